From an optimization exercise on the open Yosys and OpenROAD flow, aimed at small area, a short achievable clock period and few clock cycles per item; shortcuts taken in it are not production practice.
RTL that was checked went through simulation tests only; none was proved equivalent to the original.
The runs stand in the order in which they began. Some may have run side by side, so a run need not build on the results above it, and the first need not be the original design.
Not every run is shown, and edits may drop behaviour that the tests do not exercise.
Function not checked in runs 3, 6, 8, 9 and 11 to 14: the RTL went through the layout flow alone.
Power is estimated from default activity; no workload was simulated.

==> flow/design.v <==
module DMAC_FIFO #(
    parameter       DEPTH_LG2           = 4,
    parameter       DATA_WIDTH          = 32
    )
(
    input   wire                        clk,
    input   wire                        rst_n,
    output  wire                        full_o,
    input   wire                        wren_i,
    input   wire    [DATA_WIDTH-1:0]    wdata_i,
    output  wire                        empty_o,
    input   wire                        rden_i,
    output  wire    [DATA_WIDTH-1:0]    rdata_o
);
    localparam  FIFO_DEPTH              = (1<<DEPTH_LG2);
    reg     [DATA_WIDTH-1:0]            mem[FIFO_DEPTH];
    reg                                 full,       full_n,
                                        empty,      empty_n;
    reg     [DEPTH_LG2:0]               wrptr,      wrptr_n,
                                        rdptr,      rdptr_n;
    always_ff @(posedge clk)
        if (!rst_n) begin
            for (int i=0; i<FIFO_DEPTH; i++) begin
                mem[i]                      <= {DATA_WIDTH{1'b0}};
            end
        end
        else begin
            if (wren_i) begin
                mem[wrptr[DEPTH_LG2-1:0]]   <= wdata_i;
            end
        end
    always_ff @(posedge clk)
        if (!rst_n) begin
            full                        <= 1'b0;
            empty                       <= 1'b1;     
            wrptr                       <= {(DEPTH_LG2+1){1'b0}};
            rdptr                       <= {(DEPTH_LG2+1){1'b0}};
        end
        else begin
            full                        <= full_n;
            empty                       <= empty_n;
            wrptr                       <= wrptr_n;
            rdptr                       <= rdptr_n;
        end
    always_comb begin
        wrptr_n                     = wrptr;
        rdptr_n                     = rdptr;
        if (wren_i) begin
            wrptr_n                     = wrptr + 'd1;
        end
        if (rden_i) begin
            rdptr_n                     = rdptr + 'd1;
        end
        empty_n                     = (wrptr_n == rdptr_n);
        full_n                      = (wrptr_n[DEPTH_LG2]!=rdptr_n[DEPTH_LG2])
                                     &(wrptr_n[DEPTH_LG2-1:0]==rdptr_n[DEPTH_LG2-1:0]);
    end
    assign  full_o                      = full;
    assign  empty_o                     = empty;
    assign  rdata_o                     = mem[rdptr[DEPTH_LG2-1:0]];
endmodule
`timescale 1ns/1ps
module s_axi_control
#(parameter
    C_S_AXI_ADDR_WIDTH = 6,
    C_S_AXI_DATA_WIDTH = 32
)(
    input  wire                          ACLK,
    input  wire                          ARESET,
    input  wire                          ACLK_EN,
    input  wire [C_S_AXI_ADDR_WIDTH-1:0] AWADDR,
    input  wire                          AWVALID,
    output wire                          AWREADY,
    input  wire [C_S_AXI_DATA_WIDTH-1:0] WDATA,
    input  wire [C_S_AXI_DATA_WIDTH/8-1:0] WSTRB,
    input  wire                          WVALID,
    output wire                          WREADY,
    output wire [1:0]                    BRESP,
    output wire                          BVALID,
    input  wire                          BREADY,
    input  wire [C_S_AXI_ADDR_WIDTH-1:0] ARADDR,
    input  wire                          ARVALID,
    output wire                          ARREADY,
    output wire [C_S_AXI_DATA_WIDTH-1:0] RDATA,
    output wire [1:0]                    RRESP,
    output wire                          RVALID,
    input  wire                          RREADY,
    output wire                          user_start,    
    input  wire                          user_done,     
    output wire                          user_busy,
    output wire [31:0]                   byte_len,
    output wire [31:0]                   src_addr,
    output wire [31:0]                   dst_addr
);
localparam
    ADDR_USER_CTRL       = 6'h10,
    ADDR_BYTE_LEN_DATA   = 6'h14,
    ADDR_SRC_DATA        = 6'h18,
    ADDR_DST_DATA        = 6'h1c;
reg         aw_held;                     
reg         bvalid;
reg  [3:0]  wsel_q;                      
wire [3:0]  wsel_in;
wire [3:0]  wsel;
wire        w_hs;
wire [31:0] wmask;
assign wsel_in = { AWADDR[5:0] == ADDR_DST_DATA,
                   AWADDR[5:0] == ADDR_SRC_DATA,
                   AWADDR[5:0] == ADDR_BYTE_LEN_DATA,
                   AWADDR[5:0] == ADDR_USER_CTRL };
assign wsel    = aw_held ? wsel_q : wsel_in;
assign AWREADY = !aw_held & !bvalid;
assign WREADY  = aw_held | (AWVALID & !bvalid);
assign BVALID  = bvalid;
assign BRESP   = 2'b00;
assign w_hs    = WVALID & WREADY;
assign wmask   = { {8{WSTRB[3]}}, {8{WSTRB[2]}}, {8{WSTRB[1]}}, {8{WSTRB[0]}} };
always @(posedge ACLK) begin
    if (ARESET) begin
        aw_held <= 1'b0;
        bvalid  <= 1'b0;
        wsel_q  <= 4'd0;
    end else begin
        if (AWVALID & AWREADY & !WVALID) begin
            aw_held <= 1'b1;
            wsel_q  <= wsel_in;
        end
        if (w_hs) begin
            aw_held <= 1'b0;
            bvalid  <= 1'b1;
        end else if (BREADY) begin
            bvalid  <= 1'b0;
        end
    end
end
reg  [31:0] byte_len_reg;
reg  [31:0] src_addr_reg;
reg  [31:0] dst_addr_reg;
reg         start_f;
reg         done_f;
reg         idle_f;
always @(posedge ACLK) begin
    if (ARESET) begin
        byte_len_reg <= 32'd0;
        src_addr_reg <= 32'd0;
        dst_addr_reg <= 32'd0;
    end else if (w_hs) begin
        if (wsel[1]) byte_len_reg <= (WDATA & wmask) | (byte_len_reg & ~wmask);
        if (wsel[2]) src_addr_reg <= (WDATA & wmask) | (src_addr_reg & ~wmask);
        if (wsel[3]) dst_addr_reg <= (WDATA & wmask) | (dst_addr_reg & ~wmask);
    end
end
assign user_start = w_hs & wsel[0] & WSTRB[0] & WDATA[0] & !start_f;
assign user_busy  = start_f;
assign byte_len   = byte_len_reg;
assign src_addr   = src_addr_reg;
assign dst_addr   = dst_addr_reg;
reg         rvalid;
reg  [31:0] rdata;
wire        ar_hs;
wire [5:0]  raddr;
wire        rd_ctrl;
assign ARREADY = !rvalid;
assign RVALID  = rvalid;
assign RDATA   = rdata;
assign RRESP   = 2'b00;
assign ar_hs   = ARVALID & !rvalid;
assign raddr   = ARADDR[5:0];
assign rd_ctrl = ar_hs & (raddr == ADDR_USER_CTRL);
always @(posedge ACLK) begin
    if (ARESET) begin
        rvalid <= 1'b0;
        rdata  <= 32'd0;
    end else begin
        if (ar_hs)
            rvalid <= 1'b1;
        else if (RREADY)
            rvalid <= 1'b0;
        if (ar_hs) begin
            case (raddr)
                ADDR_USER_CTRL:     rdata[2:0] <= { idle_f, done_f | user_done, start_f & !user_done };
                ADDR_BYTE_LEN_DATA: rdata      <= byte_len_reg;
                ADDR_SRC_DATA:      rdata      <= src_addr_reg;
                ADDR_DST_DATA:      rdata      <= dst_addr_reg;
                default: ;
            endcase
        end
    end
end
always @(posedge ACLK) begin
    if (ARESET) begin
        start_f <= 1'b0;
        done_f  <= 1'b0;
        idle_f  <= 1'b0;
    end else begin
        if (user_start)
            start_f <= 1'b1;
        else if (user_done)
            start_f <= 1'b0;
        done_f  <= (done_f | user_done) & !rd_ctrl;
        idle_f  <= !start_f;
    end
end
endmodule
`timescale 1ns/1ps
module DMAC_ENGINE
(
    input   wire                clk,
    input   wire                rst_n,   
    input   wire    [31:0]      src_addr_i,
    input   wire    [31:0]      dst_addr_i,
    input   wire    [31:0]      byte_len_i,
    input   wire                start_i,     
    input   wire                busy_i,
    output  wire                done_o,      
    output  wire    [31:0]      awaddr_o,
    output  wire    [7:0]       awlen_o,
    output  wire                awvalid_o,
    input   wire                awready_i,
    output  wire    [255:0]     wdata_o,
    output  wire                wlast_o,
    output  wire                wvalid_o,
    input   wire                wready_i,
    input   wire                bvalid_i,
    output  wire    [31:0]      araddr_o,
    output  wire    [7:0]       arlen_o,
    output  wire                arvalid_o,
    input   wire                arready_i,
    input   wire    [255:0]     rdata_i,
    input   wire                rlast_i,
    input   wire                rvalid_i,
    output  wire                rready_o
);
    reg     [18:0]      bcnt;        
    reg                 arvalid,
                        awvalid,
                        issued;      
    reg     [1:0]       wout;        
    wire    [18:0]      nfull   = byte_len_i[31:13];     
    wire    [7:0]       nlast   = byte_len_i[12:5];      
    wire                at_last = (bcnt == nfull);
    wire                no_more = issued | (at_last & (nlast == 8'd0));
    wire                ar_fin  = !arvalid | arready_i;
    wire                aw_fin  = !awvalid | awready_i;
    wire                sent    = (arvalid | awvalid) & ar_fin & aw_fin;
    wire                aw_hs   = awvalid & awready_i;
    always @(posedge clk) begin
        if (!rst_n) begin
            bcnt    <= 19'd0;
            arvalid <= 1'b0;
            awvalid <= 1'b0;
            issued  <= 1'b0;
            wout    <= 2'd0;
        end else begin
            if (start_i) begin
                bcnt    <= 19'd0;
                issued  <= 1'b0;
                arvalid <= 1'b1;
                awvalid <= 1'b1;
            end else if (sent) begin
                arvalid <= 1'b0;
                awvalid <= 1'b0;
                if (at_last) issued <= 1'b1;
                else         bcnt   <= bcnt + 19'd1;
            end else begin
                if (arvalid & arready_i) arvalid <= 1'b0;
                if (awvalid & awready_i) awvalid <= 1'b0;
                if (busy_i & !arvalid & !awvalid & !no_more & (wout != 2'd3)) begin
                    arvalid <= 1'b1;
                    awvalid <= 1'b1;
                end
            end
            wout <= wout + {1'b0, aw_hs} - {1'b0, bvalid_i};
        end
    end
    assign done_o    = busy_i & !arvalid & !awvalid & no_more
                     & ((wout == 2'd0) | ((wout == 2'd1) & bvalid_i));
    assign araddr_o  = { src_addr_i[31:13] + bcnt, src_addr_i[12:5], 5'd0 };
    assign awaddr_o  = { dst_addr_i[31:13] + bcnt, dst_addr_i[12:5], 5'd0 };
    assign arlen_o   = at_last ? nlast - 8'd1 : 8'hFF;
    assign awlen_o   = arlen_o;
    assign arvalid_o = arvalid;
    assign awvalid_o = awvalid;
    assign wdata_o   = rdata_i;
    assign wlast_o   = rlast_i;
    assign wvalid_o  = rvalid_i;
    assign rready_o  = wready_i;
endmodule
`timescale 1ns / 1ps
module DMAC_TOP #(
  parameter integer C_S_AXI_CONTROL_ADDR_WIDTH = 12 ,
  parameter integer C_S_AXI_CONTROL_DATA_WIDTH = 32
)(
    input  wire                                    ap_clk,
    input  wire                                    ap_rstn,
    input  wire                                    s_axi_control_awvalid,
    output wire                                    s_axi_control_awready,
    input  wire [C_S_AXI_CONTROL_ADDR_WIDTH-1:0]   s_axi_control_awaddr ,
    input  wire                                    s_axi_control_wvalid ,
    output wire                                    s_axi_control_wready ,
    input  wire [C_S_AXI_CONTROL_DATA_WIDTH-1:0]   s_axi_control_wdata  ,
    input  wire [C_S_AXI_CONTROL_DATA_WIDTH/8-1:0] s_axi_control_wstrb  ,
    input  wire                                    s_axi_control_arvalid,
    output wire                                    s_axi_control_arready,
    input  wire [C_S_AXI_CONTROL_ADDR_WIDTH-1:0]   s_axi_control_araddr ,
    output wire                                    s_axi_control_rvalid ,
    input  wire                                    s_axi_control_rready ,
    output wire [C_S_AXI_CONTROL_DATA_WIDTH-1:0]   s_axi_control_rdata  ,
    output wire [2-1:0]                            s_axi_control_rresp  ,
    output wire                                    s_axi_control_bvalid ,
    input  wire                                    s_axi_control_bready ,
    output wire [2-1:0]                            s_axi_control_bresp  ,
    output  wire    [3:0]       m_axi_awid,
    output  wire    [31:0]      m_axi_awaddr,
    output  wire    [7:0]       m_axi_awlen,
    output  wire    [2:0]       m_axi_awsize,
    output  wire    [1:0]       m_axi_awburst,
    output  wire                m_axi_awvalid,
    input   wire                m_axi_awready,
    output  wire                m_axi_awlock,
    output  wire    [3:0]       m_axi_awcache,
    output  wire    [2:0]       m_axi_awprot,
    output  wire    [3:0]       m_axi_awqos,
    output  wire    [3:0]       m_axi_awregion,
    output  wire    [255:0]      m_axi_wdata,
    output  wire    [31:0]       m_axi_wstrb,
    output  wire                m_axi_wlast,
    output  wire                m_axi_wvalid,
    input   wire                m_axi_wready,
    input   wire    [3:0]       m_axi_bid,
    input   wire    [1:0]       m_axi_bresp,
    input   wire                m_axi_bvalid,
    output  wire                m_axi_bready,
    output  wire    [3:0]       m_axi_arid,
    output  wire    [31:0]      m_axi_araddr,
    output  wire    [7:0]       m_axi_arlen,
    output  wire    [2:0]       m_axi_arsize,
    output  wire    [1:0]       m_axi_arburst,
    output  wire                m_axi_arvalid,
    input   wire                m_axi_arready,
    output  wire                m_axi_arlock,
    output  wire    [3:0]       m_axi_arcache,
    output  wire    [2:0]       m_axi_arprot,
    output  wire    [3:0]       m_axi_arqos,
    output  wire    [3:0]       m_axi_arregion,
    input   wire    [3:0]       m_axi_rid,
    input   wire    [255:0]      m_axi_rdata,
    input   wire    [1:0]       m_axi_rresp,
    input   wire                m_axi_rlast,
    input   wire                m_axi_rvalid,
    output  wire                m_axi_rready
);
    wire                        user_start,
                                user_done,
                                user_busy;
    wire    [31:0]              src_addr,
                                dst_addr;
    wire    [31:0]              byte_len;
    assign m_axi_awlock    = 1'b0;
    assign m_axi_awcache   = 4'd0;
    assign m_axi_awprot    = 3'd0;
    assign m_axi_awqos     = 4'd0;
    assign m_axi_awregion  = 4'd0;
    assign m_axi_arlock    = 1'b0;
    assign m_axi_arcache   = 4'd0;
    assign m_axi_arprot    = 3'd0;
    assign m_axi_arqos     = 4'd0;
    assign m_axi_arregion  = 4'd0;
    assign m_axi_awid      = 4'd0;
    assign m_axi_arid      = 4'd0;
    assign m_axi_awsize    = 3'b101;         
    assign m_axi_awburst   = 2'b01;          
    assign m_axi_arsize    = 3'b101;
    assign m_axi_arburst   = 2'b01;
    assign m_axi_wstrb     = 32'hFFFF_FFFF;
    assign m_axi_bready    = 1'b1;
    s_axi_control #(
        .C_S_AXI_ADDR_WIDTH ( C_S_AXI_CONTROL_ADDR_WIDTH ),
        .C_S_AXI_DATA_WIDTH ( C_S_AXI_CONTROL_DATA_WIDTH )
    ) inst_control_s_axi (
        .ACLK      ( ap_clk                ),
        .ARESET    ( !ap_rstn              ),
        .ACLK_EN   ( 1'b1                  ),
        .AWVALID   ( s_axi_control_awvalid ),
        .AWREADY   ( s_axi_control_awready ),
        .AWADDR    ( s_axi_control_awaddr  ),
        .WVALID    ( s_axi_control_wvalid  ),
        .WREADY    ( s_axi_control_wready  ),
        .WDATA     ( s_axi_control_wdata   ),
        .WSTRB     ( s_axi_control_wstrb   ),
        .ARVALID   ( s_axi_control_arvalid ),
        .ARREADY   ( s_axi_control_arready ),
        .ARADDR    ( s_axi_control_araddr  ),
        .RVALID    ( s_axi_control_rvalid  ),
        .RREADY    ( s_axi_control_rready  ),
        .RDATA     ( s_axi_control_rdata   ),
        .RRESP     ( s_axi_control_rresp   ),
        .BVALID    ( s_axi_control_bvalid  ),
        .BREADY    ( s_axi_control_bready  ),
        .BRESP     ( s_axi_control_bresp   ),
        .user_start( user_start            ),
        .user_done ( user_done             ),
        .user_busy ( user_busy             ),
        .byte_len  ( byte_len              ),
        .src_addr  ( src_addr              ),
        .dst_addr  ( dst_addr              )
    );
    DMAC_ENGINE u_engine (
        .clk        ( ap_clk        ),
        .rst_n      ( ap_rstn       ),
        .src_addr_i ( src_addr      ),
        .dst_addr_i ( dst_addr      ),
        .byte_len_i ( byte_len      ),
        .start_i    ( user_start    ),
        .busy_i     ( user_busy     ),
        .done_o     ( user_done     ),
        .awaddr_o   ( m_axi_awaddr  ),
        .awlen_o    ( m_axi_awlen   ),
        .awvalid_o  ( m_axi_awvalid ),
        .awready_i  ( m_axi_awready ),
        .wdata_o    ( m_axi_wdata   ),
        .wlast_o    ( m_axi_wlast   ),
        .wvalid_o   ( m_axi_wvalid  ),
        .wready_i   ( m_axi_wready  ),
        .bvalid_i   ( m_axi_bvalid  ),
        .araddr_o   ( m_axi_araddr  ),
        .arlen_o    ( m_axi_arlen   ),
        .arvalid_o  ( m_axi_arvalid ),
        .arready_i  ( m_axi_arready ),
        .rdata_i    ( m_axi_rdata   ),
        .rlast_i    ( m_axi_rlast   ),
        .rvalid_i   ( m_axi_rvalid  ),
        .rready_o   ( m_axi_rready  )
    );
endmodule
==> flow/run.sh <==
#!/bin/bash
# synth_recipe.tcl (not shown) runs the flow's synth.tcl, then flattens the netlist and writes it again
# the make line also repeats each setting of config.mk as NAME=value (left out here)
make -C /OpenROAD-flow-scripts/flow DESIGN_CONFIG=/design/flow/config.mk WORK_HOME=/design/flow/orfs CLKGATE_MAP_FILE= SYNTH_SCRIPT=/design/flow/synth_recipe.tcl finish
==> flow/config.mk <==
export PLATFORM = sky130hd
export DESIGN_NAME = DMAC_TOP
export DESIGN_NICKNAME = DMAC_TOP
export VERILOG_FILES = /design/flow/design.v
export SDC_FILE = /design/flow/constraint.sdc
export NUM_CORES = 4
export LEC_CHECK = 0
export CAP_MARGIN = 20
export CORE_MARGIN = 2
export CORE_UTILIZATION = 40
export PLACE_DENSITY = 0.6
export SLEW_MARGIN = 20
==> flow/constraint.sdc <==
create_clock -name core_clock -period 10.0 [get_ports {ap_clk}]
set_input_delay 2.0000 -clock core_clock [delete_from_list [all_inputs] [get_ports {ap_clk}]]
set_output_delay 2.0000 -clock core_clock [all_outputs]
set_load 0.01 [all_outputs]
==> results_dict.tcl, run 1 <==
set metrics [dict create \
    run_status "aborted with a tool error" \
    stage_at_which_the_flow_ended "I/O pin placement" \
    firstError "[ERROR PPL-0024] Number of IO pins (806) exceeds maximum number of available positions (628). Increase the die perimeter from 703.38um to 1096.16um." \
    synth_top_area_cell "dfxtp_1" \
    synth.distinct_cells 63 \
    synth_top_flop_cell "dfxtp_1" \
    synthAdderAreaFrac 0.04682 \
    synth_edf_count 0 \
    synth.most_common_cell "buf_4" \
    synthesis.yosys.warnings 2 \
    synth_top_cell_area_share 0.2745 \
    synth_compound_area_frac 0.1519 \
    sequential_fraction_of_the_synthesis_area 0.2745 \
    synthXorXnorAreaFrac 0.04300 \
    initial_utilization 0.4093 \
    synth_top_cells_by_area "dfxtp_1 27%, buf_4 24%, a21oi_1 7.2%" \
    async_set_reset_flop_share_out_of_synthesis 0 \
    netlist_top_cells_count "380 x buf_4, 171 x a21oi_1, 162 x dfxtp_1" \
    die-width_um 175.8 \
    synth.mux.area_fraction 0.02881 \
    die-height_um 175.8 \
    main_combinational_cell_family_by_area_after_synthesis "buffers and inverters" \
    syn-instance-count 1521 \
    synth_simple_gate_area_share 0.1806 \
    synthesis.area_um2 11810 \
    placement_rows 62 \
    avgSynthCellArea_um2 7.766 \
    synth_seq_cells 162 \
]
[logic make-up after synthesis]
logic type      Yosys count
mux                      34
compound gates          301
simple gates            454
other cells               2
xor+xnor                 58
flops                   162
fa+ha+maj                43
buf+inv                 467
Testbench counts, summed over its fixed seeds: cycles 8,784, beats 6,955.
==> run 2, diff against run 1 <==
--- a/flow/config.mk
+++ b/flow/config.mk
@@ -6,7 +6,7 @@
 export NUM_CORES = 4
 export LEC_CHECK = 0
 export CAP_MARGIN = 20
-export CORE_MARGIN = 2
-export CORE_UTILIZATION = 40
+export CORE_AREA = 2 2 288 288
+export DIE_AREA = 0 0 290 290
 export PLACE_DENSITY = 0.6
 export SLEW_MARGIN = 20
==> run 2 against run 1 <==
Now clean on timing, DRC and antenna; synthesized cell count stayed put; synthesized area stayed put.
==> results_dict.tcl, run 2 <==
set metrics [dict create \
    cts_resized 0 \
    critical_path_arrival_ns 4.05 \
    drt_first_pass_iters 5 \
    run_status "no timing/DRC/antenna violations" \
    clk_transition_reported_paths_ns 0.07 \
    max_cap_violations 0 \
    worst-r2r-setup-slack_ns 7.34 \
    area_growth_syn_to_layout_pct 8.252 \
    antenna_violations_before_repair 5 \
    detail_route.wl_per_cell_um 18.02 \
    maxSlewViolCount 0 \
    pin_count_of_the_biggest_net_entering_global_routing 75 \
    dp_slack_ns 4.340 \
    cts.path.max_buffers 2 \
    final_core_utilization 0.1582 \
    most-common-layout-cells "171 x a21oi_1, 165 x clkdlybuf4s50_1, 162 x dfxtp_1" \
    placement_rows 104 \
    async_set_reset_flop_share_out_of_synthesis 0 \
    synth.most_common_cell "buf_4" \
    worstSkewPairLatency_ns 0.46 \
    finalCriticalPeriod_ns 6.050 \
    tritoncts_clock_tree "built" \
    synth_top_flop_cell "dfxtp_1" \
    drive_gt1_frac 0.04113 \
    sum_of_net_half_perimeters_after_detailed_placement_um 34390 \
    power.total_mw 1.471 \
    avgSynthCellArea_um2 7.766 \
    most_frequent_standard_cell_in_the_layout_excluding_fill_and_tap_cells "a21oi_1" \
    timing.setup.critical_path_class "reg -> out" \
    vias 9439 \
    gr-usage-all-layers 0.1001 \
    crit_start "u_engine.bcnt[0]" \
    synthesis.area_um2 11810 \
    placed_area_um2 12150 \
    netlist_top_cells_count "380 x buf_4, 171 x a21oi_1, 162 x dfxtp_1" \
    post-cts-setup-buffer-count 0 \
    clock_skew_ns 0.01077 \
    min-delay-path-class "reg -> reg" \
    hold_viol 0 \
    number_of_buffers_inserted_during_clock_tree_synthesis 17 \
    initial_utilization 0.1462 \
    power_density_nw_per_um2 115.0 \
    clock_sinks 162 \
    initialDrtViolationCount 515 \
    peakVddDrop_v 0.0001181 \
    syn-instance-count 1521 \
    hold_bufs_inserted_after_cts 0 \
    ctsHtreeMaxLevel 4 \
    final_instance_area_um2 12790 \
    grt_pass1_vias 8767 \
    grt_overflow_total 0 \
    fin_nets 1758 \
    timing.setup.tns_ns 0 \
    synth_top_cell_area_share 0.2745 \
    finalCritPeriodShare 0.6050 \
    timing.max_slew.rel_slack 0.3124 \
    synthesis.yosys.warnings 2 \
    totalWireLength_um 44090 \
    final_weighted_congestion_in_routability_driven_placement 0.7986 \
    synth_edf_count 0 \
    synth_top_area_cell "dfxtp_1" \
    setup_viol_count_final 0 \
    full_die_area_um2 84100 \
    reg2reg_start "inst_control_s_axi.aw_held" \
    cp_data_required_time_ns 8.00 \
    detail_route.vias_per_cell 3.857 \
    power.leakage_nw 4.468 \
    timing.critical_path.fanout_max 6 \
    drt_drc_violations_left 0 \
    max_slew.worst_pin.slew_ns 1.028 \
    max_freq_mhz 165.3 \
    die-height_um 290 \
    sequential_fraction_of_the_synthesis_area 0.2745 \
    setup.worst_path.end_class "output port" \
    ant_nets 0 \
    grt_first_pass_wirelength_um 61860 \
    synth_top_cells_by_area "dfxtp_1 27%, buf_4 24%, a21oi_1 7.2%" \
    clockRootBuffer "clkbuf_16" \
    critical_path.startpoint_type "flop" \
    io_buffer_count 166 \
    core_um2 80810 \
    synth_seq_cells 162 \
    synth.distinct_cells 63 \
    number_of_ports_placed_on_the_die_boundary 806 \
    rsz0062_at_grt "no" \
    die-width_um 290 \
    timing.final.ws_setup_ns 3.950 \
]
-- run 2: critical path, stage by stage, from the launching register on --
cell and delay (ns):
dfxtp_1 0.52, ha_1 0.25, inv_1 0.06, fa_1 0.40
nor2b_1 0.18, o31a_1 0.24, o41ai_2 0.14, o21ai_0 0.54
o21ai_0 0.27, xnor2_1 0.35, clkdlybuf4s50_1 0.64
-- run 2: final timing paths --
| kind | to | cells past startpoint |
|---|---|---|
| max | m_axi_araddr[29] | 10 |
| min | flop | 2 |
| max reg2reg | u_engine.bcnt[18] | 5 |
| min reg2reg | flop | 2 |
-- run 2: logic make-up (layout without fill, tap and decap cells) --
family	count (synthesis)	in the layout	synth area share
AND/OR/NAND/NOR	454	454	0.1806
multiplexers	34	34	0.02881
other	2	98	0.0006358
AO/OA/AOI/OAI	301	301	0.1519
adder cells (fa/ha/maj)	43	43	0.04682
buffers and inverters	467	237	0.2737
flip-flops	162	162	0.2745
XOR/XNOR	58	58	0.04300
-- run 2: power by group --
part / internal (mW) / switching [mW] / total [mW]
logic: 0.0355 / 0.0657 / 0.101
clock network: 0.442 / 0.277 / 0.719
registers: 0.648 / 0.00242 / 0.650
total: 1.13 / 0.345 / 1.47
-- run 2: per-layer routing --
metal | up-vias | wire (um) | global-route usage
met5 | - | 80 | 0.002836
met2 | 503 | 19850 | 0.1551
met4 | 10 | 1729 | 0.04370
met1 | 4344 | 17780 | 0.1159
met3 | 124 | 4656 | 0.04956
li1 | 4458 | - | -
-- run 2: final cells by class --
class	count	area [um^2]
flip-flops and latches	162	3243
well taps	1060	1326
clock buffers	22	444.2
diodes	1	2.502
repair buffers	178	1747
fillers	9166	68020
multi-input cells	987	5737
clock inverters	9	180.2
inverters	28	107.6
-- run 2: per-stage QoR --
step | std cells | hold WS, ns
final | 2447 | 0.4558
after global routing | 2446 | 0.4814
after CTS | 2446 | 0.4552
after detailed placement | 2415 | 0.4461
after global placement | 2415 | 0.4428
after floorplan | 1616 | 0.4332
==> run 3, diff against run 2 <==
--- a/flow/design.v
+++ b/flow/design.v
@@ -99,31 +99,27 @@
     ADDR_DST_DATA        = 6'h1c;
 reg         aw_held;                     
 reg         bvalid;
-reg  [3:0]  wsel_q;                      
-wire [3:0]  wsel_in;
-wire [3:0]  wsel;
+reg  [3:0]  wsel;                        
 wire        w_hs;
 wire [31:0] wmask;
-assign wsel_in = { AWADDR[5:0] == ADDR_DST_DATA,
-                   AWADDR[5:0] == ADDR_SRC_DATA,
-                   AWADDR[5:0] == ADDR_BYTE_LEN_DATA,
-                   AWADDR[5:0] == ADDR_USER_CTRL };
-assign wsel    = aw_held ? wsel_q : wsel_in;
 assign AWREADY = !aw_held & !bvalid;
-assign WREADY  = aw_held | (AWVALID & !bvalid);
+assign WREADY  = aw_held;
 assign BVALID  = bvalid;
 assign BRESP   = 2'b00;
-assign w_hs    = WVALID & WREADY;
+assign w_hs    = WVALID & aw_held;
 assign wmask   = { {8{WSTRB[3]}}, {8{WSTRB[2]}}, {8{WSTRB[1]}}, {8{WSTRB[0]}} };
 always @(posedge ACLK) begin
     if (ARESET) begin
         aw_held <= 1'b0;
         bvalid  <= 1'b0;
-        wsel_q  <= 4'd0;
+        wsel    <= 4'd0;
     end else begin
-        if (AWVALID & AWREADY & !WVALID) begin
+        if (AWVALID & AWREADY) begin
             aw_held <= 1'b1;
-            wsel_q  <= wsel_in;
+            wsel    <= { AWADDR[5:0] == ADDR_DST_DATA,
+                         AWADDR[5:0] == ADDR_SRC_DATA,
+                         AWADDR[5:0] == ADDR_BYTE_LEN_DATA,
+                         AWADDR[5:0] == ADDR_USER_CTRL };
         end
         if (w_hs) begin
             aw_held <= 1'b0;
@@ -211,7 +207,6 @@
     input   wire    [31:0]      dst_addr_i,
     input   wire    [31:0]      byte_len_i,
     input   wire                start_i,     
-    input   wire                busy_i,
     output  wire                done_o,      
     output  wire    [31:0]      awaddr_o,
     output  wire    [7:0]       awlen_o,
@@ -231,56 +226,74 @@
     input   wire                rvalid_i,
     output  wire                rready_o
 );
+    reg                 s_ar,        
+                        s_aw,        
+                        s_nx,        
+                        s_wb;        
     reg     [18:0]      bcnt;        
-    reg                 arvalid,
-                        awvalid,
-                        issued;      
+    reg     [18:0]      hi;          
+    reg                 last;        
     reg     [1:0]       wout;        
     wire    [18:0]      nfull   = byte_len_i[31:13];     
     wire    [7:0]       nlast   = byte_len_i[12:5];      
     wire                at_last = (bcnt == nfull);
-    wire                no_more = issued | (at_last & (nlast == 8'd0));
-    wire                ar_fin  = !arvalid | arready_i;
-    wire                aw_fin  = !awvalid | awready_i;
-    wire                sent    = (arvalid | awvalid) & ar_fin & aw_fin;
-    wire                aw_hs   = awvalid & awready_i;
+    wire                ar_hs   = s_ar & arready_i;
+    wire                aw_hs   = s_aw & awready_i;
+    wire    [18:0]      hi_sum  = (s_ar ? dst_addr_i[31:13] : src_addr_i[31:13]) + bcnt;
+    wire                fin     = (wout == 2'd0) | ((wout == 2'd1) & bvalid_i);
     always @(posedge clk) begin
         if (!rst_n) begin
+            s_ar    <= 1'b0;
+            s_aw    <= 1'b0;
+            s_nx    <= 1'b0;
+            s_wb    <= 1'b0;
             bcnt    <= 19'd0;
-            arvalid <= 1'b0;
-            awvalid <= 1'b0;
-            issued  <= 1'b0;
+            hi      <= 19'd0;
+            last    <= 1'b0;
             wout    <= 2'd0;
         end else begin
-            if (start_i) begin
-                bcnt    <= 19'd0;
-                issued  <= 1'b0;
-                arvalid <= 1'b1;
-                awvalid <= 1'b1;
-            end else if (sent) begin
-                arvalid <= 1'b0;
-                awvalid <= 1'b0;
-                if (at_last) issued <= 1'b1;
-                else         bcnt   <= bcnt + 19'd1;
-            end else begin
-                if (arvalid & arready_i) arvalid <= 1'b0;
-                if (awvalid & awready_i) awvalid <= 1'b0;
-                if (busy_i & !arvalid & !awvalid & !no_more & (wout != 2'd3)) begin
-                    arvalid <= 1'b1;
-                    awvalid <= 1'b1;
+            if (start_i | ar_hs | s_nx)
+                hi      <= hi_sum;
+            if (start_i | s_nx)
+                last    <= at_last;
+            if (start_i)
+                s_ar    <= 1'b1;
+            if (ar_hs) begin
+                s_ar    <= 1'b0;
+                s_aw    <= 1'b1;
+            end
+            if (aw_hs) begin
+                s_aw    <= 1'b0;
+                if (last) begin
+                    s_wb    <= 1'b1;
+                end else begin
+                    s_nx    <= 1'b1;
+                    bcnt    <= bcnt + 19'd1;
+                end
+            end
+            if (s_nx) begin
+                if (at_last & (nlast == 8'd0)) begin
+                    s_nx    <= 1'b0;
+                    s_wb    <= 1'b1;
+                end else if (wout != 2'd3) begin
+                    s_nx    <= 1'b0;
+                    s_ar    <= 1'b1;
                 end
             end
+            if (s_wb & fin) begin
+                s_wb    <= 1'b0;
+                bcnt    <= 19'd0;
+            end
             wout <= wout + {1'b0, aw_hs} - {1'b0, bvalid_i};
         end
     end
-    assign done_o    = busy_i & !arvalid & !awvalid & no_more
-                     & ((wout == 2'd0) | ((wout == 2'd1) & bvalid_i));
-    assign araddr_o  = { src_addr_i[31:13] + bcnt, src_addr_i[12:5], 5'd0 };
-    assign awaddr_o  = { dst_addr_i[31:13] + bcnt, dst_addr_i[12:5], 5'd0 };
-    assign arlen_o   = at_last ? nlast - 8'd1 : 8'hFF;
+    assign done_o    = s_wb & fin;
+    assign araddr_o  = { hi, src_addr_i[12:5], 5'd0 };
+    assign awaddr_o  = { hi, dst_addr_i[12:5], 5'd0 };
+    assign arlen_o   = last ? nlast - 8'd1 : 8'hFF;
     assign awlen_o   = arlen_o;
-    assign arvalid_o = arvalid;
-    assign awvalid_o = awvalid;
+    assign arvalid_o = s_ar;
+    assign awvalid_o = s_aw;
     assign wdata_o   = rdata_i;
     assign wlast_o   = rlast_i;
     assign wvalid_o  = rvalid_i;
@@ -412,7 +425,6 @@
         .dst_addr_i ( dst_addr      ),
         .byte_len_i ( byte_len      ),
         .start_i    ( user_start    ),
-        .busy_i     ( user_busy     ),
         .done_o     ( user_done     ),
         .awaddr_o   ( m_axi_awaddr  ),
         .awlen_o    ( m_axi_awlen   ),
==> run 3 against run 2 <==
Sequential share of layout area grew 3.4 points; count of clock-buffer cells in the layout shrank 4; critical path type unchanged; register-to-register slack lost 0.71 ns; die area stayed put; final cell count shrank 0.90%; first-iteration DRC count increased by 10%; synthesized cell count down 0.79%; routed wire length grew 1.0%; largest power group is now sequential cells; hold slack worse by 0.0012 ns; still clean on timing, DRC and antenna; clock skew grew 0.0050 ns.
==> results_dict.tcl, run 3 <==
set metrics [dict create \
    synth.most_common_cell "buf_4" \
    hold_ws_ns 0.4546 \
    max_cap_violations 0 \
    tritoncts_clock_tree "built" \
    initial_utilization 0.1485 \
    pin_count_of_the_biggest_net_entering_global_routing 82 \
    post-cts-setup-buffer-count 0 \
    grt_overflow_total 0 \
    critical_path_arrival_ns 2.58 \
    hold_bufs_inserted_after_cts 0 \
    number_of_buffers_inserted_during_clock_tree_synthesis 17 \
    finalCritPeriodShare 0.4582 \
    core_um2 80810 \
    most_frequent_standard_cell_in_the_layout_excluding_fill_and_tap_cells "nand2_1" \
    peakVddDrop_v 0.0001237 \
    finalCriticalPeriod_ns 4.582 \
    maxSlewViolCount 0 \
    p_sw_mw 0.4087 \
    gr-usage-all-layers 0.1029 \
    synth_seq_cells 183 \
    power.clock.fraction 0.451 \
    power_switching_share 0.2709 \
    slowest_stage "clkdlybuf4s50_1" \
    max_freq_mhz 218.3 \
    final_core_utilization 0.1578 \
    cts.path.max_buffers 2 \
    netlist_top_cells_count "404 x buf_4, 302 x nand2_1, 183 x dfxtp_1" \
    final.fill_count 9126 \
    intPower_mw 1.100 \
    avgSynthCellArea_um2 7.954 \
    placement_rows 104 \
    drt_drc_violations_left 0 \
    number_of_ports_placed_on_the_die_boundary 806 \
    power_frac_comb 0.063 \
    power.total_mw 1.508 \
    drive_gt1_frac 0.06676 \
    sequential_power_share 0.486 \
    timing.setup.tns_ns 0 \
    vias 8957 \
    timing.setup.critical_path_class "reg -> out" \
    io_buffer_count 166 \
    grt_pass1_vias 8565 \
    synth_top_area_cell "dfxtp_1" \
    final_weighted_congestion_in_routability_driven_placement 0.7926 \
    initialDrtViolationCount 567 \
    synth.distinct_cells 78 \
    synth_top_cells_by_area "dfxtp_1 31%, buf_4 25%, nand2_1 9.4%" \
    clock_skew_ns 0.01575 \
    clockRootBuffer "clkbuf_16" \
    clock_sinks 183 \
    setup_viol_count_final 0 \
    cp_data_required_time_ns 8.00 \
    full_die_area_um2 84100 \
    rsz0062_at_grt "no" \
    run_status "no timing/DRC/antenna violations" \
    die-width_um 290 \
    cts_resized 0 \
    die-height_um 290 \
    power_density_nw_per_um2 118.3 \
    ctsHtreeMaxLevel 4 \
    synth_top_flop_cell "dfxtp_1" \
    worstPathCellList "or3_1 -> nor3_1 -> nor3b_1 -> xnor2_1 -> nand2_1 -> clkdlybuf4s50_1" \
    sum_of_net_half_perimeters_after_detailed_placement_um 34850 \
    fin_nets 1714 \
    setup.worst_path.end_class "output port" \
    timing.critical_path.fanout_max 5 \
    detail_route.wl_per_cell_um 18.37 \
    max_slew.worst_pin.slew_ns 1.006 \
    clk_transition_reported_paths_ns 0.08 \
    cp_slowest_stage_delay_ns 0.53 \
    power.leakage_nw 4.186 \
    placed_area_um2 12170 \
    totalWireLength_um 44540 \
    antenna_violations_before_repair 10 \
    sequential_fraction_of_the_synthesis_area 0.3052 \
    most-common-layout-cells "302 x nand2_1, 183 x dfxtp_1, 165 x clkdlybuf4s50_1" \
    synth_edf_count 0 \
    area_growth_syn_to_layout_pct 6.244 \
    async_set_reset_flop_share_out_of_synthesis 0 \
    timing.max_slew.rel_slack 0.3276 \
    syn-instance-count 1509 \
    drt_first_pass_iters 5 \
    worstSkewPairLatency_ns 0.47 \
    min-delay-path-class "reg -> reg" \
    grt_first_pass_wirelength_um 62590 \
    detail_route.vias_per_cell 3.694 \
    synthesis.area_um2 12000 \
    hold_viol 0 \
    synth_top_cell_area_share 0.3052 \
    critical_path.startpoint_type "flop" \
    final_instance_area_um2 12750 \
    ant_nets 0 \
    synthesis.yosys.warnings 2 \
]
[run 3: area by class of cell]
class	instances	area (um^2)	share of cell area
repair buffers	178	1747	0.1370
flip-flops and latches	183	3664	0.2873
diodes	2	5.005	0.0003925
multi-input cells	956	5380	0.4219
clock buffers	18	439.2	0.03444
clock inverters	14	136.4	0.01069
inverters	14	55.05	0.004317
well taps	1060	1326	0.1040
[run 3: worst paths after layout]
path | startpoint | endpoint | slack (ns) | cells after the start
max | flop | m_axi_awlen[7] | 5.42 | 6
max reg2reg | u_engine.s_ar | u_engine.hi[10] | 6.63 | 10
min | inst_control_s_axi.rdata[22] | inst_control_s_axi.rdata[22] | 0.45 | 2
min reg2reg | inst_control_s_axi.rdata[22] | inst_control_s_axi.rdata[22] | 0.45 | 2
[run 3: per-stage QoR]
step	worst slack (ns)	instances
after floorplan	5.881	1604
after global placement	5.274	2391
after detailed placement	5.226	2391
after CTS	5.355	2423
after global routing	5.246	2423
final	5.418	2425
[run 3: cell families (layout without fill, tap and decap cells)]
logic type,count (synthesis),in the layout,synth area share
adders and majority gates,23,23,0.02460
xor gates and xnor gates,53,53,0.03867
muxes,60,60,0.05212
other,2,99,0.0006257
DFF,183,183,0.3052
AOI/OAI and AO/OA,244,244,0.1253
buffers and inverters,465,224,0.2768
and+or+nand+nor,479,479,0.1767
[run 3: power groups by stage]
stage / registers (mW) / logic [mW] / clock network (mW)
2_1_floorplan: 0.749 / 0.184 / 0
3_3_place_gp: 0.750 / 0.0946 / 0
3_5_place_dp: 0.750 / 0.0951 / 0
5_1_grt: 0.733 / 0.103 / 0.724
4_1_cts: 0.732 / 0.0955 / 0.699
6_report: 0.732 / 0.0956 / 0.680
[run 3: metal layers]
| metal | up-vias | part of all wire | GRT usage |
|---|---|---|---|
| met5 | - | 0.0025 | 0.007374 |
| met4 | 10 | 0.033 | 0.04802 |
| met3 | 116 | 0.10 | 0.04925 |
| met2 | 446 | 0.41 | 0.1459 |
| met1 | 4144 | 0.45 | 0.1294 |
| li1 | 4241 | - | - |
[run 3: worst max-delay path, delay by kind of cell, from the launching register on]
family / cells / cell delay (ns)
buf+inv: 1 / 0.53
xor+xnor: 1 / 0.15
simple gates: 4 / 1.07
flops: 1 / 0.37
==> run 4, diff against run 3 <==
--- a/flow/design.v
+++ b/flow/design.v
@@ -233,6 +233,7 @@
     reg     [18:0]      bcnt;        
     reg     [18:0]      hi;          
     reg                 last;        
+    reg     [7:0]       len;         
     reg     [1:0]       wout;        
     wire    [18:0]      nfull   = byte_len_i[31:13];     
     wire    [7:0]       nlast   = byte_len_i[12:5];      
@@ -241,6 +242,7 @@
     wire                aw_hs   = s_aw & awready_i;
     wire    [18:0]      hi_sum  = (s_ar ? dst_addr_i[31:13] : src_addr_i[31:13]) + bcnt;
     wire                fin     = (wout == 2'd0) | ((wout == 2'd1) & bvalid_i);
+    wire                idle    = !(s_ar | s_aw | s_nx | s_wb);
     always @(posedge clk) begin
         if (!rst_n) begin
             s_ar    <= 1'b0;
@@ -250,12 +252,15 @@
             bcnt    <= 19'd0;
             hi      <= 19'd0;
             last    <= 1'b0;
+            len     <= 8'd0;
             wout    <= 2'd0;
         end else begin
-            if (start_i | ar_hs | s_nx)
+            if (idle | ar_hs | s_nx)
                 hi      <= hi_sum;
-            if (start_i | s_nx)
+            if (idle | s_nx) begin
                 last    <= at_last;
+                len     <= at_last ? nlast - 8'd1 : 8'hFF;
+            end
             if (start_i)
                 s_ar    <= 1'b1;
             if (ar_hs) begin
@@ -290,7 +295,7 @@
     assign done_o    = s_wb & fin;
     assign araddr_o  = { hi, src_addr_i[12:5], 5'd0 };
     assign awaddr_o  = { hi, dst_addr_i[12:5], 5'd0 };
-    assign arlen_o   = last ? nlast - 8'd1 : 8'hFF;
+    assign arlen_o   = len;
     assign awlen_o   = arlen_o;
     assign arvalid_o = s_ar;
     assign awvalid_o = s_aw;
==> run 4 against run 3 <==
Via count up 0.21%; largest power group unchanged; sequential power increased by 5.2%; largest cell class unchanged; worst setup slack improved by 0.38 ns.
==> results_dict.tcl, run 4 <==
set metrics [dict create \
    clock_sinks 191 \
    grt_first_pass_wirelength_um 61880 \
    full_die_area_um2 84100 \
    area_growth_syn_to_layout_pct 6.090 \
    detail_route.wl_per_cell_um 18.50 \
    cp_data_required_time_ns 10.40 \
    pin_count_of_the_biggest_net_entering_global_routing 90 \
    power.leakage_nw 4.418 \
    synth_seq_cells 191 \
    sum_of_net_half_perimeters_after_detailed_placement_um 35220 \
    vias 8976 \
    peakVddDrop_v 0.00007939 \
    power.total_mw 1.567 \
    max_freq_mhz 237.8 \
    rsz0062_at_grt "no" \
    synth_edf_count 0 \
    hold_viol 0 \
    synth_top_area_cell "dfxtp_1" \
    avgSynthCellArea_um2 8.153 \
    run_status "no timing/DRC/antenna violations" \
    ant_nets 0 \
    max_slew.worst_pin.slew_ns 1.005 \
    die-height_um 290 \
    finalCriticalPeriod_ns 4.205 \
    post-cts-setup-buffer-count 0 \
    cts_resized 0 \
    netlist_top_cells_count "401 x buf_4, 310 x nand2_1, 191 x dfxtp_1" \
    drt_drc_violations_left 0 \
    min-delay-path-class "reg -> reg" \
    clk_transition_reported_paths_ns 0.08 \
    maxSlewViolCount 0 \
    number_of_buffers_and_inverters_on_the_critical_path 1 \
    io_buffer_count 166 \
    worstSkewPairLatency_ns 0.47 \
    route.met2.wl_um 18430 \
    fin_nets 1709 \
    clock_skew_ns 0.01725 \
    grt_pass1_vias 8258 \
    totalWireLength_um 44750 \
    cp_slowest_stage_delay_ns 0.80 \
    setup_viol_count_final 0 \
    placement_rows 104 \
    ctsHtreeMaxLevel 4 \
    setup.worst_path.end_class "flop" \
    tritoncts_clock_tree "built" \
    critical_path_arrival_ns 4.60 \
    wl_met1_um 19010 \
    initial_utilization 0.1525 \
    most-common-layout-cells "310 x nand2_1, 191 x dfxtp_1, 164 x clkdlybuf4s50_1" \
    timing.critical_path.fanout_max 29 \
    synth.distinct_cells 68 \
    met3RoutedLength_um 5221 \
    async_set_reset_flop_share_out_of_synthesis 0 \
    timing.setup.critical_path_class "in -> reg" \
    slowest_stage "nor2_4" \
    worstPathCellList "clkdlybuf4s50_1 -> nor4b_4 -> nand2_2 -> nor2_4 -> o211ai_1 -> a21boi_0" \
    synthesis.area_um2 12330 \
    core_um2 80810 \
    gr-usage-all-layers 0.1024 \
    number_of_buffers_inserted_during_clock_tree_synthesis 17 \
    syn-instance-count 1512 \
    max_cap_violations 0 \
    power_density_nw_per_um2 119.8 \
    synth.most_common_cell "buf_4" \
    final_weighted_congestion_in_routability_driven_placement 0.7847 \
    synth_top_flop_cell "dfxtp_1" \
    final_instance_area_um2 13080 \
    top_layer "met5" \
    placed_area_um2 12490 \
    antenna_violations_before_repair 14 \
    die-width_um 290 \
    synth_top_cell_area_share 0.3102 \
    critical_path.startpoint_type "primary input" \
    finalCritPeriodShare 0.4205 \
    grt_overflow_total 0 \
    most_frequent_standard_cell_in_the_layout_excluding_fill_and_tap_cells "nand2_1" \
    initialDrtViolationCount 451 \
    hold_bufs_inserted_after_cts 0 \
    synthesis.yosys.warnings 2 \
    timing.max_slew.rel_slack 0.3300 \
    drive_gt1_frac 0.05376 \
    number_of_ports_placed_on_the_die_boundary 806 \
    timing.setup.tns_ns 0 \
    kind_of_cell_with_the_highest_combined_delay_on_the_critical_path "simple AND/OR/NAND/NOR gates" \
    synth_top_cells_by_area "dfxtp_1 31%, buf_4 24%, nand2_1 9.4%" \
    clockRootBuffer "clkbuf_16" \
    cts.path.max_buffers 2 \
    drt_first_pass_iters 5 \
    detail_route.vias_per_cell 3.711 \
    sequential_fraction_of_the_synthesis_area 0.3102 \
]
run 4: cell count changes after synthesis, moves of 10 or more:
cell,change
a21boi_0,+133
a21oi_1,-120
nor2_1,-23
o21ai_0,+17
clkbuf_1,+15
xnor2_1,+12
nand3_1,-10
run 4: cells by family after synthesis:
group | share of synthesized area
buffers and inverters | 0.2660
AND/OR/NAND/NOR | 0.1612
AO/OA/AOI/OAI | 0.1518
flip-flops | 0.3102
XOR/XNOR | 0.04050
multiplexers | 0.04568
adder cells (fa/ha/maj) | 0.02395
other | 0.0006092
run 4: cell type report:
type                       count  area (um^2)
antenna                        1        2.502
clock buffer                  18        439.2
clock inverter                14        145.1
fill                        9161        67730
inverter                      14        52.55
multi-input combinational    949         5589
sequential                   191         3824
tap                         1060         1326
timing repair buffer         172         1699
run 4: path summary, 6_finish.rpt:
path	from	to	slack [ns]	depth (start not counted)
max	s_axi_control_araddr[5]	inst_control_s_axi.rdata[24]	5.79	6
min	inst_control_s_axi.start_f	inst_control_s_axi.idle_f	0.44	1
max reg2reg	u_engine.s_ar	u_engine.hi[12]	6.71	10
min reg2reg	inst_control_s_axi.start_f	inst_control_s_axi.idle_f	0.44	1
run 4: worst reg2reg max path, stage by stage (launching register included):
cell	delay [ns]
dfxtp_1	0.34
buf_4	0.35
mux2_2	0.41
ha_1	0.24
fa_1	0.45
a21o_1	0.21
a21boi_0	0.30
o21ai_1	0.25
a31oi_1	0.26
nor4b_1	0.07
a311o_1	0.31
run 4: metal layers:
metal	vias to the layer above	GRT usage
li1	4217	-
met1	4157	0.1232
met2	450	0.1441
met3	126	0.06143
met4	26	0.04395
met5	-	0.01305
run 4: metrics by stage:
step,worst slack (ns),instances,hold slack [ns],utilization
after CTS,5.747,2418,0.4428,0.1618
final,5.795,2419,0.4418,0.1618
after global routing,5.656,2418,0.4817,0.1618
after detailed placement,5.242,2386,0.4375,0.1546
after global placement,5.264,2386,0.4365,0.1546
after floorplan,5.881,1607,0.4060,-
run 4: power breakdown:
part / internal (mW) / switching (mW)
clock network: 0.339 / 0.353
registers: 0.764 / 0.00598
logic: 0.0448 / 0.0592
Testbench counts for the RTL of run 4, summed over its fixed seeds: cycles 9,168, beats 6,955.
==> run 5, diff against run 4 <==
==> flow/flow/run.sh (new file) <==
#!/bin/bash
# The standard layout (standard.sh, unchanged synthesis, floorplan, power grid and
# routing), with two settings changed:
#  - the port buffers that global placement inserts are buf_2 cells, not the
#    slow delay-buffer cell buffer_ports picks by default;
#  - timing repair aims for 5.9 ns of setup slack instead of 0, so it sizes and
#    buffers paths down toward the 4 ns that the port delays leave.
# The clock, its period and the I/O constraints are the standard flow's, untouched.
set -euo pipefail
export BUFFER_PORTS_ARGS="-buffer_cell sky130_fd_sc_hd__buf_2"
export SETUP_SLACK_MARGIN=5.9
bash standard.sh finish > standard.log 2>&1
==> flow/standard.sh (new file) <==
#!/bin/bash
# synth_recipe.tcl (not shown) runs the flow's synth.tcl, then flattens the netlist and writes it again
# the make line also repeats each setting of config.mk as NAME=value (left out here)
make -C /OpenROAD-flow-scripts/flow DESIGN_CONFIG=/design/flow/config.mk WORK_HOME=/design/flow/orfs CLKGATE_MAP_FILE= SYNTH_SCRIPT=/design/flow/synth_recipe.tcl "${@:-finish}"
removed: flow/run.sh
==> run 5 against run 4 <==
Synthesized area stayed put; clock skew is 0.0064 ns lower; fmax is 5.1% higher; largest cell class unchanged; still clean on timing, DRC and antenna; clock power is 24% higher.
==> results_dict.tcl, run 5 <==
set metrics [dict create \
    run_status "no timing/DRC/antenna violations" \
    most-common-layout-cells "310 x nand2_1, 191 x dfxtp_1, 165 x buf_2" \
    max_freq_mhz 249.9 \
    die-height_um 290 \
    syn-instance-count 1512 \
    setup.worst_path.end_class "output port" \
    maxSlewViolCount 0 \
    timing.setup.tns_ns 0 \
    worst-r2r-setup-slack_ns 6.58 \
    synth_top_cells_by_area "dfxtp_1 31%, buf_4 24%, nand2_1 9.4%" \
    peakVddDrop_v 0.0001003 \
    timing.setup.critical_path_class "in -> out" \
    min-delay-start "inst_control_s_axi.rdata[8]" \
    rsz0062_at_grt "no" \
    finalCriticalPeriod_ns 4.002 \
    setup_viol_count_final 0 \
    gr-usage-all-layers 0.1002 \
    synthesis.area_um2 12330 \
    io_buffer_count 166 \
    hold_end "inst_control_s_axi.rdata[8]" \
    drt_first_pass_iters 5 \
    grt_overflow_total 0 \
    post-cts-setup-buffer-count 0 \
    placedCellCount 2386 \
    synth.distinct_cells 68 \
    post_layout_nonfiller_instances 2421 \
    sequential_fraction_of_the_synthesis_area 0.3102 \
    placed_area_um2 11670 \
    fin_nets 1709 \
    avgSynthCellArea_um2 8.153 \
    max_slew.worst_pin.slew_ns 0.9895 \
    synth_edf_count 0 \
    grt_pass1_vias 8111 \
    cp_data_required_time_ns 8.00 \
    synth_seq_cells 191 \
    totalWireLength_um 43740 \
    critical_path.startpoint_type "primary input" \
    synth_top_area_cell "dfxtp_1" \
    most_frequent_standard_cell_in_the_layout_excluding_fill_and_tap_cells "nand2_1" \
    synthesis.yosys.warnings 2 \
    vias 9023 \
    placement_rows 104 \
    clock_skew_ns 0.01085 \
    die-width_um 290 \
    max_cap_violations 0 \
    final_weighted_congestion_in_routability_driven_placement 0.8032 \
    core_um2 80810 \
    ant_nets 0 \
    tritoncts_clock_tree "built" \
    clockRootBuffer "clkbuf_16" \
    number_of_ports_placed_on_the_die_boundary 806 \
    netlist_top_cells_count "401 x buf_4, 310 x nand2_1, 191 x dfxtp_1" \
    cts.path.max_buffers 2 \
    power_density_nw_per_um2 138.2 \
    final_instance_area_um2 12410 \
    full_die_area_um2 84100 \
    final.fill_count 9204 \
    detail_route.wl_per_cell_um 18.07 \
    drt_drc_violations_left 0 \
    final_core_utilization 0.1536 \
    min_delay_path_depth 2 \
    timing.max_slew.rel_slack 0.3403 \
    area_growth_syn_to_layout_pct 0.6602 \
    critical_path_arrival_ns 2.00 \
    multi_input_comb_area_um2 5594 \
    clock_sinks 191 \
    initial_utilization 0.1525 \
    synth.most_common_cell "buf_4" \
    antenna_violations_before_repair 19 \
    sum_of_net_half_perimeters_after_detailed_placement_um 34520 \
    initialDrtViolationCount 512 \
    register_cell_area_after_layout_um2 3824 \
    synth_top_cell_area_share 0.3102 \
    async_set_reset_flop_share_out_of_synthesis 0 \
    r2r_cells 10 \
    detail_route.vias_per_cell 3.727 \
    timing.rr.end "u_engine.hi[12]" \
    hold_viol 0 \
    power.leakage_nw 4.677 \
    ctsHtreeMaxLevel 4 \
    finalCritPeriodShare 0.4002 \
    grt_first_pass_wirelength_um 60320 \
    number_of_buffers_inserted_during_clock_tree_synthesis 17 \
    timing.critical_path.fanout_max 1 \
    pin_count_of_the_biggest_net_entering_global_routing 94 \
    min-delay-path-class "reg -> reg" \
    synth_top_flop_cell "dfxtp_1" \
    drive_gt1_frac 0.1745 \
    worstSkewPairLatency_ns 0.49 \
    clk_transition_reported_paths_ns 0.07 \
    reg2reg_start "u_engine.s_ar" \
]
-- run 5: cell counts after synthesis --
Identical to the previous run, type by type.
-- run 5: logic make-up (layout without fill, tap and decap cells) --
logic type	count (synthesis)	count (layout)	synth area share
DFF	191	191	0.3102
adders and majority gates	23	23	0.02395
AOI/OAI and AO/OA	266	266	0.1518
buffers and inverters	467	218	0.2660
xor gates and xnor gates	57	57	0.04050
and+or+nand+nor	452	452	0.1612
muxes	54	54	0.04568
other	2	100	0.0006092
-- run 5: layout make-up --
| cell class | instances | area share |
|---|---|---|
| inverter | 14 | 0.004235 |
| clock buffer | 19 | 0.03570 |
| clock inverter | 13 | 0.02249 |
| sequential | 191 | 0.3082 |
| antenna | 3 | 0.0006050 |
| multi-input combinational | 949 | 0.4508 |
| tap | 1060 | 0.1069 |
| timing repair buffer | 172 | 0.07109 |
-- run 5: worst max path at each step --
stage,from,to,cells past startpoint
floorplan,m_axi_wready,m_axi_rready,1
global placement,ap_rstn,u_engine.hi[16],5
detailed placement,s_axi_control_araddr[2],inst_control_s_axi.rdata[10],8
CTS,s_axi_control_araddr[2],inst_control_s_axi.rdata[4],8
global route,s_axi_control_araddr[5],inst_control_s_axi.rdata[17],6
finish,m_axi_rdata[192],m_axi_wdata[192],0
-- run 5: report_power, final --
group | total [mW] | switching, mW | leakage [nW] | internal, mW
clock | 0.857 | 0.330 | 0.349 | 0.527
sequential | 0.770 | 0.00579 | 1.54 | 0.764
combinational | 0.0876 | 0.0591 | 2.79 | 0.0284
-- run 5: repair_timing --
action	4_1_cts	5_1_grt
hold endpoints to repair	0	0
gates resized for setup	0	2
endpoints found under the setup margin	0	35
hold buffers	0	0
-- run 5: layer usage --
layer / routed length [um] / track usage / up-vias
li1: - / - / 4216
met1: 18100 / 0.1170 / 4169
met2: 18110 / 0.1424 / 463
met3: 5545 / 0.06319 / 147
met4: 1757 / 0.04548 / 28
met5: 224 / 0.007941 / -
-- run 5: per-stage QoR --
step / worst slack, ns / power, mW / hold WS [ns]
5_1_grt: 5.968 / 1.773 / 0.4733
3_5_place_dp: 5.384 / 0.8753 / 0.4475
2_1_floorplan: 5.904 / 1.010 / 0.4060
6_report: 5.998 / 1.715 / 0.4584
3_3_place_gp: 5.445 / 0.8749 / 0.4387
4_1_cts: 5.913 / 1.740 / 0.4581
==> run 6, diff against run 5 <==
--- a/flow/design.v
+++ b/flow/design.v
@@ -232,8 +232,6 @@
                         s_wb;        
     reg     [18:0]      bcnt;        
     reg     [18:0]      hi;          
-    reg                 last;        
-    reg     [7:0]       len;         
     reg     [1:0]       wout;        
     wire    [18:0]      nfull   = byte_len_i[31:13];     
     wire    [7:0]       nlast   = byte_len_i[12:5];      
@@ -251,16 +249,10 @@
             s_wb    <= 1'b0;
             bcnt    <= 19'd0;
             hi      <= 19'd0;
-            last    <= 1'b0;
-            len     <= 8'd0;
             wout    <= 2'd0;
         end else begin
             if (idle | ar_hs | s_nx)
                 hi      <= hi_sum;
-            if (idle | s_nx) begin
-                last    <= at_last;
-                len     <= at_last ? nlast - 8'd1 : 8'hFF;
-            end
             if (start_i)
                 s_ar    <= 1'b1;
             if (ar_hs) begin
@@ -269,7 +261,7 @@
             end
             if (aw_hs) begin
                 s_aw    <= 1'b0;
-                if (last) begin
+                if (at_last) begin
                     s_wb    <= 1'b1;
                 end else begin
                     s_nx    <= 1'b1;
@@ -295,7 +287,7 @@
     assign done_o    = s_wb & fin;
     assign araddr_o  = { hi, src_addr_i[12:5], 5'd0 };
     assign awaddr_o  = { hi, dst_addr_i[12:5], 5'd0 };
-    assign arlen_o   = len;
+    assign arlen_o   = at_last ? nlast - 8'd1 : 8'hFF;
     assign awlen_o   = arlen_o;
     assign arvalid_o = s_ar;
     assign awvalid_o = s_aw;
==> flow/flow/run.sh (replaced) <==
#!/bin/bash
# The standard layout (standard.sh: unchanged synthesis, floorplan, power grid and
# routing), with these settings changed:
#  - the port buffers that global placement inserts are buf_1 cells, not the
#    slow delay-buffer cell buffer_ports picks by default;
#  - clock tree synthesis uses clkbuf_4/clkbuf_8 and adds no dummy loads;
#  - timing repair aims for 5.9 ns of setup slack instead of 0, so it sizes and
#    buffers paths down toward the 4 ns that the port delays leave.
# The clock, its period and the I/O constraints are the standard flow's, untouched.
set -euo pipefail
export BUFFER_PORTS_ARGS="-buffer_cell sky130_fd_sc_hd__buf_1"
export CTS_ARGS="-sink_clustering_enable -repair_clock_nets -dont_use_dummy_load -buf_list {sky130_fd_sc_hd__clkbuf_4 sky130_fd_sc_hd__clkbuf_8}"
export SETUP_SLACK_MARGIN=5.9
bash standard.sh finish > standard.log 2>&1
==> run 6 against run 5 <==
Critical path depth increased by 8; worst setup slack got worse by 0.30 ns; sequential share of layout area increased by 0.93 points; synthesized cell count increased by 1.1%; hold slack got worse by 0.0016 ns; routed wire length increased by 6.2%; clock skew increased by 0.052 ns.
==> results_dict.tcl, run 6 <==
set metrics [dict create \
    most_frequent_standard_cell_in_the_layout_excluding_fill_and_tap_cells "nand2_1" \
    max_freq_mhz 232.3 \
    synthesis.yosys.warnings 2 \
    cp_data_required_time_ns 8.00 \
    setup_viol_count_final 0 \
    synth_seq_cells 182 \
    hold_viol 0 \
    max_cap_violations 0 \
    number_of_ports_placed_on_the_die_boundary 806 \
    sequential_fraction_of_the_synthesis_area 0.3052 \
    clockRootBuffer "clkbuf_8" \
    intPower_mw 0.8914 \
    run_status "no timing/DRC/antenna violations" \
    worst-r2r-setup-slack_ns 6.69 \
    initial_utilization 0.1477 \
    placement_rows 104 \
    final_core_utilization 0.1431 \
    area_growth_syn_to_layout_pct -3.123 \
    fin_nets 1736 \
    die-width_um 290 \
    timing.rr.end "u_engine.hi[17]" \
    critical_path_arrival_ns 2.31 \
    power_density_nw_per_um2 104.7 \
    synthesis.area_um2 11940 \
    finalCritPeriodShare 0.4305 \
    drt_first_pass_iters 5 \
    min_delay_path_depth 2 \
    timing.critical_path.fanout_max 8 \
    io_buffer_count 166 \
    clock_skew_ns 0.06325 \
    ant_nets 0 \
    maxSlewViolCount 0 \
    totalWireLength_um 46430 \
    min-delay-path-class "reg -> reg" \
    hold_bufs_inserted_after_cts 0 \
    drt_drc_violations_left 0 \
    grt_first_pass_wirelength_um 63650 \
    die-height_um 290 \
    setup.worst_path.end_class "output port" \
    finalCriticalPeriod_ns 4.305 \
    antenna_violations_before_repair 14 \
    reg2reg_start "u_engine.s_ar" \
    max_slew.worst_pin.slew_ns 1.174 \
    synth.distinct_cells 65 \
    synth_top_cells_by_area "dfxtp_1 31%, buf_4 25%, nand2_1 10%" \
    power.clock.fraction 0.335 \
    netlist_top_cells_count "401 x buf_4, 323 x nand2_1, 182 x dfxtp_1" \
    power_switching_share 0.2639 \
    power_frac_comb 0.064 \
    tritoncts_clock_tree "built" \
    hold_end "inst_control_s_axi.rdata[9]" \
    p_sw_mw 0.3196 \
    drive_gt1_frac 0.08102 \
    ctsHtreeMaxLevel 4 \
    detail_route.wl_per_cell_um 19.06 \
    cts.path.max_buffers 2 \
    async_set_reset_flop_share_out_of_synthesis 0 \
    power.leakage_nw 3.947 \
    grt_overflow_total 0 \
    final_instance_area_um2 11570 \
    critical_path.startpoint_type "flop" \
    gr-usage-all-layers 0.1056 \
    vias 9329 \
    core_um2 80810 \
    clock_sinks 182 \
    placed_area_um2 11060 \
    most-common-layout-cells "316 x nand2_1, 169 x a21oi_1, 165 x dfxtp_1" \
    clk_transition_reported_paths_ns 0.10 \
    syn-instance-count 1529 \
    timing.setup.critical_path_class "reg -> out" \
    avgSynthCellArea_um2 7.808 \
    synth.most_common_cell "buf_4" \
    sum_of_net_half_perimeters_after_detailed_placement_um 35540 \
    synth_top_cell_area_share 0.3052 \
    min-delay-start "inst_control_s_axi.rdata[9]" \
    grt_pass1_vias 8461 \
    final_weighted_congestion_in_routability_driven_placement 0.7897 \
    detail_route.vias_per_cell 3.830 \
    peakVddDrop_v 0.00007672 \
    number_of_buffers_inserted_during_clock_tree_synthesis 17 \
    full_die_area_um2 84100 \
    timing.setup.tns_ns 0 \
    worstSkewPairLatency_ns 0.54 \
    crit_start "u_engine.bcnt[12]" \
    pin_count_of_the_biggest_net_entering_global_routing 86 \
    timing.max_slew.rel_slack 0.2163 \
    initialDrtViolationCount 644 \
    sequential_power_share 0.601 \
    r2r_cells 9 \
    rsz0062_at_grt "yes" \
    synth_top_area_cell "dfxtp_1" \
    synth_edf_count 0 \
    timing.final.ws_setup_ns 5.695 \
    synth_top_flop_cell "dfxtp_1" \
    dp_slack_ns 5.382 \
]
-- run 6: cell count changes after synthesis, moves of 12 or more --
cell,previous run,this run
xnor2_1,44,19
o21ai_0,29,17
a21boi_0,133,1
xor2_1,13,26
nand2_1,310,323
a21oi_1,29,169
-- run 6: final cells by class --
type                            count  area (um^2)
Fill cell                        9331        69240
Multi-Input combinational cell    975         5454
Sequential cell                   182         3672
Tap cell                         1060         1326
Timing Repair Buffer              182        809.5
Clock buffer                       17        234.0
Inverter                           14        55.05
Antenna cell                        6        15.01
-- run 6: logic make-up (layout without fill, tap and decap cells) --
family,Yosys count,in the layout,synth area share
compound gates,273,273,0.1349
simple gates,478,480,0.1748
buf+inv,469,213,0.2770
xor+xnor,45,45,0.03301
fa+ha+maj,23,23,0.02473
mux,57,57,0.04978
other cells,2,103,0.0006290
flops,182,182,0.3052
-- run 6: what timing repair did --
item | 4_1_cts | 5_1_grt
pin swaps | 7 | 4
setup buffers | 9 | 0
gates cloned | 1 | 1
endpoints found under the setup margin | 16 | 20
gates resized for setup | 43 | 18
hold endpoints to repair | 0 | 0
-- run 6: critical path, cell delays in order, from the launching register on --
cell	delay, ns
dfxtp_4	0.38
xor2_1	0.15
nor4_2	0.37
nand4_1	0.24
nor2_4	0.16
buf_12	0.15
buf_8	0.12
nand2_4	0.06
buf_6	0.13
-- run 6: stage by stage --
step           total power, mW  instances  hold slack (ns)
2_1_floorplan           0.9607       1624           0.4213
3_3_place_gp            0.8217       2402           0.4423
3_5_place_dp            0.8220       2402           0.4470
4_1_cts                  1.226       2429           0.4567
5_1_grt                  1.260       2431           0.4842
6_report                 1.211       2436           0.4568
-- run 6: routing by layer --
layer,part of all wire,wire length (um),GRT usage
met3,0.11,5257,0.05308
met2,0.43,20110,0.1571
met1,0.42,19280,0.1264
met5,0.0025,115,0
met4,0.036,1677,0.04827
-- run 6: how the worst max path moves through the flow --
stage / endpoint / slack (ns) / cells after the start
after floorplan: m_axi_rready / 5.90 / 1
after global routing: m_axi_arlen[0] / 5.60 / 8
final: m_axi_awlen[0] / 5.69 / 8
after detailed placement: inst_control_s_axi.rdata[18] / 5.38 / 6
after global placement: m_axi_awlen[5] / 5.36 / 6
after CTS: m_axi_arlen[0] / 5.68 / 8
-- run 6: power by group through the flow --
stage          Combinational, mW  Clock (mW)  Sequential (mW)
2_1_floorplan              0.216           0            0.745
3_3_place_gp              0.0763           0            0.745
3_5_place_dp              0.0766           0            0.745
4_1_cts                   0.0772       0.421            0.728
5_1_grt                   0.0856       0.446            0.728
6_report                  0.0780       0.405            0.728
==> run 7, diff against run 6 <==
--- a/flow/design.v
+++ b/flow/design.v
@@ -232,6 +232,8 @@
                         s_wb;        
     reg     [18:0]      bcnt;        
     reg     [18:0]      hi;          
+    reg                 last;        
+    reg     [7:0]       len;         
     reg     [1:0]       wout;        
     wire    [18:0]      nfull   = byte_len_i[31:13];     
     wire    [7:0]       nlast   = byte_len_i[12:5];      
@@ -249,10 +251,16 @@
             s_wb    <= 1'b0;
             bcnt    <= 19'd0;
             hi      <= 19'd0;
+            last    <= 1'b0;
+            len     <= 8'd0;
             wout    <= 2'd0;
         end else begin
             if (idle | ar_hs | s_nx)
                 hi      <= hi_sum;
+            if (idle | s_nx) begin
+                last    <= at_last;
+                len     <= at_last ? nlast - 8'd1 : 8'hFF;
+            end
             if (start_i)
                 s_ar    <= 1'b1;
             if (ar_hs) begin
@@ -261,7 +269,7 @@
             end
             if (aw_hs) begin
                 s_aw    <= 1'b0;
-                if (at_last) begin
+                if (last) begin
                     s_wb    <= 1'b1;
                 end else begin
                     s_nx    <= 1'b1;
@@ -287,7 +295,7 @@
     assign done_o    = s_wb & fin;
     assign araddr_o  = { hi, src_addr_i[12:5], 5'd0 };
     assign awaddr_o  = { hi, dst_addr_i[12:5], 5'd0 };
-    assign arlen_o   = at_last ? nlast - 8'd1 : 8'hFF;
+    assign arlen_o   = len;
     assign awlen_o   = arlen_o;
     assign arvalid_o = s_ar;
     assign awvalid_o = s_aw;
--- a/flow/config.mk
+++ b/flow/config.mk
@@ -5,6 +5,7 @@
 export SDC_FILE = /design/flow/constraint.sdc
 export NUM_CORES = 4
 export LEC_CHECK = 0
+export ABC_AREA = 1
 export CAP_MARGIN = 20
 export CORE_AREA = 2 2 288 288
 export DIE_AREA = 0 0 290 290
==> run 7 against run 6 <==
Still clean on timing, DRC and antenna; routed wire length grew 1.4%; fmax is 7.6% higher; flip-flop and latch count grew 9; critical endpoint is now m_axi_wdata[54]; critical path depth shrank 8; sequential power grew 8.2%; power increased by 8.5%; die area stayed put; count of clock-buffer cells in the layout did not move.
==> results_dict.tcl, run 7 <==
set metrics [dict create \
    timing.critical_path.fanout_max 1 \
    die-width_um 290 \
    p_sw_mw 0.3574 \
    synth.distinct_cells 41 \
    synthesis.yosys.warnings 2 \
    worstSkewPairLatency_ns 0.49 \
    peakVddDrop_v 0.00008934 \
    critical_path.startpoint_type "primary input" \
    sequential_fraction_of_the_synthesis_area 0.3069 \
    initial_utilization 0.1542 \
    finalCritPeriodShare 0.4003 \
    pin_count_of_the_biggest_net_entering_global_routing 97 \
    core_um2 80810 \
    placedCellCount 2662 \
    synth.most_common_cell "buf_4" \
    avgSynthCellArea_um2 6.991 \
    synth_seq_cells 191 \
    timing.setup.tns_ns 0 \
    clock_sinks 191 \
    power_density_nw_per_um2 110.7 \
    full_die_area_um2 84100 \
    timing.setup.critical_path_class "in -> out" \
    post_layout_nonfiller_instances 2684 \
    synth_top_cells_by_area "dfxtp_1 31%, buf_4 24%, nand2_1 8.6%" \
    clk_transition_reported_paths_ns 0.07 \
    netlist_top_cells_count "399 x buf_4, 287 x nand2_1, 191 x dfxtp_1" \
    io_buffer_count 166 \
    cts.path.max_buffers 2 \
    synth_top_area_cell "dfxtp_1" \
    synth_top_flop_cell "dfxtp_1" \
    initialDrtViolationCount 667 \
    drt_first_pass_iters 5 \
    run_status "no timing/DRC/antenna violations" \
    critical_path_arrival_ns 2.00 \
    setup.worst_path.end_class "output port" \
    clockRootBuffer "clkbuf_8" \
    placement_rows 104 \
    synth_edf_count 0 \
    totalWireLength_um 47070 \
    async_set_reset_flop_share_out_of_synthesis 0 \
    rsz0062_at_grt "no" \
    hold_bufs_inserted_after_cts 0 \
    final_core_utilization 0.1468 \
    syn-instance-count 1782 \
    power_frac_comb 0.093 \
    most-common-layout-cells "287 x nand2_1, 191 x dfxtp_1, 186 x o21ai_0" \
    maxSlewViolCount 0 \
    vias 10190 \
    number_of_buffers_inserted_during_clock_tree_synthesis 17 \
    cp_data_required_time_ns 8.00 \
    detail_route.wl_per_cell_um 17.54 \
    power.total_mw 1.314 \
    drive_gt1_frac 0.03580 \
    number_of_ports_placed_on_the_die_boundary 806 \
    tritoncts_clock_tree "built" \
    min-delay-path-class "reg -> reg" \
    power_switching_share 0.2721 \
    area_growth_syn_to_layout_pct -4.790 \
    sum_of_net_half_perimeters_after_detailed_placement_um 37470 \
    most_frequent_standard_cell_in_the_layout_excluding_fill_and_tap_cells "nand2_1" \
    grt_first_pass_wirelength_um 66060 \
    clock_skew_ns 0.04281 \
    power.clock.fraction 0.308 \
    final_weighted_congestion_in_routability_driven_placement 0.8041 \
    grt_pass1_vias 9230 \
    fin_nets 1986 \
    sequential_power_share 0.600 \
    max_cap_violations 0 \
    finalCriticalPeriod_ns 4.003 \
    timing.max_slew.rel_slack 0.3265 \
    setup_viol_count_final 0 \
    grt_overflow_total 0 \
    max_freq_mhz 249.8 \
    detail_route.vias_per_cell 3.798 \
    synthesis.area_um2 12460 \
    drt_drc_violations_left 0 \
    antenna_violations_before_repair 4 \
    ctsHtreeMaxLevel 4 \
    gr-usage-all-layers 0.1067 \
    intPower_mw 0.9561 \
    synth_top_cell_area_share 0.3069 \
    max_slew.worst_pin.slew_ns 1.008 \
    post-cts-setup-buffer-count 0 \
    ant_nets 0 \
    power.leakage_nw 4.857 \
    hold_viol 0 \
    die-height_um 290 \
]
-- run 7: cell count changes in the layout (fill, tap and decap cells not counted), sizes merged, moves of 25 or more --
cell	change
o21ai	+169
inv	+159
nor2	+127
nand3	+43
a21oi	-40
mux2i	-38
o211ai	-35
nand2	-30
a31oi	+25
-- run 7: per-stage QoR --
stage	setup WS (ns)	hold slack, ns	instance area (um^2)
final	5.997	0.4655	11860
after global routing	5.938	0.4935	11850
after CTS	5.990	0.4661	11840
after detailed placement	5.491	0.4552	11610
after global placement	5.493	0.4504	11610
after floorplan	5.904	0.4134	13790
-- run 7: repair_timing --
item	CTS	global route
hold endpoints to repair	0	0
resized for setup	0	1
endpoints found under the setup margin	0	19
-- run 7: cell type report --
type / instances / area [um^2]
multi-input combinational: 1067 / 5152
fill: 9454 / 68950
timing repair buffer: 169 / 649.4
tap: 1060 / 1326
clock buffer: 17 / 234.0
antenna: 4 / 10.01
inverter: 176 / 665.6
sequential: 191 / 3824
-- run 7: logic make-up after synthesis --
kind of cell,after synthesis,share of synthesized area
buffers and inverters,620,0.3090
and+or+nand+nor,565,0.1939
AOI/OAI and AO/OA,360,0.1510
DFF,191,0.3069
adders and majority gates,23,0.02370
xor gates and xnor gates,21,0.01476
other,2,0.0006028
-- run 7: worst paths after layout --
path              cells after the start            start              end  slack, ns
setup / recovery                      0  m_axi_rdata[54]  m_axi_wdata[54]       6.00
hold / removal                        2             flop             flop       0.47
setup reg to reg                     14    u_engine.s_ar  u_engine.hi[16]       7.19
hold reg to reg                       2             flop             flop       0.47
-- run 7: layer usage --
layer	global-route usage	part of all wire
met1	0.1317	0.42
met5	0.01361	0.0032
met3	0.05522	0.13
met4	0.03900	0.031
met2	0.1557	0.42
-- run 7: power by group through the flow --
stage | Clock, mW | Sequential (mW) | Combinational [mW]
after floorplan | 0 | 0.803 | 0.246
after global placement | 0 | 0.806 | 0.120
after detailed placement | 0 | 0.806 | 0.120
after CTS | 0.414 | 0.788 | 0.121
after global routing | 0.441 | 0.790 | 0.136
final | 0.404 | 0.788 | 0.122
Testbench counts for the RTL of run 7, summed over its fixed seeds: cycles 9,168, beats 6,955.
==> run 8, diff against run 7 <==
--- a/flow/design.v
+++ b/flow/design.v
@@ -232,7 +232,6 @@
                         s_wb;        
     reg     [18:0]      bcnt;        
     reg     [18:0]      hi;          
-    reg                 last;        
     reg     [7:0]       len;         
     reg     [1:0]       wout;        
     wire    [18:0]      nfull   = byte_len_i[31:13];     
@@ -251,16 +250,13 @@
             s_wb    <= 1'b0;
             bcnt    <= 19'd0;
             hi      <= 19'd0;
-            last    <= 1'b0;
             len     <= 8'd0;
             wout    <= 2'd0;
         end else begin
             if (idle | ar_hs | s_nx)
                 hi      <= hi_sum;
-            if (idle | s_nx) begin
-                last    <= at_last;
+            if (idle | s_nx)
                 len     <= at_last ? nlast - 8'd1 : 8'hFF;
-            end
             if (start_i)
                 s_ar    <= 1'b1;
             if (ar_hs) begin
@@ -269,7 +265,7 @@
             end
             if (aw_hs) begin
                 s_aw    <= 1'b0;
-                if (last) begin
+                if (at_last) begin
                     s_wb    <= 1'b1;
                 end else begin
                     s_nx    <= 1'b1;
==> flow/flow/run.sh (replaced) <==
#!/bin/bash
# The standard layout (standard.sh: unchanged synthesis, floorplan, power grid and
# routing), with these settings changed:
#  - the port buffers that global placement inserts are buf_1 cells, not the
#    slow delay-buffer cell buffer_ports picks by default;
#  - clock tree synthesis uses clkbuf_4/clkbuf_8, clusters of at most 12 sinks within 40 um, and adds no dummy loads;
#  - timing repair aims for 5.9 ns of setup slack instead of 0, so it sizes and
#    buffers paths down toward the 4 ns that the port delays leave.
# The clock, its period and the I/O constraints are the standard flow's, untouched.
set -euo pipefail
export BUFFER_PORTS_ARGS="-buffer_cell sky130_fd_sc_hd__buf_1"
export CTS_ARGS="-sink_clustering_enable -sink_clustering_size 12 -sink_clustering_max_diameter 40 -repair_clock_nets -dont_use_dummy_load -buf_list {sky130_fd_sc_hd__clkbuf_4 sky130_fd_sc_hd__clkbuf_8}"
export SETUP_SLACK_MARGIN=5.9
bash standard.sh finish > standard.log 2>&1
--- a/flow/config.mk
+++ b/flow/config.mk
@@ -5,7 +5,6 @@
 export SDC_FILE = /design/flow/constraint.sdc
 export NUM_CORES = 4
 export LEC_CHECK = 0
-export ABC_AREA = 1
 export CAP_MARGIN = 20
 export CORE_AREA = 2 2 288 288
 export DIE_AREA = 0 0 290 290
==> run 8 against run 7 <==
Sequential share of layout area shrank 0.25 points; global-route usage decreased by 0.54 points; die area did not move; clock power rose by 2%; critical endpoint is now m_axi_wdata[158].
==> results_dict.tcl, run 8 <==
set metrics [dict create \
    placement_rows 104 \
    r2r_cells 9 \
    crit_start "m_axi_rdata[158]" \
    placed_area_um2 11630 \
    setup_viol_count_final 0 \
    area_growth_syn_to_layout_pct -4.703 \
    max_freq_mhz 249.9 \
    clock_skew_ns 0.03384 \
    cts_resized 0 \
    antenna_violations_before_repair 17 \
    finalCritPeriodShare 0.4001 \
    drt_drc_violations_left 0 \
    timing.setup.tns_ns 0 \
    avgSynthCellArea_um2 8.128 \
    number_of_buffers_inserted_during_clock_tree_synthesis 17 \
    full_die_area_um2 84100 \
    synth_top_cells_by_area "dfxtp_1 30%, buf_4 24%, nand2_1 9.0%" \
    power.leakage_nw 4.074 \
    totalWireLength_um 45000 \
    critical_path.startpoint_type "primary input" \
    post-cts-setup-buffer-count 0 \
    max_slew.worst_pin.slew_ns 0.9732 \
    clk_transition_reported_paths_ns 0.07 \
    cp-endpoint "m_axi_wdata[158]" \
    timing.setup.critical_path_class "in -> out" \
    power.total_mw 1.263 \
    die-height_um 290 \
    die-width_um 290 \
    final_core_utilization 0.1471 \
    multi_input_comb_area_um2 5769 \
    final.fill_count 9249 \
    number_of_ports_placed_on_the_die_boundary 806 \
    timing.critical_path.depth 0 \
    min-delay-path-class "reg -> reg" \
    synth_simple_gate_area_share 0.1625 \
    initialDrtViolationCount 643 \
    fin_nets 1734 \
    synthesis.yosys.warnings 2 \
    pin_count_of_the_biggest_net_entering_global_routing 107 \
    gr-usage-all-layers 0.1013 \
    worstSkewPairLatency_ns 0.52 \
    timing.critical_path.fanout_max 1 \
    drive_gt1_frac 0.04386 \
    most_frequent_standard_cell_in_the_layout_excluding_fill_and_tap_cells "nand2_1" \
    synth_edf_count 0 \
    timing.max_slew.rel_slack 0.3512 \
    synthXorXnorAreaFrac 0.03159 \
    max_cap_violations 0 \
    reg2reg_start "u_engine.s_ar" \
    timing.rr.end "u_engine.hi[15]" \
    most-common-layout-cells "300 x nand2_1, 190 x dfxtp_1, 164 x buf_1" \
    clock_sinks 190 \
    io_buffer_count 166 \
    core_um2 80810 \
    critical_path_arrival_ns 2.00 \
    cts.path.max_buffers 2 \
    detail_route.vias_per_cell 3.845 \
    grt_first_pass_wirelength_um 61620 \
    register_cell_area_after_layout_um2 3804 \
    dp_slack_ns 5.384 \
    synth_top_flop_cell "dfxtp_1" \
    ctsHtreeMaxLevel 4 \
    rsz0062_at_grt "no" \
    synth_seq_cells 190 \
    ant_nets 0 \
    synth_top_area_cell "dfxtp_1" \
    synth.most_common_cell "buf_4" \
    hold_viol 0 \
    power_density_nw_per_um2 106.3 \
    sum_of_net_half_perimeters_after_detailed_placement_um 34800 \
    hold_bufs_inserted_after_cts 0 \
    initial_utilization 0.1544 \
    maxSlewViolCount 0 \
    grt_pass1_vias 8397 \
    final_weighted_congestion_in_routability_driven_placement 0.7767 \
    vias 9356 \
    main_combinational_cell_family_by_area_after_synthesis "buffers and inverters" \
    finalCriticalPeriod_ns 4.001 \
    synth.distinct_cells 67 \
    run_status "no timing/DRC/antenna violations" \
    final_instance_area_um2 11890 \
    synth_compound_area_frac 0.1678 \
    syn-instance-count 1535 \
    sequential_fraction_of_the_synthesis_area 0.3049 \
    clockRootBuffer "clkbuf_8" \
    async_set_reset_flop_share_out_of_synthesis 0 \
    worst-r2r-setup-slack_ns 6.73 \
    netlist_top_cells_count "399 x buf_4, 300 x nand2_1, 190 x dfxtp_1" \
    synthesis.area_um2 12480 \
    synth_top_cell_area_share 0.3049 \
    timing.final.ws_setup_ns 5.999 \
    synthAdderAreaFrac 0.02367 \
    detail_route.wl_per_cell_um 18.49 \
    setup.worst_path.end_class "output port" \
    grt_overflow_total 0 \
    drt_first_pass_iters 5 \
    cp_data_required_time_ns 8.00 \
    peakVddDrop_v 0.00008060 \
    synth.mux.area_fraction 0.04613 \
    tritoncts_clock_tree "built" \
]
run 8: cell types whose count changed in the layout (fill, tap and decap cells not counted), sizes merged, moves of 35 or more:
cell / change
nor2: -148
a21boi: +133
a21oi: -93
o21ai: -159
mux2i: +35
inv: -154
run 8: where the power goes:
group | total [mW] | switching (mW) | internal, mW | leakage [nW]
sequential | 0.766 | 0.00569 | 0.760 | 1.53
clock | 0.413 | 0.263 | 0.150 | 0.122
combinational | 0.0844 | 0.0598 | 0.0246 | 2.42
total | 1.26 | 0.328 | 0.935 | 4.07
run 8: logic make-up after synthesis:
group	Yosys count
AOI/OAI and AO/OA	293
buffers and inverters	471
other	2
muxes	55
and+or+nand+nor	456
DFF	190
adders and majority gates	23
xor gates and xnor gates	45
run 8: worst min-delay path by stage:
stage                                      to  slack (ns)  cells past startpoint                       start
global route        inst_control_s_axi.idle_f        0.47                      1  inst_control_s_axi.start_f
finish              inst_control_s_axi.idle_f        0.45                      1  inst_control_s_axi.start_f
floorplan           inst_control_s_axi.idle_f        0.41                      1  inst_control_s_axi.start_f
CTS                 inst_control_s_axi.idle_f        0.44                      1  inst_control_s_axi.start_f
global placement    inst_control_s_axi.idle_f        0.43                      1  inst_control_s_axi.start_f
detailed placement  inst_control_s_axi.idle_f        0.43                      1  inst_control_s_axi.start_f
run 8: final cells by class:
class	count	area share
diodes	5	0.001052
multi-input cells	970	0.4852
repair buffers	172	0.05661
well taps	1060	0.1115
flip-flops and latches	190	0.3199
inverters	19	0.005998
clock buffers	17	0.01968
run 8: metrics by stage:
stage	hold WS, ns	cells
after CTS	0.4415	2427
after floorplan	0.4060	1630
after detailed placement	0.4292	2410
after global routing	0.4671	2428
final	0.4468	2433
after global placement	0.4262	2410
run 8: routing by layer:
metal,up-vias,GRT usage,wire (um)
li1,4344,-,-
met1,4322,0.1212,18510
met2,512,0.1421,18440
met3,154,0.05928,5891
met4,24,0.04954,1942
met5,-,0.007374,218
==> run 9, diff against run 8 <==
==> flow/flow/run.sh (replaced) <==
#!/bin/bash
# The standard layout (standard.sh: unchanged synthesis, floorplan, power grid and
# routing), with these settings changed:
#  - the port buffers that global placement inserts are buf_1 cells, not the
#    slow delay-buffer cell buffer_ports picks by default;
#  - clock tree synthesis uses clkbuf_8/clkbuf_16 and adds no dummy loads;
#  - timing repair aims for 5.9 ns of setup slack instead of 0, so it sizes and
#    buffers paths down toward the 4 ns that the port delays leave.
# The clock, its period and the I/O constraints are the standard flow's, untouched.
set -euo pipefail
export BUFFER_PORTS_ARGS="-buffer_cell sky130_fd_sc_hd__buf_1"
export CTS_ARGS="-sink_clustering_enable -repair_clock_nets -dont_use_dummy_load -buf_list {sky130_fd_sc_hd__clkbuf_8 sky130_fd_sc_hd__clkbuf_16}"
export SETUP_SLACK_MARGIN=5.9
bash standard.sh finish > standard.log 2>&1
==> run 9 against run 8 <==
Still clean on timing, DRC and antenna; die area stayed put; power grew 13%; clock skew down 0.011 ns; combinational power hardly changed; synthesized cell count stayed put; fmax is essentially flat; flip-flop and latch count did not move; clock power up about 40%; via count about the same; critical path type unchanged; largest cell class unchanged; highest routed layer unchanged.
==> results_dict.tcl, run 9 <==
set metrics [dict create \
    run_status "no timing/DRC/antenna violations" \
    synth_simple_gate_area_share 0.1625 \
    p_sw_mw 0.3474 \
    synth.distinct_cells 67 \
    number_of_ports_placed_on_the_die_boundary 806 \
    synthesis.yosys.warnings 2 \
    grt_pass1_vias 8404 \
    power.leakage_nw 4.173 \
    clock_skew_ns 0.02239 \
    critical_path_arrival_ns 2.00 \
    synth.most_common_cell "buf_4" \
    area_growth_syn_to_layout_pct -2.968 \
    setup.worst_path.end_class "output port" \
    power_switching_share 0.2432 \
    full_die_area_um2 84100 \
    detail_route.vias_per_cell 3.842 \
    hold_viol 0 \
    clock_sinks 190 \
    max_cap_violations 0 \
    reg2reg_start "u_engine.s_ar" \
    synth_top_area_cell "dfxtp_1" \
    synthXorXnorAreaFrac 0.03159 \
    clk_transition_reported_paths_ns 0.06 \
    detail_route.wl_per_cell_um 18.46 \
    drt_first_pass_iters 5 \
    crit_start "m_axi_rdata[246]" \
    placed_area_um2 11630 \
    multi_input_comb_area_um2 5769 \
    timing.max_slew.rel_slack 0.3558 \
    synth_top_flop_cell "dfxtp_1" \
    final_core_utilization 0.1498 \
    final.fill_count 9232 \
    max_slew.worst_pin.slew_ns 0.9662 \
    timing.rr.end "u_engine.hi[15]" \
    drt_drc_violations_left 0 \
    min-delay-path-class "reg -> reg" \
    timing.final.ws_setup_ns 5.998 \
    synth_top_cells_by_area "dfxtp_1 30%, buf_4 24%, nand2_1 9.0%" \
    timing.critical_path.fanout_max 1 \
    gr-usage-all-layers 0.1015 \
    cts.path.max_buffers 2 \
    async_set_reset_flop_share_out_of_synthesis 0 \
    netlist_top_cells_count "399 x buf_4, 300 x nand2_1, 190 x dfxtp_1" \
    timing.setup.critical_path_class "in -> out" \
    most_frequent_standard_cell_in_the_layout_excluding_fill_and_tap_cells "nand2_1" \
    setup_viol_count_final 0 \
    io_buffer_count 166 \
    ant_nets 0 \
    register_cell_area_after_layout_um2 3804 \
    sum_of_net_half_perimeters_after_detailed_placement_um 34800 \
    r2r_cells 9 \
    maxSlewViolCount 0 \
    synth.mux.area_fraction 0.04613 \
    timing.setup.tns_ns 0 \
    cp_data_required_time_ns 8.00 \
    worst-r2r-setup-slack_ns 6.74 \
    core_um2 80810 \
    synthAdderAreaFrac 0.02367 \
    syn-instance-count 1535 \
    die-width_um 290 \
    rsz0062_at_grt "no" \
    post_layout_nonfiller_instances 2434 \
    die-height_um 290 \
    max_freq_mhz 249.9 \
    fin_nets 1736 \
    min_delay_path_depth 1 \
    main_combinational_cell_family_by_area_after_synthesis "buffers and inverters" \
    initialDrtViolationCount 685 \
    synth_seq_cells 190 \
    placedCellCount 2410 \
    grt_first_pass_wirelength_um 61670 \
    final_instance_area_um2 12110 \
    synthesis.area_um2 12480 \
    power.clock.fraction 0.404 \
    min-delay-start "inst_control_s_axi.start_f" \
    ctsHtreeMaxLevel 4 \
    hold_bufs_inserted_after_cts 0 \
    clockRootBuffer "clkbuf_16" \
    sequential_power_share 0.536 \
    power_density_nw_per_um2 118.0 \
    synth_top_cell_area_share 0.3049 \
    sequential_fraction_of_the_synthesis_area 0.3049 \
    hold_end "inst_control_s_axi.idle_f" \
    tritoncts_clock_tree "built" \
    vias 9351 \
    power.total_mw 1.429 \
    worstSkewPairLatency_ns 0.46 \
    power_frac_comb 0.059 \
    placement_rows 104 \
    most-common-layout-cells "300 x nand2_1, 190 x dfxtp_1, 164 x buf_1" \
    avgSynthCellArea_um2 8.128 \
    intPower_mw 1.081 \
    dp_slack_ns 5.384 \
    totalWireLength_um 44940 \
    finalCriticalPeriod_ns 4.002 \
    finalCritPeriodShare 0.4002 \
    number_of_buffers_inserted_during_clock_tree_synthesis 17 \
    antenna_violations_before_repair 17 \
    peakVddDrop_v 0.0001161 \
    drive_gt1_frac 0.04526 \
    synth_edf_count 0 \
    pin_count_of_the_biggest_net_entering_global_routing 107 \
    synth_compound_area_frac 0.1678 \
    hold_ws_ns 0.4443 \
    critical_path.startpoint_type "primary input" \
    initial_utilization 0.1544 \
    grt_overflow_total 0 \
    final_weighted_congestion_in_routability_driven_placement 0.7767 \
]
-- run 9: cell counts after synthesis --
No cell type changed its count.
-- run 9: layout make-up --
type / instances / share of cell area
timing repair buffer: 174 / 0.05788
sequential: 190 / 0.3142
tap: 1060 / 0.1095
inverter: 19 / 0.005891
antenna: 4 / 0.0008268
multi-input combinational: 970 / 0.4765
clock buffer: 17 / 0.03514
-- run 9: repair_timing --
item	in CTS	in global routing
cloned	0	1
setup buffers	0	2
pin swaps	1	1
endpoints found under the setup margin	3	29
gates resized for setup	0	1
-- run 9: how the worst max path moves through the flow --
stage,slack (ns),end,cells after the start
finish,6.00,m_axi_wdata[246],0
global placement,5.39,inst_control_s_axi.rdata[19],6
CTS,5.89,inst_control_s_axi.rdata[19],6
detailed placement,5.38,inst_control_s_axi.rdata[19],6
floorplan,5.90,m_axi_rready,1
global route,5.92,inst_control_s_axi.rdata[30],6
-- run 9: kinds of logic (layout without fill, tap and decap cells) --
kind of cell / count (synthesis) / after routing
buffers and inverters: 471 / 210
AND/OR/NAND/NOR: 456 / 457
AO/OA/AOI/OAI: 293 / 293
flip-flops: 190 / 190
multiplexers: 55 / 55
XOR/XNOR: 45 / 45
adder cells (fa/ha/maj): 23 / 23
other: 2 / 101
-- run 9: power groups by stage --
stage / logic (mW) / registers (mW) / clock network, mW
after floorplan: 0.225 / 0.782 / 0
after global placement: 0.0829 / 0.784 / 0
after detailed placement: 0.0831 / 0.784 / 0
after CTS: 0.0833 / 0.766 / 0.599
after global routing: 0.0930 / 0.767 / 0.623
final: 0.0846 / 0.766 / 0.578
-- run 9: routing by layer --
layer | vias up | share of wire | track usage
met2 | 488 | 0.41 | 0.1424
met1 | 4346 | 0.41 | 0.1212
met4 | 22 | 0.044 | 0.05259
met5 | - | 0.0046 | 0.007374
met3 | 151 | 0.13 | 0.05821
li1 | 4344 | - | -
==> run 10, diff against run 9 <==
--- a/flow/design.v
+++ b/flow/design.v
@@ -232,6 +232,7 @@
                         s_wb;        
     reg     [18:0]      bcnt;        
     reg     [18:0]      hi;          
+    reg                 last;        
     reg     [7:0]       len;         
     reg     [1:0]       wout;        
     wire    [18:0]      nfull   = byte_len_i[31:13];     
@@ -250,13 +251,16 @@
             s_wb    <= 1'b0;
             bcnt    <= 19'd0;
             hi      <= 19'd0;
+            last    <= 1'b0;
             len     <= 8'd0;
             wout    <= 2'd0;
         end else begin
             if (idle | ar_hs | s_nx)
                 hi      <= hi_sum;
-            if (idle | s_nx)
+            if (idle | s_nx) begin
+                last    <= at_last;
                 len     <= at_last ? nlast - 8'd1 : 8'hFF;
+            end
             if (start_i)
                 s_ar    <= 1'b1;
             if (ar_hs) begin
@@ -265,7 +269,7 @@
             end
             if (aw_hs) begin
                 s_aw    <= 1'b0;
-                if (at_last) begin
+                if (last) begin
                     s_wb    <= 1'b1;
                 end else begin
                     s_nx    <= 1'b1;
==> flow/flow/run.sh (replaced) <==
#!/bin/bash
# The standard layout (standard.sh: unchanged synthesis, floorplan, power grid and
# routing), with these settings changed:
#  - the port buffers that global placement inserts are buf_1 cells, not the
#    slow delay-buffer cell buffer_ports picks by default;
#  - clock tree synthesis uses clkbuf_4/clkbuf_8 and adds no dummy loads;
#  - timing repair aims for 5.9 ns of setup slack instead of 0, so it sizes and
#    buffers paths down toward the 4 ns that the port delays leave.
# The clock, its period and the I/O constraints are the standard flow's, untouched.
set -euo pipefail
export BUFFER_PORTS_ARGS="-buffer_cell sky130_fd_sc_hd__buf_1"
export CTS_ARGS="-sink_clustering_enable -repair_clock_nets -dont_use_dummy_load -buf_list {sky130_fd_sc_hd__clkbuf_4 sky130_fd_sc_hd__clkbuf_8}"
export SETUP_SLACK_MARGIN=5.9
bash standard.sh finish > standard.log 2>&1
==> run 10 against run 9 <==
Utilization is 0.49 points lower; clock power is 29% lower; sequential share of layout area is 1.2 points higher; flip-flop and latch count is 1 higher; clock skew is 0.0085 ns higher; sequential power is 0.7% higher; largest cell class unchanged; largest power group unchanged; highest routed layer unchanged.
==> results_dict.tcl, run 10 <==
set metrics [dict create \
    run_status "no timing/DRC/antenna violations" \
    most_frequent_standard_cell_in_the_layout_excluding_fill_and_tap_cells "nand2_1" \
    number_of_ports_placed_on_the_die_boundary 806 \
    synth.distinct_cells 68 \
    hold_end "inst_control_s_axi.idle_f" \
    finalCriticalPeriod_ns 4.002 \
    power.clock.fraction 0.326 \
    timing.critical_path.fanout_max 1 \
    pin_count_of_the_biggest_net_entering_global_routing 96 \
    sum_of_net_half_perimeters_after_detailed_placement_um 34750 \
    critical_path.startpoint_type "primary input" \
    synth.most_common_cell "buf_4" \
    totalWireLength_um 43800 \
    post_layout_nonfiller_instances 2406 \
    grt_first_pass_wirelength_um 60710 \
    max_freq_mhz 249.9 \
    dp_slack_ns 5.443 \
    timing.max_slew.rel_slack 0.3193 \
    max_cap_violations 0 \
    drt_first_pass_iters 5 \
    io_buffer_count 166 \
    clk_transition_reported_paths_ns 0.08 \
    syn-instance-count 1512 \
    cts.path.max_buffers 2 \
    worst-r2r-setup-slack_ns 6.51 \
    sequential_power_share 0.608 \
    fin_nets 1710 \
    synth_seq_cells 191 \
    synth_top_cells_by_area "dfxtp_1 31%, buf_4 24%, nand2_1 9.4%" \
    clockRootBuffer "clkbuf_8" \
    cp_data_required_time_ns 8.00 \
    initial_utilization 0.1525 \
    gr-usage-all-layers 0.1006 \
    ctsHtreeMaxLevel 4 \
    ant_nets 0 \
    placedCellCount 2387 \
    final_weighted_congestion_in_routability_driven_placement 0.7981 \
    min-delay-start "inst_control_s_axi.start_f" \
    area_growth_syn_to_layout_pct -4.994 \
    synthesis.yosys.warnings 2 \
    timing.setup.critical_path_class "in -> out" \
    netlist_top_cells_count "401 x buf_4, 310 x nand2_1, 191 x dfxtp_1" \
    synthesis.area_um2 12330 \
    p_sw_mw 0.3287 \
    peakVddDrop_v 0.00008680 \
    grt_overflow_total 0 \
    min-delay-path-class "reg -> reg" \
    synth_edf_count 0 \
    globalRouteMet2Util 0.1425 \
    worstSkewPairLatency_ns 0.55 \
    power.leakage_nw 3.853 \
    grt_most_used_layer "met2" \
    power.total_mw 1.268 \
    timing.setup.tns_ns 0 \
    min_delay_path_depth 1 \
    post-cts-setup-buffer-count 0 \
    hold_bufs_inserted_after_cts 0 \
    most-common-layout-cells "310 x nand2_1, 191 x dfxtp_1, 164 x buf_1" \
    clock_sinks 191 \
    finalCritPeriodShare 0.4002 \
    timing.final.ws_setup_ns 5.998 \
    critical_path_arrival_ns 2.00 \
    final_core_utilization 0.1449 \
    die-width_um 290 \
    timing.rr.end "u_engine.hi[12]" \
    placement_rows 104 \
    rsz0062_at_grt "no" \
    r2r_cells 10 \
    number_of_buffers_inserted_during_clock_tree_synthesis 17 \
    vias 8938 \
    maxSlewViolCount 0 \
    async_set_reset_flop_share_out_of_synthesis 0 \
    power_density_nw_per_um2 108.2 \
    synth_top_cell_area_share 0.3102 \
    cts_resized 0 \
    drive_gt1_frac 0.04390 \
    hold_viol 0 \
    antenna_violations_before_repair 18 \
    sequential_fraction_of_the_synthesis_area 0.3102 \
    drt_drc_violations_left 0 \
    power_frac_comb 0.066 \
    reg2reg_start "u_engine.s_ar" \
    detail_route.vias_per_cell 3.715 \
    avgSynthCellArea_um2 8.153 \
    detail_route.wl_per_cell_um 18.20 \
    setup.worst_path.end_class "output port" \
    gr-usage-met3 0.06365 \
    grt_pass1_vias 8220 \
    intPower_mw 0.9389 \
    hold_ws_ns 0.4620 \
    synth_top_flop_cell "dfxtp_1" \
    full_die_area_um2 84100 \
    die-height_um 290 \
    global_route_track_usage_on_met1 0.1173 \
    synth_top_area_cell "dfxtp_1" \
    max_slew.worst_pin.slew_ns 1.021 \
    placed_area_um2 11470 \
    power_switching_share 0.2593 \
    core_um2 80810 \
    clock_skew_ns 0.03090 \
    initialDrtViolationCount 440 \
    setup_viol_count_final 0 \
    tritoncts_clock_tree "built" \
    final_instance_area_um2 11710 \
]
==> run 10: cell types whose count changed in the layout (fill, tap and decap cells not counted), sizes merged, moves of 5 or more <==
| cell | change |
|---|---|
| a2111oi | -5 |
| a21oi | -7 |
| and2 | -5 |
| and3 | -8 |
| inv | -5 |
| nand2 | +11 |
| nand3 | -11 |
| nand4 | +5 |
| nor2 | +12 |
| o21a | -7 |
| xnor2 | +26 |
| xor2 | -14 |
==> run 10: cell type report <==
type,instances,area [um^2]
clock buffer,17,234.0
tap,1060,1326
inverter,14,52.55
timing repair buffer,173,680.7
multi-input combinational,949,5589
antenna,2,5.005
sequential,191,3824
fill,9253,69100
==> run 10: kinds of logic (layout without fill, tap and decap cells) <==
family | count (synthesis) | in the layout | share of synthesized area
compound gates | 266 | 266 | 0.1518
xor+xnor | 57 | 57 | 0.04050
fa+ha+maj | 23 | 23 | 0.02395
buf+inv | 467 | 204 | 0.2660
flops | 191 | 191 | 0.3102
mux | 54 | 54 | 0.04568
other cells | 2 | 99 | 0.0006092
simple gates | 452 | 452 | 0.1612
==> run 10: worst max-delay path by stage <==
stage                                        from                            to  slack [ns]  cells past startpoint
after detailed placement  s_axi_control_araddr[2]  inst_control_s_axi.rdata[10]        5.44                      8
after floorplan                      m_axi_wready                  m_axi_rready        5.90                      1
after global routing      s_axi_control_araddr[2]  inst_control_s_axi.rdata[16]        5.92                      8
after CTS                        m_axi_rdata[240]              m_axi_wdata[240]        6.00                      0
after global placement    s_axi_control_araddr[2]   inst_control_s_axi.rdata[7]        5.44                      8
final                            m_axi_rdata[192]              m_axi_wdata[192]        6.00                      0
==> run 10: routing by layer <==
| metal | vias to the layer above | part of all wire |
|---|---|---|
| li1 | 4191 | - |
| met1 | 4093 | 0.41 |
| met3 | 148 | 0.13 |
| met2 | 474 | 0.41 |
| met5 | - | 0.0054 |
| met4 | 32 | 0.040 |
==> run 10: power by group through the flow <==
stage                     sequential (mW)  combinational [mW]  clock, mW
final                               0.771              0.0838      0.413
after global routing                0.772              0.0920      0.462
after CTS                           0.771              0.0839      0.439
after detailed placement            0.788              0.0838          0
after global placement              0.788              0.0834          0
after floorplan                     0.786               0.224          0
Testbench counts for the RTL of run 10, summed over its fixed seeds: cycles 9,168, beats 6,955.
==> run 11, diff against run 10 <==
--- a/flow/design.v
+++ b/flow/design.v
@@ -233,7 +233,6 @@
     reg     [18:0]      bcnt;        
     reg     [18:0]      hi;          
     reg                 last;        
-    reg     [7:0]       len;         
     reg     [1:0]       wout;        
     wire    [18:0]      nfull   = byte_len_i[31:13];     
     wire    [7:0]       nlast   = byte_len_i[12:5];      
@@ -252,15 +251,12 @@
             bcnt    <= 19'd0;
             hi      <= 19'd0;
             last    <= 1'b0;
-            len     <= 8'd0;
             wout    <= 2'd0;
         end else begin
             if (idle | ar_hs | s_nx)
                 hi      <= hi_sum;
-            if (idle | s_nx) begin
+            if (idle | s_nx)
                 last    <= at_last;
-                len     <= at_last ? nlast - 8'd1 : 8'hFF;
-            end
             if (start_i)
                 s_ar    <= 1'b1;
             if (ar_hs) begin
@@ -295,7 +291,7 @@
     assign done_o    = s_wb & fin;
     assign araddr_o  = { hi, src_addr_i[12:5], 5'd0 };
     assign awaddr_o  = { hi, dst_addr_i[12:5], 5'd0 };
-    assign arlen_o   = len;
+    assign arlen_o   = last ? nlast - 8'd1 : 8'hFF;
     assign awlen_o   = arlen_o;
     assign arvalid_o = s_ar;
     assign awvalid_o = s_aw;
==> run 11 against run 10 <==
Die area stayed put; first-iteration DRC count is 73% higher; hold slack worse by 0.022 ns; final cell count is 0.37% higher; critical path depth stayed put; worst setup slack hardly changed; synthesized area is 2.6% lower; combinational power is 2% higher.
==> results_dict.tcl, run 11 <==
set metrics [dict create \
    power_frac_comb 0.070 \
    sequential_power_share 0.599 \
    final_core_utilization 0.1404 \
    finalCriticalPeriod_ns 4.002 \
    synth_top_cells_by_area "dfxtp_1 31%, buf_4 25%, nand2_1 9.2%" \
    initialDrtViolationCount 759 \
    sequential_fraction_of_the_synthesis_area 0.3051 \
    timing.final.ws_setup_ns 5.998 \
    post-cts-setup-buffer-count 0 \
    multi_input_comb_area_um2 5340 \
    power.total_mw 1.229 \
    die-height_um 290 \
    tritoncts_clock_tree "built" \
    timing.max_slew.rel_slack 0.2823 \
    max_freq_mhz 249.9 \
    drt_drc_violations_left 0 \
    setup_viol_count_final 0 \
    io_buffer_count 166 \
    pin_count_of_the_biggest_net_entering_global_routing 73 \
    timing.setup.critical_path_class "in -> out" \
    max_slew.worst_pin.slew_ns 1.075 \
    ctsHtreeMaxLevel 4 \
    final_weighted_congestion_in_routability_driven_placement 0.7965 \
    drt_first_pass_iters 5 \
    register_cell_area_after_layout_um2 3664 \
    timing.setup.tns_ns 0 \
    min-delay-path-class "reg -> reg" \
    fin_nets 1714 \
    rsz0062_at_grt "no" \
    most_frequent_standard_cell_in_the_layout_excluding_fill_and_tap_cells "nand2_1" \
    synth_edf_count 0 \
    syn-instance-count 1519 \
    gr-usage-all-layers 0.1090 \
    hold_viol 0 \
    run_status "no timing/DRC/antenna violations" \
    sum_of_net_half_perimeters_after_detailed_placement_um 37780 \
    intPower_mw 0.9003 \
    synth.most_common_cell "buf_4" \
    clockRootBuffer "clkbuf_8" \
    critical_path_arrival_ns 2.00 \
    clock_skew_ns 0.04470 \
    power.leakage_nw 3.681 \
    async_set_reset_flop_share_out_of_synthesis 0 \
    grt_first_pass_wirelength_um 65270 \
    totalWireLength_um 48370 \
    cts.path.max_buffers 2 \
    synthesis.yosys.warnings 2 \
    synth_top_cell_area_share 0.3051 \
    finalCritPeriodShare 0.4002 \
    p_sw_mw 0.3284 \
    grt_overflow_total 0 \
    dp_slack_ns 5.443 \
    critical_path.startpoint_type "primary input" \
    drive_gt1_frac 0.05119 \
    final.fill_count 9302 \
    antenna_violations_before_repair 19 \
    area_growth_syn_to_layout_pct -5.523 \
    maxSlewViolCount 0 \
    clock_sinks 183 \
    worstSkewPairLatency_ns 0.53 \
    vias 9298 \
    synth_seq_cells 183 \
    power_density_nw_per_um2 108.3 \
    synth_top_area_cell "dfxtp_1" \
    detail_route.wl_per_cell_um 20.03 \
    synth.distinct_cells 72 \
    initial_utilization 0.1486 \
    avgSynthCellArea_um2 7.905 \
    ant_nets 0 \
    netlist_top_cells_count "402 x buf_4, 295 x nand2_1, 183 x dfxtp_1" \
    setup.worst_path.end_class "output port" \
    grt_pass1_vias 8425 \
    placement_rows 104 \
    number_of_ports_placed_on_the_die_boundary 806 \
    clk_transition_reported_paths_ns 0.07 \
    synth_top_flop_cell "dfxtp_1" \
    detail_route.vias_per_cell 3.850 \
    peakVddDrop_v 0.00007645 \
    cp_data_required_time_ns 8.00 \
    synthesis.area_um2 12010 \
    number_of_buffers_inserted_during_clock_tree_synthesis 17 \
    most-common-layout-cells "294 x nand2_1, 183 x dfxtp_1, 164 x buf_1" \
    hold_bufs_inserted_after_cts 0 \
    full_die_area_um2 84100 \
    max_cap_violations 0 \
    core_um2 80810 \
    die-width_um 290 \
    hold_ws_ns 0.4403 \
    power.clock.fraction 0.331 \
    timing.critical_path.fanout_max 1 \
    power_switching_share 0.2673 \
]
-- run 11: cell types whose count changed after synthesis, sizes merged, moves of 16 or more --
cell | before | now
a21boi | 135 | 1
a21oi | 29 | 163
mux2i | 36 | 20
nor2 | 48 | 71
o211ai | 35 | 17
o221a | 0 | 16
-- run 11: path summary, 6_finish.rpt --
path	from	endpoint	slack, ns	cells past startpoint
worst max-delay path	m_axi_rdata[91]	m_axi_wdata[91]	6.00	0
worst max register to register	u_engine.s_ar	u_engine.hi[16]	6.52	11
worst min register to register	inst_control_s_axi.start_f	inst_control_s_axi.idle_f	0.44	1
worst min-delay path	inst_control_s_axi.start_f	inst_control_s_axi.idle_f	0.44	1
-- run 11: stage by stage --
stage / cells / cell area [um^2]
4_1_cts: 2407 / 11310
5_1_grt: 2409 / 11330
2_1_floorplan: 1614 / 13340
3_5_place_dp: 2390 / 11080
3_3_place_gp: 2390 / 11080
6_report: 2415 / 11340
-- run 11: cell type report --
type	count	share of cell area
clock buffers	17	0.02062
well taps	1060	0.1169
diodes	7	0.001544
inverters	16	0.005515
repair buffers	176	0.06176
multi-input cells	956	0.4707
flip-flops and latches	183	0.3229
-- run 11: what timing repair did --
item                                    CTS  global route
cloned                                    0             1
endpoints found under the setup margin    2             7
endpoints found under the hold margin     0             0
pin swaps                                 0             1
resized for setup                         2             3
-- run 11: logic make-up after synthesis --
logic type               Yosys count  share of synthesized area
buffers and inverters            476                     0.2820
AO/OA/AOI/OAI                    264                     0.1419
AND/OR/NAND/NOR                  481                     0.1743
other                              2                  0.0006254
XOR/XNOR                          52                    0.03793
adder cells (fa/ha/maj)           23                    0.02459
flip-flops                       183                     0.3051
multiplexers                      38                    0.03355
-- run 11: routing by layer --
layer / GRT usage / up-vias / routed length (um)
li1: - / 4275 / -
met1: 0.1285 / 4306 / 19700
met2: 0.1628 / 529 / 20860
met3: 0.05285 / 162 / 5625
met4: 0.05742 / 26 / 2020
met5: 0 / - / 161
-- run 11: power by group through the flow --
stage / clock network, mW / logic [mW] / registers, mW
2_1_floorplan: 0 / 0.220 / 0.752
3_3_place_gp: 0 / 0.0844 / 0.753
3_5_place_dp: 0 / 0.0849 / 0.753
4_1_cts: 0.419 / 0.0852 / 0.736
5_1_grt: 0.443 / 0.0935 / 0.737
6_report: 0.407 / 0.0857 / 0.736
==> run 12, diff against run 11 <==
==> flow/flow/run.sh (replaced) <==
#!/bin/bash
# The standard layout (standard.sh: unchanged synthesis, floorplan, power grid and
# routing), with these settings changed:
#  - the port buffers that global placement inserts are buf_1 cells, not the
#    slow delay-buffer cell buffer_ports picks by default;
#  - clock tree synthesis uses clkbuf_4/clkbuf_8 and adds no dummy loads;
#  - timing repair aims for 6.0 ns of setup slack instead of 0, so it sizes and
#    buffers paths down toward the 4 ns that the port delays leave.
# The clock, its period and the I/O constraints are the standard flow's, untouched.
set -euo pipefail
export BUFFER_PORTS_ARGS="-buffer_cell sky130_fd_sc_hd__buf_1"
export CTS_ARGS="-sink_clustering_enable -repair_clock_nets -dont_use_dummy_load -buf_list {sky130_fd_sc_hd__clkbuf_4 sky130_fd_sc_hd__clkbuf_8}"
export SETUP_SLACK_MARGIN=6.0
bash standard.sh finish > standard.log 2>&1
==> run 12 against run 11 <==
Global-route usage up 0.077 points; worst setup slack about the same; clock skew about the same; routed wire length down 0.15%; still clean on timing, DRC and antenna.
==> results_dict.tcl, run 12 <==
set metrics [dict create \
    cts.path.max_buffers 2 \
    timing.rr.end "u_engine.hi[16]" \
    hold_end "inst_control_s_axi.idle_f" \
    timing.max_slew.rel_slack 0.3376 \
    sequential_power_share 0.599 \
    run_status "no timing/DRC/antenna violations" \
    synth_top_area_cell "dfxtp_1" \
    most_frequent_standard_cell_in_the_layout_excluding_fill_and_tap_cells "nand2_1" \
    sum_of_net_half_perimeters_after_detailed_placement_um 37780 \
    final.fill_count 9298 \
    synth.most_common_cell "buf_4" \
    worstSkewPairLatency_ns 0.53 \
    dp_slack_ns 5.443 \
    tritoncts_clock_tree "built" \
    timing.critical_path.fanout_max 1 \
    multi_input_comb_area_um2 5358 \
    antenna_violations_before_repair 19 \
    avgSynthCellArea_um2 7.905 \
    power_density_nw_per_um2 108.1 \
    pin_count_of_the_biggest_net_entering_global_routing 73 \
    synthesis.area_um2 12010 \
    synth_top_cells_by_area "dfxtp_1 31%, buf_4 25%, nand2_1 9.2%" \
    finalCritPeriodShare 0.4002 \
    hold_bufs_inserted_after_cts 0 \
    synthXorXnorAreaFrac 0.03793 \
    synth_compound_area_frac 0.1419 \
    gr-usage-all-layers 0.1098 \
    power.total_mw 1.229 \
    synth_top_cell_area_share 0.3051 \
    maxSlewViolCount 0 \
    synth.distinct_cells 72 \
    power_frac_comb 0.070 \
    synthesis.yosys.warnings 2 \
    synth.mux.area_fraction 0.03355 \
    max_cap_violations 0 \
    synth_edf_count 0 \
    grt_pass1_vias 8453 \
    core_um2 80810 \
    full_die_area_um2 84100 \
    detail_route.wl_per_cell_um 20.00 \
    intPower_mw 0.9004 \
    syn-instance-count 1519 \
    clockRootBuffer "clkbuf_8" \
    die-width_um 290 \
    max_slew.worst_pin.slew_ns 0.9936 \
    grt_first_pass_wirelength_um 65620 \
    critical_path.startpoint_type "primary input" \
    cp_data_required_time_ns 8.00 \
    critical_path_arrival_ns 2.00 \
    synth_seq_cells 183 \
    grt_overflow_total 0 \
    finalCriticalPeriod_ns 4.002 \
    hold_viol 0 \
    r2r_cells 11 \
    power.clock.fraction 0.331 \
    synth_top_flop_cell "dfxtp_1" \
    most-common-layout-cells "294 x nand2_1, 181 x dfxtp_1, 164 x buf_1" \
    setup.worst_path.end_class "output port" \
    clk_transition_reported_paths_ns 0.07 \
    p_sw_mw 0.3281 \
    drt_drc_violations_left 0 \
    timing.final.ws_setup_ns 5.998 \
    io_buffer_count 166 \
    peakVddDrop_v 0.00007548 \
    detail_route.vias_per_cell 3.849 \
    final_weighted_congestion_in_routability_driven_placement 0.7965 \
    ctsHtreeMaxLevel 4 \
    clock_skew_ns 0.04451 \
    number_of_ports_placed_on_the_die_boundary 806 \
    reg2reg_start "u_engine.s_ar" \
    power_switching_share 0.2671 \
    initialDrtViolationCount 736 \
    timing.setup.critical_path_class "in -> out" \
    main_combinational_cell_family_by_area_after_synthesis "buffers and inverters" \
    number_of_buffers_inserted_during_clock_tree_synthesis 17 \
    drive_gt1_frac 0.05341 \
    area_growth_syn_to_layout_pct -5.356 \
    drt_first_pass_iters 6 \
    totalWireLength_um 48290 \
    timing.setup.tns_ns 0 \
    vias 9295 \
    initial_utilization 0.1486 \
    synthAdderAreaFrac 0.02459 \
    power.leakage_nw 3.685 \
    fin_nets 1714 \
    die-height_um 290 \
    min_delay_path_depth 1 \
    min-delay-path-class "reg -> reg" \
    register_cell_area_after_layout_um2 3666 \
    worst-r2r-setup-slack_ns 6.52 \
    rsz0062_at_grt "yes" \
    placement_rows 104 \
    min-delay-start "inst_control_s_axi.start_f" \
    max_freq_mhz 249.9 \
    synth_simple_gate_area_share 0.1743 \
    ant_nets 0 \
    netlist_top_cells_count "402 x buf_4, 295 x nand2_1, 183 x dfxtp_1" \
    async_set_reset_flop_share_out_of_synthesis 0 \
    clock_sinks 183 \
    setup_viol_count_final 0 \
    sequential_fraction_of_the_synthesis_area 0.3051 \
]
## run 12: routing by layer
layer,up-vias,GRT usage,part of all wire
met5,-,0,0.0033
li1,4274,-,-
met4,26,0.05843,0.043
met3,166,0.05277,0.11
met2,512,0.1642,0.43
met1,4317,0.1293,0.41
## run 12: how the worst max path moves through the flow
stage	startpoint	end	slack [ns]	depth (start not counted)
global placement	s_axi_control_araddr[2]	inst_control_s_axi.rdata[14]	5.44	6
floorplan	m_axi_wready	m_axi_rready	5.90	1
global route	m_axi_rdata[91]	m_axi_wdata[91]	6.00	0
finish	m_axi_rdata[214]	m_axi_wdata[214]	6.00	0
CTS	m_axi_rdata[174]	m_axi_wdata[174]	6.00	0
detailed placement	s_axi_control_araddr[5]	inst_control_s_axi.rdata[14]	5.44	8
## run 12: logic make-up after synthesis
family | Yosys count
muxes | 38
and+or+nand+nor | 481
adders and majority gates | 23
DFF | 183
buffers and inverters | 476
AOI/OAI and AO/OA | 264
xor gates and xnor gates | 52
other | 2
## run 12: cell type report
| class | count | share of cell area |
|---|---|---|
| multi-input cells | 956 | 0.4714 |
| inverters | 16 | 0.005505 |
| diodes | 7 | 0.001541 |
| flip-flops and latches | 183 | 0.3226 |
| clock buffers | 17 | 0.02059 |
| well taps | 1060 | 0.1167 |
| repair buffers | 176 | 0.06165 |
## run 12: repair_timing
action,4_1_cts,5_1_grt
pin swaps,1,0
gates resized for setup,5,5
setup buffers,0,0
setup endpoints to repair,265,265
cloned,1,0
endpoints found under the hold margin,0,0
## run 12: power by group through the flow
stage	Combinational [mW]	Sequential [mW]	Clock, mW
finish	0.0860	0.736	0.406
global route	0.0937	0.737	0.443
detailed placement	0.0849	0.753	0
global placement	0.0844	0.753	0
CTS	0.0856	0.736	0.419
floorplan	0.220	0.752	0
## run 12: stage by stage
stage	util	cell area (um^2)	cells	hold WS (ns)
floorplan	-	13340	1614	0.4068
global placement	0.1371	11080	2390	0.4296
detailed placement	0.1371	11080	2390	0.4284
CTS	0.1402	11330	2408	0.4383
global route	0.1405	11350	2409	0.4497
finish	0.1406	11360	2415	0.4409
==> run 13, diff against run 12 <==
==> flow/flow/run.sh (replaced) <==
#!/bin/bash
# The standard layout (standard.sh: unchanged synthesis, floorplan, power grid and
# routing), with these settings changed:
#  - the port buffers that global placement inserts are buf_1 cells, not the
#    slow delay-buffer cell buffer_ports picks by default;
#  - clock tree synthesis uses clkbuf_4/clkbuf_8, clusters of at most 10 sinks within 50 um, and adds no dummy loads;
#  - timing repair aims for 6.0 ns of setup slack instead of 0, so it sizes and
#    buffers paths down toward the 4 ns that the port delays leave.
# The clock, its period and the I/O constraints are the standard flow's, untouched.
set -euo pipefail
export BUFFER_PORTS_ARGS="-buffer_cell sky130_fd_sc_hd__buf_1"
export CTS_ARGS="-sink_clustering_enable -sink_clustering_size 10 -sink_clustering_max_diameter 50 -repair_clock_nets -dont_use_dummy_load -buf_list {sky130_fd_sc_hd__clkbuf_4 sky130_fd_sc_hd__clkbuf_8}"
export SETUP_SLACK_MARGIN=6.0
bash standard.sh finish > standard.log 2>&1
==> run 13 against run 12 <==
Design area stayed put; power stayed put; fmax stayed put; routed wire length stayed put; sequential power hardly changed; critical endpoint unchanged; largest cell class unchanged.
==> results_dict.tcl, run 13 <==
set metrics [dict create \
    run_status "no timing/DRC/antenna violations" \
    synthXorXnorAreaFrac 0.03793 \
    clock_skew_ns 0.04451 \
    number_of_ports_placed_on_the_die_boundary 806 \
    post_layout_nonfiller_instances 2415 \
    io_buffer_count 166 \
    full_die_area_um2 84100 \
    totalWireLength_um 48290 \
    power_density_nw_per_um2 108.1 \
    most_frequent_standard_cell_in_the_layout_excluding_fill_and_tap_cells "nand2_1" \
    timing.setup.tns_ns 0 \
    cts.path.max_buffers 2 \
    synth_top_cell_area_share 0.3051 \
    grt_pass1_vias 8453 \
    max_slew.worst_pin.slew_ns 0.9936 \
    hold_bufs_inserted_after_cts 0 \
    max_freq_mhz 249.9 \
    netlist_top_cells_count "402 x buf_4, 295 x nand2_1, 183 x dfxtp_1" \
    die-width_um 290 \
    setup.worst_path.end_class "output port" \
    synthesis.area_um2 12010 \
    synth.mux.area_fraction 0.03355 \
    async_set_reset_flop_share_out_of_synthesis 0 \
    synth.most_common_cell "buf_4" \
    synth_edf_count 0 \
    avgSynthCellArea_um2 7.905 \
    ctsHtreeMaxLevel 4 \
    vias 9295 \
    critical_path_arrival_ns 2.00 \
    clock_sinks 183 \
    sequential_fraction_of_the_synthesis_area 0.3051 \
    final_weighted_congestion_in_routability_driven_placement 0.7965 \
    synth_compound_area_frac 0.1419 \
    power.leakage_nw 3.685 \
    timing.setup.critical_path_class "in -> out" \
    number_of_buffers_inserted_during_clock_tree_synthesis 17 \
    drt_drc_violations_left 0 \
    synth_top_area_cell "dfxtp_1" \
    ant_nets 0 \
    rsz0062_at_grt "yes" \
    sum_of_net_half_perimeters_after_detailed_placement_um 37780 \
    clk_transition_reported_paths_ns 0.07 \
    post-cts-setup-buffer-count 0 \
    gr-usage-all-layers 0.1098 \
    min-delay-path-class "reg -> reg" \
    maxSlewViolCount 0 \
    area_growth_syn_to_layout_pct -5.356 \
    worstSkewPairLatency_ns 0.53 \
    placedCellCount 2390 \
    most-common-layout-cells "294 x nand2_1, 181 x dfxtp_1, 164 x buf_1" \
    die-height_um 290 \
    pin_count_of_the_biggest_net_entering_global_routing 73 \
    cp_data_required_time_ns 8.00 \
    placement_rows 104 \
    detail_route.vias_per_cell 3.849 \
    antenna_violations_before_repair 19 \
    clockRootBuffer "clkbuf_8" \
    detail_route.wl_per_cell_um 20.00 \
    tritoncts_clock_tree "built" \
    drive_gt1_frac 0.05341 \
    timing.max_slew.rel_slack 0.3376 \
    core_um2 80810 \
    synth_simple_gate_area_share 0.1743 \
    timing.critical_path.fanout_max 1 \
    synthesis.yosys.warnings 2 \
    peakVddDrop_v 0.00007548 \
    hold_viol 0 \
    synth_seq_cells 183 \
    main_combinational_cell_family_by_area_after_synthesis "buffers and inverters" \
    syn-instance-count 1519 \
    power.total_mw 1.229 \
    max_cap_violations 0 \
    finalCritPeriodShare 0.4002 \
    fin_nets 1714 \
    initial_utilization 0.1486 \
    setup_viol_count_final 0 \
    grt_first_pass_wirelength_um 65620 \
    grt_overflow_total 0 \
    initialDrtViolationCount 736 \
    critical_path.startpoint_type "primary input" \
    synth_top_flop_cell "dfxtp_1" \
    synth_top_cells_by_area "dfxtp_1 31%, buf_4 25%, nand2_1 9.2%" \
    finalCriticalPeriod_ns 4.002 \
    drt_first_pass_iters 6 \
    synth.distinct_cells 72 \
    synthAdderAreaFrac 0.02459 \
]
[run 13: path summary, 6_finish.rpt]
check                        startpoint                         to  slack, ns  cells after the start
max reg2reg               u_engine.s_ar            u_engine.hi[16]       6.52                     11
min          inst_control_s_axi.start_f  inst_control_s_axi.idle_f       0.44                      1
max                    m_axi_rdata[214]           m_axi_wdata[214]       6.00                      0
min reg2reg  inst_control_s_axi.start_f  inst_control_s_axi.idle_f       0.44                      1
[run 13: what timing repair did]
action	CTS	global route
gates resized for setup	5	5
endpoints found under the setup margin	265	265
pin swaps	1	0
cloned	1	0
[run 13: cell families (layout without fill, tap and decap cells)]
group	Yosys count	after routing
AO/OA/AOI/OAI	264	264
buffers and inverters	476	209
AND/OR/NAND/NOR	481	482
multiplexers	38	38
adder cells (fa/ha/maj)	23	23
XOR/XNOR	52	52
other	2	104
flip-flops	183	183
[run 13: layout make-up]
| class | instances | area (um^2) |
|---|---|---|
| flip-flops and latches | 183 | 3666 |
| clock buffers | 17 | 234.0 |
| fillers | 9298 | 69440 |
| inverters | 16 | 62.56 |
| well taps | 1060 | 1326 |
| repair buffers | 176 | 700.7 |
| multi-input cells | 956 | 5358 |
| diodes | 7 | 17.52 |
[run 13: layer usage]
metal	part of all wire	track usage	wire (um)
met5	0.0033	0	161
met4	0.043	0.05843	2057
met3	0.11	0.05277	5481
met2	0.43	0.1642	20840
met1	0.41	0.1293	19750
[run 13: worst register-to-register path, stage by stage (launching register included)]
cell and delay [ns]:
dfxtp_1 0.57, buf_4 0.38, mux2_2 0.43, ha_1 0.21, inv_1 0.08, fa_1 0.21, and2b_1 0.22, o2111ai_1 0.31
a21boi_1 0.16, o31ai_1 0.39, a2111oi_0 0.18, nand3b_1 0.20
[run 13: through the flow]
stage / cell area, um^2 / setup slack [ns] / hold WS [ns] / util
floorplan: 13340 / 5.904 / 0.4068 / -
global placement: 11080 / 5.440 / 0.4296 / 0.1371
detailed placement: 11080 / 5.443 / 0.4284 / 0.1371
CTS: 11330 / 5.998 / 0.4383 / 0.1402
global route: 11350 / 5.999 / 0.4497 / 0.1405
finish: 11360 / 5.998 / 0.4409 / 0.1406
[run 13: power breakdown]
group	internal, mW	switching, mW	leakage [nW]
Clock	0.150	0.256	0.122
Sequential	0.732	0.00408	1.48
Combinational	0.0181	0.0679	2.09
==> run 14, diff against run 13 <==
==> flow/flow/run.sh (replaced) <==
#!/bin/bash
# The standard layout (standard.sh: unchanged synthesis, floorplan, power grid and
# routing), with these settings changed:
#  - the port buffers that global placement inserts are buf_1 cells, not the
#    slow delay-buffer cell buffer_ports picks by default;
#  - clock tree synthesis uses clkbuf_4/clkbuf_8 and adds no dummy loads;
#  - the constant outputs share one tie cell per value instead of one each;
#  - timing repair aims for 6.0 ns of setup slack instead of 0, so it sizes and
#    buffers paths down toward the 4 ns that the port delays leave.
# The clock, its period and the I/O constraints are the standard flow's, untouched.
set -euo pipefail
export BUFFER_PORTS_ARGS="-buffer_cell sky130_fd_sc_hd__buf_1"
export CTS_ARGS="-sink_clustering_enable -repair_clock_nets -dont_use_dummy_load -buf_list {sky130_fd_sc_hd__clkbuf_4 sky130_fd_sc_hd__clkbuf_8}"
export SETUP_SLACK_MARGIN=6.0
export SKIP_REPAIR_TIE_FANOUT=1
bash standard.sh finish > standard.log 2>&1
==> run 14 against run 13 <==
Still clean; global-route usage shrank 0.49 points; hold slack better by 0.010 ns; power is 0.17% higher; clock skew down 0.0097 ns; critical path depth did not move; synthesized cell count unchanged; clock power is essentially flat; worst setup slack got worse by 0.00061 ns; via count down 1.9%; highest routed layer unchanged.
==> results_dict.tcl, run 14 <==
set metrics [dict create \
    run_status "no timing/DRC/antenna violations" \
    cts.path.max_buffers 2 \
    clockRootBuffer "clkbuf_8" \
    timing.final.ws_setup_ns 5.997 \
    worstSkewPairLatency_ns 0.51 \
    most-common-layout-cells "295 x nand2_1, 181 x dfxtp_1, 164 x buf_1" \
    vias 9119 \
    sum_of_net_half_perimeters_after_detailed_placement_um 35240 \
    ant_nets 0 \
    synth_edf_count 0 \
    finalCriticalPeriod_ns 4.003 \
    die-width_um 290 \
    crit_start "m_axi_rdata[147]" \
    die-height_um 290 \
    final_weighted_congestion_in_routability_driven_placement 0.8471 \
    grt_first_pass_wirelength_um 63780 \
    setup_viol_count_final 0 \
    max_freq_mhz 249.8 \
    drt_drc_violations_left 0 \
    drt_first_pass_iters 5 \
    number_of_buffers_inserted_during_clock_tree_synthesis 17 \
    timing.rr.end "u_engine.hi[18]" \
    min-delay-path-class "reg -> reg" \
    clk_transition_reported_paths_ns 0.08 \
    cp-endpoint "m_axi_wdata[147]" \
    timing.max_slew.rel_slack 0.3436 \
    synth_seq_cells 183 \
    syn-instance-count 1519 \
    critical_path_arrival_ns 2.00 \
    sequential_fraction_of_the_synthesis_area 0.3051 \
    cp_data_required_time_ns 8.00 \
    async_set_reset_flop_share_out_of_synthesis 0 \
    worst-r2r-setup-slack_ns 6.46 \
    finalCritPeriodShare 0.4003 \
    grt_pass1_vias 8386 \
    power.leakage_nw 3.370 \
    number_of_ports_placed_on_the_die_boundary 806 \
    power.total_mw 1.231 \
    synth_top_cell_area_share 0.3051 \
    max_slew.worst_pin.slew_ns 0.9846 \
    power_density_nw_per_um2 111.9 \
    synth_top_area_cell "dfxtp_1" \
    clock_sinks 183 \
    netlist_top_cells_count "402 x buf_4, 295 x nand2_1, 183 x dfxtp_1" \
    synth.most_common_cell "buf_4" \
    peakVddDrop_v 0.00007599 \
    hold_viol 0 \
    initial_utilization 0.1486 \
    synth_top_flop_cell "dfxtp_1" \
    gr-usage-all-layers 0.1049 \
    area_growth_syn_to_layout_pct -8.440 \
    pin_count_of_the_biggest_net_entering_global_routing 84 \
    io_buffer_count 166 \
    timing.critical_path.fanout_max 1 \
    timing.critical_path.depth 0 \
    detail_route.wl_per_cell_um 19.67 \
    antenna_violations_before_repair 15 \
    reg2reg_start "u_engine.s_ar" \
    tritoncts_clock_tree "built" \
    rsz0062_at_grt "yes" \
    detail_route.vias_per_cell 3.939 \
    full_die_area_um2 84100 \
    critical_path.startpoint_type "primary input" \
    ctsHtreeMaxLevel 4 \
    r2r_cells 11 \
    hold_ws_ns 0.4513 \
    avgSynthCellArea_um2 7.905 \
    max_cap_violations 0 \
    totalWireLength_um 45540 \
    timing.setup.tns_ns 0 \
    clock_skew_ns 0.03476 \
    placement_rows 104 \
    hold_bufs_inserted_after_cts 0 \
    synth.distinct_cells 72 \
    grt_overflow_total 0 \
    core_um2 80810 \
    setup.worst_path.end_class "output port" \
    initialDrtViolationCount 755 \
    synthesis.area_um2 12010 \
    dp_slack_ns 5.014 \
    fin_nets 1617 \
    timing.setup.critical_path_class "in -> out" \
    synth_top_cells_by_area "dfxtp_1 31%, buf_4 25%, nand2_1 9.2%" \
    synthesis.yosys.warnings 2 \
    maxSlewViolCount 0 \
    drive_gt1_frac 0.05516 \
    most_frequent_standard_cell_in_the_layout_excluding_fill_and_tap_cells "nand2_1" \
]
[run 14: layer usage]
| layer | global-route usage | vias up | routed length, um |
|---|---|---|---|
| met5 | 0.003971 | - | 104 |
| met4 | 0.05069 | 10 | 1885 |
| met3 | 0.03722 | 146 | 4304 |
| met1 | 0.1333 | 4257 | 19630 |
| met2 | 0.1565 | 533 | 19610 |
| li1 | - | 4173 | - |
[run 14: how the worst min path moves through the flow]
stage / start / endpoint / slack [ns] / cells after the start
2_1_floorplan: inst_control_s_axi.start_f / inst_control_s_axi.idle_f / 0.41 / 1
3_3_place_gp: inst_control_s_axi.start_f / inst_control_s_axi.idle_f / 0.42 / 1
3_5_place_dp: inst_control_s_axi.start_f / inst_control_s_axi.idle_f / 0.44 / 1
4_1_cts: inst_control_s_axi.start_f / inst_control_s_axi.idle_f / 0.45 / 1
5_1_grt: flop / flop / 0.47 / 2
6_report: inst_control_s_axi.start_f / inst_control_s_axi.idle_f / 0.45 / 1
[run 14: layout make-up]
class	instances	area [um^2]
diodes	4	10.01
clock buffers	17	234.0
repair buffers	174	698.2
inverters	16	62.56
fillers	9297	69810
well taps	1060	1326
flip-flops and latches	183	3666
multi-input cells	861	4997
[run 14: cell families (layout without fill, tap and decap cells)]
kind of cell / Yosys count / in the layout / synth area share
AOI/OAI and AO/OA: 264 / 264 / 0.1419
and+or+nand+nor: 481 / 482 / 0.1743
adders and majority gates: 23 / 23 / 0.02459
DFF: 183 / 183 / 0.3051
xor gates and xnor gates: 52 / 52 / 0.03793
muxes: 38 / 38 / 0.03355
buffers and inverters: 476 / 207 / 0.2820
other: 2 / 6 / 0.0006254
[run 14: what timing repair did]
| action | CTS | global route |
|---|---|---|
| endpoints found under the setup margin | 291 | 265 |
| cloned | 1 | 0 |
| setup buffers | 1 | 0 |
| pin swaps | 1 | 0 |
| resized for setup | 5 | 4 |
| endpoints found under the hold margin | 0 | 0 |
[run 14: power breakdown]
part / internal [mW] / total (mW) / switching, mW
clock: 0.150 / 0.406 / 0.256
sequential: 0.732 / 0.738 / 0.00584
combinational: 0.0177 / 0.0868 / 0.0691
total: 0.900 / 1.23 / 0.331
[run 14: through the flow]
stage                       util  cell area [um^2]  instances
after global placement    0.1324             10700       2292
after CTS                 0.1358             10970       2311
after detailed placement  0.1324             10700       2292
final                     0.1361             10990       2315
after global routing      0.1360             10990       2312
after floorplan                -             12980       1519
==> run 15, diff against run 14 <==
--- a/flow/design.v
+++ b/flow/design.v
@@ -101,13 +101,11 @@
 reg         bvalid;
 reg  [3:0]  wsel;                        
 wire        w_hs;
-wire [31:0] wmask;
 assign AWREADY = !aw_held & !bvalid;
 assign WREADY  = aw_held;
 assign BVALID  = bvalid;
 assign BRESP   = 2'b00;
 assign w_hs    = WVALID & aw_held;
-assign wmask   = { {8{WSTRB[3]}}, {8{WSTRB[2]}}, {8{WSTRB[1]}}, {8{WSTRB[0]}} };
 always @(posedge ACLK) begin
     if (ARESET) begin
         aw_held <= 1'b0;
@@ -140,10 +138,12 @@
         byte_len_reg <= 32'd0;
         src_addr_reg <= 32'd0;
         dst_addr_reg <= 32'd0;
-    end else if (w_hs) begin
-        if (wsel[1]) byte_len_reg <= (WDATA & wmask) | (byte_len_reg & ~wmask);
-        if (wsel[2]) src_addr_reg <= (WDATA & wmask) | (src_addr_reg & ~wmask);
-        if (wsel[3]) dst_addr_reg <= (WDATA & wmask) | (dst_addr_reg & ~wmask);
+    end else begin
+        for (int b = 0; b < 4; b++) begin
+            if (w_hs & wsel[1] & WSTRB[b]) byte_len_reg[b*8 +: 8] <= WDATA[b*8 +: 8];
+            if (w_hs & wsel[2] & WSTRB[b]) src_addr_reg[b*8 +: 8] <= WDATA[b*8 +: 8];
+            if (w_hs & wsel[3] & WSTRB[b]) dst_addr_reg[b*8 +: 8] <= WDATA[b*8 +: 8];
+        end
     end
 end
 assign user_start = w_hs & wsel[0] & WSTRB[0] & WDATA[0] & !start_f;
@@ -163,6 +163,10 @@
 assign ar_hs   = ARVALID & !rvalid;
 assign raddr   = ARADDR[5:0];
 assign rd_ctrl = ar_hs & (raddr == ADDR_USER_CTRL);
+wire   rd_len  = ar_hs & (raddr == ADDR_BYTE_LEN_DATA);
+wire   rd_src  = ar_hs & (raddr == ADDR_SRC_DATA);
+wire   rd_dst  = ar_hs & (raddr == ADDR_DST_DATA);
+wire   rd_keep = !(rd_ctrl | rd_len | rd_src | rd_dst);
 always @(posedge ACLK) begin
     if (ARESET) begin
         rvalid <= 1'b0;
@@ -172,15 +176,11 @@
             rvalid <= 1'b1;
         else if (RREADY)
             rvalid <= 1'b0;
-        if (ar_hs) begin
-            case (raddr)
-                ADDR_USER_CTRL:     rdata[2:0] <= { idle_f, done_f | user_done, start_f & !user_done };
-                ADDR_BYTE_LEN_DATA: rdata      <= byte_len_reg;
-                ADDR_SRC_DATA:      rdata      <= src_addr_reg;
-                ADDR_DST_DATA:      rdata      <= dst_addr_reg;
-                default: ;
-            endcase
-        end
+        rdata <= ({32{rd_len}}  & byte_len_reg)
+               | ({32{rd_src}}  & src_addr_reg)
+               | ({32{rd_dst}}  & dst_addr_reg)
+               | ({32{rd_keep}} & rdata)
+               | ({32{rd_ctrl}} & {rdata[31:3], idle_f, done_f | user_done, start_f & !user_done});
     end
 end
 always @(posedge ACLK) begin
==> flow/flow/run.sh (replaced) <==
#!/bin/bash
# The standard layout (standard.sh: unchanged synthesis, floorplan, power grid and
# routing), with these settings changed:
#  - the port buffers that global placement inserts are buf_1 cells, not the
#    slow delay-buffer cell buffer_ports picks by default;
#  - clock tree synthesis uses clkbuf_4/clkbuf_8 and adds no dummy loads;
#  - timing repair aims for 6.0 ns of setup slack instead of 0, so it sizes and
#    buffers paths down toward the 4 ns that the port delays leave.
# The clock, its period and the I/O constraints are the standard flow's, untouched.
set -euo pipefail
export BUFFER_PORTS_ARGS="-buffer_cell sky130_fd_sc_hd__buf_1"
export CTS_ARGS="-sink_clustering_enable -repair_clock_nets -dont_use_dummy_load -buf_list {sky130_fd_sc_hd__clkbuf_4 sky130_fd_sc_hd__clkbuf_8}"
export SETUP_SLACK_MARGIN=6.0
bash standard.sh finish > standard.log 2>&1
==> run 15 against run 14 <==
Utilization rose by 0.24 points; synthesized cell count down 3.0%; worst setup slack worse by 0.0083 ns; sequential share of layout area is 0.55 points lower; non-clock buffer count increased by 5; via count shrank 4.0%; combinational power decreased by 16%; clock power is 2% lower; critical path type is now reg -> out.
==> results_dict.tcl, run 15 <==
set metrics [dict create \
    run_status "no timing/DRC/antenna violations" \
    fin_nets 1683 \
    finalCritPeriodShare 0.4011 \
    netlist_top_cells_count "399 x buf_4, 257 x nand2_1, 183 x dfxtp_1" \
    max_cap_violations 0 \
    cts.path.max_buffers 2 \
    most-common-layout-cells "255 x nand2_1, 180 x dfxtp_1, 161 x a21oi_1, 161 x buf_1, 117 x nor2_1" \
    core_um2 80810 \
    timing.critical_path.fanout_max 3 \
    synth.most_common_cell "buf_4" \
    critical_path.startpoint_type "flop" \
    worstPathCellList "or3_4 -> nor3_4 -> nor3b_2 -> xnor2_1 -> nand2_1 -> buf_2" \
    register_cell_area_after_layout_um2 3670 \
    initialDrtViolationCount 468 \
    peakVddDrop_v 0.0001189 \
    min-delay-path-class "reg -> reg" \
    totalWireLength_um 43540 \
    hold_ws_ns 0.4478 \
    max_freq_mhz 249.3 \
    die-height_um 290 \
    gr-usage-all-layers 0.09990 \
    p_sw_mw 0.3104 \
    drt_first_pass_iters 5 \
    kind_of_cell_with_the_highest_combined_delay_on_the_critical_path "simple AND/OR/NAND/NOR gates" \
    initial_utilization 0.1441 \
    die-width_um 290 \
    pin_count_of_the_biggest_net_entering_global_routing 84 \
    cp_data_required_time_ns 8.00 \
    synth.distinct_cells 54 \
    io_buffer_count 166 \
    clock_skew_ns 0.03977 \
    synth_top_cells_by_area "dfxtp_1 31%, buf_4 26%, nand2_1 8.3%" \
    cp-endpoint "m_axi_awlen[7]" \
    ant_nets 0 \
    timing.setup.tns_ns 0 \
    timing.max_slew.rel_slack 0.3486 \
    clock_sinks 183 \
    power.clock.fraction 0.329 \
    placement_rows 104 \
    sequential_power_share 0.610 \
    synth_seq_cells 183 \
    rsz0062_at_grt "yes" \
    number_of_ports_placed_on_the_die_boundary 806 \
    number_of_buffers_inserted_during_clock_tree_synthesis 17 \
    drive_gt1_frac 0.08200 \
    timing.critical_path.depth 6 \
    sum_of_net_half_perimeters_after_detailed_placement_um 34040 \
    timing.rr.end "u_engine.hi[18]" \
    finalCriticalPeriod_ns 4.011 \
    worstSkewPairLatency_ns 0.52 \
    crit_start "inst_control_s_axi.byte_len_reg[5]" \
    clk_transition_reported_paths_ns 0.08 \
    ctsHtreeMaxLevel 4 \
    grt_first_pass_wirelength_um 59800 \
    worst-r2r-setup-slack_ns 6.35 \
    synth_top_cell_area_share 0.3146 \
    synthesis.area_um2 11640 \
    drt_drc_violations_left 0 \
    maxSlewViolCount 0 \
    antenna_violations_before_repair 13 \
    power_frac_comb 0.060 \
    syn-instance-count 1474 \
    hold_viol 0 \
    synth_top_area_cell "dfxtp_1" \
    detail_route.vias_per_cell 3.678 \
    async_set_reset_flop_share_out_of_synthesis 0 \
    most_frequent_standard_cell_in_the_layout_excluding_fill_and_tap_cells "nand2_1" \
    critical_path_arrival_ns 2.01 \
    synth_edf_count 0 \
    setup.worst_path.end_class "output port" \
    power.leakage_nw 3.679 \
    number_of_buffers_and_inverters_on_the_critical_path 1 \
    max_slew.worst_pin.slew_ns 0.9771 \
    intPower_mw 0.8948 \
    final_weighted_congestion_in_routability_driven_placement 0.7945 \
    final.fill_count 9350 \
    sequential_fraction_of_the_synthesis_area 0.3146 \
    power_switching_share 0.2576 \
    cp_slowest_stage_delay_ns 0.39 \
    grt_pass1_vias 8162 \
    reg2reg_start "u_engine.s_ar" \
    synthesis.yosys.warnings 2 \
    tritoncts_clock_tree "built" \
    grt_overflow_total 0 \
    avgSynthCellArea_um2 7.899 \
    area_growth_syn_to_layout_pct -3.901 \
    slowest_stage "or3_4" \
    multi_input_comb_area_um2 5165 \
    synth_top_flop_cell "dfxtp_1" \
    vias 8757 \
    r2r_cells 12 \
    power_density_nw_per_um2 107.7 \
    setup_viol_count_final 0 \
    full_die_area_um2 84100 \
    final_core_utilization 0.1385 \
    detail_route.wl_per_cell_um 18.29 \
    clockRootBuffer "clkbuf_8" \
    timing.setup.critical_path_class "reg -> out" \
]
run 15: cells by family after synthesis:
group,Yosys count,synth area share
xor+xnor,56,0.04212
fa+ha+maj,23,0.02536
buf+inv,461,0.2772
simple gates,458,0.1662
other cells,2,0.0006450
mux,58,0.05813
flops,183,0.3146
compound gates,233,0.1156
run 15: worst register-to-register path: cells and delay by family, from the launching register on:
kind                       cells  cell delay [ns]
and+or+nand+nor                2             0.40
DFF                            1             0.48
adders and majority gates      2             0.63
buffers and inverters          2             0.45
muxes                          1             0.33
AOI/OAI and AO/OA              5             1.24
run 15: power groups by stage:
stage                     Sequential (mW)  Clock [mW]  Combinational [mW]
final                               0.736       0.397              0.0726
after global routing                0.737       0.436              0.0804
after CTS                           0.736       0.417              0.0731
after detailed placement            0.753           0              0.0733
after global placement              0.753           0              0.0728
after floorplan                     0.750           0               0.214
run 15: timing repair:
item,CTS,global route
gates resized for setup,16,4
gates cloned,0,0
setup endpoints to repair,265,264
setup buffers,4,1
pin swaps,2,2
hold buffers,0,0
hold endpoints to repair,0,0
run 15: worst min-delay path by stage:
stage | slack, ns | cells after the start | to | startpoint
global route | 0.47 | 1 | inst_control_s_axi.idle_f | inst_control_s_axi.start_f
floorplan | 0.40 | 1 | inst_control_s_axi.idle_f | inst_control_s_axi.start_f
global placement | 0.44 | 1 | inst_control_s_axi.idle_f | inst_control_s_axi.start_f
CTS | 0.46 | 1 | inst_control_s_axi.idle_f | inst_control_s_axi.start_f
finish | 0.45 | 1 | inst_control_s_axi.idle_f | inst_control_s_axi.start_f
detailed placement | 0.44 | 1 | inst_control_s_axi.idle_f | inst_control_s_axi.start_f
run 15: per-stage QoR:
| step | worst slack, ns | instances | total power, mW | instance area [um^2] |
|---|---|---|---|---|
| detailed placement | 5.679 | 2355 | 0.8263 | 10850 |
| global placement | 5.768 | 2355 | 0.8256 | 10850 |
| CTS | 5.981 | 2376 | 1.226 | 11160 |
| finish | 5.989 | 2381 | 1.205 | 11190 |
| global route | 5.863 | 2378 | 1.253 | 11180 |
| floorplan | 5.904 | 1569 | 0.9634 | 12970 |
run 15: layer usage:
layer,GRT usage,share of wire
met1,0.1176,0.41
met2,0.1424,0.41
met3,0.05614,0.12
met4,0.05246,0.046
met5,0.01078,0.0053
run 15: layout make-up:
cell class	instances	area share
multi-input cells	925	0.4616
diodes	4	0.0008946
inverters	13	0.004585
flip-flops and latches	183	0.3280
repair buffers	179	0.06553
well taps	1060	0.1185
clock buffers	17	0.02091
Testbench counts for the RTL of run 15, summed over its fixed seeds: cycles 9,168, beats 6,955.
==> run 16, diff against run 15 <==
--- a/flow/flow/run.sh
+++ b/flow/flow/run.sh
@@ -4,6 +4,7 @@
 #  - the port buffers that global placement inserts are buf_1 cells, not the
 #    slow delay-buffer cell buffer_ports picks by default;
 #  - clock tree synthesis uses clkbuf_4/clkbuf_8 and adds no dummy loads;
+#  - the constant outputs share one tie cell per value instead of one each;
 #  - timing repair aims for 6.0 ns of setup slack instead of 0, so it sizes and
 #    buffers paths down toward the 4 ns that the port delays leave.
 # The clock, its period and the I/O constraints are the standard flow's, untouched.
@@ -11,4 +12,5 @@
 export BUFFER_PORTS_ARGS="-buffer_cell sky130_fd_sc_hd__buf_1"
 export CTS_ARGS="-sink_clustering_enable -repair_clock_nets -dont_use_dummy_load -buf_list {sky130_fd_sc_hd__clkbuf_4 sky130_fd_sc_hd__clkbuf_8}"
 export SETUP_SLACK_MARGIN=6.0
+export SKIP_REPAIR_TIE_FANOUT=1
 bash standard.sh finish > standard.log 2>&1
==> run 16 against run 15 <==
Clock skew grew 0.0038 ns; synthesized area stayed put; critical path depth unchanged; count of clock-buffer cells in the layout stayed put; first-iteration DRC count rose by 2.6%; fmax is 0.56% lower; critical path type unchanged; die area unchanged; still clean; via count fell by 0.46%; critical endpoint is now m_axi_arlen[7].
==> results_dict.tcl, run 16 <==
set metrics [dict create \
    run_status "no timing/DRC/antenna violations" \
    avgSynthCellArea_um2 7.899 \
    power_density_nw_per_um2 111.7 \
    final_core_utilization 0.1345 \
    max_slew.worst_pin.slew_ns 1.045 \
    synthesis.area_um2 11640 \
    worstPathCellList "or3_4 -> nor3_4 -> nor3b_2 -> xnor2_1 -> nand2_1 -> buf_2" \
    synth_top_area_cell "dfxtp_1" \
    placedCellCount 2261 \
    grt_most_used_layer "met2" \
    rsz0062_at_grt "yes" \
    drive_gt1_frac 0.09217 \
    ant_nets 0 \
    kind_of_cell_with_the_highest_combined_delay_on_the_critical_path "simple AND/OR/NAND/NOR gates" \
    syn-instance-count 1474 \
    hold_viol 0 \
    tritoncts_clock_tree "built" \
    worst-r2r-setup-slack_ns 6.60 \
    min-delay-path-class "reg -> reg" \
    synth.most_common_cell "buf_4" \
    pin_count_of_the_biggest_net_entering_global_routing 61 \
    slowest_stage "or3_4" \
    synth_edf_count 0 \
    placement_rows 104 \
    cp_slowest_stage_delay_ns 0.40 \
    finalCritPeriodShare 0.4034 \
    dp_slack_ns 5.779 \
    clk_transition_reported_paths_ns 0.07 \
    initial_utilization 0.1441 \
    gr-usage-met3 0.05630 \
    post_layout_nonfiller_instances 2289 \
    cts.path.max_buffers 2 \
    synth_top_cell_area_share 0.3146 \
    max_freq_mhz 247.9 \
    hold_bufs_inserted_after_cts 0 \
    timing.final.ws_setup_ns 5.966 \
    setup_viol_count_final 0 \
    most_frequent_standard_cell_in_the_layout_excluding_fill_and_tap_cells "nand2_1" \
    finalCriticalPeriod_ns 4.034 \
    sequential_fraction_of_the_synthesis_area 0.3146 \
    drt_first_pass_iters 7 \
    max_cap_violations 0 \
    vias 8717 \
    drt_drc_violations_left 0 \
    critical_path.startpoint_type "flop" \
    die-width_um 290 \
    worstSkewPairLatency_ns 0.53 \
    crit_start "inst_control_s_axi.byte_len_reg[6]" \
    gr-usage-all-layers 0.1001 \
    grt_pass1_vias 8162 \
    die-height_um 290 \
    globalRouteMet2Util 0.1435 \
    number_of_ports_placed_on_the_die_boundary 806 \
    reg2reg_start "u_engine.s_ar" \
    synth_seq_cells 183 \
    timing.critical_path.fanout_max 3 \
    area_growth_syn_to_layout_pct -6.651 \
    final_instance_area_um2 10870 \
    global_route_track_usage_on_met1 0.1174 \
    final_weighted_congestion_in_routability_driven_placement 0.7960 \
    most-common-layout-cells "256 x nand2_1, 181 x dfxtp_1, 161 x a21oi_1" \
    power.leakage_nw 3.406 \
    synthesis.yosys.warnings 2 \
    clock_skew_ns 0.04358 \
    synth_top_flop_cell "dfxtp_1" \
    antenna_violations_before_repair 12 \
    detail_route.wl_per_cell_um 18.93 \
    synth_top_cells_by_area "dfxtp_1 31%, buf_4 26%, nand2_1 8.3%" \
    core_um2 80810 \
    peakVddDrop_v 0.0001188 \
    totalWireLength_um 43340 \
    async_set_reset_flop_share_out_of_synthesis 0 \
    placed_area_um2 10510 \
    ctsHtreeMaxLevel 4 \
    setup.worst_path.end_class "output port" \
    cp_data_required_time_ns 8.00 \
    detail_route.vias_per_cell 3.808 \
    maxSlewViolCount 0 \
    clockRootBuffer "clkbuf_8" \
    sum_of_net_half_perimeters_after_detailed_placement_um 33880 \
    timing.setup.critical_path_class "reg -> out" \
    netlist_top_cells_count "399 x buf_4, 257 x nand2_1, 183 x dfxtp_1" \
    synth.distinct_cells 54 \
    io_buffer_count 166 \
    clock_sinks 183 \
    grt_overflow_total 0 \
    min-delay-start "inst_control_s_axi.dst_addr_reg[1]" \
    number_of_buffers_inserted_during_clock_tree_synthesis 17 \
    grt_first_pass_wirelength_um 60230 \
    number_of_buffers_and_inverters_on_the_critical_path 1 \
    timing.max_slew.rel_slack 0.3033 \
    full_die_area_um2 84100 \
    critical_path_arrival_ns 2.03 \
    initialDrtViolationCount 480 \
    timing.setup.tns_ns 0 \
    fin_nets 1592 \
]
run 16: logic make-up (layout without fill, tap and decap cells):
group                      count (synthesis)  count (layout)  synth area share
AOI/OAI and AO/OA                        233             233            0.1156
other                                      2               5         0.0006450
and+or+nand+nor                          458             458            0.1662
buffers and inverters                    461             213            0.2772
muxes                                     58              58           0.05813
DFF                                      183             183            0.3146
adders and majority gates                 23              23           0.02536
xor gates and xnor gates                  56              56           0.04212
run 16: routing by layer:
layer	part of all wire	routed length (um)	vias to the layer above
met4	0.048	2084	10
met1	0.41	17770	4045
met2	0.41	17890	529
li1	-	-	3990
met5	0.0015	67	-
met3	0.13	5521	143
run 16: through the flow:
step,total power [mW],hold slack [ns]
3_3_place_gp,0.8261,0.4401
4_1_cts,1.233,0.4561
6_report,1.214,0.4545
3_5_place_dp,0.8267,0.4416
5_1_grt,1.266,0.4767
2_1_floorplan,0.9634,0.3975
run 16: worst paths after layout:
path                                                      endpoint  cells past startpoint
worst max-delay path                                m_axi_arlen[7]                      6
worst min-delay path            inst_control_s_axi.dst_addr_reg[1]                      2
worst max register to register                     u_engine.hi[17]                     10
worst min register to register  inst_control_s_axi.dst_addr_reg[1]                      2
run 16: worst min-delay path, delay by kind of cell, from the launching register on:
family	cells	cell delay, ns
and+or+nand+nor	1	0.05
AOI/OAI and AO/OA	1	0.05
DFF	1	0.31
run 16: cell type report:
| cell class | count | area [um^2] |
|---|---|---|
| fill | 9344 | 69940 |
| multi-input combinational | 830 | 4813 |
| sequential | 183 | 3671 |
| tap | 1060 | 1326 |
| timing repair buffer | 183 | 765.7 |
| clock buffer | 17 | 234.0 |
| inverter | 13 | 51.30 |
| antenna | 3 | 7.507 |
run 16: power by group:
part           internal, mW  switching [mW]
combinational        0.0148          0.0613
sequential            0.730         0.00378
clock                 0.150           0.254
run 16: what timing repair did:
item                                    in CTS  in global routing
setup buffers                                7                  1
pin swaps                                    4                  3
gates resized for setup                     20                  0
endpoints found under the setup margin     265                265
==> run 17, diff against run 16 <==
--- a/flow/config.mk
+++ b/flow/config.mk
@@ -8,5 +8,5 @@
 export CAP_MARGIN = 20
 export CORE_AREA = 2 2 288 288
 export DIE_AREA = 0 0 290 290
-export PLACE_DENSITY = 0.6
+export PLACE_DENSITY = 0.8
 export SLEW_MARGIN = 20
==> run 17 against run 16 <==
Fmax is 0.59% higher; register-to-register slack worse by 0.38 ns; routed wire length is 3.4% higher; first-iteration DRC count is 25% higher; clock power hardly changed; sequential power hardly changed; via count is 1.6% higher; synthesized cell count stayed put; hold slack worse by 0.015 ns; power is 0.22% lower; critical path type unchanged; critical endpoint is now m_axi_awlen[7]; largest cell class unchanged; highest routed layer unchanged.
==> results_dict.tcl, run 17 <==
set metrics [dict create \
    run_status "no timing/DRC/antenna violations" \
    vias 8858 \
    io_buffer_count 166 \
    final_instance_area_um2 10830 \
    synth_top_area_cell "dfxtp_1" \
    sequential_fraction_of_the_synthesis_area 0.3146 \
    setup.worst_path.end_class "output port" \
    grt_first_pass_wirelength_um 62070 \
    min-delay-path-class "reg -> reg" \
    netlist_top_cells_count "399 x buf_4, 257 x nand2_1, 183 x dfxtp_1" \
    synthesis.area_um2 11640 \
    power_density_nw_per_um2 111.9 \
    synth_edf_count 0 \
    drt_first_pass_iters 7 \
    placed_area_um2 10520 \
    hold_viol 0 \
    cts.path.max_buffers 2 \
    timing.critical_path.fanout_max 5 \
    detail_route.vias_per_cell 3.875 \
    clk_transition_reported_paths_ns 0.10 \
    synth_top_cell_area_share 0.3146 \
    avgSynthCellArea_um2 7.899 \
    synth.most_common_cell "buf_4" \
    worstSkewPairLatency_ns 0.51 \
    finalCritPeriodShare 0.4010 \
    number_of_buffers_inserted_during_clock_tree_synthesis 17 \
    max_freq_mhz 249.4 \
    synthesis.yosys.warnings 2 \
    full_die_area_um2 84100 \
    most_frequent_standard_cell_in_the_layout_excluding_fill_and_tap_cells "nand2_1" \
    tritoncts_clock_tree "built" \
    drt_drc_violations_left 0 \
    final_weighted_congestion_in_routability_driven_placement 0.8408 \
    detail_route.wl_per_cell_um 19.61 \
    die-height_um 290 \
    max_slew.worst_pin.slew_ns 0.9657 \
    finalCriticalPeriod_ns 4.010 \
    cp_slowest_stage_delay_ns 0.42 \
    placement_rows 104 \
    initialDrtViolationCount 602 \
    initial_utilization 0.1441 \
    core_um2 80810 \
    clock_skew_ns 0.04748 \
    synth_top_flop_cell "dfxtp_1" \
    pin_count_of_the_biggest_net_entering_global_routing 86 \
    critical_path.startpoint_type "flop" \
    critical_path_arrival_ns 2.01 \
    rsz0062_at_grt "yes" \
    synth.distinct_cells 54 \
    ctsHtreeMaxLevel 4 \
    timing.setup.critical_path_class "reg -> out" \
    peakVddDrop_v 0.0001169 \
    setup_viol_count_final 0 \
    timing.setup.tns_ns 0 \
    grt_overflow_total 0 \
    cp_data_required_time_ns 8.00 \
    most-common-layout-cells "256 x nand2_1, 181 x dfxtp_1, 161 x a21oi_1" \
    power.leakage_nw 3.385 \
    ant_nets 0 \
    worstPathCellList "or3_4 -> nor3_4 -> nor3b_2 -> xnor2_1 -> nand2_1 -> buf_2" \
    max_cap_violations 0 \
    drive_gt1_frac 0.08674 \
    totalWireLength_um 44830 \
    antenna_violations_before_repair 21 \
    syn-instance-count 1474 \
    area_growth_syn_to_layout_pct -6.974 \
    maxSlewViolCount 0 \
    fin_nets 1588 \
    gr-usage-all-layers 0.1037 \
    clock_sinks 183 \
    sum_of_net_half_perimeters_after_detailed_placement_um 35180 \
    number_of_ports_placed_on_the_die_boundary 806 \
    final.fill_count 9254 \
    clockRootBuffer "clkbuf_8" \
    grt_pass1_vias 8284 \
    power.total_mw 1.212 \
    async_set_reset_flop_share_out_of_synthesis 0 \
    synth_top_cells_by_area "dfxtp_1 31%, buf_4 26%, nand2_1 8.3%" \
    slowest_stage "or3_4" \
    timing.max_slew.rel_slack 0.3562 \
    synth_seq_cells 183 \
    final_core_utilization 0.1340 \
    die-width_um 290 \
]
-- run 17: cell types whose count changed in the layout (fill, tap and decap cells not counted), sizes merged --
| cell | delta |
|---|---|
| buf | -4 |
| diode | +1 |
-- run 17: what timing repair did --
action,CTS,global route
hold buffers,0,0
setup buffers,2,0
setup endpoints to repair,265,267
gates resized for setup,12,7
pin swaps,1,1
-- run 17: final timing paths --
check,startpoint,endpoint,slack (ns),cells after the start
worst min register to register,inst_control_s_axi.start_f,inst_control_s_axi.idle_f,0.44,1
worst min-delay path,inst_control_s_axi.start_f,inst_control_s_axi.idle_f,0.44,1
worst max register to register,u_engine.s_ar,u_engine.hi[18],6.22,12
worst max-delay path,inst_control_s_axi.byte_len_reg[5],m_axi_awlen[7],5.99,6
-- run 17: critical path, delay by kind of cell, from the launching register on --
kind,cells,cell delay (ns)
xor+xnor,1,0.13
flops,1,0.34
simple gates,4,0.85
buf+inv,1,0.20
-- run 17: metal layers --
layer,global-route usage,vias to the layer above,share of wire,routed length (um)
li1,-,3978,-,-
met1,0.1216,4063,0.40,17860
met2,0.1472,601,0.41,18240
met3,0.05691,186,0.13,5870
met4,0.06034,30,0.058,2622
met5,0.005672,-,0.0052,232
-- run 17: final cells by class --
class,instances,area [um^2],area share
timing repair buffer,179,738.2,0.06815
multi-input combinational,830,4806,0.4437
inverter,13,51.30,0.004736
antenna,4,10.01,0.0009241
clock buffer,17,234.0,0.02160
tap,1060,1326,0.1224
sequential,183,3666,0.3385
-- run 17: power breakdown --
part	total, mW	leakage [nW]	internal (mW)	switching (mW)
sequential	0.734	1.48	0.731	0.00344
combinational	0.0746	1.79	0.0148	0.0598
clock	0.403	0.122	0.151	0.252
total	1.21	3.38	0.896	0.315
-- run 17: through the flow --
step	worst slack, ns	hold WS (ns)	cells
3_5_place_dp	5.744	0.4262	2263
5_1_grt	5.888	0.4601	2284
2_1_floorplan	5.904	0.3975	1474
3_3_place_gp	5.754	0.4226	2262
4_1_cts	5.934	0.4416	2282
6_report	5.990	0.4395	2286
-- run 17: cells by family after synthesis --
family / synth area share
flops: 0.3146
mux: 0.05813
other cells: 0.0006450
compound gates: 0.1156
buf+inv: 0.2772
simple gates: 0.1662
fa+ha+maj: 0.02536
xor+xnor: 0.04212
==> run 18, diff against run 17 <==
--- a/flow/config.mk
+++ b/flow/config.mk
@@ -6,7 +6,7 @@
 export NUM_CORES = 4
 export LEC_CHECK = 0
 export CAP_MARGIN = 20
-export CORE_AREA = 2 2 288 288
-export DIE_AREA = 0 0 290 290
-export PLACE_DENSITY = 0.8
+export CORE_AREA = 2 2 278 278
+export DIE_AREA = 0 0 280 280
+export PLACE_DENSITY = 0.6
 export SLEW_MARGIN = 20
==> run 18 against run 17 <==
Still clean; die area decreased by 6.8%; count of clock-buffer cells in the layout unchanged; fmax decreased by 2.3%; critical path depth unchanged; sequential power about the same; design area down 0.43%; global-route usage rose by 0.87 points; critical path type unchanged; critical endpoint is now m_axi_arlen[7].
==> results_dict.tcl, run 18 <==
set metrics [dict create \
    power.leakage_nw 3.402 \
    gr-usage-met3 0.05771 \
    antenna_violations_before_repair 10 \
    max_cap_violations 0 \
    gr-usage-all-layers 0.1124 \
    final.fill_count 8711 \
    globalRouteMet2Util 0.1556 \
    hold_bufs_inserted_after_cts 0 \
    area_growth_syn_to_layout_pct -7.372 \
    multi_input_comb_area_um2 4836 \
    synth_edf_count 0 \
    critical_path_arrival_ns 2.10 \
    number_of_ports_placed_on_the_die_boundary 806 \
    grt_most_used_layer "met2" \
    maxSlewViolCount 0 \
    syn-instance-count 1474 \
    clock_sinks 183 \
    drt_drc_violations_left 0 \
    clock_skew_ns 0.03707 \
    synth_top_area_cell "dfxtp_1" \
    reg2reg_start "u_engine.s_ar" \
    synth_seq_cells 183 \
    number_of_buffers_inserted_during_clock_tree_synthesis 17 \
    synth.most_common_cell "buf_4" \
    min-delay-path-class "reg -> reg" \
    hold_viol 0 \
    number_of_buffers_and_inverters_on_the_critical_path 1 \
    post_layout_nonfiller_instances 2208 \
    fin_nets 1593 \
    timing.final.ws_setup_ns 5.895 \
    worstSkewPairLatency_ns 0.50 \
    drt_first_pass_iters 5 \
    setup.worst_path.end_class "output port" \
    critical_path.startpoint_type "flop" \
    timing.rr.end "u_engine.hi[17]" \
    finalCriticalPeriod_ns 4.105 \
    initial_utilization 0.1538 \
    ant_nets 0 \
    power_density_nw_per_um2 114.1 \
    hold_end "inst_control_s_axi.idle_f" \
    timing.critical_path.fanout_max 4 \
    placedCellCount 2181 \
    most_frequent_standard_cell_in_the_layout_excluding_fill_and_tap_cells "nand2_1" \
    full_die_area_um2 78400 \
    grt_pass1_vias 8344 \
    synthesis.yosys.warnings 2 \
    cts.path.max_buffers 2 \
    synthesis.area_um2 11640 \
    die-height_um 280 \
    synth.distinct_cells 54 \
    worst-r2r-setup-slack_ns 6.42 \
    timing.setup.critical_path_class "reg -> out" \
    global_route_track_usage_on_met1 0.1405 \
    sequential_fraction_of_the_synthesis_area 0.3146 \
    grt_first_pass_wirelength_um 62440 \
    final_instance_area_um2 10790 \
    drive_gt1_frac 0.09291 \
    die-width_um 280 \
    setup_viol_count_final 0 \
    totalWireLength_um 45130 \
    synth_top_cell_area_share 0.3146 \
    pin_count_of_the_biggest_net_entering_global_routing 93 \
    r2r_cells 10 \
    initialDrtViolationCount 687 \
    clockRootBuffer "clkbuf_8" \
    final_weighted_congestion_in_routability_driven_placement 0.7999 \
    io_buffer_count 166 \
    detail_route.wl_per_cell_um 20.44 \
    synth_top_cells_by_area "dfxtp_1 31%, buf_4 26%, nand2_1 8.3%" \
    register_cell_area_after_layout_um2 3669 \
    finalCritPeriodShare 0.4105 \
    netlist_top_cells_count "399 x buf_4, 257 x nand2_1, 183 x dfxtp_1" \
    ctsHtreeMaxLevel 4 \
    cp_slowest_stage_delay_ns 0.40 \
    timing.critical_path.depth 6 \
    cp_data_required_time_ns 8.00 \
    rsz0062_at_grt "yes" \
    tritoncts_clock_tree "built" \
    min_delay_path_depth 1 \
    final_core_utilization 0.1425 \
    max_freq_mhz 243.6 \
    grt_overflow_total 0 \
    clk_transition_reported_paths_ns 0.10 \
    detail_route.vias_per_cell 3.943 \
    peakVddDrop_v 0.00006840 \
    max_slew.worst_pin.slew_ns 1.066 \
    timing.setup.tns_ns 0 \
    synth_top_flop_cell "dfxtp_1" \
    dp_slack_ns 5.316 \
    sum_of_net_half_perimeters_after_detailed_placement_um 35470 \
    slowest_stage "or3_4" \
    async_set_reset_flop_share_out_of_synthesis 0 \
    placed_area_um2 10420 \
    core_um2 75700 \
    vias 8707 \
    worstPathCellList "or3_4 -> nor3_4 -> nor3b_2 -> xnor2_1 -> nand2_1 -> buf_2" \
    timing.max_slew.rel_slack 0.2894 \
    most-common-layout-cells "256 x nand2_1, 181 x dfxtp_1, 161 x a21oi_1, 161 x buf_1, 116 x nor2_1" \
    run_status "no timing/DRC/antenna violations" \
    placement_rows 101 \
    min-delay-start "inst_control_s_axi.start_f" \
    kind_of_cell_with_the_highest_combined_delay_on_the_critical_path "simple AND/OR/NAND/NOR gates" \
    avgSynthCellArea_um2 7.899 \
]
run 18: repair_timing:
item | 4_1_cts | 5_1_grt
setup endpoints to repair | 281 | 263
gates resized for setup | 11 | 7
buffers inserted | 0 | 7
pin swaps | 1 | 2
run 18: worst max-delay path by stage:
stage                                       startpoint                           end  slack [ns]
floorplan                                 m_axi_wready                  m_axi_rready        5.90
global placement               s_axi_control_araddr[1]  inst_control_s_axi.rdata[21]        5.35
detailed placement             s_axi_control_araddr[1]  inst_control_s_axi.rdata[16]        5.32
CTS                 inst_control_s_axi.byte_len_reg[5]                m_axi_arlen[7]        5.87
global route        inst_control_s_axi.byte_len_reg[5]                m_axi_arlen[7]        5.81
finish              inst_control_s_axi.byte_len_reg[5]                m_axi_arlen[7]        5.90
run 18: kinds of logic after synthesis:
| logic type | Yosys count | share of synthesized area |
|---|---|---|
| other | 2 | 0.0006450 |
| adder cells (fa/ha/maj) | 23 | 0.02536 |
| flip-flops | 183 | 0.3146 |
| XOR/XNOR | 56 | 0.04212 |
| AO/OA/AOI/OAI | 233 | 0.1156 |
| buffers and inverters | 461 | 0.2772 |
| multiplexers | 58 | 0.05813 |
| AND/OR/NAND/NOR | 458 | 0.1662 |
run 18: metrics by stage:
| stage | power (mW) | hold WS, ns |
|---|---|---|
| final | 1.231 | 0.4484 |
| after floorplan | 0.9634 | 0.3975 |
| after global placement | 0.8263 | 0.4289 |
| after CTS | 1.243 | 0.4499 |
| after detailed placement | 0.8267 | 0.4341 |
| after global routing | 1.273 | 0.4748 |
run 18: cell type report:
class	instances	share of cell area
inverters	13	0.004756
flip-flops and latches	183	0.3401
clock buffers	17	0.02169
repair buffers	184	0.07088
multi-input cells	830	0.4484
well taps	978	0.1135
diodes	3	0.0006961
run 18: where the power goes:
part / total, mW / switching [mW] / internal (mW)
logic: 0.0778 / 0.0631 / 0.0147
registers: 0.734 / 0.00341 / 0.730
clock network: 0.419 / 0.268 / 0.151
total: 1.23 / 0.335 / 0.896
run 18: layer usage:
metal | share of wire | wire length, um
met5 | 0.0031 | 140
met4 | 0.048 | 2158
met3 | 0.12 | 5549
met2 | 0.40 | 17940
met1 | 0.43 | 19350
==> run 19, diff against run 18 <==
--- a/flow/flow/run.sh
+++ b/flow/flow/run.sh
@@ -5,12 +5,12 @@
 #    slow delay-buffer cell buffer_ports picks by default;
 #  - clock tree synthesis uses clkbuf_4/clkbuf_8 and adds no dummy loads;
 #  - the constant outputs share one tie cell per value instead of one each;
-#  - timing repair aims for 6.0 ns of setup slack instead of 0, so it sizes and
+#  - timing repair aims for 6.1 ns of setup slack instead of 0, so it sizes and
 #    buffers paths down toward the 4 ns that the port delays leave.
 # The clock, its period and the I/O constraints are the standard flow's, untouched.
 set -euo pipefail
 export BUFFER_PORTS_ARGS="-buffer_cell sky130_fd_sc_hd__buf_1"
 export CTS_ARGS="-sink_clustering_enable -repair_clock_nets -dont_use_dummy_load -buf_list {sky130_fd_sc_hd__clkbuf_4 sky130_fd_sc_hd__clkbuf_8}"
-export SETUP_SLACK_MARGIN=6.0
+export SETUP_SLACK_MARGIN=6.1
 export SKIP_REPAIR_TIE_FANOUT=1
 bash standard.sh finish > standard.log 2>&1
--- a/flow/config.mk
+++ b/flow/config.mk
@@ -6,7 +6,7 @@
 export NUM_CORES = 4
 export LEC_CHECK = 0
 export CAP_MARGIN = 20
-export CORE_AREA = 2 2 278 278
-export DIE_AREA = 0 0 280 280
+export CORE_AREA = 2 2 288 288
+export DIE_AREA = 0 0 290 290
 export PLACE_DENSITY = 0.6
 export SLEW_MARGIN = 20
==> run 19 against run 18 <==
Routed wire length down 4.0%; critical path depth down 6; count of clock-buffer cells in the layout unchanged; first-iteration DRC count down 29%; via count about the same; synthesized cell count unchanged; die area up 7.3%; power down 1.3%; hold slack better by 0.0055 ns; largest power group unchanged; register-to-register slack better by 0.17 ns; fmax up 2.5%.
==> results_dict.tcl, run 19 <==
set metrics [dict create \
    rsz0062_at_grt "yes" \
    maxSlewViolCount 0 \
    worstSkewPairLatency_ns 0.53 \
    netlist_top_cells_count "399 x buf_4, 257 x nand2_1, 183 x dfxtp_1" \
    setup.worst_path.end_class "output port" \
    initial_utilization 0.1441 \
    timing.critical_path.fanout_max 1 \
    placement_rows 104 \
    core_um2 80810 \
    critical_path.startpoint_type "primary input" \
    cp_data_required_time_ns 8.00 \
    finalCritPeriodShare 0.4003 \
    max_cap_violations 0 \
    critical_path_arrival_ns 2.00 \
    ant_nets 0 \
    most-common-layout-cells "255 x nand2_1, 180 x dfxtp_1, 161 x a21oi_1" \
    synth_top_cells_by_area "dfxtp_1 31%, buf_4 26%, nand2_1 8.3%" \
    synthesis.area_um2 11640 \
    synth_seq_cells 183 \
    pin_count_of_the_biggest_net_entering_global_routing 61 \
    drt_drc_violations_left 0 \
    placedCellCount 2261 \
    timing.max_slew.rel_slack 0.2838 \
    number_of_buffers_inserted_during_clock_tree_synthesis 17 \
    power.leakage_nw 3.411 \
    timing.setup.critical_path_class "in -> out" \
    clk_transition_reported_paths_ns 0.07 \
    synth_top_cell_area_share 0.3146 \
    synth_top_area_cell "dfxtp_1" \
    final.fill_count 9340 \
    max_freq_mhz 249.8 \
    detail_route.wl_per_cell_um 18.93 \
    gr-usage-all-layers 0.1001 \
    synth_top_flop_cell "dfxtp_1" \
    grt_first_pass_wirelength_um 60230 \
    full_die_area_um2 84100 \
    detail_route.vias_per_cell 3.800 \
    synthesis.yosys.warnings 2 \
    tritoncts_clock_tree "built" \
    hold_viol 0 \
    final_weighted_congestion_in_routability_driven_placement 0.7960 \
    run_status "no timing/DRC/antenna violations" \
    fin_nets 1593 \
    antenna_violations_before_repair 12 \
    die-height_um 290 \
    hold_bufs_inserted_after_cts 0 \
    area_growth_syn_to_layout_pct -6.523 \
    vias 8701 \
    synth_edf_count 0 \
    totalWireLength_um 43340 \
    grt_pass1_vias 8162 \
    clock_skew_ns 0.04351 \
    clock_sinks 183 \
    drive_gt1_frac 0.09454 \
    number_of_ports_placed_on_the_die_boundary 806 \
    min-delay-path-class "reg -> reg" \
    power_density_nw_per_um2 111.6 \
    io_buffer_count 166 \
    sum_of_net_half_perimeters_after_detailed_placement_um 33880 \
    clockRootBuffer "clkbuf_8" \
    most_frequent_standard_cell_in_the_layout_excluding_fill_and_tap_cells "nand2_1" \
    peakVddDrop_v 0.0001188 \
    max_slew.worst_pin.slew_ns 1.074 \
    syn-instance-count 1474 \
    synth.most_common_cell "buf_4" \
    finalCriticalPeriod_ns 4.003 \
    initialDrtViolationCount 487 \
    ctsHtreeMaxLevel 4 \
    grt_overflow_total 0 \
    cts.path.max_buffers 2 \
    synth.distinct_cells 54 \
    post_layout_nonfiller_instances 2290 \
    async_set_reset_flop_share_out_of_synthesis 0 \
    drt_first_pass_iters 5 \
    sequential_fraction_of_the_synthesis_area 0.3146 \
    timing.setup.tns_ns 0 \
    setup_viol_count_final 0 \
    die-width_um 290 \
    avgSynthCellArea_um2 7.899 \
]
==> run 19: cell counts after synthesis <==
Identical to the previous run, type by type.
==> run 19: path summary, 6_finish.rpt <==
path              slack [ns]  depth (start not counted)                          startpoint                                  to
hold / removal          0.45                          2  inst_control_s_axi.dst_addr_reg[1]  inst_control_s_axi.dst_addr_reg[1]
hold reg to reg         0.45                          2  inst_control_s_axi.dst_addr_reg[1]  inst_control_s_axi.dst_addr_reg[1]
setup / recovery        6.00                          0                     m_axi_rdata[54]                     m_axi_wdata[54]
setup reg to reg        6.59                         10                       u_engine.s_ar                     u_engine.hi[17]
==> run 19: area by class of cell <==
cell class                      instances  area (um^2)  share of cell area
Antenna cell                            3        7.507           0.0006897
Timing Repair Buffer                  184        777.0             0.07139
Inverter                               13        51.30            0.004713
Sequential cell                       183         3672              0.3374
Tap cell                             1060         1326              0.1219
Multi-Input combinational cell        830         4816              0.4425
Clock buffer                           17        234.0             0.02150
==> run 19: stage by stage <==
stage	setup slack (ns)	cell area [um^2]	power [mW]	util	hold slack, ns
after floorplan	5.904	12620	0.9634	-	0.3975
after global routing	5.894	10880	1.266	0.1347	0.4767
after CTS	5.928	10860	1.233	0.1343	0.4561
after global placement	5.785	10510	0.8261	0.1300	0.4401
after detailed placement	5.779	10510	0.8267	0.1300	0.4416
final	5.997	10880	1.215	0.1347	0.4539
==> run 19: cells by family (layout without fill, tap and decap cells) <==
kind of cell	after synthesis	count (layout)	share of synthesized area
other	2	5	0.0006450
adders and majority gates	23	23	0.02536
DFF	183	183	0.3146
xor gates and xnor gates	56	56	0.04212
muxes	58	58	0.05813
AOI/OAI and AO/OA	233	233	0.1156
and+or+nand+nor	458	458	0.1662
buffers and inverters	461	214	0.2772
==> run 19: repair_timing <==
action,in CTS,in global routing
endpoints found under the setup margin,271,267
buffers inserted,7,2
pin swaps,4,4
resized for setup,21,2
==> run 19: layer usage <==
layer | vias to the layer above | share of wire | wire (um) | track usage
li1 | 3997 | - | - | -
met1 | 4025 | 0.41 | 17920 | 0.1174
met2 | 528 | 0.41 | 17850 | 0.1435
met3 | 141 | 0.13 | 5435 | 0.05630
met4 | 10 | 0.048 | 2074 | 0.05373
met5 | - | 0.0015 | 67 | 0.002836
==> run 19: where the power goes <==
part	switching (mW)	internal, mW
Combinational	0.0612	0.0149
Clock	0.254	0.150
Sequential	0.00376	0.730

[separate check: timing with driven ports]
The flow's constraints put no driver on any port. The routed layouts listed below were extracted and timed again, unchanged, in two steps. Step 1 (the two cells are an assumption about what drives the block):
set clk [get_ports {ap_clk}]
set_driving_cell -lib_cell sky130_fd_sc_hd__clkbuf_16 $clk
set_driving_cell -lib_cell sky130_fd_sc_hd__buf_2 [delete_from_list [all_inputs] $clk]
Step 2 times the ports against the registers' clock, not the clock port: input delays grow and output delays shrink by t, the midpoint of the rising clock arrivals with the driver on. Three values: no drivers, after step 1, after step 2; two values: the first two.
run	t, ns	setup WS [ns]	worst register clock-pin slew, ns
run 2	0.494	3.950 / 3.907 / 4.401	0.07 / 0.07
run 3	0.516	5.418 / 5.360 / 5.127	0.08 / 0.08
run 4	0.506	5.795 / 5.817 / 5.311	0.08 / 0.08
run 5	0.526	5.998 / 5.887 / 5.589	0.08 / 0.08
run 6	0.570	5.695 / 5.634 / 5.357	0.12 / 0.12
run 7	0.513	5.997 / 5.858 / 5.649	0.11 / 0.11
run 8	0.552	5.999 / 5.878 / 5.539	0.11 / 0.11
run 9	0.495	5.998 / 5.877 / 5.611	0.08 / 0.08
run 10	0.578	5.998 / 5.886 / 5.529	0.11 / 0.11
run 11	0.559	5.998 / 5.878 / 5.506	0.12 / 0.12
run 12	0.558	5.998 / 5.878 / 5.622	0.12 / 0.12
run 13	0.558	5.998 / 5.878 / 5.622	0.12 / 0.12
run 14	0.547	5.997 / 5.867 / 5.703	0.10 / 0.10
run 15	0.553	5.989 / 5.875 / 5.710	0.11 / 0.11
run 16	0.556	5.966 / 5.851 / 5.673	0.11 / 0.11
run 17	0.541	5.990 / 5.883 / 5.792	0.12 / 0.12
run 18	0.538	5.895 / 5.839 / 5.649	0.11 / 0.11
run 19	0.554	5.997 / 5.851 / 5.737	0.11 / 0.11
After both steps setup and hold are still met in every run listed. For run 11, which loses most, drivers alone change the setup slack by -0.120 ns; drivers and shift together by -0.492 ns.
